Background: an optimization exercise with open tools, aiming at small area. Do not read the settings as production practice.
Only simulation tests tie the RTL to the original design; equivalence was not proved.
The runs stand in the order in which they began. Some may have run side by side, so a run need not build on the results above it, and the first need not be the original design.
The series may have gaps, and a smaller design here may also do less where the tests do not look.
Power is estimated from default activity; no workload was simulated.

$ cat design/flow/constraint.sdc
create_clock -name core_clock -period 15.0 [get_ports {i_CLK}]
set_input_delay 3.0000 -clock core_clock [delete_from_list [all_inputs] [get_ports {i_CLK}]]
set_output_delay 3.0000 -clock core_clock [all_outputs]
set_load 0.01 [all_outputs]
$ cat design/flow/config.mk
export PLATFORM = sky130hd
export DESIGN_NAME = ALU
export DESIGN_NICKNAME = ALU
export VERILOG_FILES = /design/flow/design.v
export SDC_FILE = /design/flow/constraint.sdc
export NUM_CORES = 4
export LEC_CHECK = 0
export CAP_MARGIN = 20
export CORE_MARGIN = 2
export CORE_UTILIZATION = 40
export SLEW_MARGIN = 20
$ cat design/flow/run.sh
#!/bin/bash
# synth_recipe.tcl (not shown) runs the flow's synth.tcl, then flattens the netlist and writes it again
# the make line also repeats each setting of config.mk as NAME=value (left out here)
make -C /OpenROAD-flow-scripts/flow DESIGN_CONFIG=/design/flow/config.mk WORK_HOME=/design/flow/orfs CLKGATE_MAP_FILE= SYNTH_SCRIPT=/design/flow/synth_recipe.tcl finish
$ cat design/flow/design.v
package UART_PACKAGE; 
    parameter DATA_WIDTH = 8;
    parameter ADDRESS_WIDTH = 4;
    parameter ALU_FUN_WIDTH = 4;
    typedef enum logic [3:0] {
        OP_ADD     = 4'b0000,   
        OP_SUB     = 4'b0001,   
        OP_MUL     = 4'b0010,   
        OP_DIV     = 4'b0011,   
        OP_AND     = 4'b0100,   
        OP_OR      = 4'b0101,   
        OP_NAND    = 4'b0110,   
        OP_NOR     = 4'b0111,   
        OP_XOR     = 4'b1000,   
        OP_XNOR    = 4'b1001,   
        OP_CMP_EQ  = 4'b1010,   
        OP_CMP_GT  = 4'b1011,   
        OP_SHR     = 4'b1100,   
        OP_SHL     = 4'b1101,   
        OP_NOP     = 4'b1110,   
        OP_INVALID = 4'b1111    
    } opcode_t;
endpackage : UART_PACKAGE 
import UART_PACKAGE::*;
module ALU (
    input i_CLK,
    input i_RSTn,
    input [ALU_FUN_WIDTH-1:0] i_ALU_FUN,
    input [DATA_WIDTH-1:0] i_A,
    input [DATA_WIDTH-1:0] i_B,
    input i_Enable,
    output logic [2*DATA_WIDTH-1:0] o_ALU_OUT,
    output logic o_CF,    
    output logic o_OF,    
    output logic o_EF,    
    output logic o_ZF,    
    output logic o_OUT_VALID
);
    localparam int RES_WIDTH = 2*DATA_WIDTH + 4;
    function automatic logic [RES_WIDTH-1:0] alu_add (
        input logic [DATA_WIDTH-1:0] a,
        input logic [DATA_WIDTH-1:0] b
    );
        logic [2*DATA_WIDTH-1:0] res;
        logic cf, of, zf, ef;
        logic [DATA_WIDTH:0] temp_sum;   
        temp_sum = {1'b0, a} + {1'b0, b};
        res = temp_sum[DATA_WIDTH-1:0];   
        cf = temp_sum[DATA_WIDTH];            
        of = (a[DATA_WIDTH-1] == b[DATA_WIDTH-1]) && 
             (res[DATA_WIDTH-1] != a[DATA_WIDTH-1]);
        zf = (res == 0);
        ef = (a == b);
        alu_add = {res, cf, of, zf, ef};
    endfunction
    function automatic logic [RES_WIDTH-1:0] alu_sub (
        input logic [DATA_WIDTH-1:0] a,
        input logic [DATA_WIDTH-1:0] b
    );
        logic [2*DATA_WIDTH-1:0] res;
        logic cf, of, zf, ef;
        logic [DATA_WIDTH:0] temp_diff;
        temp_diff = {1'b0, a} - {1'b0, b};
        res = temp_diff[DATA_WIDTH-1:0];
        cf = temp_diff[DATA_WIDTH];   
        of = (a[DATA_WIDTH-1] != b[DATA_WIDTH-1]) && 
             (res[DATA_WIDTH-1] != a[DATA_WIDTH-1]);
        zf = (res == 0);
        ef = (a == b);
        alu_sub = {res, cf, of, zf, ef};
    endfunction
    function automatic logic [RES_WIDTH-1:0] alu_mul (
        input logic [DATA_WIDTH-1:0] a,
        input logic [DATA_WIDTH-1:0] b
    );
        logic [2*DATA_WIDTH-1:0] res;
        logic cf, of, zf, ef;
        logic [2*DATA_WIDTH-1:0] temp_prod;
        temp_prod = a * b;
        res = temp_prod;
        cf = 1'b0;
        of = (temp_prod[2*DATA_WIDTH-1:DATA_WIDTH] != 0);
        zf = (temp_prod == 0);
        ef = (a == b);
        alu_mul = {res, cf, of, zf, ef};
    endfunction
    function automatic logic [RES_WIDTH-1:0] alu_div (
        input logic [DATA_WIDTH-1:0] a,
        input logic [DATA_WIDTH-1:0] b
    );
        logic [2*DATA_WIDTH-1:0] res;
        logic cf, of, zf, ef;
        logic [DATA_WIDTH-1:0] quotient, remainder;
        if (b == 0) begin
            quotient = {DATA_WIDTH{1'b1}};
            remainder = {DATA_WIDTH{1'b1}};
            cf = 1'b1;   
        end else begin
            quotient = a / b;
            remainder = a % b;
            cf = 1'b0;
        end
        res = {remainder, quotient};   
        of = 1'b0;
        zf = (quotient == 0);
        ef = (a == b);
        alu_div = {res, cf, of, zf, ef};
    endfunction
    function automatic logic [RES_WIDTH-1:0] alu_and (
        input logic [DATA_WIDTH-1:0] a,
        input logic [DATA_WIDTH-1:0] b
    );
        logic [2*DATA_WIDTH-1:0] res;
        logic cf, of, zf, ef;
        logic [DATA_WIDTH-1:0] temp_result;
        temp_result = a & b;
        res = {{DATA_WIDTH{1'b0}}, temp_result};   
        cf = 1'b0;
        of = 1'b0;
        zf = (temp_result == 0);
        ef = (a == b);
        alu_and = {res, cf, of, zf, ef};
    endfunction
    function automatic logic [RES_WIDTH-1:0] alu_or (
        input logic [DATA_WIDTH-1:0] a,
        input logic [DATA_WIDTH-1:0] b
    );
        logic [2*DATA_WIDTH-1:0] res;
        logic cf, of, zf, ef;
        logic [DATA_WIDTH-1:0] temp_result;
        temp_result = a | b;
        res = {{DATA_WIDTH{1'b0}}, temp_result};
        cf = 1'b0;
        of = 1'b0;
        zf = (temp_result == 0);
        ef = (a == b);
        alu_or = {res, cf, of, zf, ef};
    endfunction
    function automatic logic [RES_WIDTH-1:0] alu_nand (
        input logic [DATA_WIDTH-1:0] a,
        input logic [DATA_WIDTH-1:0] b
    );
        logic [2*DATA_WIDTH-1:0] res;
        logic cf, of, zf, ef;
        logic [DATA_WIDTH-1:0] temp_result;
        temp_result = ~(a & b);
        res = {{DATA_WIDTH{1'b0}}, temp_result};
        cf = 1'b0;
        of = 1'b0;
        zf = (temp_result == 0);
        ef = (a == b);
        alu_nand = {res, cf, of, zf, ef};
    endfunction
    function automatic logic [RES_WIDTH-1:0] alu_nor (
        input logic [DATA_WIDTH-1:0] a,
        input logic [DATA_WIDTH-1:0] b
    );
        logic [2*DATA_WIDTH-1:0] res;
        logic cf, of, zf, ef;
        logic [DATA_WIDTH-1:0] temp_result;
        temp_result = ~(a | b);
        res = {{DATA_WIDTH{1'b0}}, temp_result};
        cf = 1'b0;
        of = 1'b0;
        zf = (temp_result == 0);
        ef = (a == b);
        alu_nor = {res, cf, of, zf, ef};
    endfunction
    function automatic logic [RES_WIDTH-1:0] alu_xor (
        input logic [DATA_WIDTH-1:0] a,
        input logic [DATA_WIDTH-1:0] b
    );
        logic [2*DATA_WIDTH-1:0] res;
        logic cf, of, zf, ef;
        logic [DATA_WIDTH-1:0] temp_result;
        temp_result = a ^ b;
        res = {{DATA_WIDTH{1'b0}}, temp_result};
        cf = 1'b0;
        of = 1'b0;
        zf = (temp_result == 0);
        ef = (a == b);
        alu_xor = {res, cf, of, zf, ef};
    endfunction
    function automatic logic [RES_WIDTH-1:0] alu_xnor (
        input logic [DATA_WIDTH-1:0] a,
        input logic [DATA_WIDTH-1:0] b
    );
        logic [2*DATA_WIDTH-1:0] res;
        logic cf, of, zf, ef;
        logic [DATA_WIDTH-1:0] temp_result;
        temp_result = ~(a ^ b);
        res = {{DATA_WIDTH{1'b0}}, temp_result};
        cf = 1'b0;
        of = 1'b0;
        zf = (temp_result == 0);
        ef = (a == b);
        alu_xnor = {res, cf, of, zf, ef};
    endfunction
    function automatic logic [RES_WIDTH-1:0] alu_cmp_eq (
        input logic [DATA_WIDTH-1:0] a,
        input logic [DATA_WIDTH-1:0] b
    );
        logic [2*DATA_WIDTH-1:0] res;
        logic cf, of, zf, ef;
        logic equal_result;
        equal_result = (a == b) ? 1'b1 : 1'b0;
        res = {{2*DATA_WIDTH-1{1'b0}}, equal_result};
        cf = 1'b0;
        of = 1'b0;
        zf = 1'b0;   
        ef = equal_result;   
        alu_cmp_eq = {res, cf, of, zf, ef};
    endfunction
    function automatic logic [RES_WIDTH-1:0] alu_cmp_gt (
        input logic [DATA_WIDTH-1:0] a,
        input logic [DATA_WIDTH-1:0] b
    );
        logic [2*DATA_WIDTH-1:0] res;
        logic cf, of, zf, ef;
        logic greater_result;
        greater_result = (a > b) ? 1'b1 : 1'b0;
        res = {{2*DATA_WIDTH-1{1'b0}}, greater_result};
        cf = 1'b0;
        of = 1'b0;
        zf = 1'b0;
        ef = (a == b);   
        alu_cmp_gt = {res, cf, of, zf, ef};
    endfunction
    function automatic logic [RES_WIDTH-1:0] alu_shr (
        input logic [DATA_WIDTH-1:0] a,
        input logic [DATA_WIDTH-1:0] b
    );
        logic [2*DATA_WIDTH-1:0] res;
        logic cf, of, zf, ef;
        logic [DATA_WIDTH-1:0] temp_result;
        cf = a[0];   
        temp_result = a >> 1;
        res = {{DATA_WIDTH{1'b0}}, temp_result};
        of = 1'b0;
        zf = (temp_result == 0);
        ef = (a == b);   
        alu_shr = {res, cf, of, zf, ef};
    endfunction
    function automatic logic [RES_WIDTH-1:0] alu_shl (
        input logic [DATA_WIDTH-1:0] a,
        input logic [DATA_WIDTH-1:0] b
    );
        logic [2*DATA_WIDTH-1:0] res;
        logic cf, of, zf, ef;
        logic [DATA_WIDTH-1:0] temp_result;
        cf = a[DATA_WIDTH-1];   
        temp_result = a << 1;
        res = {{DATA_WIDTH{1'b0}}, temp_result};
        of = a[DATA_WIDTH-1] ^ temp_result[DATA_WIDTH-1];
        zf = (temp_result == 0);
        ef = (a == b);
        alu_shl = {res, cf, of, zf, ef};
    endfunction
    logic [ALU_FUN_WIDTH-1:0] op;
    assign op = i_ALU_FUN;
    logic [RES_WIDTH-1:0] r;
    always_comb begin : pb_ALU_comb
        case (op)
            OP_ADD:   r = alu_add(i_A, i_B);
            OP_SUB:   r = alu_sub(i_A, i_B);
            OP_MUL:   r = alu_mul(i_A, i_B);
            OP_DIV:   r = alu_div(i_A, i_B);
            OP_AND:   r = alu_and(i_A, i_B);
            OP_OR:    r = alu_or(i_A, i_B);
            OP_NAND:  r = alu_nand(i_A, i_B);
            OP_NOR:   r = alu_nor(i_A, i_B);
            OP_XOR:   r = alu_xor(i_A, i_B);
            OP_XNOR:  r = alu_xnor(i_A, i_B);
            OP_CMP_EQ: r = alu_cmp_eq(i_A, i_B);
            OP_CMP_GT: r = alu_cmp_gt(i_A, i_B);
            OP_SHR:   r = alu_shr(i_A, i_B);
            OP_SHL:   r = alu_shl(i_A, i_B);
            default:  r = '0;
        endcase
    end
    always_ff @( posedge i_CLK, negedge i_RSTn ) begin : pb_ALU
        if (!i_RSTn) begin
            o_ALU_OUT <= 'b0;
            o_CF <= 1'b0;
            o_OF <= 1'b0;
            o_ZF <= 1'b0;
            o_EF <= 1'b0;
            o_OUT_VALID <= 'b0;
        end else if (i_Enable) begin
            {o_ALU_OUT, o_CF, o_OF, o_ZF, o_EF} <= r;
            o_OUT_VALID <= (op != OP_NOP) && (op != OP_INVALID);
        end else begin
            o_OUT_VALID <= 'b0;
        end
    end
endmodule
==> reports/results.txt, run 1 <==
Hold Path Depth = 1
Synthesized Nets = 1072
drt total wl = 25800 µm
DR vias = 7313
fill count = 1781
Slew Viols, Final = 0
CTS Hold Buffers Added = 0
synth-to-layout area growth = 13.3%
gpl congestion = 0.969
Placeable Area = 17200 µm²
Chip Width = 136 µm
mean post-synth cell area = 7.66 µm²
Layout Cells excl Fill = 1167
clock latency on the worst-skew pair = 0.25 ns
peak per-stage delay on the critical path = 0.53 ns
vias in the first global route = 6795
CTS Buf Count = 3
grt ovf = 0
RR Endpoint = o_OF$_DFFE_PN0P_
asr flop ratio synth = 1.00
Final nets = 1104
Least-Margin Pin Slew = 0.959 ns
Buffers on Ports = 43
RSZ-0062 raised after global routing = yes
Crit. End Element = flip-flop
total of max-cap violations = 0
Min-Delay Startpoint = o_ALU_OUT[6]$_DFFE_PN0P_
clk buf depth = 2
routed len/inst = 22.1 µm
Top FF cell, synth = dfrtp_1
R2R Path Start = o_OF$_DFFE_PN0P_
worst hold margin = 0.493 ns
Setup TNS = 0 ns
minimum clock period = 14.24 ns
ANT nets after route = 0
layout cells sized above 1 = 0.0764
register area share after synthesis = 0.0753
endpoints failing hold = 0
most frequent cells in the layout = ha_1 (99), nor2_1 (89), inv_1 (81)
DRC = 0
slowest cell on the critical path = clkdlybuf4s50_1
final setup vio count = 0
Final Cell Area = 7900 µm²
Worst EP arrival = 14.38 ns
clock sink total = 21
R2R depth = 5
skew final = 0 ns
clk slew on worst S/H paths = 0.06 ns
Rows = 48
type of the most critical hold path = reg2reg
# IOs = 44
leak pwr = 0.00345 µW
distinct cell type count after synthesis = 84
total chip power = 702 µW
status = timing/DRC/antenna clean
Post-DP Area = 7690 µm²
Placed Instances = 1161
detailed placer's ending HPWL = 19900 µm
Worst slew margin = 0.359
most used cell, CP = ha_1
CTS tree = built
Crit Path Max Fanout = 11
Crit path max-delay family = compound AO/OA/AOI/OAI gates
H-tree levels = 1
Worst Setup Start Kind = input port
Initial Util = 0.406
post-synthesis instance total = 911
EDFF count, synth = 0
die area = 18500 µm²
Root Buffer = clkbuf_16
Syn Std Cell Area = 6980 µm²
commonest non-fill, non-tap cell in the layout = ha_1
Crit path buffers/inverters = 4
fin crit share = 0.949
n_diodes = 0
area share of the largest cell type after synthesis = 0.178
PwrDens = 88.8 nW/µm²
post-synth top area cell = ha_1
synthesis-stage register bit count = 21
highest clock rate = 70.2 MHz
largest net degree at the start of global routing = 48
Vias/cell = 6.27
GRT Total Usage = 0.276
WS Path Type = in2reg
1st-iter DRT viols = 808
initial antenna violation count = 0
first-pass GRT wire length = 39400 µm
Hold EP = o_ALU_OUT[6]$_DFFE_PN0P_
CP Data Required Time = 15.14 ns
Worst VDD drop = 51.3 µV
R2R setup slack = 13.83 ns
chip height = 136 µm
leading post-synthesis cells by cell area = ha_1 (18%), fa_1 (11%), dfrtp_1 (7.5%)
Synth warnings = 1
drt first pass iters = 5
final cells by class:
cell class                      count  area [µm²]  area share
Multi-Input combinational cell    764        6080       0.769
Sequential cell                    21         526      0.0665
Timing Repair Buffer               68         618      0.0782
Inverter                           85         319      0.0404
Clock buffer                        4        78.8     0.00997
Tap cell                          225         282      0.0356
synth_stat cells, types with 5 or more instances:
cell type and number:
a2111oi_0 7, a211oi_1 14, a21o_1 12, a21oi_1 39
a221oi_1 7, a22o_1 5, a22oi_1 12, a31oi_1 11
clkbuf_1 35, dfrtp_1 21, fa_1 39, ha_1 99
inv_1 81, mux2i_1 13, nand2_1 74, nand2b_1 17
nand3_1 15, nand4_1 9, nor2_1 92, nor2b_1 22
nor3_1 25, nor3b_1 6, nor4_1 7, o211ai_1 11
o21a_1 11, o21ai_0 42, o21bai_1 6, o221ai_1 5
o22ai_1 10, o2bb2ai_1 9, or2_2 5, or3_1 11
or4_1 6, xnor2_1 30, xor2_1 12
worst max path at each step:
stage | start | to | slack [ns] | depth (start not counted)
3_5_place_dp | i_B[5] | o_ALU_OUT[14]$_DFFE_PN0P_ | 0.21 | 45
3_3_place_gp | i_B[7] | o_ALU_OUT[14]$_DFFE_PN0P_ | 0.30 | 45
6_report | i_B[5] | o_ALU_OUT[14]$_DFFE_PN0P_ | 0.76 | 48
4_1_cts | i_B[5] | o_ALU_OUT[14]$_DFFE_PN0P_ | 0.44 | 46
2_1_floorplan | i_B[6] | o_ALU_OUT[14]$_DFFE_PN0P_ | 1.43 | 45
5_1_grt | i_B[7] | o_ALU_OUT[14]$_DFFE_PN0P_ | -0.08 | 49
power by group:
part	switching (µW)	internal, µW
Sequential	3.97	63.3
Clock	20.7	36.2
Combinational	355	223
Total	379	322
logic make-up (layout without fill, tap and decap cells):
kind of cell             Yosys count  after routing  share of synthesized area
buffers and inverters            126            157                     0.0703
multiplexers                      17             17                     0.0256
flip-flops                        21             21                     0.0753
AND/OR/NAND/NOR                  311            311                      0.222
adder cells (fa/ha/maj)          138            138                      0.289
XOR/XNOR                          42             42                     0.0527
AO/OA/AOI/OAI                    256            256                      0.265
sequential cells by signal, indices dropped and copies added (netlist names):
signal	count
o_ZF	1
o_OUT_VALID	1
o_ALU_OUT	16
o_EF	1
o_OF	1
o_CF	1
repair_timing:
| item | 4_1_cts | 5_1_grt |
|---|---|---|
| gates resized for setup | 0 | 28 |
| endpoints found under the hold margin | 0 | 0 |
| buffers inserted | 0 | 2 |
| setup endpoints to repair | 0 | 10 |
worst reg2reg max path, delay by kind of cell, from the launching register on:
kind | cells | cell delay (ns)
compound gates | 3 | 0.39
flops | 1 | 0.38
simple gates | 2 | 0.24
metrics by stage:
stage / utilization / worst slack [ns]
finish: 0.460 / 0.762
detailed placement: 0.448 / 0.209
global route: 0.460 / -0.0816
floorplan: - / 1.43
CTS: 0.452 / 0.440
global placement: 0.448 / 0.296
per-layer routing:
| metal | part of all wire | GRT usage | vias up |
|---|---|---|---|
| met3 | 0.083 | 0.0377 | 67 |
| li1 | - | - | 3378 |
| met4 | 0.034 | 0.0787 | 0 |
| met2 | 0.45 | 0.441 | 331 |
| met1 | 0.44 | 0.387 | 3537 |
| met5 | 0 | 0 | - |
==> run 2, diff against run 1 <==
==> design/flow/design.v (replaced) <==
package UART_PACKAGE; 
    parameter DATA_WIDTH = 8;
    parameter ADDRESS_WIDTH = 4;
    parameter ALU_FUN_WIDTH = 4;
    typedef enum logic [3:0] {
        OP_ADD     = 4'b0000,   
        OP_SUB     = 4'b0001,   
        OP_MUL     = 4'b0010,   
        OP_DIV     = 4'b0011,   
        OP_AND     = 4'b0100,   
        OP_OR      = 4'b0101,   
        OP_NAND    = 4'b0110,   
        OP_NOR     = 4'b0111,   
        OP_XOR     = 4'b1000,   
        OP_XNOR    = 4'b1001,   
        OP_CMP_EQ  = 4'b1010,   
        OP_CMP_GT  = 4'b1011,   
        OP_SHR     = 4'b1100,   
        OP_SHL     = 4'b1101,   
        OP_NOP     = 4'b1110,   
        OP_INVALID = 4'b1111    
    } opcode_t;
endpackage : UART_PACKAGE 
module ALU (
    input i_CLK,
    input i_RSTn,
    input [3:0] i_ALU_FUN,
    input [7:0] i_A,
    input [7:0] i_B,
    input i_Enable,
    output logic [15:0] o_ALU_OUT,
    output logic o_CF,    
    output logic o_OF,    
    output logic o_EF,    
    output logic o_ZF,    
    output logic o_OUT_VALID
);
    wire [7:0] a = i_A;
    wire [7:0] b = i_B;
    wire [3:0] op = i_ALU_FUN;
    wire       sub = op[0];
    wire [7:0] bx  = b ^ {8{sub}};
    logic [8:0] ac;
    logic [7:0] sum;
    always_comb begin
        ac[0] = sub;
        for (int i = 0; i < 8; i++) begin
            sum[i]  = a[i] ^ bx[i] ^ ac[i];
            ac[i+1] = (a[i] & bx[i]) | (ac[i] & (a[i] ^ bx[i]));
        end
    end
    wire eq   = (a == b);
    wire add_of = (a[7] == bx[7]) & (sum[7] != a[7]);
    logic [15:0] prod;
    logic [7:0]  macc;       
    logic [8:0]  mt;
    logic [8:0]  mc;
    always_comb begin
        prod[0] = a[0] & b[0];
        macc = {1'b0, a[7:1] & {7{b[0]}}};
        for (int j = 1; j < 8; j++) begin
            mc[0] = 1'b0;
            for (int i = 0; i < 8; i++) begin
                mt[i]   = macc[i] ^ (a[i] & b[j]) ^ mc[i];
                mc[i+1] = (macc[i] & (a[i] & b[j])) | (mc[i] & (macc[i] ^ (a[i] & b[j])));
            end
            mt[8] = mc[8];
            prod[j] = mt[0];
            macc = mt[8:1];
        end
        prod[15:8] = macc;
    end
    logic [7:0] quo;
    logic [7:0] rem;
    logic [7:0] dr, dd;
    logic [8:0] dc;
    logic       bhz;
    always_comb begin
        rem = '0;
        for (int k = 7; k >= 0; k--) begin
            dr = {rem[6:0], a[k]};
            bhz = 1'b1;
            for (int i = 8 - k; i < 8; i++) bhz = bhz & ~b[i];
            dc[0] = 1'b1;
            for (int i = 0; i < 8 - k; i++) begin
                dd[i]   = dr[i] ^ ~b[i] ^ dc[i];
                dc[i+1] = (dr[i] & ~b[i]) | (dc[i] & (dr[i] ^ ~b[i]));
            end
            quo[k] = bhz & dc[8-k];
            rem = '0;
            for (int i = 0; i < 8 - k; i++) rem[i] = quo[k] ? dd[i] : dr[i];
        end
    end
    wire bz = (b == 8'd0);
    logic [7:0] lg;
    always_comb begin
        case (op[3:0])
            4'd4:    lg = a & b;
            4'd5:    lg = a | b;
            4'd6:    lg = ~(a & b);
            4'd7:    lg = ~(a | b);
            4'd8:    lg = a ^ b;
            default: lg = ~(a ^ b);
        endcase
    end
    logic [15:0] res;
    logic cf, of, zf, ef;
    always_comb begin
        res = '0; cf = 1'b0; of = 1'b0; zf = 1'b0; ef = eq;
        case (op)
            4'd0, 4'd1: begin
                res[7:0] = sum;
                cf = ac[8] ^ sub;
                of = add_of;
                zf = (sum == 8'd0);
            end
            4'd2: begin
                res = prod;
                of = (prod[15:8] != 8'd0);
                zf = (a == 8'd0) | (b == 8'd0);
            end
            4'd3: begin
                res = {rem | {8{bz}}, quo};
                cf = bz;
                zf = ~ac[8];           
            end
            4'd4, 4'd5, 4'd6, 4'd7, 4'd8, 4'd9: begin
                res[7:0] = lg;
                zf = (lg == 8'd0);
            end
            4'd10: res[0] = eq;
            4'd11: res[0] = ac[8] & ~eq;
            4'd12: begin
                res[7:0] = {1'b0, a[7:1]};
                cf = a[0];
                zf = (a[7:1] == 7'd0);
            end
            4'd13: begin
                res[7:0] = {a[6:0], 1'b0};
                cf = a[7];
                of = a[7] ^ a[6];
                zf = (a[6:0] == 7'd0);
            end
            default: ef = 1'b0;
        endcase
    end
    always_ff @(posedge i_CLK, negedge i_RSTn) begin
        if (!i_RSTn) begin
            o_ALU_OUT   <= '0;
            o_CF        <= 1'b0;
            o_OF        <= 1'b0;
            o_ZF        <= 1'b0;
            o_EF        <= 1'b0;
            o_OUT_VALID <= 1'b0;
        end else if (i_Enable) begin
            o_ALU_OUT   <= res;
            o_CF        <= cf;
            o_OF        <= of;
            o_ZF        <= zf;
            o_EF        <= ef;
            o_OUT_VALID <= ~(op[3] & op[2] & op[1]);
        end else begin
            o_OUT_VALID <= 1'b0;
        end
    end
endmodule
==> run 2 against run 1 <==
The layout now fails its checks (negative setup slack); critical path depth grew 11; combinational power shrank 6.9%; die area shrank 22%; first-iteration DRC count shrank 45%; critical path type unchanged; largest power group unchanged; highest routed layer is now met5.
==> reports/results.txt, run 2 <==
Critical Path Start = i_B[7]
routed length on met2 = 8110 µm
minimum clock period = 17.03 ns
violated checks = negative setup slack
synth-to-layout area growth = 26.7%
grt ovf = 0
WS Path Type = in2reg
drt first pass iters = 6
slowest cell on the critical path = or4_4
CTS Hold Buffers Added = 0
DR vias = 4976
Syn Std Cell Area = 5380 µm²
peak per-stage delay on the critical path = 0.54 ns
detailed placer's ending HPWL = 13800 µm
drt total wl = 17100 µm
die area = 14400 µm²
commonest non-fill, non-tap cell in the layout = buf_4
post-synth top area cell = fa_1
vias in the first global route = 5174
register area share after synthesis = 0.0976
first-pass GRT wire length = 27900 µm
DRC = 0
Worst VDD drop = 54.0 µV
Largest register FFs = 16
Least-Margin Pin Slew = 0.972 ns
Layout Cells excl Fill = 882
Final nets = 854
Place WS = -2.87 ns
Vias/cell = 5.64
top cells by count, synth = fa_1 (83), inv_1 (69), nor2_1 (67)
post-synthesis instance total = 608
count leader, synth = fa_1
R2R Path Start = o_ALU_OUT[5]$_DFFE_PN0P_
leading post-synthesis cells by cell area = fa_1 (31%), dfrtp_1 (9.8%), ha_1 (9.5%)
WL met1 = 7440 µm
ANT nets after route = 0
CTS tree = built
1st-iter DRT viols = 445
register area = 526 µm²
Rows = 42
clock latency on the worst-skew pair = 0.25 ns
initial antenna violation count = 2
routed len/inst = 19.4 µm
total of max-cap violations = 0
clk slew on worst S/H paths = 0.06 ns
clock sink total = 21
CTS Buf Count = 3
fill count = 1266
Worst EP arrival = 17.22 ns
status = finished with violations
mean post-synth cell area = 8.85 µm²
worst hold margin = 0.485 ns
H-tree levels = 1
wire length on met3 = 1040 µm
final setup vio count = 9
Multi-input gate area = 4660 µm²
clk buf depth = 2
chip height = 120 µm
fin crit share = 1.14
layout cells sized above 1 = 0.263
largest net degree at the start of global routing = 41
EDFF count, synth = 0
Placed Instances = 867
type of the most critical hold path = reg2reg
skew final = 0 ns
Synth warnings = 1
Buffers on Ports = 43
RSZ-0062 raised after global routing = yes
Largest Register = o_ALU_OUT
gpl congestion = 0.945
final worst setup slack = -2.03 ns
n_diodes = 0
asr flop ratio synth = 1.00
Chip Width = 120 µm
Slew Viols, Final = 0
Worst slew margin = 0.350
synthesis-stage register bit count = 21
Worst Setup Start Kind = input port
highest clock rate = 58.7 MHz
Initial Util = 0.408
Top FF cell, synth = dfrtp_1
GRT Total Usage = 0.247
Final Cell Area = 6820 µm²
uppermost routed layer = met5
PwrDens = 97.1 nW/µm²
Post-DP Area = 6580 µm²
Placeable Area = 13200 µm²
leak pwr = 0.00295 µW
Min-Delay Startpoint = o_ALU_OUT[7]$_DFFE_PN0P_
distinct cell type count after synthesis = 75
area share of the largest cell type after synthesis = 0.309
# IOs = 44
Synthesized Nets = 755
Crit. End Element = flip-flop
most used cell, CP = fa_2
most frequent cells in the layout = buf_4 (83), nor2_1 (65), inv_1 (61)
CP Data Required Time = 15.19 ns
endpoints failing hold = 0
Root Buffer = clkbuf_16
Crit Path Max Fanout = 5
## run 2: timing repair
| item | 4_1_cts | 5_1_grt |
|---|---|---|
| setup endpoints to repair | 9 | 10 |
| pin swaps | 44 | 26 |
| buffers inserted | 7 | 4 |
| gates resized for setup | 44 | 7 |
## run 2: through the flow
stage / power (µW) / TNS [ns] / utilization
CTS: 656 / -19.01 / 0.512
detailed placement: 590 / -25.70 / 0.499
global route: 720 / -22.19 / 0.517
finish: 662 / -17.97 / 0.517
floorplan: 410 / -19.58 / -
global placement: 587 / -22.47 / 0.499
## run 2: worst paths after layout
kind | endpoint | slack (ns) | depth (start not counted)
hold / removal | o_ALU_OUT[7]$_DFFE_PN0P_ | 0.48 | 1
min in group asynchronous | o_ALU_OUT[5]$_DFFE_PN0P_ | 3.26 | 1
hold reg to reg | o_ALU_OUT[7]$_DFFE_PN0P_ | 0.48 | 1
setup / recovery | o_ALU_OUT[0]$_DFFE_PN0P_ | -2.03 | 59
max in group asynchronous | o_ALU_OUT[2]$_DFFE_PN0P_ | 11.19 | 1
setup reg to reg | o_ALU_OUT[5]$_DFFE_PN0P_ | 14.16 | 2
## run 2: where the power goes
part	switching (µW)	internal (µW)	total, µW
clock network	19.7	35.8	55.5
registers	4.63	64.6	69.3
logic	287	250	538
## run 2: kinds of logic (layout without fill, tap and decap cells)
logic type                 count (synthesis)  in the layout  synth area share
buffers and inverters                    106            204            0.0783
AOI/OAI and AO/OA                        127            127             0.169
DFF                                       21             21            0.0976
xor gates and xnor gates                  14             14            0.0228
adders and majority gates                124            124             0.404
muxes                                     16             16            0.0316
and+or+nand+nor                          200            200             0.196
## run 2: cell type report
type                       instances  share of cell area
timing repair buffer             128               0.156
clock inverter                     1            0.000734
clock buffer                       3              0.0110
tap                              176              0.0323
inverter                          72              0.0398
sequential                        21              0.0771
multi-input combinational        481               0.683
## run 2: worst max-delay path: cells and delay by family
kind	cells	cell delay [ns]
AOI/OAI and AO/OA	8	0.96
adders and majority gates	27	8.72
buffers and inverters	9	0.51
muxes	2	0.67
and+or+nand+nor	13	3.34
## run 2: routing by layer
layer,track usage,vias up
li1,-,2283
met1,0.335,2468
met2,0.424,186
met3,0.0271,35
met4,0.0559,4
met5,0,-
==> run 3, diff against run 2 <==
--- a/design/flow/design.v
+++ b/design/flow/design.v
@@ -70,27 +70,34 @@
         end
         prod[15:8] = macc;
     end
-    logic [7:0] quo;
-    logic [7:0] rem;
-    logic [7:0] dr, dd;
-    logic [8:0] dc;
-    logic       bhz;
-    always_comb begin
-        rem = '0;
-        for (int k = 7; k >= 0; k--) begin
-            dr = {rem[6:0], a[k]};
-            bhz = 1'b1;
-            for (int i = 8 - k; i < 8; i++) bhz = bhz & ~b[i];
-            dc[0] = 1'b1;
-            for (int i = 0; i < 8 - k; i++) begin
-                dd[i]   = dr[i] ^ ~b[i] ^ dc[i];
-                dc[i+1] = (dr[i] & ~b[i]) | (dc[i] & (dr[i] ^ ~b[i]));
-            end
-            quo[k] = bhz & dc[8-k];
-            rem = '0;
-            for (int i = 0; i < 8 - k; i++) rem[i] = quo[k] ? dd[i] : dr[i];
+    wire [7:0] quo;
+    wire [7:0] rm [0:8];
+    assign rm[8] = 8'd0;
+    genvar k;
+    generate for (k = 7; k >= 0; k--) begin : st
+        localparam int W = 8 - k;
+        wire [W-1:0] r;
+        if (W == 1) begin : w1
+            assign r = a[k];
+        end else begin : wn
+            assign r = {rm[k+1][W-2:0], a[k]};
         end
-    end
+        wire [W:0] d = {1'b0, r} - {1'b0, b[W-1:0]};
+        wire bhz;
+        if (W == 8) begin : h8
+            assign bhz = 1'b1;
+        end else begin : hn
+            assign bhz = (b[7:W] == 0);
+        end
+        assign quo[k] = bhz & ~d[W];
+        wire [W-1:0] rn = quo[k] ? d[W-1:0] : r;
+        if (W == 8) begin : z8
+            assign rm[k] = rn;
+        end else begin : zn
+            assign rm[k] = {{(8-W){1'b0}}, rn};
+        end
+    end endgenerate
+    wire [7:0] rem = rm[0];
     wire bz = (b == 8'd0);
     logic [7:0] lg;
     always_comb begin
--- a/design/flow/config.mk
+++ b/design/flow/config.mk
@@ -5,6 +5,7 @@
 export SDC_FILE = /design/flow/constraint.sdc
 export NUM_CORES = 4
 export LEC_CHECK = 0
+export ABC_AREA = 1
 export CAP_MARGIN = 20
 export CORE_MARGIN = 2
 export CORE_UTILIZATION = 40
==> run 3 against run 2 <==
Now clean on timing, DRC and antenna; register-to-register slack improved by 0.14 ns; die area rose by 6.2%; worst setup slack improved by 3.7 ns; utilization fell by 6.0 points; global-route usage fell by 1.5 points; critical endpoint is now o_OF$_DFFE_PN0P_; largest cell class unchanged; highest routed layer is now met4.
==> reports/results.txt, run 3 <==
status = timing/DRC/antenna clean
CTS resizes = 0
top cells by count, synth = nand2_1 (182), inv_1 (139), ha_1 (68)
DRC = 0
drt first pass iters = 5
post-synthesis instance total = 784
Min-Delay Startpoint = o_ALU_OUT[6]$_DFFE_PN0P_
most frequent cells in the layout = nand2_1 (182), inv_1 (139), ha_1 (68)
skew final = 0 ns
leading post-synthesis cells by cell area = fa_1 (22%), ha_1 (15%), nand2_1 (12%)
1st-iter DRT viols = 385
Crit path buffers/inverters = 4
vias in the first global route = 5252
post-synth top area cell = fa_1
Slew Viols, Final = 0
n_diodes = 0
EDFF count, synth = 0
H-tree levels = 1
clock sink total = 21
synthesis-stage register bit count = 21
grt ovf = 0
fill count = 1436
CTS Hold Buffers Added = 0
RR Endpoint = o_ALU_OUT[8]$_DFFE_PN0P_
Largest Register = o_ALU_OUT
total of max-cap violations = 0
Buffers on Ports = 43
register area share after synthesis = 0.0918
final core utilization = 0.457
Worst Setup Start Kind = input port
WS Path Type = in2reg
commonest non-fill, non-tap cell in the layout = nand2_1
endpoints failing hold = 0
Worst slew margin = 0.367
Placeable Area = 13900 µm²
slowest cell on the critical path = clkdlybuf4s50_1
initial antenna violation count = 0
mean post-synth cell area = 7.30 µm²
CTS Buf Count = 3
Largest register FFs = 16
asr flop ratio synth = 1.00
largest net degree at the start of global routing = 25
Final nets = 968
R2R Path Start = o_ALU_OUT[8]$_DFFE_PN0P_
RSZ-0062 raised after global routing = no
Crit. End Element = flip-flop
detailed placer's ending HPWL = 13800 µm
clk buf depth = 2
layout cells sized above 1 = 0.0553
Top FF cell, synth = dfrtp_1
Chip Width = 124 µm
fin crit share = 0.890
Worst EP arrival = 13.49 ns
Synthesized Nets = 937
Rows = 43
minimum clock period = 13.36 ns
Setup TNS = 0 ns
R2R setup slack = 14.30 ns
type of the most critical hold path = reg2reg
CP Data Required Time = 15.14 ns
final setup vio count = 0
Worst VDD drop = 64.7 µV
first-pass GRT wire length = 27400 µm
die area = 15300 µm²
gpl congestion = 0.947
GRT Total Usage = 0.231
worst hold margin = 0.478 ns
# IOs = 44
Initial Util = 0.411
highest clock rate = 74.9 MHz
ANT nets after route = 0
Root Buffer = clkbuf_16
peak per-stage delay on the critical path = 0.83 ns
Synth warnings = 1
synth-to-layout area growth = 11.3%
CTS tree = built
Least-Margin Pin Slew = 0.945 ns
PwrDens = 101 nW/µm²
routed len/inst = 17.0 µm
leak pwr = 0.00338 µW
Final Cell Area = 6370 µm²
Vias/cell = 5.33
Setup Fix Bufs, Post-CTS = 0
Hold Path Depth = 2
Syn Std Cell Area = 5730 µm²
drt total wl = 16900 µm
chip height = 124 µm
CP Depth = 29
Post-DP Area = 6290 µm²
R2R depth = 2
clock latency on the worst-skew pair = 0.25 ns
Crit path max-delay family = adder cells
clk slew on worst S/H paths = 0.05 ns
DR vias = 5297
most used cell, CP = fa_1
Crit Path Max Fanout = 11
distinct cell type count after synthesis = 47
count leader, synth = nand2_1
area share of the largest cell type after synthesis = 0.217
Hold EP = o_ALU_OUT[6]$_DFFE_PN0P_
run 3: changes by cell type after synthesis, moves of 9 or more:
cell / delta
ha_1: +27
nand2_1: +138
xor2_1: +12
clkbuf_1: -14
nand3_1: +32
inv_1: +70
nand2b_1: -13
fa_1: -21
nor2_1: -24
o21ai_0: +9
o22ai_1: +15
o21ai_1: +9
run 3: logic make-up (layout without fill, tap and decap cells):
family,Yosys count,count (layout),share of synthesized area
XOR/XNOR,25,25,0.0382
AND/OR/NAND/NOR,312,312,0.246
AO/OA/AOI/OAI,130,130,0.141
adder cells (fa/ha/maj),130,130,0.365
flip-flops,21,21,0.0918
buffers and inverters,166,196,0.118
run 3: area by class of cell:
type                    count  area [µm²]  share of cell area
clock buffers               4        78.8              0.0124
inverters                 143         539              0.0847
multi-input cells         597        4530               0.710
flip-flops and latches     21         526              0.0825
repair buffers             49         475              0.0746
well taps                 180         225              0.0354
run 3: routing by layer:
layer  GRT usage  part of all wire
met5           0                 0
met4      0.0710             0.032
met3      0.0188             0.054
met2       0.390              0.45
met1       0.316              0.46
run 3: worst max path at each step:
stage                start                        end  slack (ns)
floorplan           i_A[0]           o_OF$_DFFE_PN0P_        2.62
global placement    i_B[0]           o_OF$_DFFE_PN0P_        1.42
detailed placement  i_B[0]           o_OF$_DFFE_PN0P_        1.41
CTS                 i_B[0]           o_OF$_DFFE_PN0P_        1.63
global route        i_B[0]  o_ALU_OUT[10]$_DFFE_PN0P_        0.81
finish              i_B[0]           o_OF$_DFFE_PN0P_        1.64
run 3: metrics by stage:
stage | power, µW | worst slack, ns | cells
6_report | 645 | 1.64 | 994
5_1_grt | 723 | 0.811 | 994
4_1_cts | 645 | 1.63 | 994
3_5_place_dp | 587 | 1.41 | 990
3_3_place_gp | 594 | 1.42 | 990
2_1_floorplan | 436 | 2.62 | 784
run 3: power by group:
part / leakage (µW) / internal [µW] / switching (µW)
sequential: 0.000269 / 65.5 / 4.62
combinational: 0.00307 / 226 / 295
clock: 0.0000382 / 36.1 / 18.7
total: 0.00338 / 327 / 318
run 3: worst reg2reg max path: stages, from the launching register on:
cell and delay (ns):
dfrtp_1 0.39, o22ai_1 0.15, inv_1 0.06
==> run 4, diff against run 3 <==
==> design/flow/flow/run.sh (new file) <==
#!/bin/bash
# Standard ORFS layout, with two changes:
#  * after the standard synthesis, the combinational logic between the
#    registers and adder cells is re-mapped by ABC with an area-oriented
#    script (registers, full/half adders and all names of registers untouched);
#  * ports are buffered with buf_1 instead of the default buffer cell.
set -euo pipefail
W=$(pwd)
R=$W/orfs/results/$FLOW_PLATFORM/ALU/base
YOSYS=$FLOW_HOME/../tools/install/yosys/bin/yosys
[ -x "$YOSYS" ] || YOSYS=yosys

echo "export BUFFER_PORTS_ARGS = -buffer_cell sky130_fd_sc_hd__buf_1" >> config.mk

bash standard.sh synth > synth_standard.log 2>&1
cp $R/1_2_yosys.v $W/synth_standard.v
cp $R/1_synth.sdc $W/synth_standard.sdc 2>/dev/null || true

LIB=$FLOW_HOME/platforms/$FLOW_PLATFORM/lib/sky130_fd_sc_hd__tt_025C_1v80.lib \
IN=$W/synth_standard.v OUT=$W/synth_remap.v SCRIPT=$W/flow/remap.abc \
  $YOSYS -c $W/flow/remap.tcl > remap.log 2>&1

cp $W/synth_remap.v $R/1_2_yosys.v
rm -f $R/1_synth.odb $R/1_synth.sdc
bash standard.sh synth > synth_odb.log 2>&1
bash standard.sh > flow.log 2>&1
==> design/flow/flow/remap.abc (new file) <==
strash
dch
map -a
==> design/flow/flow/remap.tcl (new file) <==
# Re-map the combinational logic of the standard synthesis netlist with ABC.
yosys -import
set lib $::env(LIB)
read_liberty -ignore_miss_func -overwrite $lib
read_verilog $::env(IN)
hierarchy -top ALU
# cells kept as they are: registers, adders, tie cells
foreach c {fa_1 fa_2 fa_4 ha_1 ha_2 ha_4 dfrtp_1 dfrtp_2 dfrtp_4 conb_1} {
  catch { setattr -mod -set keep_hierarchy 1 sky130_fd_sc_hd__$c }
}
flatten
foreach c {fa_1 fa_2 fa_4 ha_1 ha_2 ha_4 dfrtp_1 dfrtp_2 dfrtp_4 conb_1} {
  catch { blackbox sky130_fd_sc_hd__$c }
}
select ALU
opt -purge
set dont_use {}
foreach c {probe_p_8 probec_p_8 lpflow_bleeder_1 lpflow_clkbufkapwr_1 lpflow_clkbufkapwr_16
  lpflow_clkbufkapwr_2 lpflow_clkbufkapwr_4 lpflow_clkbufkapwr_8 lpflow_clkinvkapwr_1
  lpflow_clkinvkapwr_16 lpflow_clkinvkapwr_2 lpflow_clkinvkapwr_4 lpflow_clkinvkapwr_8
  lpflow_decapkapwr_12 lpflow_decapkapwr_3 lpflow_decapkapwr_4 lpflow_decapkapwr_6
  lpflow_decapkapwr_8 lpflow_inputiso0n_1 lpflow_inputiso0p_1 lpflow_inputiso1n_1
  lpflow_inputiso1p_1 lpflow_inputisolatch_1 lpflow_isobufsrc_1 lpflow_isobufsrc_16
  lpflow_isobufsrc_2 lpflow_isobufsrc_4 lpflow_isobufsrc_8 lpflow_isobufsrckapwr_16
  lpflow_lsbuf_lh_hl_isowell_tap_1 lpflow_lsbuf_lh_hl_isowell_tap_2
  lpflow_lsbuf_lh_hl_isowell_tap_4 lpflow_lsbuf_lh_isowell_4 lpflow_lsbuf_lh_isowell_tap_1
  lpflow_lsbuf_lh_isowell_tap_2 lpflow_lsbuf_lh_isowell_tap_4} {
  lappend dont_use -dont_use sky130_fd_sc_hd__$c
}
abc -script $::env(SCRIPT) -liberty $lib {*}$dont_use
splitnets
opt_clean -purge
hilomap -singleton -hicell sky130_fd_sc_hd__conb_1 HI -locell sky130_fd_sc_hd__conb_1 LO
insbuf -buf sky130_fd_sc_hd__buf_4 A X
opt_clean -purge
yosys rename -hide w:*.*
yosys rename -enumerate
read_liberty -lib -overwrite $lib
select ALU
tee -o $::env(OUT).stat stat -liberty $lib
check -assert -mapped
write_verilog -noattr -noexpr -nohex -nodec -selected $::env(OUT)
==> design/flow/standard.sh (new file) <==
#!/bin/bash
# synth_recipe.tcl (not shown) runs the flow's synth.tcl, then flattens the netlist and writes it again
# the make line also repeats each setting of config.mk as NAME=value (left out here)
make -C /OpenROAD-flow-scripts/flow DESIGN_CONFIG=/design/flow/config.mk WORK_HOME=/design/flow/orfs CLKGATE_MAP_FILE= SYNTH_SCRIPT=/design/flow/synth_recipe.tcl "${@:-finish}"
--- a/design/flow/config.mk
+++ b/design/flow/config.mk
@@ -9,4 +9,6 @@
 export CAP_MARGIN = 20
 export CORE_MARGIN = 2
 export CORE_UTILIZATION = 40
+export CTS_BUF_LIST = sky130_fd_sc_hd__clkbuf_4
 export SLEW_MARGIN = 20
+export BUFFER_PORTS_ARGS = -buffer_cell sky130_fd_sc_hd__buf_1
removed: design/flow/run.sh
==> run 4 against run 3 <==
Combinational power shrank 9.4%; register-to-register slack lost 0.02 ns; design area shrank 12%; sequential share of layout area grew 1.2 points; fmax shrank 1.8%; sequential power is essentially flat; clock skew is the same; critical path depth grew 33; critical path type unchanged; largest cell class unchanged; largest power group unchanged.
==> reports/results.txt, run 4 <==
status = timing/DRC/antenna clean
commonest non-fill, non-tap cell in the layout = nor2_1
Worst slew margin = 0.378
slowest cell on the critical path = fa_1
Syn Std Cell Area = 5170 µm²
Vias/cell = 5.54
first-pass GRT wire length = 24800 µm
leak pwr = 0.00233 µW
Slew Viols, Final = 0
Final nets = 864
routed len/inst = 17.7 µm
Crit. End Element = flip-flop
DR vias = 4890
Worst VDD drop = 67.0 µV
layout cells sized above 1 = 0.0451
Min-Delay Startpoint = o_EF$_DFFE_PN0P_
most used cell, CP = nor2_1
clk slew on worst S/H paths = 0.11 ns
clk buf depth = 2
type of the most critical hold path = reg2reg
mean post-synth cell area = 7.73 µm²
Synthesized Nets = 822
Setup Fix Bufs, Post-CTS = 0
drt total wl = 15600 µm
grt ovf = 0
wire length on met3 = 1030 µm
largest net degree at the start of global routing = 22
RSZ-0062 raised after global routing = no
RR Endpoint = o_ALU_OUT[5]$_DFFE_PN0P_
gpl congestion = 0.967
highest clock rate = 73.5 MHz
R2R Path Start = o_ALU_OUT[5]$_DFFE_PN0P_
1st-iter DRT viols = 449
Setup TNS = 0 ns
die area = 13900 µm²
endpoints failing hold = 0
fill count = 1295
Crit Path Max Fanout = 12
PwrDens = 102 nW/µm²
detailed placer's ending HPWL = 12800 µm
Multi-input gate area = 4210 µm²
peak per-stage delay on the critical path = 0.48 ns
Critical Path Start = i_B[7]
Post-DP Area = 5510 µm²
H-tree levels = 1
vias in the first global route = 4715
DRC = 0
GRT Total Usage = 0.225
Crit path max-delay family = compound AO/OA/AOI/OAI gates
skew final = 0 ns
drt first pass iters = 5
Rows = 41
CTS resizes = 0
CTS Buf Count = 3
chip height = 118 µm
Least-Margin Pin Slew = 0.930 ns
Largest Register = o_ALU_OUT
Hold EP = o_EF$_DFFE_PN0P_
Worst EP arrival = 13.79 ns
Largest register FFs = 16
clock sink total = 21
final setup vio count = 0
minimum clock period = 13.61 ns
Root Buffer = clkbuf_4
register area = 526 µm²
Final Cell Area = 5580 µm²
Chip Width = 118 µm
fin crit share = 0.907
# IOs = 44
CTS Hold Buffers Added = 0
clock latency on the worst-skew pair = 0.29 ns
post-synthesis instance total = 669
Hold Path Depth = 2
synth-to-layout area growth = 7.81%
routed length on met2 = 7160 µm
n_diodes = 0
Worst Setup Start Kind = input port
R2R depth = 2
CP Data Required Time = 15.19 ns
initial antenna violation count = 0
Crit path buffers/inverters = 7
total of max-cap violations = 0
Placeable Area = 12600 µm²
uppermost routed layer = met4
Synth warnings = 1
Initial Util = 0.410
WL met1 = 7020 µm
CTS tree = built
R2R setup slack = 14.28 ns
WS Path Type = in2reg
most frequent cells in the layout = nor2_1 (120), clkinv_1 (97), nand2_1 (83)
ANT nets after route = 0
Buffers on Ports = 43
## run 4: cell type report
| cell class | count | area share |
|---|---|---|
| clock buffer | 4 | 0.00538 |
| timing repair buffer | 53 | 0.0426 |
| sequential | 21 | 0.0942 |
| multi-input combinational | 535 | 0.754 |
| inverter | 97 | 0.0653 |
| tap | 172 | 0.0386 |
## run 4: layer usage
layer,track usage,vias up
met5,0,-
met4,0.0550,0
met3,0.0334,28
met2,0.375,156
met1,0.308,2374
li1,-,2332
## run 4: worst reg2reg max path, delay by kind of cell (launching register included)
family / cells / cell delay [ns]
compound gates: 1 / 0.06
flops: 1 / 0.40
simple gates: 1 / 0.10
## run 4: power by group
part,internal [µW],switching [µW],total (µW)
clock network,12.2,15.8,28.0
logic,200,272,471
registers,65.1,4.80,69.9
total,277,292,569
## run 4: how the worst max path moves through the flow
stage                                end  slack [ns]  cells past startpoint
2_1_floorplan  o_ALU_OUT[12]$_DFFE_PN0P_        1.44                     60
3_3_place_gp   o_ALU_OUT[11]$_DFFE_PN0P_        1.00                     61
3_5_place_dp   o_ALU_OUT[11]$_DFFE_PN0P_        0.25                     61
4_1_cts        o_ALU_OUT[11]$_DFFE_PN0P_        0.52                     61
5_1_grt         o_ALU_OUT[9]$_DFFE_PN0P_        0.06                     65
6_report       o_ALU_OUT[12]$_DFFE_PN0P_        1.39                     62
## run 4: through the flow
stage / setup WS (ns) / std cells / hold WS, ns / power (µW) / utilization
2_1_floorplan: 1.44 / 669 / 0.454 / 413 / -
3_3_place_gp: 1.00 / 878 / 0.465 / 533 / 0.436
4_1_cts: 0.516 / 882 / 0.501 / 567 / 0.439
3_5_place_dp: 0.251 / 878 / 0.475 / 537 / 0.436
6_report: 1.39 / 882 / 0.496 / 569 / 0.442
5_1_grt: 0.0567 / 882 / 0.520 / 625 / 0.442
==> run 5, diff against run 4 <==
--- a/design/flow/flow/run.sh
+++ b/design/flow/flow/run.sh
@@ -1,8 +1,8 @@
 #!/bin/bash
 # Standard ORFS layout, with two changes:
 #  * after the standard synthesis, the combinational logic between the
-#    registers and adder cells is re-mapped by ABC with an area-oriented
-#    script (registers, full/half adders and all names of registers untouched);
+#    registers is re-mapped by ABC with an area-oriented
+#    script (deepsyn, then amap); registers and their names are untouched;
 #  * ports are buffered with buf_1 instead of the default buffer cell.
 set -euo pipefail
 W=$(pwd)
==> design/flow/flow/remap.abc (replaced) <==
strash
&get -n
&deepsyn -T 60
&put
dch -f
amap
--- a/design/flow/flow/remap.tcl
+++ b/design/flow/flow/remap.tcl
@@ -5,11 +5,11 @@
 read_verilog $::env(IN)
 hierarchy -top ALU
 # cells kept as they are: registers, adders, tie cells
-foreach c {fa_1 fa_2 fa_4 ha_1 ha_2 ha_4 dfrtp_1 dfrtp_2 dfrtp_4 conb_1} {
+foreach c {dfrtp_1 dfrtp_2 dfrtp_4 dfxtp_1 dfxtp_2 dfxtp_4 conb_1} {
   catch { setattr -mod -set keep_hierarchy 1 sky130_fd_sc_hd__$c }
 }
 flatten
-foreach c {fa_1 fa_2 fa_4 ha_1 ha_2 ha_4 dfrtp_1 dfrtp_2 dfrtp_4 conb_1} {
+foreach c {dfrtp_1 dfrtp_2 dfrtp_4 dfxtp_1 dfxtp_2 dfxtp_4 conb_1} {
   catch { blackbox sky130_fd_sc_hd__$c }
 }
 select ALU
@@ -31,10 +31,11 @@
 splitnets
 opt_clean -purge
 hilomap -singleton -hicell sky130_fd_sc_hd__conb_1 HI -locell sky130_fd_sc_hd__conb_1 LO
-insbuf -buf sky130_fd_sc_hd__buf_4 A X
 opt_clean -purge
 yosys rename -hide w:*.*
-yosys rename -enumerate
+yosys rename -enumerate -pattern rm_%_
+insbuf -buf sky130_fd_sc_hd__buf_4 A X
+yosys rename -enumerate -pattern rb_%_
 read_liberty -lib -overwrite $lib
 select ALU
 tee -o $::env(OUT).stat stat -liberty $lib
--- a/design/flow/config.mk
+++ b/design/flow/config.mk
@@ -8,7 +8,7 @@
 export ABC_AREA = 1
 export CAP_MARGIN = 20
 export CORE_MARGIN = 2
-export CORE_UTILIZATION = 40
-export CTS_BUF_LIST = sky130_fd_sc_hd__clkbuf_4
+export CORE_UTILIZATION = 30
+export CTS_BUF_LIST = sky130_fd_sc_hd__clkbuf_8
 export SLEW_MARGIN = 20
 export BUFFER_PORTS_ARGS = -buffer_cell sky130_fd_sc_hd__buf_1
==> run 5 against run 4 <==
Fmax down 2.1%; clock skew is the same; non-clock buffer count is 17 higher; largest cell class unchanged; critical endpoint is now o_ALU_OUT[14]$_DFFE_PN0P_; worst hold slack got worse by 0.013 ns.
==> reports/results.txt, run 5 <==
status = timing/DRC/antenna clean
highest clock rate = 72.0 MHz
GRT Total Usage = 0.213
total chip power = 418 µW
peak per-stage delay on the critical path = 0.41 ns
chip height = 125 µm
largest net degree at the start of global routing = 28
Least-Margin Pin Slew = 0.881 ns
DRC = 0
Switching Fraction = 0.555
DR vias = 6095
Crit. End Element = flip-flop
total of max-cap violations = 0
CTS tree = built
Worst slew margin = 0.411
Worst Setup Start Kind = input port
most used cell, CP = nor2_1
Clk network pwr share = 0.096
clock latency on the worst-skew pair = 0.26 ns
type of the most critical hold path = reg2reg
1st-iter DRT viols = 784
Worst EP arrival = 14.10 ns
final worst setup slack = 1.11 ns
CTS Hold Buffers Added = 0
Placeable Area = 14400 µm²
vias in the first global route = 5287
Synth warnings = 1
final setup vio count = 0
worst hold margin = 0.483 ns
Syn Std Cell Area = 4360 µm²
CP Data Required Time = 15.21 ns
Largest register FFs = 16
Crit Path Max Fanout = 8
Initial Util = 0.303
detailed placer's ending HPWL = 13000 µm
Worst VDD drop = 28.6 µV
n_diodes = 0
commonest non-fill, non-tap cell in the layout = nor2_1
Buffers on Ports = 43
Place WS = 0.0174 ns
mean post-synth cell area = 5.57 µm²
PwrDens = 83.6 nW/µm²
combinational power share = 0.742
fin crit share = 0.926
clock sink total = 21
post-synthesis instance total = 782
skew final = 0 ns
Slew Viols, Final = 0
Chip Width = 125 µm
routed len/inst = 16.9 µm
die area = 15500 µm²
layout cells sized above 1 = 0.0679
endpoints failing hold = 0
first-pass GRT wire length = 27200 µm
synth-to-layout area growth = 14.7%
# IOs = 44
clk slew on worst S/H paths = 0.08 ns
slowest cell on the critical path = o32ai_1
most frequent cells in the layout = nor2_1 (193), o21ai_0 (103), nand2_1 (99)
Seq pwr share = 0.162
Largest Register = o_ALU_OUT
gpl congestion = 0.995
ANT nets after route = 0
Vias/cell = 5.95
Rows = 44
internal cell power = 186 µW
initial antenna violation count = 0
minimum clock period = 13.89 ns
R2R setup slack = 14.27 ns
WS Path Type = in2reg
H-tree levels = 1
clk buf depth = 2
Synthesized Nets = 805
drt first pass iters = 6
drt total wl = 17300 µm
leak pwr = 0.00175 µW
grt ovf = 0
Net Switching = 232 µW
Root Buffer = clkbuf_8
CTS Buf Count = 3
Final nets = 864
==> run 5: layer usage <==
metal  GRT usage  part of all wire
met1       0.291              0.42
met2       0.346              0.45
met3      0.0253             0.096
met4      0.0753             0.032
met5           0                 0
==> run 5: layout make-up <==
type / instances / area, µm²
Fill cell: 1588 / 9370
Multi-Input combinational cell: 689 / 3620
Sequential cell: 21 / 526
Timing Repair Buffer: 70 / 364
Tap cell: 184 / 230
Inverter: 56 / 214
Clock buffer: 3 / 41.3
Clock inverter: 1 / 5.00
==> run 5: critical path, delay by kind of cell <==
kind,cells,cell delay (ns)
buf+inv,7,0.84
simple gates,38,4.88
compound gates,29,5.33
==> run 5: timing repair <==
item / CTS / global route
endpoints found under the setup margin: 0 / 10
setup buffers: 0 / 8
gates resized for setup: 0 / 32
==> run 5: worst paths after layout <==
check	startpoint	end	cells past startpoint
setup / recovery	i_B[6]	o_ALU_OUT[14]$_DFFE_PN0P_	74
hold / removal	o_ALU_OUT[1]$_DFFE_PN0P_	o_ALU_OUT[1]$_DFFE_PN0P_	1
setup reg to reg	o_ALU_OUT[0]$_DFFE_PN0P_	o_ALU_OUT[0]$_DFFE_PN0P_	1
hold reg to reg	o_ALU_OUT[1]$_DFFE_PN0P_	o_ALU_OUT[1]$_DFFE_PN0P_	1
max in group asynchronous	i_RSTn	o_ALU_OUT[4]$_DFFE_PN0P_	2
min in group asynchronous	i_RSTn	o_ALU_OUT[5]$_DFFE_PN0P_	2
==> run 5: power groups by stage <==
| stage | clock (µW) | combinational (µW) | sequential (µW) |
|---|---|---|---|
| 2_1_floorplan | 0 | 227 | 68.2 |
| 3_3_place_gp | 0 | 291 | 68.8 |
| 3_5_place_dp | 0 | 294 | 68.9 |
| 4_1_cts | 41.0 | 295 | 67.8 |
| 5_1_grt | 42.8 | 352 | 68.6 |
| 6_report | 40.2 | 310 | 67.7 |
==> run 5: through the flow <==
step,utilization,cells,TNS (ns),instance area (µm²)
finish,0.348,1024,0,5000
global route,0.348,1024,-0.649,5000
CTS,0.335,1016,0,4820
detailed placement,0.332,1012,0,4770
global placement,0.332,1012,0,4770
floorplan,-,782,0,4360
==> run 6, diff against run 5 <==
--- a/design/flow/config.mk
+++ b/design/flow/config.mk
@@ -10,5 +10,6 @@
 export CORE_MARGIN = 2
 export CORE_UTILIZATION = 30
 export CTS_BUF_LIST = sky130_fd_sc_hd__clkbuf_8
+export GPL_TIMING_DRIVEN = 0
 export SLEW_MARGIN = 20
 export BUFFER_PORTS_ARGS = -buffer_cell sky130_fd_sc_hd__buf_1
==> run 6 against run 5 <==
Die area stayed put; total power is 0.78% higher; clock skew stayed put; critical path depth is 2 higher; largest cell class unchanged; largest power group unchanged; highest routed layer unchanged.
==> reports/results.txt, run 6 <==
status = timing/DRC/antenna clean
chip height = 125 µm
worst hold margin = 0.481 ns
R2R Path Start = o_ALU_OUT[0]$_DFFE_PN0P_
clk slew on worst S/H paths = 0.07 ns
Final Cell Area = 5060 µm²
endpoints failing hold = 0
clock latency on the worst-skew pair = 0.27 ns
Multi-input gate area = 3670 µm²
most frequent cells in the layout = nor2_1 (192), o21ai_0 (102), nand2_1 (98)
Crit. End Element = flip-flop
CTS Hold Buffers Added = 0
largest net degree at the start of global routing = 28
initial antenna violation count = 0
R2R depth = 1
Final nets = 863
Crit path max-delay family = compound AO/OA/AOI/OAI gates
RR Endpoint = o_ALU_OUT[0]$_DFFE_PN0P_
most used cell, CP = nor2_1
Largest register FFs = 16
WS Path Type = in2reg
Placed Instances = 1009
Hold EP = o_ALU_OUT[5]$_DFFE_PN0P_
Placeable Area = 14400 µm²
gpl congestion = 1.06
Buffers on Ports = 43
Root Buffer = clkbuf_8
fin crit share = 0.964
Setup TNS = 0 ns
Worst slew margin = 0.367
GRT Total Usage = 0.202
post-synthesis instance total = 782
leak pwr = 0.00179 µW
CTS Buf Count = 3
Crit path buffers/inverters = 7
Initial Util = 0.303
mean post-synth cell area = 5.57 µm²
Synth warnings = 1
skew final = 0 ns
vias in the first global route = 5214
total of max-cap violations = 0
PwrDens = 83.2 nW/µm²
DR vias = 5903
1st-iter DRT viols = 600
grt met2 use = 0.343
Min-Delay Startpoint = o_ALU_OUT[5]$_DFFE_PN0P_
Worst EP arrival = 14.65 ns
register area = 526 µm²
synth-to-layout area growth = 16.2%
minimum clock period = 14.45 ns
final setup vio count = 0
grt ovf = 0
Rows = 44
detailed placer's ending HPWL = 12400 µm
fill count = 1589
GRT busiest layer = met2
CP Data Required Time = 15.20 ns
H-tree levels = 1
ANT nets after route = 0
type of the most critical hold path = reg2reg
Largest Register = o_ALU_OUT
DRC = 0
drt first pass iters = 5
commonest non-fill, non-tap cell in the layout = nor2_1
drt total wl = 16700 µm
Post-DP Area = 4750 µm²
CTS tree = built
Chip Width = 125 µm
Layout Cells excl Fill = 1023
Vias/cell = 5.77
Worst VDD drop = 35.9 µV
R2R setup slack = 14.30 ns
GR Util met3 = 0.0326
# IOs = 44
routed len/inst = 16.4 µm
slowest cell on the critical path = a221oi_2
Synthesized Nets = 805
peak per-stage delay on the critical path = 0.38 ns
Worst Setup Start Kind = input port
Hold Path Depth = 1
Slew Viols, Final = 0
n_diodes = 0
Place WS = -1.35 ns
clk buf depth = 2
die area = 15500 µm²
highest clock rate = 69.2 MHz
Least-Margin Pin Slew = 0.950 ns
first-pass GRT wire length = 26200 µm
Syn Std Cell Area = 4360 µm²
clock sink total = 21
Crit Path Max Fanout = 11
met1 Use GR = 0.266
final worst setup slack = 0.547 ns
layout cells sized above 1 = 0.0930
run 6: area by class of cell:
cell class / instances / area share
Buffer: 16 / 0.0237
Timing Repair Buffer: 53 / 0.0479
Clock buffer: 3 / 0.00815
Multi-Input combinational cell: 689 / 0.725
Clock inverter: 1 / 0.000988
Tap cell: 184 / 0.0455
Inverter: 56 / 0.0452
Sequential cell: 21 / 0.104
run 6: worst max path at each step:
| stage | from | end | slack, ns | cells past startpoint |
|---|---|---|---|---|
| final | i_B[7] | o_ALU_OUT[9]$_DFFE_PN0P_ | 0.55 | 76 |
| after floorplan | i_B[6] | o_ALU_OUT[10]$_DFFE_PN0P_ | 1.76 | 70 |
| after global routing | i_B[7] | o_ALU_OUT[9]$_DFFE_PN0P_ | -0.33 | 78 |
| after CTS | i_B[0] | o_ALU_OUT[12]$_DFFE_PN0P_ | 0.07 | 71 |
| after global placement | i_B[7] | o_ALU_OUT[12]$_DFFE_PN0P_ | -1.07 | 75 |
| after detailed placement | i_B[7] | o_ALU_OUT[12]$_DFFE_PN0P_ | -1.35 | 75 |
run 6: power by group:
group          switching, µW  internal [µW]  leakage [µW]
Combinational            206            109       0.00150
Clock                   20.0           18.5     0.0000255
Sequential              4.06           63.5      0.000255
Total                    230            191       0.00179
run 6: per-stage QoR:
| stage | power, µW | util |
|---|---|---|
| after global routing | 466 | 0.352 |
| final | 421 | 0.352 |
| after detailed placement | 364 | 0.331 |
| after floorplan | 295 | - |
| after CTS | 406 | 0.336 |
| after global placement | 358 | 0.331 |
run 6: repair_timing:
| item | 4_1_cts | 5_1_grt |
|---|---|---|
| pin swaps | 0 | 4 |
| gates resized for setup | 13 | 46 |
| setup endpoints to repair | 9 | 10 |
| endpoints found under the hold margin | 0 | 0 |
| buffers inserted | 0 | 10 |
run 6: per-layer routing:
metal | up-vias | part of all wire
met5 | - | 0
met4 | 0 | 0.022
met3 | 26 | 0.077
met2 | 223 | 0.47
met1 | 2662 | 0.43
li1 | 2992 | -
==> run 7, diff against run 6 <==
--- a/design/flow/design.v
+++ b/design/flow/design.v
@@ -40,12 +40,27 @@
     wire [3:0] op = i_ALU_FUN;
     wire       sub = op[0];
     wire [7:0] bx  = b ^ {8{sub}};
+    logic [3:0] tt;
+    always_comb begin
+        case (op)
+            4'd4:    tt = 4'b1000;    
+            4'd5:    tt = 4'b1110;    
+            4'd6:    tt = 4'b0111;    
+            4'd7:    tt = 4'b0001;    
+            4'd8:    tt = 4'b0110;    
+            4'd9:    tt = 4'b1001;    
+            4'd0:    tt = 4'b0110;    
+            default: tt = 4'b1001;    
+        endcase
+    end
+    wire arith = (op[3:1] == 3'd0);
     logic [8:0] ac;
-    logic [7:0] sum;
+    logic [7:0] sum, lg;
     always_comb begin
         ac[0] = sub;
         for (int i = 0; i < 8; i++) begin
-            sum[i]  = a[i] ^ bx[i] ^ ac[i];
+            lg[i]   = tt[{a[i], b[i]}];
+            sum[i]  = lg[i] ^ (ac[i] & arith);
             ac[i+1] = (a[i] & bx[i]) | (ac[i] & (a[i] ^ bx[i]));
         end
     end
@@ -99,17 +114,6 @@
     end endgenerate
     wire [7:0] rem = rm[0];
     wire bz = (b == 8'd0);
-    logic [7:0] lg;
-    always_comb begin
-        case (op[3:0])
-            4'd4:    lg = a & b;
-            4'd5:    lg = a | b;
-            4'd6:    lg = ~(a & b);
-            4'd7:    lg = ~(a | b);
-            4'd8:    lg = a ^ b;
-            default: lg = ~(a ^ b);
-        endcase
-    end
     logic [15:0] res;
     logic cf, of, zf, ef;
     always_comb begin
@@ -132,8 +136,8 @@
                 zf = ~ac[8];           
             end
             4'd4, 4'd5, 4'd6, 4'd7, 4'd8, 4'd9: begin
-                res[7:0] = lg;
-                zf = (lg == 8'd0);
+                res[7:0] = sum;
+                zf = (sum == 8'd0);
             end
             4'd10: res[0] = eq;
             4'd11: res[0] = ac[8] & ~eq;
--- a/design/flow/flow/run.sh
+++ b/design/flow/flow/run.sh
@@ -3,6 +3,8 @@
 #  * after the standard synthesis, the combinational logic between the
 #    registers is re-mapped by ABC with an area-oriented
 #    script (deepsyn, then amap); registers and their names are untouched;
+#    an output port's bits are then wired straight to their registers
+#    (fixports.py) instead of through an alias that needs a buffer;
 #  * ports are buffered with buf_1 instead of the default buffer cell.
 set -euo pipefail
 W=$(pwd)
@@ -20,7 +22,7 @@
 IN=$W/synth_standard.v OUT=$W/synth_remap.v SCRIPT=$W/flow/remap.abc \
   $YOSYS -c $W/flow/remap.tcl > remap.log 2>&1
 
-cp $W/synth_remap.v $R/1_2_yosys.v
+python3 $W/flow/fixports.py $W/synth_remap.v $R/1_2_yosys.v > fixports.log 2>&1
 rm -f $R/1_synth.odb $R/1_synth.sdc
 bash standard.sh synth > synth_odb.log 2>&1
 bash standard.sh > flow.log 2>&1
==> design/flow/flow/fixports.py (new file) <==
"""Replace 'assign port = {w1, w2, ...};' aliases in a flat Verilog netlist by
using the port bits directly, so that no buffer is needed between a register
and its output port. Usage: fixports.py in.v out.v"""
import re, sys
src = open(sys.argv[1]).read()
ports = {}
for m in re.finditer(r'^\s*(input|output)\s+(\[(\d+):(\d+)\]\s+)?(\w+)\s*;', src, re.M):
    ports[m.group(5)] = (m.group(1), int(m.group(3)) if m.group(3) else None, int(m.group(4)) if m.group(4) else None)
subst = {}
def drop(m):
    lhs, rhs = m.group(1).strip(), m.group(2).strip()
    if lhs not in ports or ports[lhs][0] != 'output':
        return m.group(0)
    _, msb, lsb = ports[lhs]
    if rhs.startswith('{'):
        parts = [p.strip() for p in rhs[1:-1].split(',')]
    else:
        parts = [rhs]
    width = 1 if msb is None else msb - lsb + 1
    if len(parts) != width or not all(re.fullmatch(r'[A-Za-z_]\w*', p) for p in parts):
        return m.group(0)
    for k, p in enumerate(parts):
        bit = (msb - k) if msb is not None else None
        if p in ports or p in subst:
            return m.group(0)
        subst[p] = lhs if bit is None else f'{lhs}[{bit}]'
    return ''
out = re.sub(r'^\s*assign\s+(\w+)\s*=\s*([^;]+);\s*$\n', drop, src, flags=re.M)
for w in subst:
    out = re.sub(r'^\s*wire\s+' + re.escape(w) + r'\s*;\s*$\n', '', out, flags=re.M)
if subst:
    pat = re.compile(r'(?<![\w\\$.])(' + '|'.join(map(re.escape, sorted(subst, key=len, reverse=True))) + r')(?![\w\[])')
    out = pat.sub(lambda m: subst[m.group(1)], out)
open(sys.argv[2], 'w').write(out)
print(f'fixports: {len(subst)} port bits connected directly')
--- a/design/flow/flow/remap.tcl
+++ b/design/flow/flow/remap.tcl
@@ -34,8 +34,8 @@
 opt_clean -purge
 yosys rename -hide w:*.*
 yosys rename -enumerate -pattern rm_%_
-insbuf -buf sky130_fd_sc_hd__buf_4 A X
-yosys rename -enumerate -pattern rb_%_
+
+
 read_liberty -lib -overwrite $lib
 select ALU
 tee -o $::env(OUT).stat stat -liberty $lib
--- a/design/flow/config.mk
+++ b/design/flow/config.mk
@@ -10,6 +10,5 @@
 export CORE_MARGIN = 2
 export CORE_UTILIZATION = 30
 export CTS_BUF_LIST = sky130_fd_sc_hd__clkbuf_8
-export GPL_TIMING_DRIVEN = 0
 export SLEW_MARGIN = 20
 export BUFFER_PORTS_ARGS = -buffer_cell sky130_fd_sc_hd__buf_1
==> run 7 against run 6 <==
Synthesized cell count decreased by 4.3%; still clean on timing, DRC and antenna; critical path depth increased by 2; register-to-register slack got worse by 0.03 ns; first-iteration DRC count increased by 29%; via count decreased by 2.5%; flip-flop and latch count unchanged; sequential share of layout area increased by 0.58 points; largest power group unchanged; worst setup slack improved by 0.33 ns.
==> reports/results.txt, run 7 <==
status = timing/DRC/antenna clean
Largest register FFs = 16
leak pwr = 0.00173 µW
post-synthesis instance total = 748
Layout Cells excl Fill = 995
largest net degree at the start of global routing = 28
Clk network pwr share = 0.079
CTS tree = built
commonest non-fill, non-tap cell in the layout = nor2_1
uppermost routed layer = met4
grt ovf = 0
drt total wl = 15500 µm
most frequent cells in the layout = nor2_1 (195), nand2_1 (107), o21ai_0 (93)
DR vias = 5757
highest clock rate = 70.8 MHz
PwrDens = 97.1 nW/µm²
clk slew on worst S/H paths = 0.08 ns
Chip Width = 121 µm
Root Buffer = clkbuf_8
detailed placer's ending HPWL = 11900 µm
GRT Total Usage = 0.210
internal cell power = 206 µW
Placeable Area = 13200 µm²
Placed Instances = 988
clock sink total = 21
1st-iter DRT viols = 776
layout cells sized above 1 = 0.0611
routed len/inst = 15.6 µm
wire length on met3 = 1700 µm
Final Cell Area = 4800 µm²
Worst EP arrival = 14.32 ns
WS Path Type = in2reg
synth-to-layout area growth = 17.5%
Place WS = -0.180 ns
Buffers on Ports = 43
Crit. End Element = flip-flop
Synthesized Nets = 771
# IOs = 44
type of the most critical hold path = reg2reg
most used cell, CP = nor2_1
worst hold margin = 0.485 ns
slowest cell on the critical path = or3_1
WL met1 = 6640 µm
Synth warnings = 1
endpoints failing hold = 0
Vias/cell = 5.79
total of max-cap violations = 0
fin crit share = 0.941
gpl congestion = 0.983
Post-DP Area = 4620 µm²
Worst Setup Start Kind = input port
vias in the first global route = 5143
combinational power share = 0.776
Net Switching = 260 µW
Syn Std Cell Area = 4080 µm²
Least-Margin Pin Slew = 1.01 ns
H-tree levels = 1
CTS Buf Count = 3
Final nets = 843
Crit Path Max Fanout = 7
final worst setup slack = 0.880 ns
CP Data Required Time = 15.20 ns
Worst slew margin = 0.318
minimum clock period = 14.12 ns
Rows = 42
routed length on met2 = 6820 µm
ANT nets after route = 0
initial antenna violation count = 0
Initial Util = 0.308
n_diodes = 0
final setup vio count = 0
peak per-stage delay on the critical path = 0.37 ns
skew final = 0 ns
Worst VDD drop = 55.1 µV
Slew Viols, Final = 0
first-pass GRT wire length = 25100 µm
Seq pwr share = 0.145
DRC = 0
Largest Register = o_ALU_OUT
mean post-synth cell area = 5.46 µm²
clock latency on the worst-skew pair = 0.26 ns
drt first pass iters = 6
chip height = 121 µm
Switching Fraction = 0.559
die area = 14600 µm²
clk buf depth = 2
-- run 7: path summary, 6_finish.rpt --
check / start / to / slack (ns) / depth (start not counted)
max: i_B[6] / o_ALU_OUT[13]$_DFFE_PN0P_ / 0.88 / 78
min reg2reg: o_ALU_OUT[15]$_DFFE_PN0P_ / o_ALU_OUT[15]$_DFFE_PN0P_ / 0.48 / 1
max in group asynchronous: i_RSTn / o_ALU_OUT[7]$_DFFE_PN0P_ / 12.10 / 2
min in group asynchronous: i_RSTn / o_ALU_OUT[13]$_DFFE_PN0P_ / 2.69 / 2
max reg2reg: o_ZF$_DFFE_PN0P_ / o_ZF$_DFFE_PN0P_ / 14.27 / 1
min: o_ALU_OUT[15]$_DFFE_PN0P_ / o_ALU_OUT[15]$_DFFE_PN0P_ / 0.48 / 1
-- run 7: worst max-delay path: cells and delay by family --
kind | cells | cell delay [ns]
buf+inv | 6 | 0.56
compound gates | 29 | 4.80
simple gates | 43 | 5.92
-- run 7: final cells by class --
class / instances / area [µm²]
fillers: 1474 / 8440
multi-input cells: 671 / 3450
flip-flops and latches: 21 / 526
repair buffers: 67 / 342
well taps: 176 / 220
inverters: 56 / 210
clock buffers: 3 / 41.3
clock inverters: 1 / 5.00
-- run 7: repair_timing --
action,CTS,global route
setup endpoints to repair,0,9
hold buffers,0,0
setup buffers,0,3
resized for setup,0,29
-- run 7: layer usage --
layer  track usage  vias up
met1         0.293     2526
met2         0.338      313
met3        0.0321       39
li1              -     2879
met5             0        -
met4        0.0560        0
-- run 7: through the flow --
step            util  power (µW)  TNS (ns)
2_1_floorplan      -         334         0
3_3_place_gp   0.349         410         0
3_5_place_dp   0.349         415    -0.619
4_1_cts        0.353         454         0
5_1_grt        0.362         520    -0.706
6_report       0.362         466         0
-- run 7: power by group through the flow --
stage	Combinational, µW	Clock, µW	Sequential (µW)
6_report	362	36.9	67.6
5_1_grt	411	40.8	68.3
4_1_cts	348	38.5	67.6
3_5_place_dp	346	0	68.8
3_3_place_gp	342	0	68.6
2_1_floorplan	262	0	71.6
==> run 8, diff against run 7 <==
--- a/design/flow/design.v
+++ b/design/flow/design.v
@@ -38,34 +38,7 @@
     wire [7:0] a = i_A;
     wire [7:0] b = i_B;
     wire [3:0] op = i_ALU_FUN;
-    wire       sub = op[0];
-    wire [7:0] bx  = b ^ {8{sub}};
-    logic [3:0] tt;
-    always_comb begin
-        case (op)
-            4'd4:    tt = 4'b1000;    
-            4'd5:    tt = 4'b1110;    
-            4'd6:    tt = 4'b0111;    
-            4'd7:    tt = 4'b0001;    
-            4'd8:    tt = 4'b0110;    
-            4'd9:    tt = 4'b1001;    
-            4'd0:    tt = 4'b0110;    
-            default: tt = 4'b1001;    
-        endcase
-    end
-    wire arith = (op[3:1] == 3'd0);
-    logic [8:0] ac;
-    logic [7:0] sum, lg;
-    always_comb begin
-        ac[0] = sub;
-        for (int i = 0; i < 8; i++) begin
-            lg[i]   = tt[{a[i], b[i]}];
-            sum[i]  = lg[i] ^ (ac[i] & arith);
-            ac[i+1] = (a[i] & bx[i]) | (ac[i] & (a[i] ^ bx[i]));
-        end
-    end
-    wire eq   = (a == b);
-    wire add_of = (a[7] == bx[7]) & (sum[7] != a[7]);
+    wire eq = (a == b);
     logic [15:0] prod;
     logic [7:0]  macc;       
     logic [8:0]  mt;
@@ -86,10 +59,10 @@
         prod[15:8] = macc;
     end
     wire [7:0] quo;
-    wire [7:0] rm [0:8];
+    wire [7:0] rm [1:8];
     assign rm[8] = 8'd0;
     genvar k;
-    generate for (k = 7; k >= 0; k--) begin : st
+    generate for (k = 7; k >= 1; k--) begin : st
         localparam int W = 8 - k;
         wire [W-1:0] r;
         if (W == 1) begin : w1
@@ -98,22 +71,42 @@
             assign r = {rm[k+1][W-2:0], a[k]};
         end
         wire [W:0] d = {1'b0, r} - {1'b0, b[W-1:0]};
-        wire bhz;
-        if (W == 8) begin : h8
-            assign bhz = 1'b1;
-        end else begin : hn
-            assign bhz = (b[7:W] == 0);
-        end
+        wire bhz = (b[7:W] == 0);
         assign quo[k] = bhz & ~d[W];
         wire [W-1:0] rn = quo[k] ? d[W-1:0] : r;
-        if (W == 8) begin : z8
-            assign rm[k] = rn;
-        end else begin : zn
-            assign rm[k] = {{(8-W){1'b0}}, rn};
+        assign rm[k] = {{(8-W){1'b0}}, rn};
+    end endgenerate
+    wire       isdiv = (op == 4'd3);
+    wire [7:0] lx  = isdiv ? {rm[1][6:0], a[0]} : a;
+    wire [7:0] ly  = b ^ {8{op[0]}};
+    logic [3:0] tt;
+    always_comb begin
+        case (op)
+            4'd4:    tt = 4'b1000;    
+            4'd5:    tt = 4'b1110;    
+            4'd6:    tt = 4'b0111;    
+            4'd7:    tt = 4'b0001;    
+            4'd8:    tt = 4'b0110;    
+            4'd9:    tt = 4'b1001;    
+            4'd0:    tt = 4'b0110;    
+            default: tt = 4'b1001;    
+        endcase
+    end
+    wire arith = (op[3:2] == 2'd0);
+    logic [8:0] ac;
+    logic [7:0] sum;
+    always_comb begin
+        ac[0] = op[0];
+        for (int i = 0; i < 8; i++) begin
+            sum[i]  = tt[{lx[i], b[i]}] ^ (ac[i] & arith);
+            ac[i+1] = (lx[i] & ly[i]) | (ac[i] & (lx[i] ^ ly[i]));
         end
-    end endgenerate
-    wire [7:0] rem = rm[0];
+    end
+    wire       co  = ac[8];           
+    assign quo[0] = co;
+    wire [7:0] rem = co ? sum : lx;
     wire bz = (b == 8'd0);
+    wire add_of = (a[7] == ly[7]) & (sum[7] != a[7]);
     logic [15:0] res;
     logic cf, of, zf, ef;
     always_comb begin
@@ -121,7 +114,7 @@
         case (op)
             4'd0, 4'd1: begin
                 res[7:0] = sum;
-                cf = ac[8] ^ sub;
+                cf = co ^ op[0];
                 of = add_of;
                 zf = (sum == 8'd0);
             end
@@ -133,14 +126,14 @@
             4'd3: begin
                 res = {rem | {8{bz}}, quo};
                 cf = bz;
-                zf = ~ac[8];           
+                zf = (quo == 8'd0);
             end
             4'd4, 4'd5, 4'd6, 4'd7, 4'd8, 4'd9: begin
                 res[7:0] = sum;
                 zf = (sum == 8'd0);
             end
             4'd10: res[0] = eq;
-            4'd11: res[0] = ac[8] & ~eq;
+            4'd11: res[0] = co & ~eq;
             4'd12: begin
                 res[7:0] = {1'b0, a[7:1]};
                 cf = a[0];
==> run 8 against run 7 <==
Largest cell class unchanged; worst hold slack barely moved; sequential power fell by 0.6%; first-iteration DRC count fell by 18%; via count fell by 5.1%; critical path type unchanged; non-clock buffer count fell by 3; utilization fell by 1.3 points; flip-flop and latch count did not move; combinational power fell by 1%; clock skew did not move; design area fell by 4.6%; total power fell by 0.27%; worst setup slack improved by 0.35 ns.
==> reports/results.txt, run 8 <==
status = timing/DRC/antenna clean
drt first pass iters = 6
fill count = 1487
Syn Std Cell Area = 3970 µm²
H-tree levels = 1
Initial Util = 0.303
Clk network pwr share = 0.087
leak pwr = 0.00165 µW
grt ovf = 0
slowest cell on the critical path = o21ai_1
fin crit share = 0.918
Final nets = 822
Worst Setup EP = o_OF$_DFFE_PN0P_
Critical Path Start = i_B[7]
Synth warnings = 1
GRT Total Usage = 0.208
Least-Margin Pin Slew = 1.07 ns
first-pass GRT wire length = 24400 µm
most frequent cells in the layout = nor2_1 (157), nand2_1 (139), o21ai_0 (98)
DRC = 0
synth-to-layout area growth = 15.2%
total of max-cap violations = 0
minimum clock period = 13.77 ns
routed len/inst = 15.5 µm
Root Buffer = clkbuf_8
Worst VDD drop = 47.9 µV
Buffers on Ports = 43
Synthesized Nets = 753
CTS Buf Count = 3
CTS tree = built
post-synthesis instance total = 730
endpoints failing hold = 0
n_diodes = 0
total chip power = 465 µW
R2R depth = 2
initial antenna violation count = 0
die area = 14200 µm²
CP Data Required Time = 15.14 ns
clk buf depth = 2
Chip Width = 119 µm
Net Switching = 260 µW
highest clock rate = 72.6 MHz
Crit. End Element = flip-flop
commonest non-fill, non-tap cell in the layout = nor2_1
CTS Hold Buffers Added = 0
gpl congestion = 0.965
peak per-stage delay on the critical path = 0.39 ns
drt total wl = 15100 µm
clock latency on the worst-skew pair = 0.27 ns
Largest Register = o_ALU_OUT
Rows = 42
RR Endpoint = o_ALU_OUT[1]$_DFFE_PN0P_
Worst slew margin = 0.284
final worst setup slack = 1.23 ns
PwrDens = 102 nW/µm²
Switching Fraction = 0.558
Worst EP arrival = 13.92 ns
Crit Path Max Fanout = 7
WS Path Type = in2reg
clock sink total = 21
R2R setup slack = 14.24 ns
Seq pwr share = 0.145
Placeable Area = 13100 µm²
internal cell power = 205 µW
Vias/cell = 5.61
Place WS = 0.0172 ns
Largest register FFs = 16
ANT nets after route = 0
vias in the first global route = 4888
detailed placer's ending HPWL = 11600 µm
R2R Path Start = o_ALU_OUT[1]$_DFFE_PN0P_
largest net degree at the start of global routing = 26
type of the most critical hold path = reg2reg
skew final = 0 ns
mean post-synth cell area = 5.44 µm²
Worst Setup Start Kind = input port
layout cells sized above 1 = 0.0388
Slew Viols, Final = 0
1st-iter DRT viols = 633
clk slew on worst S/H paths = 0.09 ns
Hold Path Depth = 1
chip height = 119 µm
DR vias = 5465
combinational power share = 0.768
most used cell, CP = nor2_1
# IOs = 44
final setup vio count = 0
run 8: final cells by class:
cell class	count	area (µm²)	area share
clock buffers	3	41.3	0.00902
well taps	176	220	0.0481
flip-flops and latches	21	526	0.115
inverters	56	214	0.0467
clock inverters	1	5.00	0.00109
multi-input cells	653	3250	0.710
repair buffers	64	320	0.0700
run 8: power by group through the flow:
stage | logic, µW | registers [µW] | clock network, µW
floorplan | 271 | 71.2 | 0
global placement | 344 | 68.1 | 0
detailed placement | 349 | 68.4 | 0
CTS | 350 | 67.2 | 41.3
global route | 412 | 68.0 | 42.4
finish | 357 | 67.2 | 40.7
run 8: worst max-delay path: cells and delay by family:
kind,cells,cell delay [ns]
compound gates,32,5.99
simple gates,30,3.91
buf+inv,7,0.97
run 8: layer usage:
layer | GRT usage | share of wire | vias to the layer above
li1 | - | - | 2801
met3 | 0.0201 | 0.077 | 47
met2 | 0.353 | 0.46 | 236
met5 | 0 | 0 | -
met4 | 0.0751 | 0.031 | 0
met1 | 0.274 | 0.43 | 2381
run 8: worst min-delay path by stage:
stage | from | end
after floorplan | o_ALU_OUT[0]$_DFFE_PN0P_ | o_ALU_OUT[0]$_DFFE_PN0P_
after global placement | o_ALU_OUT[0]$_DFFE_PN0P_ | o_ALU_OUT[0]$_DFFE_PN0P_
after detailed placement | o_ALU_OUT[15]$_DFFE_PN0P_ | o_ALU_OUT[15]$_DFFE_PN0P_
after CTS | o_ALU_OUT[5]$_DFFE_PN0P_ | o_ALU_OUT[5]$_DFFE_PN0P_
after global routing | o_ALU_OUT[15]$_DFFE_PN0P_ | o_ALU_OUT[15]$_DFFE_PN0P_
final | o_ALU_OUT[0]$_DFFE_PN0P_ | o_ALU_OUT[0]$_DFFE_PN0P_
run 8: stage by stage:
stage          hold slack [ns]  std cells  utilization  setup TNS, ns  area, µm²
2_1_floorplan            0.516        730            -              0       3970
3_3_place_gp             0.464        967        0.343              0       4490
3_5_place_dp             0.466        967        0.343              0       4490
4_1_cts                  0.491        971        0.347              0       4530
5_1_grt                  0.503        974        0.350         -0.244       4580
6_report                 0.485        974        0.350              0       4580
run 8: repair_timing:
action                     in CTS  in global routing
setup endpoints to repair       0                 16
buffers inserted                0                  3
resized for setup               0                 13
==> run 9, diff against run 8 <==
--- a/design/flow/config.mk
+++ b/design/flow/config.mk
@@ -10,5 +10,6 @@
 export CORE_MARGIN = 2
 export CORE_UTILIZATION = 30
 export CTS_BUF_LIST = sky130_fd_sc_hd__clkbuf_8
+export GPL_TIMING_DRIVEN = 0
 export SLEW_MARGIN = 20
 export BUFFER_PORTS_ARGS = -buffer_cell sky130_fd_sc_hd__buf_1
==> run 9 against run 8 <==
Via count down 1.8%; sequential share of layout area up 0.076 points; design area down 0.66%; critical path type unchanged; critical endpoint is now o_ALU_OUT[12]$_DFFE_PN0P_; highest routed layer unchanged.
==> reports/results.txt, run 9 <==
status = timing/DRC/antenna clean
Root Buffer = clkbuf_8
H-tree levels = 1
slowest cell on the critical path = o21ai_0
most frequent cells in the layout = nor2_1 (157), nand2_1 (139), o21ai_0 (94)
synth-to-layout area growth = 14.5%
type of the most critical hold path = reg2reg
CP Data Required Time = 15.16 ns
met1 Use GR = 0.270
die area = 14200 µm²
Worst VDD drop = 46.1 µV
layout cells sized above 1 = 0.0381
skew final = 0 ns
total chip power = 461 µW
DRC = 0
GRT busiest layer = met2
final setup vio count = 0
first-pass GRT wire length = 23900 µm
GR Util met3 = 0.0273
Worst slew margin = 0.406
grt ovf = 0
clock latency on the worst-skew pair = 0.27 ns
PwrDens = 101 nW/µm²
clock sink total = 21
Placeable Area = 13100 µm²
fin crit share = 0.912
initial antenna violation count = 0
Initial Util = 0.303
Largest register FFs = 16
commonest non-fill, non-tap cell in the layout = nor2_1
1st-iter DRT viols = 470
Rows = 42
worst hold margin = 0.488 ns
Crit. End Element = flip-flop
minimum clock period = 13.69 ns
Syn Std Cell Area = 3970 µm²
clk buf depth = 2
Worst EP arrival = 13.84 ns
largest net degree at the start of global routing = 26
Post-DP Area = 4350 µm²
CTS Buf Count = 3
Crit path buffers/inverters = 8
WS Path Type = in2reg
endpoints failing hold = 0
Crit path max-delay family = compound AO/OA/AOI/OAI gates
Final Cell Area = 4550 µm²
drt total wl = 14400 µm
ANT nets after route = 0
highest clock rate = 73.1 MHz
Crit Path Max Fanout = 18
routed len/inst = 15.0 µm
most used cell, CP = nor2_1
drt first pass iters = 6
Placed Instances = 949
Buffers on Ports = 43
# IOs = 44
CTS Hold Buffers Added = 0
Synth warnings = 1
peak per-stage delay on the critical path = 0.54 ns
grt met2 use = 0.343
Synthesized Nets = 753
vias in the first global route = 4843
detailed placer's ending HPWL = 11000 µm
clk slew on worst S/H paths = 0.09 ns
mean post-synth cell area = 5.44 µm²
Largest Register = o_ALU_OUT
Slew Viols, Final = 0
DR vias = 5369
GRT Total Usage = 0.204
total of max-cap violations = 0
post-synthesis instance total = 730
Final nets = 811
Least-Margin Pin Slew = 0.885 ns
chip height = 119 µm
CTS tree = built
n_diodes = 0
Vias/cell = 5.58
Worst Setup Start Kind = input port
fill count = 1485
gpl congestion = 0.920
leak pwr = 0.00162 µW
Chip Width = 119 µm
Layout Cells excl Fill = 963
==> run 9: cell count changes in the layout (fill, tap and decap cells not counted), moves of 3 or more <==
| cell | delta |
|---|---|
| clkinv_1 | -3 |
| o21ai_0 | -4 |
| buf_4 | -12 |
| o21ai_1 | +4 |
| o22ai_2 | +3 |
| o22ai_1 | -3 |
==> run 9: layer usage <==
layer  up-vias  share of wire  wire length, µm
met3        34          0.056              811
met5         -              0                0
met2       183           0.46             6650
met1      2363           0.46             6560
met4         0          0.028              397
li1       2789              -                -
==> run 9: report_power, final <==
part / internal, µW / switching, µW / total, µW
clock: 18.6 / 21.3 / 39.8
combinational: 123 / 231 / 354
sequential: 63.3 / 4.02 / 67.3
total: 205 / 256 / 461
==> run 9: worst paths after layout <==
kind | start | to | slack [ns] | depth (start not counted)
setup / recovery | i_B[0] | o_ALU_OUT[12]$_DFFE_PN0P_ | 1.31 | 66
max in group asynchronous | i_RSTn | o_ALU_OUT[1]$_DFFE_PN0P_ | 11.99 | 1
setup reg to reg | o_ALU_OUT[1]$_DFFE_PN0P_ | o_ALU_OUT[1]$_DFFE_PN0P_ | 14.30 | 2
hold reg to reg | o_ALU_OUT[3]$_DFFE_PN0P_ | o_ALU_OUT[3]$_DFFE_PN0P_ | 0.49 | 1
min in group asynchronous | i_RSTn | o_ALU_OUT[7]$_DFFE_PN0P_ | 2.68 | 1
hold / removal | o_ALU_OUT[3]$_DFFE_PN0P_ | o_ALU_OUT[3]$_DFFE_PN0P_ | 0.49 | 1
==> run 9: timing repair <==
item,in CTS,in global routing
pin swaps,0,2
buffers inserted,0,9
endpoints found under the setup margin,10,18
resized for setup,4,23
gates cloned,0,1
hold endpoints to repair,0,0
==> run 9: layout make-up <==
type	count	area (µm²)	share of cell area
Clock inverter	1	5.00	0.00110
Inverter	56	221	0.0487
Clock buffer	3	41.3	0.00908
Multi-Input combinational cell	654	3300	0.726
Timing Repair Buffer	52	231	0.0509
Tap cell	176	220	0.0484
Sequential cell	21	526	0.116
==> run 9: stage by stage <==
stage,utilization,setup slack [ns],setup TNS (ns)
2_1_floorplan,-,1.96,0
3_3_place_gp,0.333,-1.34,-11.46
5_1_grt,0.347,-0.0670,-0.131
6_report,0.347,1.31,0
4_1_cts,0.337,0.0811,0
3_5_place_dp,0.333,-0.900,-7.38
==> run 9: worst register-to-register path: cells and delay by family (launching register included) <==
kind,cells,cell delay [ns]
DFF,1,0.39
AOI/OAI and AO/OA,1,0.10
and+or+nand+nor,1,0.07
==> run 10, diff against run 9 <==
--- a/design/flow/flow/run.sh
+++ b/design/flow/flow/run.sh
@@ -5,7 +5,8 @@
 #    script (deepsyn, then amap); registers and their names are untouched;
 #    an output port's bits are then wired straight to their registers
 #    (fixports.py) instead of through an alias that needs a buffer;
-#  * ports are buffered with buf_1 instead of the default buffer cell.
+#  * ports are buffered with buf_1 instead of the default buffer cell;
+#  * after global routing, non-critical gates are downsized (RECOVER_POWER).
 set -euo pipefail
 W=$(pwd)
 R=$W/orfs/results/$FLOW_PLATFORM/ALU/base
@@ -13,6 +14,7 @@
 [ -x "$YOSYS" ] || YOSYS=yosys
 
 echo "export BUFFER_PORTS_ARGS = -buffer_cell sky130_fd_sc_hd__buf_1" >> config.mk
+echo "export RECOVER_POWER = 100" >> config.mk
 
 bash standard.sh synth > synth_standard.log 2>&1
 cp $R/1_2_yosys.v $W/synth_standard.v
--- a/design/flow/config.mk
+++ b/design/flow/config.mk
@@ -6,10 +6,10 @@
 export NUM_CORES = 4
 export LEC_CHECK = 0
 export ABC_AREA = 1
-export CAP_MARGIN = 20
+export CAP_MARGIN = 5
 export CORE_MARGIN = 2
 export CORE_UTILIZATION = 30
 export CTS_BUF_LIST = sky130_fd_sc_hd__clkbuf_8
-export GPL_TIMING_DRIVEN = 0
-export SLEW_MARGIN = 20
+export SLEW_MARGIN = 5
 export BUFFER_PORTS_ARGS = -buffer_cell sky130_fd_sc_hd__buf_1
+export RECOVER_POWER = 100
==> run 10 against run 9 <==
Critical path depth grew 3; first-iteration DRC count grew 39%; worst hold slack lost 0.0021 ns; clock power grew 2%; die area is the same; critical path type unchanged; design area grew 0.50%; via count grew 1.7%.
==> reports/results.txt, run 10 <==
1st-iter DRT viols = 652
internal cell power = 205 µW
first-pass GRT wire length = 24400 µm
status = timing/DRC/antenna clean
Crit Path Max Fanout = 7
total of max-cap violations = 0
Clk network pwr share = 0.087
Switching Fraction = 0.559
final core utilization = 0.349
DR vias = 5459
Root Buffer = clkbuf_8
most used cell, CP = nor2_1
highest clock rate = 72.5 MHz
R2R Path Start = o_ALU_OUT[1]$_DFFE_PN0P_
Syn Std Cell Area = 3970 µm²
drt first pass iters = 6
clk slew on worst S/H paths = 0.09 ns
synth-to-layout area growth = 15.1%
Placeable Area = 13100 µm²
detailed placer's ending HPWL = 11600 µm
Largest register FFs = 16
Worst Setup Start Kind = input port
DRC = 0
Worst slew margin = 0.190
Largest Register = o_ALU_OUT
Synthesized Nets = 753
peak per-stage delay on the critical path = 0.40 ns
Synth warnings = 1
Rows = 42
clk buf depth = 2
# IOs = 44
mean post-synth cell area = 5.44 µm²
Slew Viols, Final = 0
Min-Delay Startpoint = o_ALU_OUT[0]$_DFFE_PN0P_
skew final = 0 ns
slowest cell on the critical path = o21ai_1
gpl congestion = 0.965
CP Data Required Time = 15.14 ns
WS Path Type = in2reg
vias in the first global route = 4888
largest net degree at the start of global routing = 26
CTS tree = built
final setup vio count = 0
Worst VDD drop = 47.8 µV
Setup TNS = 0 ns
GRT Total Usage = 0.208
H-tree levels = 1
endpoints failing hold = 0
CTS Buf Count = 3
Initial Util = 0.303
routed len/inst = 15.5 µm
Buffers on Ports = 43
combinational power share = 0.768
chip height = 119 µm
initial antenna violation count = 0
die area = 14200 µm²
minimum clock period = 13.80 ns
n_diodes = 0
Final nets = 822
leak pwr = 0.00165 µW
Crit. End Element = flip-flop
fin crit share = 0.920
Net Switching = 260 µW
Critical Path Start = i_B[7]
clock latency on the worst-skew pair = 0.27 ns
clock sink total = 21
post-synthesis instance total = 730
Least-Margin Pin Slew = 1.21 ns
type of the most critical hold path = reg2reg
most frequent cells in the layout = nor2_1 (157), nand2_1 (139), o21ai_0 (98)
PwrDens = 102 nW/µm²
grt ovf = 0
ANT nets after route = 0
layout cells sized above 1 = 0.0363
drt total wl = 15100 µm
commonest non-fill, non-tap cell in the layout = nor2_1
Worst EP arrival = 13.94 ns
Vias/cell = 5.60
Seq pwr share = 0.145
Chip Width = 119 µm
-- run 10: changes by cell type in the layout (fill, tap and decap cells not counted), sizes merged --
cell	delta
o21ai	-1
clkbuf	+2
buf	+10
inv	-1
clkinv	+2
clkinvlp	-1
-- run 10: path summary, 6_finish.rpt --
path | end | slack, ns | cells after the start
max reg2reg | o_ALU_OUT[1]$_DFFE_PN0P_ | 14.23 | 2
max | o_OF$_DFFE_PN0P_ | 1.20 | 69
max in group asynchronous | o_ALU_OUT[6]$_DFFE_PN0P_ | 11.25 | 2
min reg2reg | o_ALU_OUT[0]$_DFFE_PN0P_ | 0.49 | 1
min in group asynchronous | o_ALU_OUT[15]$_DFFE_PN0P_ | 3.04 | 2
min | o_ALU_OUT[0]$_DFFE_PN0P_ | 0.49 | 1
-- run 10: worst max-delay path, delay by kind of cell --
| family | cells | cell delay [ns] |
|---|---|---|
| compound gates | 32 | 6.03 |
| simple gates | 30 | 3.93 |
| buf+inv | 7 | 0.98 |
-- run 10: cell type report --
class | instances | area, µm²
fill | 1487 | 8520
multi-input combinational | 653 | 3250
sequential | 21 | 526
timing repair buffer | 64 | 313
tap | 176 | 220
inverter | 56 | 214
clock buffer | 3 | 41.3
clock inverter | 1 | 5.00
-- run 10: timing repair --
item	CTS	global route
setup endpoints to repair	0	16
setup buffers	0	3
resized for setup	0	14
hold buffers	0	0
-- run 10: power by group through the flow --
stage               Sequential, µW  Clock, µW  Combinational [µW]
finish                        67.2       40.6                 357
global route                  68.0       42.4                 412
CTS                           67.2       41.3                 350
floorplan                     71.2          0                 271
detailed placement            68.4          0                 349
global placement              68.1          0                 344
-- run 10: per-layer routing --
| metal | track usage | routed length, µm |
|---|---|---|
| met1 | 0.274 | 6570 |
| met2 | 0.353 | 6850 |
| met3 | 0.0201 | 1150 |
| met4 | 0.0751 | 533 |
| met5 | 0 | 0 |
-- run 10: through the flow --
step | worst slack (ns) | hold WS (ns) | power, µW | cell area [µm²] | instances
6_report | 1.20 | 0.485 | 465 | 4570 | 974
5_1_grt | -0.0829 | 0.503 | 522 | 4570 | 974
4_1_cts | 0.253 | 0.491 | 459 | 4530 | 971
3_5_place_dp | 0.0172 | 0.466 | 417 | 4490 | 967
3_3_place_gp | 0.280 | 0.464 | 413 | 4490 | 967
2_1_floorplan | 1.96 | 0.516 | 342 | 3970 | 730
==> run 11, diff against run 10 <==
==> design/flow/flow/run.sh (replaced) <==
#!/bin/bash
# Standard ORFS layout, with these changes:
#  * after the standard synthesis, fapol.py keeps the multiplier's full and
#    half adder cells (choosing each full adder's polarity so that no
#    inverters sit between adder cells) and turns the other adder cells back
#    into logic; the combinational logic between the registers and the kept
#    adder cells is then re-mapped by ABC with an area-oriented
#    script (deepsyn, then amap); registers and their names are untouched;
#    an output port's bits are then wired straight to their registers
#    (fixports.py) instead of through an alias that needs a buffer;
#  * ports are buffered with buf_1 instead of the default buffer cell.
set -euo pipefail
W=$(pwd)
R=$W/orfs/results/$FLOW_PLATFORM/ALU/base
YOSYS=$FLOW_HOME/../tools/install/yosys/bin/yosys
[ -x "$YOSYS" ] || YOSYS=yosys

echo "export BUFFER_PORTS_ARGS = -buffer_cell sky130_fd_sc_hd__buf_1" >> config.mk

bash standard.sh synth > synth_standard.log 2>&1
cp $R/1_2_yosys.v $W/synth_standard.v
cp $R/1_synth.sdc $W/synth_standard.sdc 2>/dev/null || true

python3 $W/flow/fapol.py $W/synth_standard.v $W/synth_fapol.v > fapol.log 2>&1

LIB=$FLOW_HOME/platforms/$FLOW_PLATFORM/lib/sky130_fd_sc_hd__tt_025C_1v80.lib \
IN=$W/synth_fapol.v SOFT=$W/flow/soft.v OUT=$W/synth_remap.v SCRIPT=$W/flow/remap.abc \
  $YOSYS -c $W/flow/remap.tcl > remap.log 2>&1

python3 $W/flow/fixports.py $W/synth_remap.v $R/1_2_yosys.v > fixports.log 2>&1
rm -f $R/1_synth.odb $R/1_synth.sdc
bash standard.sh synth > synth_odb.log 2>&1
bash standard.sh > flow.log 2>&1
==> design/flow/flow/fapol.py (new file) <==
"""Choose which full/half adder cells of the standard synthesis netlist stay
adder cells, and in which polarity.

Adder cells that form the multiplier array (every input comes from another
kept adder cell or from a 2-input gate of two primary inputs, through
inverters or buffers only) stay sky130 adder cells; all other adder cells are
renamed to fa_soft / ha_soft (plain logic, re-mapped by ABC). A full adder is
self-dual, FA(~a,~b,~c) = ~FA(a,b,c), so a kept full adder may be used with
all its pins inverted; a local search picks the polarities that leave the
fewest inverters between adder cells. Inverting a cell is written as inverter
cells on its five pins, which ABC then merges with the logic around it.

Usage: fapol.py in.v out.v"""
import re, sys

src = open(sys.argv[1]).read()
cell_re = re.compile(r'(sky130_fd_sc_hd__\w+)\s+(\\\S+\s|\S+)\s*\((.*?)\);', re.S)
pin_re = re.compile(r'\.(\w+)\(([^()]*)\)')
OUTS = {'X', 'Y', 'Q', 'Q_N', 'SUM', 'COUT', 'HI', 'LO'}

cells = []
for m in cell_re.finditer(src):
    typ, name, body = m.group(1), m.group(2), m.group(3)
    pins = {k: v.strip() for k, v in pin_re.findall(body)}
    cells.append({'type': typ[17:], 'name': name, 'pins': pins, 'span': m.span()})

drv = {}
for i, c in enumerate(cells):
    for p, n in c['pins'].items():
        if p in OUTS:
            drv[n] = (i, p)

def is_inv(t): return re.match(r'(clk)?inv(lp)?_\d+$', t) is not None
def is_buf(t): return re.match(r'(clk)?buf_\d+$', t) is not None
def is_adder(t): return t.startswith('fa_') or t.startswith('ha_')
PI_RE = re.compile(r'^(i_A|i_B)\[\d+\]$')

def trace(n):
    par = 0
    seen = 0
    while n in drv and seen < 50:
        i, p = drv[n]
        t = cells[i]['type']
        if is_inv(t):
            par ^= 1; n = cells[i]['pins']['A']
        elif is_buf(t):
            n = cells[i]['pins']['A']
        else:
            return n, i, par
        seen += 1
    return n, None, par

def is_pp_gate(i):
    c = cells[i]
    if not re.match(r'(nand2|and2|nor2|or2)_\d+$', c['type']):
        return False
    ins = [v for k, v in c['pins'].items() if k not in OUTS]
    return len(ins) == 2 and all(trace(v)[1] is None and PI_RE.match(trace(v)[0]) for v in ins)

IN_PINS = {'fa': ['A', 'B', 'CIN'], 'ha': ['A', 'B']}
def kind(t): return t[:2]

def is_pi_adder(i):
    c = cells[i]
    return is_adder(c['type']) and all(
        trace(c['pins'][p])[1] is None and PI_RE.match(trace(c['pins'][p])[0])
        for p in IN_PINS[kind(c['type'])])

kept = {i for i, c in enumerate(cells) if is_adder(c['type']) and not is_pi_adder(i)}
changed = True
while changed:
    changed = False
    for i in sorted(kept):
        c = cells[i]
        ok = True
        for p in IN_PINS[kind(c['type'])]:
            n, j, par = trace(c['pins'][p])
            if j is None or not (j in kept or is_pp_gate(j) or is_pi_adder(j)):
                ok = False
                break
        if not ok:
            kept.discard(i)
            changed = True

# edges between kept adder cells: (src, dst, parity)
edges = []
for i in kept:
    c = cells[i]
    for p in IN_PINS[kind(c['type'])]:
        n, j, par = trace(c['pins'][p])
        if j in kept:
            edges.append((j, i, par))
fas = [i for i in kept if kind(cells[i]['type']) == 'fa']
adj = {i: [] for i in kept}
for e in edges:
    adj[e[0]].append(e)
    adj[e[1]].append(e)

def cost(f):
    return sum((par ^ f[u] ^ f[v]) for u, v, par in edges)

def search(f):
    improved = True
    while improved:
        improved = False
        for i in fas:
            before = sum((par ^ f[u] ^ f[v]) for u, v, par in adj[i])
            f[i] ^= 1
            after = sum((par ^ f[u] ^ f[v]) for u, v, par in adj[i])
            if after < before:
                improved = True
            else:
                f[i] ^= 1
    return f

best = None
for start in (0, 1):
    f = {i: 0 for i in kept}
    for i in fas:
        f[i] = start
    f = search(f)
    if best is None or cost(f) < cost(best):
        best = f
f = best
print(f'fapol: {len(kept)} of {sum(1 for c in cells if is_adder(c["type"]))} adder cells kept, '
      f'{sum(f[i] for i in fas)} inverted; inverted edges {cost({i: 0 for i in kept})} -> {cost(f)}')

# rewrite
out = []
new_wires = []
last = 0
k = 0
for i, c in enumerate(cells):
    a, b = c['span']
    out.append(src[last:a])
    last = b
    t = c['type']
    if is_adder(t) and i not in kept:
        out.append(src[a:b].replace('sky130_fd_sc_hd__' + t, kind(t) + '_soft', 1))
    elif i in kept and f[i]:
        pins = dict(c['pins'])
        extra = []
        for p in IN_PINS['fa']:
            w = f'fpi_{k}_'; k += 1
            new_wires.append(w)
            extra.append(f'  sky130_fd_sc_hd__inv_1 {w}c (.A({pins[p]}), .Y({w}));')
            pins[p] = w
        for p in ('SUM', 'COUT'):
            if p in pins and pins[p]:
                w = f'fpo_{k}_'; k += 1
                new_wires.append(w)
                extra.append(f'  sky130_fd_sc_hd__inv_1 {w}c (.A({w}), .Y({pins[p]}));')
                pins[p] = w
        body = ', '.join(f'.{p}({v})' for p, v in pins.items())
        out.append(f'sky130_fd_sc_hd__{t} {c["name"]} ({body});\n' + '\n'.join(extra))
    else:
        out.append(src[a:b])
out.append(src[last:])
text = ''.join(out)
decl = ''.join(f'  wire {w};\n' for w in new_wires)
text = re.sub(r'(module\s+\w+\s*\([^;]*\);\n)', lambda m: m.group(1) + decl, text, count=1)
open(sys.argv[2], 'w').write(text)
--- a/design/flow/flow/remap.tcl
+++ b/design/flow/flow/remap.tcl
@@ -2,17 +2,19 @@
 yosys -import
 set lib $::env(LIB)
 read_liberty -ignore_miss_func -overwrite $lib
+read_verilog $::env(SOFT)
 read_verilog $::env(IN)
 hierarchy -top ALU
 # cells kept as they are: registers, adders, tie cells
-foreach c {dfrtp_1 dfrtp_2 dfrtp_4 dfxtp_1 dfxtp_2 dfxtp_4 conb_1} {
+foreach c {fa_1 fa_2 fa_4 ha_1 ha_2 ha_4 dfrtp_1 dfrtp_2 dfrtp_4 dfxtp_1 dfxtp_2 dfxtp_4 conb_1} {
   catch { setattr -mod -set keep_hierarchy 1 sky130_fd_sc_hd__$c }
 }
 flatten
-foreach c {dfrtp_1 dfrtp_2 dfrtp_4 dfxtp_1 dfxtp_2 dfxtp_4 conb_1} {
+foreach c {fa_1 fa_2 fa_4 ha_1 ha_2 ha_4 dfrtp_1 dfrtp_2 dfrtp_4 dfxtp_1 dfxtp_2 dfxtp_4 conb_1} {
   catch { blackbox sky130_fd_sc_hd__$c }
 }
 select ALU
+techmap
 opt -purge
 set dont_use {}
 foreach c {probe_p_8 probec_p_8 lpflow_bleeder_1 lpflow_clkbufkapwr_1 lpflow_clkbufkapwr_16
==> design/flow/flow/soft.v (new file) <==
// Adder cells that fapol.py turns back into plain logic.
module fa_soft (input A, input B, input CIN, output COUT, output SUM);
  assign SUM = A ^ B ^ CIN;
  assign COUT = (A & B) | (CIN & (A ^ B));
endmodule
module ha_soft (input A, input B, output COUT, output SUM);
  assign SUM = A ^ B;
  assign COUT = A & B;
endmodule
--- a/design/flow/config.mk
+++ b/design/flow/config.mk
@@ -6,10 +6,10 @@
 export NUM_CORES = 4
 export LEC_CHECK = 0
 export ABC_AREA = 1
-export CAP_MARGIN = 5
+export CAP_MARGIN = 20
 export CORE_MARGIN = 2
 export CORE_UTILIZATION = 30
 export CTS_BUF_LIST = sky130_fd_sc_hd__clkbuf_8
-export SLEW_MARGIN = 5
+export GPL_TIMING_DRIVEN = 0
+export SLEW_MARGIN = 20
 export BUFFER_PORTS_ARGS = -buffer_cell sky130_fd_sc_hd__buf_1
-export RECOVER_POWER = 100
==> run 11 against run 10 <==
Via count down 22%; still clean on timing, DRC and antenna; routed wire length fell by 14%; global-route usage fell by 2.3 points; clock-buffer cell count unchanged; critical path type unchanged; sequential power increased by 3.0%; clock skew unchanged; flip-flop and latch count did not move; register-to-register slack gained 0.06 ns; non-clock buffer count shrank 18; cell count down 21%.
==> reports/results.txt, run 11 <==
post-synthesis instance total = 545
commonest non-fill, non-tap cell in the layout = nor2_1
Hold Path Depth = 1
chip height = 118 µm
routed len/inst = 16.9 µm
ANT nets after route = 0
R2R setup slack = 14.29 ns
PwrDens = 109 nW/µm²
Worst Setup Start Kind = input port
fin crit share = 0.923
CTS tree = built
clock sink total = 21
status = timing/DRC/antenna clean
Syn Std Cell Area = 3860 µm²
R2R Path Start = o_EF$_DFFE_PN0P_
CTS Hold Buffers Added = 0
drt first pass iters = 5
Worst EP arrival = 14.04 ns
clk slew on worst S/H paths = 0.08 ns
most used cell, CP = nor2_1
Placed Instances = 760
largest net degree at the start of global routing = 25
Worst slew margin = 0.278
layout cells sized above 1 = 0.0588
Initial Util = 0.306
minimum clock period = 13.84 ns
detailed placer's ending HPWL = 10400 µm
peak per-stage delay on the critical path = 0.38 ns
Synthesized Nets = 624
H-tree levels = 1
CTS Buf Count = 3
Largest Register = o_ALU_OUT
# IOs = 44
DRC = 0
Synth warnings = 1
Layout Cells excl Fill = 767
grt ovf = 0
clock latency on the worst-skew pair = 0.25 ns
Largest register FFs = 16
highest clock rate = 72.2 MHz
mean post-synth cell area = 7.09 µm²
fill count = 1387
Worst Setup EP = o_ALU_OUT[14]$_DFFE_PN0P_
register area = 526 µm²
clk buf depth = 2
drt total wl = 13000 µm
RR Endpoint = o_EF$_DFFE_PN0P_
die area = 13800 µm²
Crit. End Element = flip-flop
Buffers on Ports = 43
GRT Total Usage = 0.185
Least-Margin Pin Slew = 1.07 ns
worst hold margin = 0.496 ns
Root Buffer = clkbuf_8
final setup vio count = 0
initial antenna violation count = 0
leak pwr = 0.00169 µW
first-pass GRT wire length = 21200 µm
Slew Viols, Final = 0
DR vias = 4263
Crit Path Max Fanout = 10
Final nets = 675
most frequent cells in the layout = nor2_1 (160), fa_1 (48), nand2_1 (48)
endpoints failing hold = 0
Placeable Area = 12600 µm²
Vias/cell = 5.56
vias in the first global route = 4037
gpl congestion = 0.954
total of max-cap violations = 0
1st-iter DRT viols = 447
synth-to-layout area growth = 14.1%
CP Data Required Time = 15.20 ns
RSZ-0062 raised after global routing = no
skew final = 0 ns
Multi-input gate area = 3250 µm²
R2R depth = 1
slowest cell on the critical path = or3_1
WS Path Type = in2reg
type of the most critical hold path = reg2reg
n_diodes = 0
Critical Path Start = i_B[6]
Rows = 41
Chip Width = 118 µm
Worst VDD drop = 43.4 µV
run 11: stage by stage:
stage                     instance area (µm²)  TNS (ns)  setup WS [ns]  utilization  total power, µW
after floorplan                          3860         0           2.12            -              347
after global placement                   4240     -4.66         -0.663        0.336              426
after detailed placement                 4240     -7.70         -0.932        0.336              450
after CTS                                4300         0         0.0958        0.341              488
after global routing                     4410         0         0.0506        0.350              546
final                                    4410         0           1.16        0.350              483
run 11: worst min path at each step:
stage	from	end	slack, ns
detailed placement	o_CF$_DFFE_PN0P_	o_CF$_DFFE_PN0P_	0.48
global route	o_ALU_OUT[2]$_DFFE_PN0P_	o_ALU_OUT[2]$_DFFE_PN0P_	0.51
global placement	o_ALU_OUT[2]$_DFFE_PN0P_	o_ALU_OUT[2]$_DFFE_PN0P_	0.47
CTS	o_CF$_DFFE_PN0P_	o_CF$_DFFE_PN0P_	0.51
finish	o_ALU_OUT[2]$_DFFE_PN0P_	o_ALU_OUT[2]$_DFFE_PN0P_	0.50
floorplan	o_ALU_OUT[2]$_DFFE_PN0P_	o_ALU_OUT[2]$_DFFE_PN0P_	0.52
run 11: cell type report:
cell class	instances	area share
Multi-Input combinational cell	480	0.737
Sequential cell	21	0.119
Tap cell	172	0.0488
Timing Repair Buffer	46	0.0428
Inverter	44	0.0414
Clock buffer	3	0.00936
Clock inverter	1	0.00170
run 11: worst max-delay path, delay by kind of cell:
family,cells,cell delay [ns]
and+or+nand+nor,32,4.55
AOI/OAI and AO/OA,33,5.56
buffers and inverters,7,0.91
run 11: layer usage:
layer / global-route usage / wire length (µm)
met3: 0.0160 / 604
met2: 0.305 / 6110
met4: 0.0392 / 174
met1: 0.265 / 6070
met5: 0 / 0
run 11: report_power, final:
part / switching (µW) / internal [µW]
combinational: 206 / 171
clock: 17.5 / 18.7
sequential: 4.47 / 64.8
total: 228 / 255
run 11: timing repair:
action,in CTS,in global routing
hold endpoints to repair,0,0
endpoints found under the setup margin,12,16
setup buffers,0,3
resized for setup,7,27
==> run 12, diff against run 11 <==
--- a/design/flow/config.mk
+++ b/design/flow/config.mk
@@ -11,5 +11,6 @@
 export CORE_UTILIZATION = 30
 export CTS_BUF_LIST = sky130_fd_sc_hd__clkbuf_8
 export GPL_TIMING_DRIVEN = 0
+export SETUP_SLACK_MARGIN = -0.5
 export SLEW_MARGIN = 20
 export BUFFER_PORTS_ARGS = -buffer_cell sky130_fd_sc_hd__buf_1
==> run 12 against run 11 <==
Clock power hardly changed; clock skew unchanged; critical path type unchanged; utilization is 0.21 points higher; largest power group unchanged; still clean; largest cell class unchanged.
==> reports/results.txt, run 12 <==
status = timing/DRC/antenna clean
mean post-synth cell area = 7.09 µm²
Hold Path Depth = 1
die area = 13800 µm²
n_diodes = 0
Chip Width = 118 µm
Worst EP arrival = 14.46 ns
chip height = 118 µm
routed len/inst = 16.9 µm
routed length on met2 = 6200 µm
commonest non-fill, non-tap cell in the layout = nor2_1
ANT nets after route = 0
post-synthesis instance total = 545
Switching Fraction = 0.471
CP Data Required Time = 15.20 ns
most frequent cells in the layout = nor2_1 (162), fa_1 (48), nand2_1 (48)
clock sink total = 21
DRC = 0
drt total wl = 13100 µm
R2R depth = 1
Largest Register = o_ALU_OUT
Root Buffer = clkbuf_8
clock latency on the worst-skew pair = 0.25 ns
Worst slew margin = 0.274
Least-Margin Pin Slew = 1.08 ns
GRT Total Usage = 0.185
Crit path buffers/inverters = 7
Final nets = 684
largest net degree at the start of global routing = 25
vias in the first global route = 4043
CTS tree = built
Buffers on Ports = 43
Synthesized Nets = 624
first-pass GRT wire length = 21200 µm
Slew Viols, Final = 0
Vias/cell = 5.59
CTS Hold Buffers Added = 0
internal cell power = 254 µW
clk buf depth = 2
Clk network pwr share = 0.075
Net Switching = 227 µW
Crit Path Max Fanout = 10
DR vias = 4339
Crit. End Element = flip-flop
fin crit share = 0.951
leak pwr = 0.00171 µW
synth-to-layout area growth = 14.8%
gpl congestion = 0.954
clk slew on worst S/H paths = 0.08 ns
drt first pass iters = 5
CTS Buf Count = 3
total of max-cap violations = 0
H-tree levels = 1
minimum clock period = 14.26 ns
WL met1 = 6060 µm
# IOs = 44
detailed placer's ending HPWL = 10400 µm
type of the most critical hold path = reg2reg
combinational power share = 0.781
Synth warnings = 1
highest clock rate = 70.1 MHz
1st-iter DRT viols = 418
peak per-stage delay on the critical path = 0.35 ns
Layout Cells excl Fill = 776
final setup vio count = 0
final core utilization = 0.352
Syn Std Cell Area = 3860 µm²
initial antenna violation count = 0
Placed Instances = 760
Worst Setup Start Kind = input port
skew final = 0 ns
uppermost routed layer = met4
Crit path max-delay family = compound AO/OA/AOI/OAI gates
slowest cell on the critical path = a31oi_1
most used cell, CP = nor2_1
layout cells sized above 1 = 0.0563
endpoints failing hold = 0
PwrDens = 108 nW/µm²
Rows = 41
CP Depth = 74
Placeable Area = 12600 µm²
wire length on met3 = 628 µm
worst hold margin = 0.496 ns
Largest register FFs = 16
Seq pwr share = 0.144
Worst VDD drop = 43.4 µV
WS Path Type = in2reg
Initial Util = 0.306
grt ovf = 0
-- run 12: metal layers --
layer,up-vias,track usage
met5,-,0
met4,0,0.0392
met3,18,0.0165
met2,155,0.306
met1,2113,0.264
li1,2053,-
-- run 12: final timing paths --
path,startpoint,to,slack [ns]
min,o_ALU_OUT[2]$_DFFE_PN0P_,o_ALU_OUT[2]$_DFFE_PN0P_,0.50
min in group asynchronous,i_RSTn,o_ALU_OUT[11]$_DFFE_PN0P_,2.70
max in group asynchronous,i_RSTn,o_ALU_OUT[2]$_DFFE_PN0P_,11.96
max,i_B[6],o_ALU_OUT[10]$_DFFE_PN0P_,0.74
max reg2reg,o_EF$_DFFE_PN0P_,o_EF$_DFFE_PN0P_,14.29
min reg2reg,o_ALU_OUT[2]$_DFFE_PN0P_,o_ALU_OUT[2]$_DFFE_PN0P_,0.50
-- run 12: layout make-up --
cell class	instances	area, µm²
Fill cell	1388	8180
Multi-Input combinational cell	480	3200
Sequential cell	21	526
Timing Repair Buffer	55	256
Tap cell	172	215
Inverter	44	189
Clock buffer	3	41.3
Clock inverter	1	7.51
-- run 12: power groups by stage --
| stage | Combinational [µW] | Sequential, µW | Clock, µW |
|---|---|---|---|
| 6_report | 376 | 69.2 | 36.3 |
| 5_1_grt | 433 | 70.6 | 40.9 |
| 4_1_cts | 381 | 69.4 | 37.8 |
| 3_5_place_dp | 380 | 70.5 | 0 |
| 3_3_place_gp | 356 | 70.2 | 0 |
| 2_1_floorplan | 273 | 74.0 | 0 |
-- run 12: repair_timing --
item,4_1_cts,5_1_grt
resized for setup,1,19
hold endpoints to repair,0,0
setup buffers,0,12
setup endpoints to repair,7,15
-- run 12: stage by stage --
stage	setup TNS, ns	instance area, µm²	setup slack (ns)	total power (µW)
6_report	0	4440	0.740	481
5_1_grt	-4.66	4440	-0.556	545
4_1_cts	-2.78	4290	-0.498	488
3_5_place_dp	-7.70	4240	-0.932	450
3_3_place_gp	-4.66	4240	-0.663	426
2_1_floorplan	0	3860	2.12	347
==> run 13, diff against run 12 <==
--- a/design/flow/config.mk
+++ b/design/flow/config.mk
@@ -10,7 +10,8 @@
 export CORE_MARGIN = 2
 export CORE_UTILIZATION = 30
 export CTS_BUF_LIST = sky130_fd_sc_hd__clkbuf_8
+export CTS_CLUSTER_DIAMETER = 200
+export CTS_CLUSTER_SIZE = 30
 export GPL_TIMING_DRIVEN = 0
-export SETUP_SLACK_MARGIN = -0.5
 export SLEW_MARGIN = 20
 export BUFFER_PORTS_ARGS = -buffer_cell sky130_fd_sc_hd__buf_1
==> run 13 against run 12 <==
Critical path type unchanged; clock power is essentially flat; via count shrank 1.8%; critical path depth shrank 2; register-to-register slack is essentially flat; still clean; synthesized area is the same; design area shrank 0.59%; total power grew 0.33%.
==> reports/results.txt, run 13 <==
status = timing/DRC/antenna clean
Worst slew margin = 0.278
Worst Setup Start Kind = input port
Crit path buffers/inverters = 7
Worst VDD drop = 43.4 µV
R2R Path Start = o_EF$_DFFE_PN0P_
gpl congestion = 0.954
RSZ-0062 raised after global routing = no
CTS Buf Count = 3
mean post-synth cell area = 7.09 µm²
fin crit share = 0.923
Root Buffer = clkbuf_8
largest net degree at the start of global routing = 25
most used cell, CP = nor2_1
synth-to-layout area growth = 14.1%
Vias/cell = 5.56
CP Data Required Time = 15.20 ns
drt total wl = 13000 µm
Final Cell Area = 4410 µm²
# IOs = 44
internal cell power = 255 µW
CTS tree = built
total chip power = 483 µW
Net Switching = 228 µW
total of max-cap violations = 0
DR vias = 4263
Largest register FFs = 16
grt ovf = 0
type of the most critical hold path = reg2reg
layout cells sized above 1 = 0.0588
Placed Instances = 760
Min-Delay Startpoint = o_ALU_OUT[2]$_DFFE_PN0P_
clk buf depth = 2
DRC = 0
chip height = 118 µm
Synth warnings = 1
fill count = 1387
Placeable Area = 12600 µm²
Layout Cells excl Fill = 767
Worst EP arrival = 14.04 ns
skew final = 0 ns
Final nets = 675
WS Path Type = in2reg
peak per-stage delay on the critical path = 0.38 ns
drt first pass iters = 5
clk slew on worst S/H paths = 0.08 ns
slowest cell on the critical path = or3_1
clock latency on the worst-skew pair = 0.25 ns
Crit. End Element = flip-flop
clock sink total = 21
vias in the first global route = 4037
commonest non-fill, non-tap cell in the layout = nor2_1
routed len/inst = 16.9 µm
highest clock rate = 72.2 MHz
detailed placer's ending HPWL = 10400 µm
combinational power share = 0.782
CTS Hold Buffers Added = 0
post-synthesis instance total = 545
most frequent cells in the layout = nor2_1 (160), fa_1 (48), nand2_1 (48)
final setup vio count = 0
first-pass GRT wire length = 21200 µm
Clk network pwr share = 0.075
Largest Register = o_ALU_OUT
Synthesized Nets = 624
Syn Std Cell Area = 3860 µm²
Initial Util = 0.306
Least-Margin Pin Slew = 1.07 ns
Buffers on Ports = 43
Post-DP Area = 4240 µm²
Rows = 41
Slew Viols, Final = 0
Switching Fraction = 0.472
PwrDens = 109 nW/µm²
H-tree levels = 1
Setup TNS = 0 ns
Chip Width = 118 µm
Critical Path Start = i_B[6]
minimum clock period = 13.84 ns
Crit path max-delay family = compound AO/OA/AOI/OAI gates
Seq pwr share = 0.143
initial antenna violation count = 0
leak pwr = 0.00169 µW
die area = 13800 µm²
endpoints failing hold = 0
n_diodes = 0
1st-iter DRT viols = 447
ANT nets after route = 0
Crit Path Max Fanout = 10
GRT Total Usage = 0.185
## run 13: final timing paths
path                                             end  slack [ns]  depth (start not counted)
setup reg to reg                    o_EF$_DFFE_PN0P_       14.29                          1
hold / removal              o_ALU_OUT[2]$_DFFE_PN0P_        0.50                          1
max in group asynchronous   o_ALU_OUT[2]$_DFFE_PN0P_       11.96                          1
min in group asynchronous  o_ALU_OUT[11]$_DFFE_PN0P_        2.70                          1
hold reg to reg             o_ALU_OUT[2]$_DFFE_PN0P_        0.50                          1
setup / recovery           o_ALU_OUT[14]$_DFFE_PN0P_        1.16                         72
## run 13: power groups by stage
stage / Clock, µW / Combinational [µW] / Sequential [µW]
finish: 36.2 / 377 / 69.2
detailed placement: 0 / 380 / 70.5
global placement: 0 / 356 / 70.2
floorplan: 0 / 273 / 74.0
CTS: 37.8 / 381 / 69.4
global route: 40.9 / 435 / 70.6
## run 13: metrics by stage
step           setup WS (ns)   util  hold WS [ns]
4_1_cts               0.0958  0.341         0.505
3_5_place_dp          -0.932  0.336         0.484
2_1_floorplan           2.12      -         0.516
6_report                1.16  0.350         0.496
3_3_place_gp          -0.663  0.336         0.466
5_1_grt               0.0506  0.350         0.515
## run 13: per-layer routing
metal | global-route usage | wire, µm | share of wire
met5 | 0 | 0 | 0
met4 | 0.0392 | 174 | 0.013
met3 | 0.0160 | 604 | 0.047
met2 | 0.305 | 6110 | 0.47
met1 | 0.265 | 6070 | 0.47
## run 13: area by class of cell
| class | count | area [µm²] | area share |
|---|---|---|---|
| clock inverters | 1 | 7.51 | 0.00170 |
| flip-flops and latches | 21 | 526 | 0.119 |
| multi-input cells | 480 | 3250 | 0.737 |
| repair buffers | 46 | 189 | 0.0428 |
| inverters | 44 | 183 | 0.0414 |
| clock buffers | 3 | 41.3 | 0.00936 |
| well taps | 172 | 215 | 0.0488 |
## run 13: timing repair
action	in CTS	in global routing
setup buffers	0	3
endpoints found under the hold margin	0	0
setup endpoints to repair	12	16
gates cloned	0	0
gates resized for setup	7	27
==> run 14, diff against run 13 <==
--- a/design/flow/flow/run.sh
+++ b/design/flow/flow/run.sh
@@ -5,7 +5,7 @@
 #    inverters sit between adder cells) and turns the other adder cells back
 #    into logic; the combinational logic between the registers and the kept
 #    adder cells is then re-mapped by ABC with an area-oriented
-#    script (deepsyn, then amap); registers and their names are untouched;
+#    script (deepsyn twice, then amap); registers and their names are untouched;
 #    an output port's bits are then wired straight to their registers
 #    (fixports.py) instead of through an alias that needs a buffer;
 #  * ports are buffered with buf_1 instead of the default buffer cell.
==> design/flow/flow/remap.abc (replaced) <==
strash
&get -n
&deepsyn -T 40
&put
strash
dc2
&get -n
&deepsyn -T 40 -S 3
&put
dch -f
amap
--- a/design/flow/config.mk
+++ b/design/flow/config.mk
@@ -10,8 +10,6 @@
 export CORE_MARGIN = 2
 export CORE_UTILIZATION = 30
 export CTS_BUF_LIST = sky130_fd_sc_hd__clkbuf_8
-export CTS_CLUSTER_DIAMETER = 200
-export CTS_CLUSTER_SIZE = 30
 export GPL_TIMING_DRIVEN = 0
 export SLEW_MARGIN = 20
 export BUFFER_PORTS_ARGS = -buffer_cell sky130_fd_sc_hd__buf_1
==> run 14 against run 13 <==
Die area shrank 1.1%; utilization rose by 0.087 points; non-clock buffer count up 9; global-route usage rose by 0.29 points; clock-buffer cell count unchanged; cell count decreased by 1.7%; sequential share of layout area is 0.068 points higher; synthesized area decreased by 1.1%; worst setup slack got worse by 0.031 ns; critical path depth down 3; still clean.
==> reports/results.txt, run 14 <==
status = timing/DRC/antenna clean
clock sink total = 21
Placed Instances = 739
DR vias = 4261
slowest cell on the critical path = o21ai_0
most used cell, CP = nor2_1
Placeable Area = 12500 µm²
WS Path Type = in2reg
Largest Register = o_ALU_OUT
Synthesized Nets = 602
mean post-synth cell area = 7.31 µm²
Min-Delay Startpoint = o_ALU_OUT[2]$_DFFE_PN0P_
Worst Setup Start Kind = input port
Vias/cell = 5.65
CTS tree = built
Slew Viols, Final = 0
initial antenna violation count = 0
Root Buffer = clkbuf_8
grt ovf = 0
Layout Cells excl Fill = 754
Initial Util = 0.305
n_diodes = 0
die area = 13700 µm²
post-synthesis instance total = 523
final setup vio count = 0
highest clock rate = 72.1 MHz
drt total wl = 13000 µm
CTS Buf Count = 3
DRC = 0
Place WS = -0.266 ns
Rows = 41
commonest non-fill, non-tap cell in the layout = nor2_1
peak per-stage delay on the critical path = 0.40 ns
clk slew on worst S/H paths = 0.08 ns
Final nets = 662
skew final = 0 ns
layout cells sized above 1 = 0.0567
chip height = 117 µm
clock latency on the worst-skew pair = 0.25 ns
PwrDens = 109 nW/µm²
Buffers on Ports = 43
vias in the first global route = 3783
# IOs = 44
ANT nets after route = 0
CP Data Required Time = 15.14 ns
gpl congestion = 0.962
type of the most critical hold path = reg2reg
GRT Total Usage = 0.188
synth-to-layout area growth = 14.8%
Critical Path Start = i_B[7]
Worst slew margin = 0.393
Chip Width = 117 µm
minimum clock period = 13.87 ns
final core utilization = 0.350
leak pwr = 0.00168 µW
Least-Margin Pin Slew = 0.906 ns
R2R Path Start = o_ALU_OUT[1]$_DFFE_PN0P_
Worst EP arrival = 14.01 ns
routed len/inst = 17.2 µm
fin crit share = 0.925
Crit Path Max Fanout = 8
Crit. End Element = flip-flop
detailed placer's ending HPWL = 10100 µm
Synth warnings = 1
Worst VDD drop = 63.1 µV
most frequent cells in the layout = nor2_1 (154), fa_1 (48), nand2_1 (44)
drt first pass iters = 5
clk buf depth = 2
endpoints failing hold = 0
Syn Std Cell Area = 3820 µm²
first-pass GRT wire length = 20000 µm
Largest register FFs = 16
final worst setup slack = 1.13 ns
largest net degree at the start of global routing = 28
CTS Hold Buffers Added = 0
H-tree levels = 1
worst hold margin = 0.485 ns
1st-iter DRT viols = 395
total of max-cap violations = 0
## run 14: stage by stage
stage          area, µm²  setup TNS [ns]  power (µW)
2_1_floorplan       3820               0         351
3_3_place_gp        4200        -0.00457         433
6_report            4390               0         477
3_5_place_dp        4210           -1.70         443
5_1_grt             4390          -0.106         532
4_1_cts             4260               0         479
## run 14: path summary, 6_finish.rpt
| path | to | slack (ns) | depth (start not counted) |
|---|---|---|---|
| max in group asynchronous | o_ALU_OUT[8]$_DFFE_PN0P_ | 11.93 | 1 |
| max reg2reg | o_ALU_OUT[1]$_DFFE_PN0P_ | 14.26 | 2 |
| min in group asynchronous | o_ALU_OUT[5]$_DFFE_PN0P_ | 2.71 | 1 |
| max | o_ALU_OUT[8]$_DFFE_PN0P_ | 1.13 | 69 |
| min reg2reg | o_ALU_OUT[2]$_DFFE_PN0P_ | 0.48 | 1 |
| min | o_ALU_OUT[2]$_DFFE_PN0P_ | 0.48 | 1 |
## run 14: worst max-delay path: cells and delay by family
| family | cells | cell delay, ns |
|---|---|---|
| AO/OA/AOI/OAI | 33 | 6.12 |
| buffers and inverters | 2 | 0.29 |
| AND/OR/NAND/NOR | 34 | 4.58 |
## run 14: final cells by class
class | count | area [µm²]
clock buffer | 3 | 41.3
sequential | 21 | 526
timing repair buffer | 55 | 255
clock inverter | 1 | 3.75
tap | 172 | 215
fill | 1363 | 8130
multi-input combinational | 463 | 3180
inverter | 39 | 166
## run 14: timing repair
action / in CTS / in global routing
pin swaps: 0 / 1
endpoints found under the setup margin: 6 / 15
resized for setup: 2 / 19
setup buffers: 0 / 11
## run 14: layer usage
layer  global-route usage  share of wire  vias up
li1                     -              -     2016
met1                0.267           0.45     2057
met2                0.292           0.45      168
met3               0.0309          0.066       20
met4               0.0627          0.029        0
met5                    0              0        -
## run 14: power by group
| group | switching [µW] | internal [µW] | total [µW] |
|---|---|---|---|
| Combinational | 205 | 166 | 370 |
| Sequential | 5.56 | 64.8 | 70.4 |
| Clock | 17.8 | 18.2 | 36.0 |
==> run 15, diff against run 14 <==
--- a/design/flow/config.mk
+++ b/design/flow/config.mk
@@ -8,7 +8,7 @@
 export ABC_AREA = 1
 export CAP_MARGIN = 20
 export CORE_MARGIN = 2
-export CORE_UTILIZATION = 30
+export CORE_UTILIZATION = 45
 export CTS_BUF_LIST = sky130_fd_sc_hd__clkbuf_8
 export GPL_TIMING_DRIVEN = 0
 export SLEW_MARGIN = 20
==> run 15 against run 14 <==
Clock skew stayed put; synthesized cell count stayed put; synthesized area stayed put; critical path type unchanged; largest cell class unchanged.
==> reports/results.txt, run 15 <==
status = timing/DRC/antenna clean
Initial Util = 0.465
Synthesized Nets = 602
total of max-cap violations = 0
Worst Setup Start Kind = input port
Slew Viols, Final = 0
Largest Register = o_ALU_OUT
Worst VDD drop = 79.7 µV
first-pass GRT wire length = 19600 µm
GRT Total Usage = 0.275
drt first pass iters = 5
R2R depth = 2
endpoints failing hold = 0
DR vias = 4247
vias in the first global route = 3742
chip height = 96.2 µm
clk buf depth = 2
Hold Path Depth = 1
type of the most critical hold path = reg2reg
Multi-input gate area = 3200 µm²
Min-Delay Startpoint = o_ALU_OUT[2]$_DFFE_PN0P_
Vias/cell = 6.13
H-tree levels = 1
drt total wl = 12400 µm
Crit Path Max Fanout = 11
skew final = 0 ns
R2R Path Start = o_ALU_OUT[1]$_DFFE_PN0P_
most used cell, CP = nor2_1
Final Cell Area = 4370 µm²
mean post-synth cell area = 7.31 µm²
Post-DP Area = 4120 µm²
post-synthesis instance total = 523
Worst slew margin = 0.278
routed len/inst = 18.0 µm
Final nets = 668
minimum clock period = 13.69 ns
CTS Hold Buffers Added = 0
peak per-stage delay on the critical path = 0.49 ns
Crit. End Element = flip-flop
CP Data Required Time = 15.14 ns
final core utilization = 0.532
Critical Path Start = i_B[1]
DRC = 0
n_diodes = 0
leak pwr = 0.00170 µW
commonest non-fill, non-tap cell in the layout = nor2_1
Synth warnings = 1
fill count = 821
synth-to-layout area growth = 14.4%
total chip power = 475 µW
CTS Buf Count = 3
fin crit share = 0.912
highest clock rate = 73.1 MHz
detailed placer's ending HPWL = 9620 µm
die area = 9250 µm²
most frequent cells in the layout = nor2_1 (154), fa_1 (48), nand2_1 (44)
Rows = 33
Least-Margin Pin Slew = 1.08 ns
CTS tree = built
Chip Width = 96.2 µm
slowest cell on the critical path = buf_1
RR Endpoint = o_ALU_OUT[1]$_DFFE_PN0P_
1st-iter DRT viols = 370
register area = 526 µm²
Worst EP arrival = 13.82 ns
WS Path Type = in2reg
Placed Instances = 671
R2R setup slack = 14.29 ns
Root Buffer = clkbuf_8
clock latency on the worst-skew pair = 0.26 ns
Buffers on Ports = 43
Crit path max-delay family = compound AO/OA/AOI/OAI gates
clk slew on worst S/H paths = 0.08 ns
ANT nets after route = 0
# IOs = 44
initial antenna violation count = 0
Crit path buffers/inverters = 3
Placeable Area = 8220 µm²
Largest register FFs = 16
largest net degree at the start of global routing = 28
PwrDens = 109 nW/µm²
Hold EP = o_ALU_OUT[2]$_DFFE_PN0P_
Layout Cells excl Fill = 693
grt ovf = 0
final setup vio count = 0
Syn Std Cell Area = 3820 µm²
layout cells sized above 1 = 0.0731
gpl congestion = 0.964
clock sink total = 21
run 15: worst max path at each step:
stage,end,slack [ns],cells after the start
2_1_floorplan,o_ALU_OUT[8]$_DFFE_PN0P_,2.74,65
6_report,o_ALU_OUT[14]$_DFFE_PN0P_,1.31,64
3_5_place_dp,o_ALU_OUT[13]$_DFFE_PN0P_,-0.16,63
3_3_place_gp,o_ALU_OUT[13]$_DFFE_PN0P_,-0.005,63
5_1_grt,o_ALU_OUT[14]$_DFFE_PN0P_,-0.04,66
4_1_cts,o_ALU_OUT[13]$_DFFE_PN0P_,0.05,63
run 15: final cells by class:
class | instances | share of cell area
multi-input cells | 463 | 0.732
flip-flops and latches | 21 | 0.120
repair buffers | 61 | 0.0687
inverters | 39 | 0.0386
well taps | 105 | 0.0301
clock buffers | 3 | 0.00944
clock inverters | 1 | 0.00114
run 15: through the flow:
| stage | TNS, ns | setup WS, ns | hold WS, ns |
|---|---|---|---|
| 3_5_place_dp | -0.640 | -0.162 | 0.468 |
| 2_1_floorplan | 0 | 2.74 | 0.516 |
| 4_1_cts | 0 | 0.0528 | 0.486 |
| 3_3_place_gp | -0.00477 | -0.00477 | 0.460 |
| 6_report | 0 | 1.31 | 0.480 |
| 5_1_grt | -0.0872 | -0.0370 | 0.503 |
run 15: repair_timing:
action / in CTS / in global routing
gates resized for setup: 0 / 22
setup endpoints to repair: 0 / 17
buffers inserted: 0 / 18
run 15: metal layers:
layer	part of all wire	vias to the layer above	track usage
li1	-	2027	-
met1	0.46	2009	0.411
met2	0.43	184	0.426
met3	0.075	27	0.0149
met4	0.033	0	0.0881
met5	0	-	0
run 15: power by group:
part | internal (µW) | total (µW) | switching [µW]
clock | 18.5 | 36.8 | 18.4
sequential | 64.8 | 69.7 | 4.83
combinational | 166 | 368 | 202
total | 249 | 475 | 226
run 15: worst register-to-register path: stages (launching register included):
cell and delay (ns):
dfrtp_1 0.40, nor2_1 0.11, a41oi_1 0.06
==> run 16, diff against run 15 <==
--- a/design/flow/flow/run.sh
+++ b/design/flow/flow/run.sh
@@ -8,14 +8,14 @@
 #    script (deepsyn twice, then amap); registers and their names are untouched;
 #    an output port's bits are then wired straight to their registers
 #    (fixports.py) instead of through an alias that needs a buffer;
-#  * ports are buffered with buf_1 instead of the default buffer cell.
+#  * ports are buffered with buf_2 instead of the default buffer cell.
 set -euo pipefail
 W=$(pwd)
 R=$W/orfs/results/$FLOW_PLATFORM/ALU/base
 YOSYS=$FLOW_HOME/../tools/install/yosys/bin/yosys
 [ -x "$YOSYS" ] || YOSYS=yosys
 
-echo "export BUFFER_PORTS_ARGS = -buffer_cell sky130_fd_sc_hd__buf_1" >> config.mk
+echo "export BUFFER_PORTS_ARGS = -buffer_cell sky130_fd_sc_hd__buf_2" >> config.mk
 
 bash standard.sh synth > synth_standard.log 2>&1
 cp $R/1_2_yosys.v $W/synth_standard.v
--- a/design/flow/config.mk
+++ b/design/flow/config.mk
@@ -8,8 +8,8 @@
 export ABC_AREA = 1
 export CAP_MARGIN = 20
 export CORE_MARGIN = 2
-export CORE_UTILIZATION = 45
+export CORE_UTILIZATION = 30
 export CTS_BUF_LIST = sky130_fd_sc_hd__clkbuf_8
 export GPL_TIMING_DRIVEN = 0
 export SLEW_MARGIN = 20
-export BUFFER_PORTS_ARGS = -buffer_cell sky130_fd_sc_hd__buf_1
+export BUFFER_PORTS_ARGS = -buffer_cell sky130_fd_sc_hd__buf_2
==> run 16 against run 15 <==
Still clean; die area is 48% higher; clock power hardly changed; cell count is 8.1% higher; routed wire length is 3.7% higher; non-clock buffer count is 11 lower; synthesized cell count stayed put; flip-flop and latch count stayed put; synthesized area stayed put; worst hold slack worse by 0.0033 ns; critical path depth is 3 higher; clock-buffer cell count stayed put; sequential share of layout area is 0.13 points lower; critical endpoint unchanged.
==> reports/results.txt, run 16 <==
status = timing/DRC/antenna clean
Crit path max-delay family = compound AO/OA/AOI/OAI gates
chip height = 117 µm
vias in the first global route = 3796
final core utilization = 0.353
Crit. End Element = flip-flop
leak pwr = 0.00177 µW
WS Path Type = in2reg
Crit Path Max Fanout = 16
endpoints failing hold = 0
detailed placer's ending HPWL = 10200 µm
Synth warnings = 1
Layout Cells excl Fill = 749
most frequent cells in the layout = nor2_1 (154), fa_1 (48), nand2_1 (45)
initial antenna violation count = 0
Chip Width = 117 µm
Worst slew margin = 0.428
largest net degree at the start of global routing = 28
Place WS = -0.142 ns
CTS tree = built
Largest register FFs = 16
Placed Instances = 739
H-tree levels = 1
drt first pass iters = 6
Worst Setup Start Kind = input port
peak per-stage delay on the critical path = 0.35 ns
post-synthesis instance total = 523
RSZ-0062 raised after global routing = no
Worst VDD drop = 48.8 µV
CTS Hold Buffers Added = 0
skew final = 0 ns
PwrDens = 108 nW/µm²
clock latency on the worst-skew pair = 0.26 ns
Worst EP arrival = 13.99 ns
Vias/cell = 5.61
total of max-cap violations = 0
minimum clock period = 13.85 ns
Placeable Area = 12500 µm²
Setup TNS = 0 ns
layout cells sized above 1 = 0.123
commonest non-fill, non-tap cell in the layout = nor2_1
Crit path buffers/inverters = 4
worst hold margin = 0.477 ns
DR vias = 4200
grt ovf = 0
Buffers on Ports = 43
Synthesized Nets = 602
first-pass GRT wire length = 20000 µm
clk buf depth = 2
fill count = 1371
CTS Buf Count = 3
most used cell, CP = nor2_1
1st-iter DRT viols = 301
final worst setup slack = 1.15 ns
CP Data Required Time = 15.14 ns
Final nets = 657
Initial Util = 0.305
final setup vio count = 0
drt total wl = 12900 µm
GRT Total Usage = 0.187
slowest cell on the critical path = clkinvlp_4
clock sink total = 21
Rows = 41
DRC = 0
Slew Viols, Final = 0
clk slew on worst S/H paths = 0.08 ns
fin crit share = 0.923
synth-to-layout area growth = 15.6%
n_diodes = 0
ANT nets after route = 0
Syn Std Cell Area = 3820 µm²
mean post-synth cell area = 7.31 µm²
type of the most critical hold path = reg2reg
# IOs = 44
routed len/inst = 17.2 µm
gpl congestion = 0.991
Least-Margin Pin Slew = 0.854 ns
highest clock rate = 72.2 MHz
die area = 13700 µm²
Largest Register = o_ALU_OUT
Root Buffer = clkbuf_8
-- run 16: path summary, 6_finish.rpt --
path	from	endpoint	slack, ns	depth (start not counted)
min	o_OF$_DFFE_PN0P_	o_OF$_DFFE_PN0P_	0.48	1
max in group asynchronous	i_RSTn	o_ALU_OUT[6]$_DFFE_PN0P_	11.97	1
min in group asynchronous	i_RSTn	o_ALU_OUT[5]$_DFFE_PN0P_	2.69	1
max reg2reg	o_ALU_OUT[11]$_DFFE_PN0P_	o_ALU_OUT[11]$_DFFE_PN0P_	14.30	2
max	i_B[2]	o_ALU_OUT[14]$_DFFE_PN0P_	1.15	67
min reg2reg	o_OF$_DFFE_PN0P_	o_OF$_DFFE_PN0P_	0.48	1
-- run 16: stage by stage --
stage                     instance area [µm²]  total power [µW]
after detailed placement                 4270               448
after CTS                                4310               486
after floorplan                          3820               351
final                                    4420               478
after global routing                     4420               539
after global placement                   4250               435
-- run 16: per-layer routing --
metal  vias up  track usage  wire (µm)
li1       1999            -          -
met2       168        0.305       5890
met4         0       0.0533        325
met5         -            0          0
met1      2008        0.259       5740
met3        25       0.0263        950
-- run 16: final cells by class --
cell class                 count  area (µm²)  share of cell area
multi-input combinational    463        3200               0.724
timing repair buffer          50         268              0.0606
clock buffer                   3        41.3             0.00935
sequential                    21         526               0.119
inverter                      39         165              0.0374
tap                          172         215              0.0487
clock inverter                 1        5.00             0.00113
-- run 16: where the power goes --
| group | switching (µW) | internal, µW | leakage [µW] |
|---|---|---|---|
| logic | 204 | 167 | 0.00149 |
| registers | 5.14 | 64.8 | 0.000255 |
| clock network | 18.5 | 18.5 | 0.0000255 |
-- run 16: what timing repair did --
action | 4_1_cts | 5_1_grt
buffers inserted | 0 | 6
resized for setup | 0 | 20
setup endpoints to repair | 0 | 16
==> run 17, diff against run 16 <==
--- a/design/flow/flow/run.sh
+++ b/design/flow/flow/run.sh
@@ -8,14 +8,14 @@
 #    script (deepsyn twice, then amap); registers and their names are untouched;
 #    an output port's bits are then wired straight to their registers
 #    (fixports.py) instead of through an alias that needs a buffer;
-#  * ports are buffered with buf_2 instead of the default buffer cell.
+#  * ports are buffered with buf_1 instead of the default buffer cell.
 set -euo pipefail
 W=$(pwd)
 R=$W/orfs/results/$FLOW_PLATFORM/ALU/base
 YOSYS=$FLOW_HOME/../tools/install/yosys/bin/yosys
 [ -x "$YOSYS" ] || YOSYS=yosys
 
-echo "export BUFFER_PORTS_ARGS = -buffer_cell sky130_fd_sc_hd__buf_2" >> config.mk
+echo "export BUFFER_PORTS_ARGS = -buffer_cell sky130_fd_sc_hd__buf_1" >> config.mk
 
 bash standard.sh synth > synth_standard.log 2>&1
 cp $R/1_2_yosys.v $W/synth_standard.v
--- a/design/flow/config.mk
+++ b/design/flow/config.mk
@@ -9,7 +9,7 @@
 export CAP_MARGIN = 20
 export CORE_MARGIN = 2
 export CORE_UTILIZATION = 30
-export CTS_BUF_LIST = sky130_fd_sc_hd__clkbuf_8
+export CTS_BUF_LIST = sky130_fd_sc_hd__clkbuf_4 sky130_fd_sc_hd__clkbuf_8
 export GPL_TIMING_DRIVEN = 0
 export SLEW_MARGIN = 20
-export BUFFER_PORTS_ARGS = -buffer_cell sky130_fd_sc_hd__buf_2
+export BUFFER_PORTS_ARGS = -buffer_cell sky130_fd_sc_hd__buf_1
==> run 17 against run 16 <==
Still clean on timing, DRC and antenna; worst hold slack better by 0.0055 ns; clock-buffer cell count increased by 1; via count is 1.3% higher; clock power rose by 4%; critical endpoint is now o_ALU_OUT[8]$_DFFE_PN0P_; largest cell class unchanged; largest power group unchanged.
==> reports/results.txt, run 17 <==
skew final = 0 ns
chip height = 117 µm
Placeable Area = 12500 µm²
total of max-cap violations = 0
Initial Util = 0.305
Syn Std Cell Area = 3820 µm²
Slew Viols, Final = 0
Multi-input gate area = 3180 µm²
most frequent cells in the layout = nor2_1 (154), fa_1 (48), nand2_1 (44)
drt total wl = 13000 µm
die area = 13700 µm²
fin crit share = 0.922
clock sink total = 21
initial antenna violation count = 0
minimum clock period = 13.83 ns
clock latency on the worst-skew pair = 0.25 ns
CTS tree = built
endpoints failing hold = 0
Min-Delay Startpoint = o_ALU_OUT[2]$_DFFE_PN0P_
Crit. End Element = flip-flop
Worst EP arrival = 13.97 ns
Root Buffer = clkbuf_8
# IOs = 44
Vias/cell = 5.64
DR vias = 4254
Rows = 41
Worst slew margin = 0.371
highest clock rate = 72.3 MHz
status = timing/DRC/antenna clean
Final nets = 662
Synth warnings = 1
ANT nets after route = 0
1st-iter DRT viols = 426
clk slew on worst S/H paths = 0.08 ns
register area = 526 µm²
Buffers on Ports = 43
commonest non-fill, non-tap cell in the layout = nor2_1
drt first pass iters = 5
Critical Path Start = i_B[7]
WS Path Type = in2reg
slowest cell on the critical path = or2_1
Synthesized Nets = 602
GRT Total Usage = 0.188
layout cells sized above 1 = 0.0584
Worst Setup Start Kind = input port
peak per-stage delay on the critical path = 0.34 ns
synth-to-layout area growth = 14.9%
mean post-synth cell area = 7.31 µm²
Least-Margin Pin Slew = 0.939 ns
PwrDens = 109 nW/µm²
first-pass GRT wire length = 20100 µm
most used cell, CP = nor2_1
detailed placer's ending HPWL = 10100 µm
CTS Buf Count = 3
n_diodes = 0
R2R Path Start = o_ALU_OUT[1]$_DFFE_PN0P_
largest net degree at the start of global routing = 28
Chip Width = 117 µm
Crit Path Max Fanout = 8
final core utilization = 0.351
Worst VDD drop = 63.0 µV
Crit path max-delay family = compound AO/OA/AOI/OAI gates
clk buf depth = 2
DRC = 0
vias in the first global route = 3757
routed len/inst = 17.2 µm
gpl congestion = 0.962
fill count = 1364
Largest register FFs = 16
Largest Register = o_ALU_OUT
worst hold margin = 0.483 ns
CP Data Required Time = 15.14 ns
CTS Hold Buffers Added = 0
H-tree levels = 1
post-synthesis instance total = 523
leak pwr = 0.00168 µW
grt ovf = 0
type of the most critical hold path = reg2reg
Crit path buffers/inverters = 2
final setup vio count = 0
run 17: area by class of cell:
| cell class | count | share of cell area |
|---|---|---|
| inverters | 39 | 0.0379 |
| repair buffers | 55 | 0.0581 |
| multi-input cells | 463 | 0.724 |
| well taps | 172 | 0.0490 |
| flip-flops and latches | 21 | 0.120 |
| clock buffers | 4 | 0.0111 |
run 17: what timing repair did:
action	4_1_cts	5_1_grt
endpoints found under the setup margin	6	15
resized for setup	2	19
pin swaps	0	1
hold endpoints to repair	0	0
buffers inserted	0	11
run 17: per-stage QoR:
stage | std cells | area, µm² | TNS, ns | power (µW) | setup slack [ns]
after floorplan | 523 | 3820 | 0 | 351 | 2.74
after global routing | 754 | 4390 | -0.101 | 535 | -0.0374
after CTS | 743 | 4260 | 0 | 482 | 0.113
after global placement | 738 | 4200 | -0.00457 | 433 | -0.00457
after detailed placement | 739 | 4210 | -1.70 | 443 | -0.266
final | 754 | 4390 | 0 | 479 | 1.17
run 17: worst register-to-register path: stages, from the launching register on:
cell and delay, ns:
dfrtp_1 0.42, nor2_1 0.11, a41oi_1 0.06
run 17: final timing paths:
path / endpoint / cells after the start / slack [ns]
setup reg to reg: o_ALU_OUT[1]$_DFFE_PN0P_ / 2 / 14.26
setup / recovery: o_ALU_OUT[8]$_DFFE_PN0P_ / 72 / 1.17
max in group asynchronous: o_ALU_OUT[8]$_DFFE_PN0P_ / 1 / 11.93
hold reg to reg: o_ALU_OUT[2]$_DFFE_PN0P_ / 1 / 0.48
hold / removal: o_ALU_OUT[2]$_DFFE_PN0P_ / 1 / 0.48
min in group asynchronous: o_ALU_OUT[5]$_DFFE_PN0P_ / 1 / 2.71
run 17: metal layers:
metal | up-vias | global-route usage | wire length [µm] | part of all wire
met3 | 18 | 0.0299 | 983 | 0.076
li1 | 2011 | - | - | -
met1 | 2042 | 0.269 | 5800 | 0.45
met4 | 0 | 0.0518 | 303 | 0.023
met5 | - | 0 | 0 | 0
met2 | 183 | 0.297 | 5910 | 0.45
run 17: power breakdown:
part	switching [µW]	total (µW)	internal, µW
Sequential	5.53	70.4	64.8
Clock	17.6	38.3	20.7
Combinational	205	370	166
Total	228	479	251
==> run 18, diff against run 17 <==
--- a/design/flow/flow/run.sh
+++ b/design/flow/flow/run.sh
@@ -8,7 +8,8 @@
 #    script (deepsyn twice, then amap); registers and their names are untouched;
 #    an output port's bits are then wired straight to their registers
 #    (fixports.py) instead of through an alias that needs a buffer;
-#  * ports are buffered with buf_1 instead of the default buffer cell.
+#  * ports are buffered with buf_1 instead of the default buffer cell;
+#  * no repair after global routing (its parasitics estimate is pessimistic).
 set -euo pipefail
 W=$(pwd)
 R=$W/orfs/results/$FLOW_PLATFORM/ALU/base
@@ -16,6 +17,7 @@
 [ -x "$YOSYS" ] || YOSYS=yosys
 
 echo "export BUFFER_PORTS_ARGS = -buffer_cell sky130_fd_sc_hd__buf_1" >> config.mk
+echo "export SKIP_INCREMENTAL_REPAIR = 1" >> config.mk
 
 bash standard.sh synth > synth_standard.log 2>&1
 cp $R/1_2_yosys.v $W/synth_standard.v
--- a/design/flow/config.mk
+++ b/design/flow/config.mk
@@ -9,7 +9,8 @@
 export CAP_MARGIN = 20
 export CORE_MARGIN = 2
 export CORE_UTILIZATION = 30
-export CTS_BUF_LIST = sky130_fd_sc_hd__clkbuf_4 sky130_fd_sc_hd__clkbuf_8
+export CTS_BUF_LIST = sky130_fd_sc_hd__clkbuf_8
 export GPL_TIMING_DRIVEN = 0
 export SLEW_MARGIN = 20
 export BUFFER_PORTS_ARGS = -buffer_cell sky130_fd_sc_hd__buf_1
+export SKIP_INCREMENTAL_REPAIR = 1
==> run 18 against run 17 <==
Global-route usage is essentially flat; worst setup slack lost 1.2 ns; sequential power is essentially flat; fmax shrank 7.9%; clock skew is the same; now fails the layout checks on negative setup slack; routed wire length shrank 1.6%; highest routed layer unchanged; clock-buffer cell count shrank 1; synthesized cell count is the same; die area is the same; worst hold slack is essentially flat.
==> reports/results.txt, run 18 <==
status = finished with violations
violated checks = negative setup slack
1st-iter DRT viols = 344
Synth warnings = 1
# IOs = 44
Setup Fix Bufs, Post-CTS = 0
final setup vio count = 3
drt total wl = 12800 µm
Multi-input gate area = 3160 µm²
type of the most critical hold path = reg2reg
total of max-cap violations = 0
Largest register FFs = 16
DRC = 0
Syn Std Cell Area = 3820 µm²
grt ovf = 0
register area = 526 µm²
die area = 13700 µm²
minimum clock period = 15.01 ns
CTS resizes = 2
Placeable Area = 12500 µm²
Largest Register = o_ALU_OUT
Worst Setup Start Kind = input port
PwrDens = 111 nW/µm²
most frequent cells in the layout = nor2_1 (155), fa_1 (48), nand2_1 (45)
slowest cell on the critical path = clkinv_1
drt first pass iters = 6
leak pwr = 0.00161 µW
CTS Hold Buffers Added = 0
commonest non-fill, non-tap cell in the layout = nor2_1
CTS Buf Count = 3
Worst VDD drop = 63.0 µV
clock latency on the worst-skew pair = 0.25 ns
chip height = 117 µm
Root Buffer = clkbuf_8
fill count = 1368
gpl congestion = 0.962
Vias/cell = 5.66
DR vias = 4209
clk buf depth = 2
synth-to-layout area growth = 11.4%
total chip power = 472 µW
highest clock rate = 66.6 MHz
Worst slew margin = 0.213
fin crit share = 1.00
Chip Width = 117 µm
initial antenna violation count = 0
Crit Path Max Fanout = 16
H-tree levels = 1
Placed Instances = 739
most used cell, CP = nor2_1
Synthesized Nets = 602
routed len/inst = 17.2 µm
clock sink total = 21
detailed placer's ending HPWL = 10100 µm
peak per-stage delay on the critical path = 0.55 ns
mean post-synth cell area = 7.31 µm²
Setup TNS = -0.0287 ns
Slew Viols, Final = 0
CP Data Required Time = 15.14 ns
Layout Cells excl Fill = 743
Rows = 41
GRT Total Usage = 0.188
ANT nets after route = 0
first-pass GRT wire length = 20000 µm
WS Path Type = in2reg
CTS tree = built
Crit. End Element = flip-flop
layout cells sized above 1 = 0.0123
clk slew on worst S/H paths = 0.08 ns
final worst setup slack = -0.0131 ns
largest net degree at the start of global routing = 28
Least-Margin Pin Slew = 1.18 ns
skew final = 0 ns
Worst EP arrival = 15.15 ns
post-synthesis instance total = 523
Final nets = 651
vias in the first global route = 3783
n_diodes = 0
Initial Util = 0.305
endpoints failing hold = 0
Buffers on Ports = 43
-- run 18: cell count changes in the layout (fill, tap and decap cells not counted), moves of 3 or more --
cell and delta:
clkinvlp_4 -4, buf_1 +3, clkinv_1 +6, buf_4 -11, clkbuf_2 -3
-- run 18: report_power, final --
part	leakage, µW	switching [µW]	internal [µW]	total [µW]
logic	0.00133	203	163	366
clock network	0.0000269	17.4	18.2	35.6
registers	0.000255	5.61	64.8	70.4
-- run 18: worst paths after layout --
path	slack [ns]	depth (start not counted)	start	end
min in group asynchronous	2.95	1	i_RSTn	o_ALU_OUT[5]$_DFFE_PN0P_
setup reg to reg	14.21	2	o_ALU_OUT[1]$_DFFE_PN0P_	o_ALU_OUT[1]$_DFFE_PN0P_
hold reg to reg	0.48	1	o_ALU_OUT[2]$_DFFE_PN0P_	o_ALU_OUT[2]$_DFFE_PN0P_
hold / removal	0.48	1	o_ALU_OUT[2]$_DFFE_PN0P_	o_ALU_OUT[2]$_DFFE_PN0P_
setup / recovery	-0.01	64	i_B[2]	o_ALU_OUT[8]$_DFFE_PN0P_
max in group asynchronous	11.38	1	i_RSTn	o_ALU_OUT[8]$_DFFE_PN0P_
-- run 18: area by class of cell --
type                    count  share of cell area
multi-input cells         463               0.741
flip-flops and latches     21               0.123
well taps                 172              0.0505
repair buffers             44              0.0397
inverters                  39              0.0350
clock buffers               3             0.00969
clock inverters             1            0.000881
-- run 18: metrics by stage --
step,setup slack (ns),hold WS [ns],area (µm²),utilization
finish,-0.0131,0.482,4260,0.340
global route,-1.38,0.516,4260,0.340
CTS,0.113,0.488,4260,0.340
detailed placement,-0.266,0.471,4210,0.336
global placement,-0.00457,0.462,4200,0.335
floorplan,2.74,0.516,3820,-
-- run 18: routing by layer --
layer | vias up | global-route usage | wire length [µm]
li1 | 1991 | - | -
met1 | 2008 | 0.267 | 5730
met2 | 183 | 0.292 | 5650
met3 | 27 | 0.0309 | 971
met4 | 0 | 0.0627 | 427
met5 | - | 0 | 0
-- run 18: worst max-delay path: cells and delay by family --
kind                   cells  cell delay, ns
AOI/OAI and AO/OA         33            6.85
buffers and inverters      3            1.17
and+or+nand+nor           28            4.16
==> run 19, diff against run 18 <==
--- a/design/flow/flow/run.sh
+++ b/design/flow/flow/run.sh
@@ -8,8 +8,7 @@
 #    script (deepsyn twice, then amap); registers and their names are untouched;
 #    an output port's bits are then wired straight to their registers
 #    (fixports.py) instead of through an alias that needs a buffer;
-#  * ports are buffered with buf_1 instead of the default buffer cell;
-#  * no repair after global routing (its parasitics estimate is pessimistic).
+#  * ports are buffered with buf_1 instead of the default buffer cell.
 set -euo pipefail
 W=$(pwd)
 R=$W/orfs/results/$FLOW_PLATFORM/ALU/base
@@ -17,7 +16,6 @@
 [ -x "$YOSYS" ] || YOSYS=yosys
 
 echo "export BUFFER_PORTS_ARGS = -buffer_cell sky130_fd_sc_hd__buf_1" >> config.mk
-echo "export SKIP_INCREMENTAL_REPAIR = 1" >> config.mk
 
 bash standard.sh synth > synth_standard.log 2>&1
 cp $R/1_2_yosys.v $W/synth_standard.v
--- a/design/flow/config.mk
+++ b/design/flow/config.mk
@@ -8,9 +8,8 @@
 export ABC_AREA = 1
 export CAP_MARGIN = 20
 export CORE_MARGIN = 2
-export CORE_UTILIZATION = 30
+export CORE_UTILIZATION = 22
 export CTS_BUF_LIST = sky130_fd_sc_hd__clkbuf_8
 export GPL_TIMING_DRIVEN = 0
 export SLEW_MARGIN = 20
 export BUFFER_PORTS_ARGS = -buffer_cell sky130_fd_sc_hd__buf_1
-export SKIP_INCREMENTAL_REPAIR = 1
==> run 19 against run 18 <==
The run now finishes clean; total power rose by 2.3%; register-to-register slack improved by 0.05 ns; sequential power barely moved; clock power rose by 4%; largest power group unchanged.
==> reports/results.txt, run 19 <==
status = timing/DRC/antenna clean
Place WS = -0.245 ns
fill count = 1937
routed len/inst = 15.9 µm
clock sink total = 21
Least-Margin Pin Slew = 0.920 ns
drt first pass iters = 5
Largest Register = o_ALU_OUT
gpl congestion = 0.952
final core utilization = 0.258
clock latency on the worst-skew pair = 0.25 ns
layout cells sized above 1 = 0.0486
type of the most critical hold path = reg2reg
slowest cell on the critical path = o21ai_0
Placed Instances = 792
vias in the first global route = 3838
Worst VDD drop = 53.0 µV
Syn Std Cell Area = 3820 µm²
Synth warnings = 1
most used cell, CP = nor2_1
endpoints failing hold = 0
Crit Path Max Fanout = 8
Setup TNS = 0 ns
Crit path max-delay family = compound AO/OA/AOI/OAI gates
drt total wl = 12700 µm
Worst EP arrival = 13.93 ns
clk buf depth = 2
leak pwr = 0.00165 µW
ANT nets after route = 0
DR vias = 4158
Synthesized Nets = 602
# IOs = 44
Initial Util = 0.223
Worst slew margin = 0.384
WS Path Type = in2reg
final worst setup slack = 1.27 ns
detailed placer's ending HPWL = 10100 µm
largest net degree at the start of global routing = 28
Crit. End Element = flip-flop
fin crit share = 0.916
peak per-stage delay on the critical path = 0.33 ns
synth-to-layout area growth = 15.4%
PwrDens = 109 nW/µm²
post-synthesis instance total = 523
Slew Viols, Final = 0
CTS tree = built
first-pass GRT wire length = 20500 µm
initial antenna violation count = 0
Largest register FFs = 16
die area = 18400 µm²
Worst Setup Start Kind = input port
grt ovf = 0
clk slew on worst S/H paths = 0.08 ns
Rows = 48
skew final = 0 ns
Crit path buffers/inverters = 3
chip height = 136 µm
Root Buffer = clkbuf_8
Buffers on Ports = 43
minimum clock period = 13.73 ns
most frequent cells in the layout = nor2_1 (154), fa_1 (48), nand2_1 (44)
1st-iter DRT viols = 389
CP Data Required Time = 15.20 ns
Layout Cells excl Fill = 801
mean post-synth cell area = 7.31 µm²
Placeable Area = 17100 µm²
commonest non-fill, non-tap cell in the layout = nor2_1
total of max-cap violations = 0
GRT Total Usage = 0.138
DRC = 0
Vias/cell = 5.19
final setup vio count = 0
highest clock rate = 72.8 MHz
CTS Hold Buffers Added = 0
n_diodes = 0
Chip Width = 136 µm
H-tree levels = 1
CTS Buf Count = 3
RSZ-0062 raised after global routing = no
Final nets = 656
==> run 19: area by class of cell <==
type	count	area, µm²	share of cell area
Clock buffer	3	41.3	0.00936
Tap cell	225	282	0.0638
Sequential cell	21	526	0.119
Multi-Input combinational cell	463	3190	0.723
Timing Repair Buffer	49	210	0.0476
Clock inverter	1	5.00	0.00113
Inverter	39	160	0.0363
==> run 19: worst paths after layout <==
| kind | cells after the start | start | slack (ns) | to |
|---|---|---|---|---|
| min | 2 | o_EF$_DFFE_PN0P_ | 0.49 | o_EF$_DFFE_PN0P_ |
| min in group asynchronous | 1 | i_RSTn | 2.69 | o_ALU_OUT[12]$_DFFE_PN0P_ |
| max reg2reg | 2 | o_ALU_OUT[1]$_DFFE_PN0P_ | 14.26 | o_ALU_OUT[1]$_DFFE_PN0P_ |
| max in group asynchronous | 1 | i_RSTn | 11.98 | o_CF$_DFFE_PN0P_ |
| min reg2reg | 2 | o_EF$_DFFE_PN0P_ | 0.49 | o_EF$_DFFE_PN0P_ |
| max | 70 | i_B[7] | 1.27 | o_ALU_OUT[12]$_DFFE_PN0P_ |
==> run 19: through the flow <==
| step | hold slack (ns) | area, µm² | power [µW] |
|---|---|---|---|
| after floorplan | 0.516 | 3820 | 351 |
| after CTS | 0.500 | 4330 | 487 |
| after detailed placement | 0.480 | 4280 | 449 |
| after global placement | 0.459 | 4270 | 437 |
| after global routing | 0.531 | 4410 | 541 |
| final | 0.494 | 4410 | 483 |
==> run 19: power breakdown <==
group	switching, µW	total [µW]	internal [µW]
Clock	18.7	37.2	18.5
Combinational	207	375	168
Sequential	5.68	70.5	64.8
Total	232	483	251
==> run 19: metal layers <==
| metal | up-vias | global-route usage | wire length (µm) |
|---|---|---|---|
| met5 | - | 0 | 0 |
| met4 | 0 | 0.0313 | 233 |
| met3 | 16 | 0.0257 | 1050 |
| met2 | 164 | 0.217 | 5730 |
| met1 | 1976 | 0.196 | 5720 |
| li1 | 2002 | - | - |
==> run 19: what timing repair did <==
action / in CTS / in global routing
gates resized for setup: 3 / 17
endpoints found under the setup margin: 3 / 16
setup buffers: 0 / 5
==> run 19: worst register-to-register path: stages (launching register included) <==
cell and delay [ns]:
dfrtp_1 0.40, nor2_1 0.11, a41oi_1 0.07
==> run 20, diff against run 19 <==
--- a/design/flow/config.mk
+++ b/design/flow/config.mk
@@ -8,7 +8,7 @@
 export ABC_AREA = 1
 export CAP_MARGIN = 20
 export CORE_MARGIN = 2
-export CORE_UTILIZATION = 22
+export CORE_UTILIZATION = 35
 export CTS_BUF_LIST = sky130_fd_sc_hd__clkbuf_8
 export GPL_TIMING_DRIVEN = 0
 export SLEW_MARGIN = 20
==> run 20 against run 19 <==
Highest routed layer unchanged; global-route usage grew 7.7 points; largest cell class unchanged; flip-flop and latch count did not move; clock skew is the same; fmax shrank 0.42%.
==> reports/results.txt, run 20 <==
leak pwr = 0.00167 µW
routed len/inst = 17.6 µm
Worst EP arrival = 13.98 ns
drt first pass iters = 5
Syn Std Cell Area = 3820 µm²
chip height = 109 µm
gpl congestion = 0.922
post-synthesis instance total = 523
clock latency on the worst-skew pair = 0.26 ns
mean post-synth cell area = 7.31 µm²
Crit path buffers/inverters = 3
Worst slew margin = 0.314
synth-to-layout area growth = 13.4%
PwrDens = 111 nW/µm²
vias in the first global route = 3845
R2R depth = 2
Buffers on Ports = 43
Least-Margin Pin Slew = 1.02 ns
Slew Viols, Final = 0
ANT nets after route = 0
Hold Path Depth = 1
first-pass GRT wire length = 19900 µm
CTS tree = built
1st-iter DRT viols = 387
CP Depth = 70
fin crit share = 0.919
CP Data Required Time = 15.19 ns
Worst Setup Start Kind = input port
commonest non-fill, non-tap cell in the layout = nor2_1
R2R setup slack = 14.30 ns
n_diodes = 0
largest net degree at the start of global routing = 28
minimum clock period = 13.79 ns
most frequent cells in the layout = nor2_1 (153), fa_1 (48), nand2_1 (44)
peak per-stage delay on the critical path = 0.42 ns
skew final = 0 ns
highest clock rate = 72.5 MHz
Synthesized Nets = 602
Seq pwr share = 0.145
Net Switching = 230 µW
Crit. End Element = flip-flop
detailed placer's ending HPWL = 9950 µm
worst hold margin = 0.482 ns
drt total wl = 12600 µm
DR vias = 4235
Initial Util = 0.356
combinational power share = 0.779
Final nets = 659
clk buf depth = 2
Clk network pwr share = 0.076
Chip Width = 109 µm
Synth warnings = 1
Largest Register = o_ALU_OUT
GRT Total Usage = 0.215
initial antenna violation count = 0
Crit Path Max Fanout = 8
H-tree levels = 1
Crit path max-delay family = compound AO/OA/AOI/OAI gates
CTS Buf Count = 3
# IOs = 44
Placeable Area = 10700 µm²
Switching Fraction = 0.479
Rows = 38
type of the most critical hold path = reg2reg
die area = 11800 µm²
WS Path Type = in2reg
Worst VDD drop = 62.5 µV
Largest register FFs = 16
DRC = 0
clk slew on worst S/H paths = 0.08 ns
internal cell power = 250 µW
total chip power = 480 µW
final setup vio count = 0
slowest cell on the critical path = nor3_2
Layout Cells excl Fill = 719
total of max-cap violations = 0
grt ovf = 0
layout cells sized above 1 = 0.0570
Placed Instances = 706
status = timing/DRC/antenna clean
clock sink total = 21
Vias/cell = 5.89
Root Buffer = clkbuf_8
most used cell, CP = nor2_1
endpoints failing hold = 0
## run 20: worst paths after layout
check | to | startpoint
max in group asynchronous | o_ALU_OUT[13]$_DFFE_PN0P_ | i_RSTn
min in group asynchronous | o_EF$_DFFE_PN0P_ | i_RSTn
worst min register to register | o_ALU_OUT[2]$_DFFE_PN0P_ | o_ALU_OUT[2]$_DFFE_PN0P_
worst max-delay path | o_ALU_OUT[12]$_DFFE_PN0P_ | i_B[7]
worst min-delay path | o_ALU_OUT[2]$_DFFE_PN0P_ | o_ALU_OUT[2]$_DFFE_PN0P_
worst max register to register | o_ALU_OUT[1]$_DFFE_PN0P_ | o_ALU_OUT[1]$_DFFE_PN0P_
## run 20: metrics by stage
| stage | utilization | cell area (µm²) | TNS (ns) | worst slack [ns] |
|---|---|---|---|---|
| after floorplan | - | 3820 | 0 | 2.74 |
| after global placement | 0.387 | 4160 | 0 | 0.0646 |
| after detailed placement | 0.388 | 4160 | -2.59 | -0.331 |
| after CTS | 0.392 | 4210 | 0 | 0.122 |
| after global routing | 0.403 | 4340 | -0.380 | -0.0716 |
| final | 0.403 | 4340 | 0 | 1.21 |
## run 20: repair_timing
action	in CTS	in global routing
pin swaps	0	1
cloned	0	0
hold buffers	0	0
buffers inserted	0	9
gates resized for setup	3	22
setup endpoints to repair	7	17
## run 20: power groups by stage
stage | logic, µW | registers (µW) | clock network, µW
3_3_place_gp | 361 | 71.0 | 0
5_1_grt | 425 | 70.9 | 40.3
3_5_place_dp | 375 | 71.0 | 0
6_report | 374 | 69.7 | 36.5
2_1_floorplan | 277 | 74.1 | 0
4_1_cts | 377 | 69.8 | 38.0
## run 20: cell type report
cell class                 count  area (µm²)
tap                          140         175
inverter                      39         161
fill                        1173        6410
multi-input combinational    463        3190
timing repair buffer          52         233
clock inverter                 1        5.00
clock buffer                   3        41.3
sequential                    21         526
## run 20: per-layer routing
metal  global-route usage  vias to the layer above  share of wire
li1                     -                     2002              -
met1                0.306                     2060           0.46
met5                    0                        -              0
met3               0.0211                       16          0.060
met2                0.349                      157           0.46
met4               0.0549                        0          0.020
==> run 21, diff against run 20 <==
--- a/design/flow/config.mk
+++ b/design/flow/config.mk
@@ -8,7 +8,7 @@
 export ABC_AREA = 1
 export CAP_MARGIN = 20
 export CORE_MARGIN = 2
-export CORE_UTILIZATION = 35
+export CORE_UTILIZATION = 15
 export CTS_BUF_LIST = sky130_fd_sc_hd__clkbuf_8
 export GPL_TIMING_DRIVEN = 0
 export SLEW_MARGIN = 20
==> run 21 against run 20 <==
Worst hold slack about the same; still clean on timing, DRC and antenna; first-iteration DRC count grew 2.8%; clock skew stayed put; synthesized cell count unchanged; routed wire length rose by 2.8%; flip-flop and latch count is the same; non-clock buffer count grew 13; critical path depth unchanged; clock power is essentially flat; sequential power grew 0.6%; utilization is 22 points lower.
==> reports/results.txt, run 21 <==
status = timing/DRC/antenna clean
H-tree levels = 1
drt total wl = 13000 µm
most frequent cells in the layout = nor2_1 (153), fa_1 (48), nand2_1 (44)
chip height = 164 µm
Worst EP arrival = 13.83 ns
Setup TNS = 0 ns
Vias/cell = 4.59
Crit Path Max Fanout = 8
skew final = 0 ns
final core utilization = 0.187
CTS Buf Count = 3
Synthesized Nets = 602
clk slew on worst S/H paths = 0.07 ns
total chip power = 483 µW
Syn Std Cell Area = 3820 µm²
grt ovf = 0
Worst VDD drop = 51.9 µV
GRT Total Usage = 0.0945
Least-Margin Pin Slew = 0.869 ns
highest clock rate = 73.4 MHz
Largest Register = o_ALU_OUT
leak pwr = 0.00173 µW
CP Data Required Time = 15.20 ns
most used cell, CP = nor2_1
type of the most critical hold path = reg2reg
Worst slew margin = 0.418
minimum clock period = 13.63 ns
DRC = 0
DR vias = 4241
mean post-synth cell area = 7.31 µm²
commonest non-fill, non-tap cell in the layout = nor2_1
Synth warnings = 1
PwrDens = 103 nW/µm²
fill count = 2900
Rows = 58
Placeable Area = 25100 µm²
slowest cell on the critical path = nor3_2
clock latency on the worst-skew pair = 0.26 ns
drt first pass iters = 5
CTS tree = built
Final nets = 672
vias in the first global route = 3771
die area = 26800 µm²
1st-iter DRT viols = 398
Initial Util = 0.152
Slew Viols, Final = 0
worst hold margin = 0.482 ns
detailed placer's ending HPWL = 10300 µm
gpl congestion = 0.869
Crit. End Element = flip-flop
layout cells sized above 1 = 0.0811
Buffers on Ports = 43
total of max-cap violations = 0
first-pass GRT wire length = 20400 µm
routed len/inst = 14.1 µm
Largest register FFs = 16
Root Buffer = clkbuf_8
# IOs = 44
Layout Cells excl Fill = 924
Worst Setup Start Kind = input port
CTS Hold Buffers Added = 0
initial antenna violation count = 5
WS Path Type = in2reg
endpoints failing hold = 0
Chip Width = 164 µm
Placed Instances = 897
final setup vio count = 0
fin crit share = 0.909
clk buf depth = 2
largest net degree at the start of global routing = 28
synth-to-layout area growth = 22.8%
peak per-stage delay on the critical path = 0.38 ns
ANT nets after route = 0
clock sink total = 21
post-synthesis instance total = 523
[run 21: stage by stage]
step,instance area (µm²),worst slack [ns]
2_1_floorplan,3820,2.74
3_3_place_gp,4400,-0.147
3_5_place_dp,4410,-0.191
4_1_cts,4460,0.0262
5_1_grt,4690,-0.0360
6_report,4690,1.37
[run 21: layer usage]
metal  GRT usage  up-vias  routed length, µm
li1            -     2035                  -
met3      0.0188       16               1180
met1       0.139     2011               5990
met2       0.144      173               5680
met5           0        -                 33
met4      0.0140        6                106
[run 21: critical path: cells and delay by family]
family | cells | cell delay [ns]
AND/OR/NAND/NOR | 30 | 3.91
buffers and inverters | 4 | 0.89
AO/OA/AOI/OAI | 36 | 6.03
[run 21: layout make-up]
class                           count  area, µm²  area share
Timing Repair Buffer               65        332      0.0706
Clock inverter                      1       3.75    0.000800
Tap cell                          330        413      0.0880
Inverter                           39        165      0.0352
Multi-Input combinational cell    463       3210       0.684
Clock buffer                        3       41.3     0.00880
Sequential cell                    21        526       0.112
Antenna cell                        2       5.00     0.00107
[run 21: final timing paths]
check / from / endpoint / slack [ns] / depth (start not counted)
max in group asynchronous: i_RSTn / o_ALU_OUT[7]$_DFFE_PN0P_ / 11.99 / 1
hold reg to reg: o_OF$_DFFE_PN0P_ / o_OF$_DFFE_PN0P_ / 0.48 / 1
hold / removal: o_OF$_DFFE_PN0P_ / o_OF$_DFFE_PN0P_ / 0.48 / 1
setup / recovery: i_B[3] / o_ALU_OUT[9]$_DFFE_PN0P_ / 1.37 / 70
min in group asynchronous: i_RSTn / o_EF$_DFFE_PN0P_ / 2.69 / 1
setup reg to reg: o_ALU_OUT[1]$_DFFE_PN0P_ / o_ALU_OUT[1]$_DFFE_PN0P_ / 14.29 / 2
[run 21: where the power goes]
group          switching [µW]  internal, µW  leakage [µW]
Clock                    18.2          18.2     0.0000269
Sequential               5.29          64.8      0.000255
Combinational             207           169       0.00144
[run 21: what timing repair did]
item,4_1_cts,5_1_grt
gates resized for setup,0,25
setup buffers,0,21
endpoints found under the setup margin,0,18
==> run 22, diff against run 21 <==
--- a/design/flow/config.mk
+++ b/design/flow/config.mk
@@ -8,8 +8,8 @@
 export ABC_AREA = 1
 export CAP_MARGIN = 20
 export CORE_MARGIN = 2
-export CORE_UTILIZATION = 15
-export CTS_BUF_LIST = sky130_fd_sc_hd__clkbuf_8
+export CORE_UTILIZATION = 22
+export CTS_BUF_LIST = sky130_fd_sc_hd__clkbuf_4 sky130_fd_sc_hd__clkbuf_8
 export GPL_TIMING_DRIVEN = 0
 export SLEW_MARGIN = 20
 export BUFFER_PORTS_ARGS = -buffer_cell sky130_fd_sc_hd__buf_1
==> run 22 against run 21 <==
Still clean on timing, DRC and antenna; die area is 31% lower; clock-buffer cell count unchanged; total power hardly changed; combinational power about the same; synthesized area unchanged; via count is 2.0% lower; sequential power rose by 0.6%.
==> reports/results.txt, run 22 <==
Synthesized Nets = 602
gpl congestion = 0.952
Slew Viols, Final = 0
chip height = 136 µm
DR vias = 4158
Worst VDD drop = 53.0 µV
DRC = 0
first-pass GRT wire length = 20500 µm
Crit. End Element = flip-flop
largest net degree at the start of global routing = 28
clock sink total = 21
total chip power = 483 µW
RR Endpoint = o_ALU_OUT[1]$_DFFE_PN0P_
R2R setup slack = 14.26 ns
CTS Buf Count = 3
Placed Instances = 792
slowest cell on the critical path = o21ai_0
WS Path Type = in2reg
Worst EP arrival = 13.93 ns
register area = 526 µm²
PwrDens = 109 nW/µm²
ANT nets after route = 0
Vias/cell = 5.19
initial antenna violation count = 0
R2R Path Start = o_ALU_OUT[1]$_DFFE_PN0P_
fill count = 1937
Critical Path Start = i_B[7]
n_diodes = 0
fin crit share = 0.916
commonest non-fill, non-tap cell in the layout = nor2_1
Initial Util = 0.223
skew final = 0 ns
Multi-input gate area = 3190 µm²
layout cells sized above 1 = 0.0486
# IOs = 44
drt total wl = 12700 µm
mean post-synth cell area = 7.31 µm²
Layout Cells excl Fill = 801
R2R depth = 2
Crit Path Max Fanout = 8
leak pwr = 0.00165 µW
Final nets = 656
CP Data Required Time = 15.20 ns
Worst Setup Start Kind = input port
status = timing/DRC/antenna clean
Syn Std Cell Area = 3820 µm²
Chip Width = 136 µm
Worst Setup EP = o_ALU_OUT[12]$_DFFE_PN0P_
Buffers on Ports = 43
synth-to-layout area growth = 15.4%
Worst slew margin = 0.384
Placeable Area = 17100 µm²
minimum clock period = 13.73 ns
post-synthesis instance total = 523
highest clock rate = 72.8 MHz
RSZ-0062 raised after global routing = no
type of the most critical hold path = reg2reg
endpoints failing hold = 0
Least-Margin Pin Slew = 0.920 ns
1st-iter DRT viols = 389
Rows = 48
Root Buffer = clkbuf_8
detailed placer's ending HPWL = 10100 µm
vias in the first global route = 3838
H-tree levels = 1
total of max-cap violations = 0
CTS tree = built
die area = 18400 µm²
clk buf depth = 2
most frequent cells in the layout = nor2_1 (154), fa_1 (48), nand2_1 (44)
grt ovf = 0
GRT Total Usage = 0.138
peak per-stage delay on the critical path = 0.33 ns
final core utilization = 0.258
most used cell, CP = nor2_1
routed len/inst = 15.9 µm
Largest register FFs = 16
Min-Delay Startpoint = o_EF$_DFFE_PN0P_
Setup TNS = 0 ns
final setup vio count = 0
clock latency on the worst-skew pair = 0.25 ns
worst hold margin = 0.494 ns
Largest Register = o_ALU_OUT
clk slew on worst S/H paths = 0.08 ns
Synth warnings = 1
drt first pass iters = 5
==> run 22: cell count changes in the layout (fill, tap and decap cells not counted), moves of 2 or more <==
cell / before / now
buf_4: 22 / 6
clkinvlp_4: 5 / 2
clkinv_2: 0 / 2
diode_2: 2 / 0
inv_4: 0 / 2
o21ai_0: 30 / 32
o21ai_1: 3 / 1
==> run 22: what timing repair did <==
action | in CTS | in global routing
hold buffers | 0 | 0
resized for setup | 3 | 17
endpoints found under the hold margin | 0 | 0
buffers inserted | 0 | 5
setup endpoints to repair | 3 | 16
==> run 22: worst min-delay path by stage <==
stage | to | slack (ns) | depth (start not counted)
5_1_grt | o_ALU_OUT[12]$_DFFE_PN0P_ | 0.53 | 1
2_1_floorplan | o_ALU_OUT[2]$_DFFE_PN0P_ | 0.52 | 1
3_3_place_gp | o_OF$_DFFE_PN0P_ | 0.46 | 1
6_report | o_EF$_DFFE_PN0P_ | 0.49 | 2
3_5_place_dp | o_EF$_DFFE_PN0P_ | 0.48 | 2
4_1_cts | o_EF$_DFFE_PN0P_ | 0.50 | 2
==> run 22: final cells by class <==
cell class / count / area share
well taps: 225 / 0.0638
flip-flops and latches: 21 / 0.119
inverters: 39 / 0.0363
repair buffers: 49 / 0.0476
multi-input cells: 463 / 0.723
clock buffers: 3 / 0.00936
clock inverters: 1 / 0.00113
==> run 22: routing by layer <==
layer	part of all wire	vias up	routed length (µm)	track usage
li1	-	2002	-	-
met1	0.45	1976	5720	0.196
met2	0.45	164	5730	0.217
met3	0.082	16	1050	0.0257
met4	0.018	0	233	0.0313
met5	0	-	0	0
==> run 22: power by group <==
group | leakage, µW | switching (µW) | internal, µW | total [µW]
combinational | 0.00137 | 207 | 168 | 375
sequential | 0.000255 | 5.68 | 64.8 | 70.5
clock | 0.0000255 | 18.7 | 18.5 | 37.2
total | 0.00165 | 232 | 251 | 483
==> run 22: critical path: cells and delay by family <==
| kind | cells | cell delay (ns) |
|---|---|---|
| compound gates | 35 | 6.19 |
| buf+inv | 3 | 0.48 |
| simple gates | 32 | 4.24 |
==> run 22: stage by stage <==
step | area [µm²] | setup slack (ns)
after floorplan | 3820 | 2.74
after global placement | 4270 | -0.162
after detailed placement | 4280 | -0.245
after CTS | 4330 | 0.149
after global routing | 4410 | 0.00476
final | 4410 | 1.27

[static timing again, ports no longer ideal]
In the flow no input, the clock included, has a driving cell. The finished layouts below were timed again as built, in two steps.
Step 1 assumes that a clkbuf_16 drives the clock port and a buf_2 every other input.
Step 2 moves the port delays by t, midway between the first and last clock arrival at a register: inputs arrive t later, outputs are due t later. That takes back most of the time a late clock gives input paths.
Three values: ideal, step 1, step 2; two values: the first two.
run | shift t [ns] | setup WS [ns] | worst setup path at the end
run 1 | 0.286 | 0.762 / 0.771 / 0.485 | input to register
run 2 | 0.276 | -2.026 / -2.056 / -2.332 | input to register
run 3 | 0.275 | 1.644 / 1.645 / 1.371 | input to register
run 4 | 0.316 | 1.395 / 1.397 / 1.081 | input to register
run 5 | 0.292 | 1.105 / 1.106 / 0.814 | input to register
run 6 | 0.290 | 0.547 / 0.550 / 0.260 | input to register
run 7 | 0.284 | 0.880 / 0.886 / 0.602 | input to register
run 8 | 0.291 | 1.225 / 1.229 / 0.938 | input to register
run 9 | 0.290 | 1.315 / 1.310 / 1.020 | input to register
run 10 | 0.291 | 1.201 / 1.205 / 0.913 | input to register
run 11 | 0.277 | 1.157 / 1.162 / 0.885 | input to register
run 12 | 0.278 | 0.740 / 0.745 / 0.468 | input to register
run 13 | 0.277 | 1.157 / 1.162 / 0.885 | input to register
run 14 | 0.277 | 1.126 / 1.132 / 0.855 | input to register
run 15 | 0.279 | 1.313 / 1.314 / 1.035 | input to register
run 16 | 0.280 | 1.148 / 1.150 / 0.870 | input to register
run 17 | 0.275 | 1.167 / 1.172 / 0.897 | input to register
run 18 | 0.276 | -0.013 / -0.012 / -0.288 | input to register
run 19 | 0.280 | 1.267 / 1.271 / 0.991 | input to register
run 20 | 0.279 | 1.209 / 1.211 / 0.931 | input to register
run 21 | 0.282 | 1.371 / 1.355 / 1.072 | input to register
run 22 | 0.280 | 1.267 / 1.271 / 0.991 | input to register
The setup slack of run 4, which loses most, moves by +0.002 ns with the drivers and by -0.314 ns with both steps.
